Context: an optimization exercise on an open-source flow, tuned for small area. The choices shown serve that exercise and are no tape-out recipe.
Where RTL was checked, it was by simulation tests only, not by an equivalence proof against the original.
Order is by start time. A run may have started before the one above it ended, and the first run may already hold edits.
Some runs may be left out. An edit can pass the tests and still lose a function that they never use.
The RTL of runs 3 and 5 was laid out without a check of its function.

==> design.v <==
module UC(
    input [17:0] sw,
    input ligar,
    input enviar,
    output [3:0] dest,
    output [3:0] src1,
    output [3:0] src2,
    output [15:0] imm_ext,
    output reg alu_src,
    output reg [2:0] alu_op,
    output reg write_enable,
	 output reg clear
);
    wire [2:0] opcode = sw[17:15];
    assign dest = sw[14:11];
    assign src1 = sw[10:7];
    assign src2 = sw[6:3];
    wire       sinal = sw[6];
    wire [5:0] valor = sw[5:0];
    assign imm_ext = (sinal) ? -{10'b0, valor} : {10'b0, valor};
    always @(*) begin
        write_enable = 0;
        alu_op = 3'b000;
        alu_src = 0;
		  clear=0;
        case (opcode)
            3'b000: begin  
                write_enable = 1;
                alu_src = 1;      
                alu_op = 3'b000;  
            end
            3'b001: begin  
                write_enable = 1;
                alu_src = 0;
                alu_op = 3'b001;
            end
            3'b010: begin  
                write_enable = 1;
                alu_src = 1;
                alu_op = 3'b001;   
            end
            3'b011: begin  
                write_enable = 1;
                alu_src = 0;
                alu_op = 3'b011;
            end
            3'b100: begin  
                write_enable = 1;
                alu_src = 1;
                alu_op = 3'b011;
            end
            3'b101: begin  
                write_enable = 1;
                alu_src = 0;
                alu_op = 3'b101;
            end
				3'b110: begin  
					write_enable = 1;
               alu_src = 0;
               alu_op = 3'b110;
					clear = 1;
				end
        endcase
    end
endmodule
module alu (
    input [15:0] A,
    input [15:0] B,
    input [2:0] op,
    output reg [15:0] result
);
    always @(*) begin
        case(op)
            3'b000: result = B;         
            3'b001: result = A + B;     
            3'b011: result = A - B;     
            3'b101: result = A * B;     
            default: result = 16'd0;
        endcase
    end
endmodule
module memory (
    input clock,
    input reset,           
    input write_enable,    
    input [3:0] addr_dest,  
    input [3:0] addr_src1,  
    input [3:0] addr_src2,  
    input [15:0] data_in,   
    output [15:0] out_src1,  
    output [15:0] out_src2   
);
    reg [15:0] ram [0:15];
    integer i;
    assign out_src1 = ram[addr_src1];
    assign out_src2 = ram[addr_src2];
    always @(posedge clock) begin
        if (reset) begin
            for (i = 0; i < 16; i = i + 1) begin
                ram[i] <= 16'b0;
            end
        end
        else if (write_enable) begin
            ram[addr_dest] <= data_in;
        end
    end
endmodule
module lcd_controller (
    input clk,
    input reset,
    input [7:0] data_in,
    input rs_in,
    input start,
    output reg done,
    output [7:0] LCD_DATA,
    output reg LCD_RS,
    output LCD_RW,
    output reg LCD_EN,
    output LCD_ON,
    output LCD_BLON
);
    assign LCD_RW   = 1'b0; 
    assign LCD_ON   = 1'b1; 
    assign LCD_BLON = 1'b1; 
    assign LCD_DATA = data_bus;
    reg [7:0] data_bus;
    reg [31:0] contador;  
    localparam IDLE      = 0;
    localparam SETUP     = 1; 
    localparam PULSE_HI  = 2; 
    localparam PULSE_LO  = 3; 
    localparam WAIT_HOLD = 4; 
    reg [2:0] estado;
    localparam DELAY_SAFE = 32'd250; 
    localparam PULSE_WIDTH = 32'd10;
    always @(posedge clk) begin
        if (reset) begin
            estado <= IDLE;
            LCD_EN <= 0;
            LCD_RS <= 0;
            done <= 0;
            data_bus <= 8'h00;
            contador <= 0;
        end 
        else begin
            case (estado)
                IDLE: begin
                    done <= 0;
                    LCD_EN <= 0;
                    if (start) begin
                        data_bus <= data_in;
                        LCD_RS   <= rs_in;
                        estado   <= SETUP;
                        contador <= 0;
                    end
                end
                SETUP: begin
                    LCD_EN <= 0;
                    if (contador < PULSE_WIDTH) begin
                        contador <= contador + 1'b1;
                    end else begin
                        estado <= PULSE_HI;
                        contador <= 0;
                    end
                end
                PULSE_HI: begin
                    LCD_EN <= 1;
                    if (contador < PULSE_WIDTH) begin
                        contador <= contador + 1'b1;
                    end else begin
                        estado <= PULSE_LO;
                        contador <= 0;
                    end
                end
                PULSE_LO: begin
                    LCD_EN <= 0;
                    estado <= WAIT_HOLD;
                    contador <= 0;
                end
                WAIT_HOLD: begin
                    if (contador < DELAY_SAFE) begin
                        contador <= contador + 1'b1;
                    end else begin
                        done <= 1;
                        estado <= IDLE;
                    end
                end
            endcase
        end
    end
endmodule
module lcd_ini (
    input clk,
    input reset,
    input [2:0] opcode_in,
    input [3:0] reg_index_in,
    input [15:0] reg_value_in,
    input update_in, 
    output [7:0] LCD_DATA,
    output LCD_RS, LCD_RW, LCD_EN, LCD_ON, LCD_BLON,
    output reg inicializado
);
    reg [7:0] lcd_data_in;
    reg lcd_rs_in;
    reg lcd_start;
    wire lcd_done;
	 reg [15:0] num;
	 reg sinal;
    lcd_controller u_lcd_driver (
        .clk(clk), .reset(reset),
        .data_in(lcd_data_in), .rs_in(lcd_rs_in), .start(lcd_start), .done(lcd_done),
        .LCD_DATA(LCD_DATA), .LCD_RS(LCD_RS), .LCD_RW(LCD_RW), .LCD_EN(LCD_EN),
        .LCD_ON(LCD_ON), .LCD_BLON(LCD_BLON)
    );
    reg [4:0] state; 
    reg [31:0] delay_boot; 
    reg [7:0] mensagem [0:31]; 
    reg [5:0] char_index;  
    reg update_prev;
    wire update_posedge;
    assign update_posedge = update_in && !update_prev; 
    integer i;
	 integer j;
    localparam CMD_INIT_FUNC = 8'h38;
    localparam CMD_DISPLAY   = 8'h0C;
    localparam CMD_CLEAR     = 8'h01;
    localparam CMD_ENTRY     = 8'h06;
    localparam CMD_NEW_LINE  = 8'hC0;
    localparam CMD_HOME      = 8'h02;
    always @(posedge clk) begin
        if (reset) begin
            state <= 0;
            lcd_start <= 0;
            inicializado <= 0;
            delay_boot <= 0;
            char_index <= 0;
            update_prev <= 0;
            for(i=0; i<32; i=i+1) mensagem[i] <= " ";
        end else begin
            update_prev <= update_in;
            case (state)
                0: begin 
                    if (delay_boot < 32'd1_000) delay_boot <= delay_boot + 1'b1; 
                    else state <= 1; 
                end
                1: begin lcd_data_in <= CMD_INIT_FUNC; lcd_rs_in <= 0; lcd_start <= 1; state <= 2; end
                2: begin if (lcd_start) lcd_start <= 0; if (lcd_done) state <= 3; end
                3: begin lcd_data_in <= CMD_DISPLAY;   lcd_rs_in <= 0; lcd_start <= 1; state <= 4; end
                4: begin if (lcd_start) lcd_start <= 0; if (lcd_done) state <= 5; end
                5: begin lcd_data_in <= CMD_CLEAR;     lcd_rs_in <= 0; lcd_start <= 1; state <= 6; end
                6: begin if (lcd_start) lcd_start <= 0; if (lcd_done) state <= 7; end
                7: begin lcd_data_in <= CMD_ENTRY;     lcd_rs_in <= 0; lcd_start <= 1; state <= 8; end
                8: begin 
                    if (lcd_start) lcd_start <= 0; 
                    if (lcd_done) begin 
                        inicializado <= 1; 
                        state <= 11;  
                    end 
                end
                11: begin
                    if (update_posedge) begin
                        state <= 12; 
                    end
                end
                12: begin
                    for(i=0; i<32; i=i+1) mensagem[i] = " ";
                    case(opcode_in)
                        3'b000: begin mensagem[0]="L"; mensagem[1]="O"; mensagem[2]="A"; mensagem[3]="D"; end
                        3'b001: begin mensagem[0]="A"; mensagem[1]="D"; mensagem[2]="D"; end
                        3'b010: begin mensagem[0]="A"; mensagem[1]="D"; mensagem[2]="D"; mensagem[3]="I"; end
                        3'b011: begin mensagem[0]="S"; mensagem[1]="U"; mensagem[2]="B"; end
                        3'b100: begin mensagem[0]="S"; mensagem[1]="U"; mensagem[2]="B"; mensagem[3]="I"; end
                        3'b101: begin mensagem[0]="M"; mensagem[1]="U"; mensagem[2]="L"; end
                        3'b110: begin mensagem[0]="C"; mensagem[1]="L"; mensagem[2]="R"; mensagem[3]="R"; end
                        default:begin mensagem[0]="?"; end
                    endcase
                    mensagem[10] = "[";
						  mensagem[11] = reg_index_in[3]? "1" : "0";
						  mensagem[12] = reg_index_in[2]? "1" : "0";
						  mensagem[13] = reg_index_in[1]? "1" : "0";
						  mensagem[14] = reg_index_in[0]? "1" : "0";
						  mensagem[15] = "]";
                    if (opcode_in == 3'b110) begin 
                         mensagem[16]="O"; mensagem[17]="K"; 
                    end else begin
								sinal = reg_value_in[15];
								if (sinal) begin
								  num = (~reg_value_in) + 1;  
								 end else begin
									  num = reg_value_in;
								 end
                         mensagem[31] = (num%10) + "0";
								 num=num/10;
                         mensagem[30] = (num%10) + "0";
								 num=num/10;
                         mensagem[29] = (num%10) + "0";
								 num=num/10;
                         mensagem[28] = (num%10) + "0";
								 num=num/10;
                         mensagem[27] = (num%10) + "0";
								 mensagem[26] = sinal?"-":"+";
                    end
                    state <= 13; 
                end
                13: begin lcd_data_in <= CMD_HOME; lcd_rs_in <= 0; lcd_start <= 1; state <= 14; end
                14: begin if (lcd_start) lcd_start <= 0; if (lcd_done) begin char_index <= 0; state <= 9; end end
                9: begin
                    if (char_index == 32) begin
                        state <= 11;  
                    end 
                    else if (char_index == 16) begin
                        lcd_data_in <= CMD_NEW_LINE; 
                        lcd_rs_in   <= 0;  
                        lcd_start   <= 1;
                        state       <= 15;  
                    end 
                    else begin
                        lcd_data_in <= mensagem[char_index];
                        lcd_rs_in   <= 1;  
                        lcd_start   <= 1;
                        state       <= 10;
                    end
                end
                10: begin 
                    if (lcd_start) lcd_start <= 0;
                    if (lcd_done) begin 
                        char_index <= char_index + 1'b1;
                        state <= 9; 
                    end
                end
                15: begin
                    if (lcd_start) lcd_start <= 0;
                    if (lcd_done) begin
                        lcd_data_in <= mensagem[16];
                        lcd_rs_in   <= 1;  
                        lcd_start   <= 1;
                        state       <= 16;  
                    end
                end
                16: begin
                    if (lcd_start) lcd_start <= 0;
                    if (lcd_done) begin
                        char_index <= 17;  
                        state <= 9;
                    end
                end
            endcase
        end
    end
endmodule
module mini_cpu (
    input clock,
    input reset,         
    input enviar,        
    input [17:0] sw,     
    output [15:0] ledr,  
    output [7:0] ledg,   
    output [7:0] LCD_DATA,
    output LCD_RS, LCD_RW, LCD_EN, LCD_ON, LCD_BLON
);
    wire [2:0] opcode; 
    assign opcode = sw[17:15]; 
    wire [3:0] dest, src1, src2;
    wire [15:0] imm_ext_uc;
    wire alu_src_uc;        
    wire [2:0] alu_op_uc;   
    wire write_enable_uc;   
    wire resetMemory;       
    wire [15:0] dado_reg1, dado_reg2;
    wire [15:0] entrada_b_ula; 
    wire [15:0] resultado_ula; 
    reg fsm_write_enable;        
    reg [15:0] dado_para_gravar; 
    reg [2:0]  lcd_opcode_reg;
    reg [3:0]  lcd_dest_reg;
    reg [15:0] lcd_value_reg;
    reg        lcd_update_signal;
    UC unidade_controle (
        .sw(sw),
        .ligar(1'b1), 
        .enviar(enviar),
        .dest(), .src1(src1), .src2(src2), 
        .imm_ext(imm_ext_uc),
        .alu_src(alu_src_uc),
        .alu_op(alu_op_uc),
        .write_enable(write_enable_uc),
        .clear(resetMemory)
    );
    assign dest = sw[14:11]; 
    memory banco_registradores (
        .clock(clock),
        .reset(~reset || resetMemory),       
        .write_enable(fsm_write_enable), 
        .addr_dest(dest),     
        .addr_src1(src1),     
        .addr_src2(src2),     
        .data_in(dado_para_gravar), 
        .out_src1(dado_reg1), 
        .out_src2(dado_reg2)  
    );
    assign entrada_b_ula = (alu_src_uc) ? imm_ext_uc : dado_reg2;
    alu ula (
        .A(dado_reg1),       
        .B(entrada_b_ula),   
        .op(alu_op_uc),      
        .result(resultado_ula)
    );
    wire lcd_pronto;
    lcd_ini meu_lcd (
        .clk(clock),
        .reset(~reset), 
        .opcode_in(opcode), 
        .reg_index_in(dest),
        .reg_value_in(lcd_value_reg),
        .update_in(lcd_update_signal), 
        .LCD_DATA(LCD_DATA),
        .LCD_RS(LCD_RS), .LCD_RW(LCD_RW), .LCD_EN(LCD_EN),
        .LCD_ON(LCD_ON), .LCD_BLON(LCD_BLON),
        .inicializado(lcd_pronto)
    );
    reg [2:0] estado;
    localparam IDLE     = 3'd0;
    localparam DECODE   = 3'd1;
    localparam EXECUTE  = 3'd2;
    localparam WRITE    = 3'd3;
    localparam WAIT_REL = 3'd4;
    assign ledg = {lcd_pronto, 4'b0, estado}; 
    assign ledr = dado_para_gravar; 
    always @(posedge clock) begin
        if (~reset) begin 
            estado <= IDLE;
            fsm_write_enable <= 0;
            dado_para_gravar <= 0;
            lcd_opcode_reg <= 3'b111;
            lcd_dest_reg <= 0;
            lcd_value_reg <= 0;
            lcd_update_signal <= 0;
        end else begin
            case (estado)
                IDLE: begin
                    fsm_write_enable <= 0;
                    lcd_update_signal <= 0; 
                    if (!enviar) estado <= DECODE; 
                end
                DECODE: begin
                    if (opcode == 3'b000) begin 
                        dado_para_gravar <= imm_ext_uc;
                        estado <= WRITE;
                    end else begin
                        estado <= EXECUTE; 
                    end
                end
                EXECUTE: begin
                    dado_para_gravar <= resultado_ula;
                    estado <= WRITE;
                end
                WRITE: begin
                    if (write_enable_uc) fsm_write_enable <= 1;
                    lcd_opcode_reg <= opcode;
                    lcd_dest_reg   <= dest;
                    lcd_value_reg  <= dado_para_gravar;
                    lcd_update_signal <= 1; 
                    estado <= WAIT_REL;
                end
                WAIT_REL: begin
                    fsm_write_enable <= 0; 
                    if (enviar) begin  
                        lcd_update_signal <= 0;  
                        estado <= IDLE;
                    end
                end
            endcase
        end
    end
endmodule
==> run.sh <==
#!/bin/bash
# synth_recipe.tcl (not shown) runs the flow's synth.tcl, then flattens the netlist and writes it again
# the make line also repeats each setting of config.mk as NAME=value (left out here)
make -C /OpenROAD-flow-scripts/flow DESIGN_CONFIG=/design/flow/config.mk WORK_HOME=/design/flow/orfs CLKGATE_MAP_FILE= SYNTH_SCRIPT=/design/flow/synth_recipe.tcl finish
==> config.mk <==
export PLATFORM = sky130hd
export DESIGN_NAME = mini_cpu
export DESIGN_NICKNAME = mini_cpu
export VERILOG_FILES = /design/flow/design.v
export SDC_FILE = /design/flow/constraint.sdc
export NUM_CORES = 4
export LEC_CHECK = 0
export CAP_MARGIN = 20
export CORE_MARGIN = 2
export CORE_UTILIZATION = 40
export SLEW_MARGIN = 20
==> constraint.sdc <==
create_clock -name core_clock -period 15.0 [get_ports {clock}]
set_input_delay 3.0000 -clock core_clock [delete_from_list [all_inputs] [get_ports {clock}]]
set_output_delay 3.0000 -clock core_clock [all_outputs]
set_load 0.01 [all_outputs]
==> results.cfg, run 1 <==
[synth]
netlist_top_cells_area = edfxtp_1 (24%), dfxtp_1 (12%), mux4_2 (11%), and2_1 (6.3%), fa_1 (4.9%)
yosysWarnings = 7
synth_top_flop_cell = edfxtp_1
ys_async_sr_fraction_pct = 0
syn_area_per_cell_um2 = 9.94
synth_cell_types = 116
yosysTopAreaCellShare_pct = 24.2
synthCells = 3307
seq_area_frac_synth_pct = 36.4
synth.cell_area_mm2 = 0.0329
ys_seq_elements = 465
synth_edf_count = 265
synth_area_leader_cell = edfxtp_1

[global_route]
grt_pass1_vias = 24347
grt_start_max_net_pins = 82
grt_use_total_pct = 21.7
overflow = 0
antenna_found_initial = 2
grt_pass1_wl_um = 145000

[worst_setup_path]
r2r_setup_slack_ns = 4.37
cp_num_cells = 26
cp.required_ns = 15.53
path_class = in2reg
crit_fanout = 40
crit_end = dado_para_gravar[15]
rr_endpoint = meu_lcd.mensagem[30][6]
rr_worst_depth = 33
rr_startpoint = lcd_value_reg[2]
cp_top_family = adder cells
arrival_ns = 11.20
cp-startpoint = sw[3]
crit_path_frequent_cell = xnor2_1
critPathMaxStageDelay_ns = 0.97
worstSetupEndpointType = flip-flop
crit_buf_inv = 5
slowest_stage = a21oi_1
start_kind = primary input

[finish]
drive_gt1_share_pct = 11.5
largest_registers = banco_registradores.ram (256), meu_lcd.mensagem (71)
fillCellCount = 7746
instances_no_fill = 4375
fin_util_pct = 44.0
largest-register = banco_registradores.ram
fin_nets = 3470
areaGrowthSynthToFinish_pct = 9.35
largest_register_ffs = 256
diodes = 0

[clock_network]
clkTransAtPathRegs_ns = 0.06
cts_made_buffers = 48
cts.sinks = 465
clock-root-buffer = clkbuf_16
cts_setup_buffers = 0
ctsLongestPathBuffers = 3
htree_levels = 2
cts_tree = yes
holdBufCountCts = 0
cts_resized = 0
insertion_delay_ns = 0.63

[floorplanning]
core_area_mm2 = 0.0817
std_cell_rows = 105
ios = 58
start_util_pct = 40.2
die_width_um = 291
fp.dieH_um = 291
die-area_mm2 = 0.0845

[route]
wirelength_um = 92800
drt-initial-drc-count = 2431
route.antenna.remaining_nets = 0
num_vias = 25284
routedWlPerCell_um = 21.2
firstDrtPassIters = 5
drc_errors = 0
via_per_inst = 5.78

[sta]
drv_slew = 0
fin_crit_ns = 10.66
clock.fmax_mhz = 93.8
finalSetupViolCount = 0
rsz0062_at_grt = no
slew_headroom_pct = 19.2
post-route-period-util_pct = 71.1
tns_ns = 0
finalClockSkew_ns = 0.0567
hold_violations = 0
worst_slew_pin_slew_ns = 1.21

[placement]
dp_cells = 4286
place_congestion = 0.927
dpl.hpwl_um = 65600
placement.io_buffers = 50

[outcome]
status = finished clean

[worst_hold_path]
hp-class = reg2reg

[run]
max_cap_violations = 0
-- stage by stage --
stage | hold slack (ns) | setup slack, ns | instance area, um2
after floorplan | 0.414 | 3.95 | 32900
after global placement | 0.439 | 3.83 | 34400
after detailed placement | 0.443 | 3.78 | 34400
after CTS | 0.454 | 4.38 | 35900
after global routing | 0.472 | 3.53 | 35900
final | 0.450 | 4.34 | 35900
-- cell usage after synthesis (36+ instances only) --
cell type and n:
inv_1 159, a21oi_1 136, ha_1 102, xor2_1 48, nor3_1 49, fa_1 81, nor2_1 223, nand3_1 79
edfxtp_1 265, xnor2_1 95, a31oi_1 36, nor2b_1 78, o21ai_0 130, nand2_1 311, mux4_2 157, a21boi_0 47
dfxtp_1 200, clkbuf_1 162, and2_1 329
-- layout make-up --
class                   instances  area [um2]  share of cell area [%]
clock buffers                  68        1290                    3.58
clock inverters                21         206                   0.574
inverters                     168         644                    1.79
multi-input cells            2470       19500                    54.4
flip-flops and latches        465       12000                    33.3
well taps                    1070        1340                    3.73
repair buffers                113         966                    2.69
-- tightest hold or removal path, cell delays in order, from the launching register on --
cell and delay (ns):
dfxtp_1 0.31, nand2_1 0.05, o21ai_1 0.05
-- logic make-up (layout without fill, tap and decap cells) --
group           after synthesis  after routing  synth area share (%)
compound gates              681            681                  14.5
buf+inv                     378            370                  4.56
flops                       465            465                  36.4
xor+xnor                    143            143                  3.81
fa+ha+maj                   185            185                  8.88
simple gates               1248           1248                  19.5
mux                         205            205                  12.3
other cells                   2              8                0.0229
-- cells in the final DEF, fill, tap and decap left out, drive strengths merged, types with 15 or more instances in the layout --
cell / count
nand4: 26
xnor2: 95
a221oi: 16
and3: 27
clkbuf: 68
inv: 162
nand2: 314
edfxtp: 265
ha: 102
and2: 331
dfxtp: 200
o21ai: 153
o21bai: 15
buf: 68
nor4: 22
o31ai: 15
a31oi: 36
a22oi: 27
fa: 81
mux2i: 35
nand3: 80
o211ai: 25
a21o: 24
nand2b: 32
a21oi: 138
nor2b: 78
xor2: 48
clkinv: 25
a211oi: 21
o211a: 28
mux4: 157
nor3: 52
nor2: 225
clkdlybuf4s50: 45
a21boi: 51
-- metal layers --
metal	global-route usage [%]	up-vias	routed length, um	part of all wire, %
li1	-	11860	-	-
met1	31.4	12421	42800	46
met2	33.9	860	40900	44
met3	3.11	143	6400	6.9
met4	6.18	0	2700	2.9
met5	0	-	0	0
-- worst min-delay path by stage --
stage / startpoint / endpoint / cells past startpoint
5_1_grt: meu_lcd.delay_boot[25] / meu_lcd.delay_boot[25] / 1
6_report: meu_lcd.mensagem[29][7] / meu_lcd.mensagem[29][7] / 2
4_1_cts: meu_lcd.mensagem[27][3] / meu_lcd.mensagem[27][3] / 2
3_3_place_gp: meu_lcd.mensagem[0][5] / meu_lcd.mensagem[0][5] / 1
3_5_place_dp: meu_lcd.mensagem[0][5] / meu_lcd.mensagem[0][5] / 1
2_1_floorplan: meu_lcd.mensagem[27][3] / meu_lcd.mensagem[27][3] / 2
Power of run 1 is not shown: the default activity estimate is doubtful for this run.
==> run 2, diff against run 1 <==
==> design.v (replaced) <==
module UC (
    input clock,
    input reset,
    input enviar,
    input [2:0] opcode,
    output [2:0] estado,      
    output load_res,          
    output reg_we,            
    output upd                
);
    reg [2:0] st;
    always @(posedge clock) begin
        if (~reset) st <= 3'd0;
        else case (st)
            3'd0: st <= enviar ? 3'd0 : 3'd1;
            3'd1: st <= (opcode == 3'b000) ? 3'd3 : 3'd2;
            3'd2: st <= 3'd3;
            3'd3: st <= (opcode == 3'b111) ? 3'd6 : 3'd4;
            default: st <= enviar ? 3'd0 : 3'd5;
        endcase
    end
    assign estado   = {st[2], st[1] & ~st[2], st[0] & ~st[2]};
    assign load_res = (st == 3'd2) | ((st == 3'd1) & (opcode == 3'b000));
    assign reg_we   = (st == 3'd4);
    assign upd      = st[2] & ~st[0];
endmodule
module alu (
    input [15:0] A,
    input [15:0] R2,
    input [17:0] sw,
    output reg [15:0] result
);
    wire [15:0] imm = sw[6] ? -{10'b0, sw[5:0]} : {10'b0, sw[5:0]};
    always @(*) begin
        case (sw[17:15])
            3'b000: result = imm;
            3'b001: result = A + R2;
            3'b010: result = A + imm;
            3'b011: result = A - R2;
            3'b100: result = A - imm;
            3'b101: result = A * R2;
            3'b110: result = 16'd0;
            default: result = R2;
        endcase
    end
endmodule
module memory (
    input clock,
    input clear,
    input write_enable,
    input [3:0] addr_dest,
    input [3:0] addr_src1,
    input [3:0] addr_src2,
    input [15:0] data_in,
    output [15:0] out_src1,
    output [15:0] out_src2
);
    reg [15:0] ram [0:15];
    integer i;
    assign out_src1 = ram[addr_src1];
    assign out_src2 = ram[addr_src2];
    always @(posedge clock) begin
        for (i = 0; i < 16; i = i + 1)
            if (clear) ram[i] <= 16'd0;
            else if (write_enable && addr_dest == i) ram[i] <= data_in;
    end
endmodule
module lcd_controller (
    input clk,
    input sample,            
    input [15:0] value,
    input [5:0] seq,         
    input load_ev,           
    output reg [3:0] digit
);
    reg [15:0] m;
    reg [3:0]  b;            
    reg        cy;
    reg        act;          
    reg        fin;          
    reg        neg;          
    wire conv   = (seq[5:3] == 3'b111) & (seq[2:0] != 3'b000) & (seq[2:0] != 3'b111);
    wire negsl  = (seq[2:0] == 3'b001);
    wire addph  = seq[0] & ~negsl;
    wire bnd    = (b == 4'd15);
    reg [15:0] kc;
    always @(*) begin
        case (seq[2:0])
            3'b010: kc = ~16'd10000;
            3'b011: kc = 16'd1000;
            3'b100: kc = ~16'd100;
            3'b101: kc = 16'd10;
            3'b110: kc = ~16'd1;
            default: kc = 16'd0;
        endcase
    end
    wire a  = m[0] ^ (act & negsl);
    wire k  = act & kc[b];
    wire ci = (b == 4'd0) ? (act & ~addph) : cy;
    wire s  = a ^ k ^ ci;
    wire co = (a & k) | (a & ci) | (k & ci);
    wire term = negsl | (addph ? co : ~co);
    always @(posedge clk) begin
        cy <= co;
        if (sample) begin
            m <= value;
            b <= 4'd0;
            neg <= value[15];
        end else begin
            m <= {s, m[15:1]};
            b <= b + 4'd1;
        end
        if (load_ev) begin
            digit <= seq[0] ? 4'd10 : 4'd15;
            fin <= 1'b0;
        end else if (bnd & act) begin
            digit <= addph ? digit - 4'd1 : digit + 4'd1;
            if (term) fin <= 1'b1;
        end
        if (bnd) act <= conv & ~fin & ~(act & term) & (~negsl | neg);
    end
endmodule
module lcd_ini (
    input clk,
    input reset,                 
    input [2:0] opcode_in,
    input [3:0] reg_index_in,
    input [15:0] reg_value_in,
    input update_in,             
    output reg [7:0] LCD_DATA,
    output reg LCD_RS,
    output LCD_EN,
    output inicializado
);
    reg [5:0] seq;
    reg [9:0] t;
    localparam S_BOOT = 6'd0, S_IDLE = 6'd5, S_SAMPLE = 6'd6, S_HOME = 6'd7, S_NL = 6'd8;
    reg [2:0] op;
    reg [3:0] rd;
    reg       sgn;
    wire [3:0] digit;
    wire sample  = (seq == S_SAMPLE);
    wire load_ev = (t == 10'd1) & (seq != S_BOOT);
    lcd_controller conv (
        .clk(clk), .sample(sample), .value(reg_value_in),
        .seq(seq), .load_ev(load_ev), .digit(digit)
    );
    wire slot_end = (seq == S_BOOT) ? (t == 10'd1000) :
                    (seq == S_NL)   ? (t == 10'd275)  :
                    (seq == 6'h3F)  ? (t == 10'd277)  :
                                      (t == 10'd276);
    always @(posedge clk) begin
        if (reset) begin
            seq <= S_BOOT;
            t <= 10'd0;
        end else if (seq == S_IDLE) begin
            t <= 10'd0;
            if (update_in) seq <= S_SAMPLE;
        end else if (seq == S_SAMPLE) begin
            t <= 10'd0;
            seq <= S_HOME;
        end else if (slot_end) begin
            t <= 10'd0;
            case (seq)
                6'd4:    seq <= S_IDLE;
                S_HOME:  seq <= 6'h20;
                6'h2F:   seq <= S_NL;
                S_NL:    seq <= 6'h30;
                6'h3F:   seq <= S_IDLE;
                default: seq <= seq + 6'd1;
            endcase
        end else begin
            t <= t + 10'd1;
        end
    end
    always @(posedge clk) begin
        if (sample) begin
            op  <= opcode_in;
            rd  <= reg_index_in;
            sgn <= reg_value_in[15];
        end
    end
    wire clr = (op == 3'b110);
    reg [7:0] ch;
    always @(*) begin
        ch = " ";
        case (seq[4:0])
            5'd0: case (op)
                      3'b000: ch = "L";
                      3'b001, 3'b010: ch = "A";
                      3'b011, 3'b100: ch = "S";
                      3'b101: ch = "M";
                      3'b110: ch = "C";
                      default: ch = "?";
                  endcase
            5'd1: case (op)
                      3'b000: ch = "O";
                      3'b001, 3'b010: ch = "D";
                      3'b011, 3'b100: ch = "U";
                      3'b101: ch = "U";
                      3'b110: ch = "L";
                      default: ch = " ";
                  endcase
            5'd2: case (op)
                      3'b000: ch = "A";
                      3'b001, 3'b010: ch = "D";
                      3'b011, 3'b100: ch = "B";
                      3'b101: ch = "L";
                      3'b110: ch = "R";
                      default: ch = " ";
                  endcase
            5'd3: case (op)
                      3'b000: ch = "D";
                      3'b010, 3'b100: ch = "I";
                      3'b110: ch = "R";
                      default: ch = " ";
                  endcase
            5'd10: ch = "[";
            5'd11: ch = rd[3] ? "1" : "0";
            5'd12: ch = rd[2] ? "1" : "0";
            5'd13: ch = rd[1] ? "1" : "0";
            5'd14: ch = rd[0] ? "1" : "0";
            5'd15: ch = "]";
            5'd16: ch = clr ? "O" : " ";
            5'd17: ch = clr ? "K" : " ";
            5'd26: ch = clr ? " " : (sgn ? "-" : "+");
            5'd27, 5'd28, 5'd29, 5'd30, 5'd31: ch = clr ? " " : {4'h3, digit};
            default: ch = " ";
        endcase
    end
    reg [7:0] byte_out;
    always @(*) begin
        if (seq[5]) byte_out = ch;
        else case (seq[3:0])
            4'd1: byte_out = 8'h38;
            4'd2: byte_out = 8'h0C;
            4'd3: byte_out = 8'h01;
            4'd4: byte_out = 8'h06;
            4'd7: byte_out = 8'h02;
            default: byte_out = 8'hC0;
        endcase
    end
    always @(posedge clk) begin
        if (reset) begin
            LCD_DATA <= 8'h00;
            LCD_RS <= 1'b0;
        end else if (load_ev) begin
            LCD_DATA <= byte_out;
            LCD_RS <= seq[5];
        end
    end
    assign LCD_EN = (seq != S_BOOT) & (t >= 10'd14) & (t <= 10'd24);
    assign inicializado = seq[5] | (seq[4:0] > 5'd4);
endmodule
module mini_cpu (
    input clock,
    input reset,         
    input enviar,        
    input [17:0] sw,
    output [15:0] ledr,
    output [7:0] ledg,
    output [7:0] LCD_DATA,
    output LCD_RS, LCD_RW, LCD_EN, LCD_ON, LCD_BLON
);
    wire [2:0] opcode = sw[17:15];
    wire [3:0] dest = sw[14:11];
    wire [2:0] estado;
    wire load_res;
    wire reg_we;
    wire upd;
    UC unidade_controle (
        .clock(clock), .reset(reset), .enviar(enviar), .opcode(opcode),
        .estado(estado), .load_res(load_res), .reg_we(reg_we), .upd(upd)
    );
    wire [15:0] dado_reg1, dado_reg2;
    reg  [15:0] dado_para_gravar;
    wire [15:0] resultado_ula;
    memory banco_registradores (
        .clock(clock),
        .clear(~reset | (opcode == 3'b110)),
        .write_enable(reg_we),
        .addr_dest(dest),
        .addr_src1(sw[10:7]),
        .addr_src2(sw[6:3]),
        .data_in(dado_para_gravar),
        .out_src1(dado_reg1),
        .out_src2(dado_reg2)
    );
    alu ula (
        .A(dado_reg1),
        .R2(dado_reg2),
        .sw(sw),
        .result(resultado_ula)
    );
    always @(posedge clock) begin
        if (~reset) dado_para_gravar <= 16'd0;
        else if (load_res) dado_para_gravar <= resultado_ula;
    end
    wire lcd_pronto;
    lcd_ini meu_lcd (
        .clk(clock),
        .reset(~reset),
        .opcode_in(opcode),
        .reg_index_in(dest),
        .reg_value_in(dado_para_gravar),
        .update_in(upd),
        .LCD_DATA(LCD_DATA),
        .LCD_RS(LCD_RS), .LCD_EN(LCD_EN),
        .inicializado(lcd_pronto)
    );
    assign LCD_RW   = 1'b0;
    assign LCD_ON   = 1'b1;
    assign LCD_BLON = 1'b1;
    assign ledg = {lcd_pronto, 4'b0, estado};
    assign ledr = dado_para_gravar;
endmodule
==> run 2 against run 1 <==
Against the previous run: still clean on timing, DRC and antenna; via count decreased by 0.79%; first-iteration DRC count increased by 38%; non-clock buffer count rose by 2; critical path type unchanged; largest cell class unchanged.
==> results.cfg, run 2 <==
[outcome]
status = finished clean

[finish]
largest_register_ffs = 256
multi_input_area_mm2 = 0.0160
final_common_cell = nand2_1
fin_util_pct = 44.4
fillCellCount = 6180
areaGrowthSynthToFinish_pct = 9.43
fin_nets = 3388
final_cell_mix = nand2_1 (752), a21oi_1 (375), dfxtp_1 (321)
ff_latch_area_mm2 = 0.00684
largest_registers = banco_registradores.ram (256), dado_para_gravar (16), meu_lcd.conv.m (16)
drive_gt1_share_pct = 7.21
largest-register = banco_registradores.ram

[clock_network]
ctsLongestPathBuffers = 3
clock-root-buffer = clkbuf_16
cts_setup_buffers = 0
insertion_delay_ns = 0.60
cts_made_buffers = 42
cts_tree = yes
cts_resized = 0
clkTransAtPathRegs_ns = 0.06
htree_levels = 2
cts.sinks = 335
holdBufCountCts = 0

[synth]
synth_edf_count = 13
synth_top_flop_cell = dfxtp_1
synthTopCellsByCount = nand2_1 (753), a21oi_1 (375), dfxtp_1 (322)
yosysTopAreaCellShare_pct = 26.3
synth-compound-area-share_pct = 23.3
synth.cell_area_mm2 = 0.0246
yosysWarnings = 7
ys_async_sr_fraction_pct = 0
synthCells = 3279
synth_top_family_by_area = simple AND/OR/NAND/NOR gates
synth_xor_area_share_pct = 3.06
synth_area_leader_cell = dfxtp_1
seq_area_frac_synth_pct = 27.8
synth.most_common_cell = nand2_1
syn_area_per_cell_um2 = 7.49
netlist_top_cells_area = dfxtp_1 (26%), nand2_1 (12%), a21oi_1 (7.6%), fa_1 (6.8%), ha_1 (4.1%)
synth_cell_types = 109
synthAdderAreaFrac_pct = 10.9
yosys.area_share.simple_pct = 23.5
synthMuxAreaShare_pct = 3.91
ys_seq_elements = 335

[global_route]
grt_start_max_net_pins = 98
antenna_found_initial = 1
grt_use_total_pct = 32.9
overflow = 0
grt_pass1_wl_um = 156000
grt_pass1_vias = 23316

[route]
drc_errors = 0
route.antenna.remaining_nets = 0
num_vias = 25084
via_per_inst = 6.25
wirelength_um = 106000
routedWlPerCell_um = 26.5
drt-initial-drc-count = 3351
firstDrtPassIters = 9

[floorplanning]
core_area_mm2 = 0.0605
die-area_mm2 = 0.0634
std_cell_rows = 90
fp.dieH_um = 252
start_util_pct = 40.6
die_width_um = 252
ios = 58

[sta]
clock.fmax_mhz = 93.5
rsz0062_at_grt = no
post-route-period-util_pct = 71.3
drv_slew = 0
slew_headroom_pct = 20.1
worst_slew_pin_slew_ns = 1.19
tns_ns = 0
finalClockSkew_ns = 0.0334
finalSetupViolCount = 0
fin_crit_ns = 10.70
hold_violations = 0

[worst_hold_path]
hp-class = reg2reg

[worst_setup_path]
crit_fanout = 53
worstSetupEndpointType = flip-flop
path_class = in2reg
cp.required_ns = 15.47
start_kind = primary input
arrival_ns = 11.17

[placement]
placement.io_buffers = 50
dpl.hpwl_um = 75000
place_congestion = 1.07

[run]
max_cap_violations = 0
run 2: cell types whose count changed in the layout (fill, tap and decap cells not counted), moves of 26 or more:
cell / previous run / this run
nand2_1: 311 / 752
and2_1: 329 / 18
edfxtp_1: 265 / 13
a21oi_1: 135 / 375
mux4_2: 157 / 3
dfxtp_1: 200 / 321
a21boi_0: 47 / 4
xnor2_1: 95 / 56
nor2b_1: 78 / 44
nand3_1: 79 / 51
xor2_1: 48 / 22
run 2: layout make-up:
cell class                 count  share of cell area (%)
timing repair buffer         115                    3.57
inverter                     183                    2.56
clock buffer                  58                    4.43
tap                          782                    3.64
multi-input combinational   2526                    59.4
clock inverter                15                   0.904
sequential                   335                    25.5
antenna                        2                  0.0186
run 2: cell families (layout without fill, tap and decap cells):
kind of cell / Yosys count / count (layout)
fa+ha+maj: 165 / 165
simple gates: 1311 / 1311
xor+xnor: 81 / 81
other cells: 2 / 9
compound gates: 874 / 874
flops: 335 / 335
buf+inv: 423 / 371
mux: 88 / 88
run 2: path summary, 6_finish.rpt:
check                                startpoint              endpoint  slack (ns)  depth (start not counted)
setup / recovery                         sw[10]  dado_para_gravar[15]        4.30                         28
setup reg to reg  banco_registradores.ram[1][1]  dado_para_gravar[14]        7.81                         27
hold / removal                meu_lcd.conv.m[9]     meu_lcd.conv.m[8]        0.42                          2
hold reg to reg               meu_lcd.conv.m[9]     meu_lcd.conv.m[8]        0.42                          2
run 2: routing by layer:
layer	GRT usage, %	vias up	share of wire [%]
met2	49.5	1601	42
met5	0	-	0
li1	-	11196	-
met1	43.9	11897	40
met4	18.6	0	6.5
met3	6.80	390	11
run 2: worst max-delay path, stage by stage:
cell and delay, ns:
buf_2 0.35, buf_4 0.62, inv_1 0.59, a32o_1 0.41
a31oi_1 0.13, o211ai_1 0.11, o22ai_1 0.65, inv_1 0.24
nand2_1 0.14, fa_1 0.45, fa_1 0.53, inv_1 0.06
fa_1 0.49, fa_1 0.49, inv_1 0.05, fa_1 0.45
fa_1 0.40, xor2_1 0.17, xnor2_1 0.20, xnor2_1 0.16
xnor2_1 0.16, xnor2_1 0.16, xnor2_1 0.15, xnor2_1 0.14
xnor3_1 0.44, xnor2_1 0.14, a21oi_1 0.15, a21oi_1 0.08
run 2: through the flow:
| step | worst slack, ns | hold WS, ns | area [um2] | cells |
|---|---|---|---|---|
| 3_3_place_gp | 3.95 | 0.405 | 25400 | 3940 |
| 2_1_floorplan | 5.35 | 0.399 | 24600 | 3284 |
| 3_5_place_dp | 3.92 | 0.410 | 25400 | 3940 |
| 4_1_cts | 4.45 | 0.424 | 26800 | 4013 |
| 6_report | 4.30 | 0.417 | 26900 | 4016 |
| 5_1_grt | 3.94 | 0.445 | 26900 | 4014 |
Power of run 2 is not shown: the default activity estimate is doubtful for this run.
==> run 3, diff against run 2 <==
--- a/design.v
+++ b/design.v
@@ -28,21 +28,284 @@
     input [15:0] A,
     input [15:0] R2,
     input [17:0] sw,
-    output reg [15:0] result
+    output [15:0] result
 );
-    wire [15:0] imm = sw[6] ? -{10'b0, sw[5:0]} : {10'b0, sw[5:0]};
-    always @(*) begin
-        case (sw[17:15])
-            3'b000: result = imm;
-            3'b001: result = A + R2;
-            3'b010: result = A + imm;
-            3'b011: result = A - R2;
-            3'b100: result = A - imm;
-            3'b101: result = A * R2;
-            3'b110: result = 16'd0;
-            default: result = R2;
-        endcase
-    end
+    wire [2:0] op = sw[17:15];
+    wire mul    = (op == 3'b101);
+    wire addsub = (op == 3'b001) | (op == 3'b010) | (op == 3'b011) | (op == 3'b100);
+    wire useimm = (op == 3'b000) | (op == 3'b010) | (op == 3'b100);
+    wire sub    = (op == 3'b011) | (op == 3'b100);
+    wire zero   = mul | (op == 3'b110);
+    wire negf   = (sub ^ (useimm & sw[6])) & ~zero;
+    wire [15:0] Bv = useimm ? {10'b0, sw[5:0]} : R2;
+    wire [15:0] N  = (Bv & {16{~zero}}) ^ {16{negf}};
+    wire [15:0] M  = mul ? R2 : {15'b0, addsub};
+    wire one0 = M[0] ^ 1'b0;
+    wire two0 = (M[1] & ~M[0] & ~1'b0) | (~M[1] & M[0] & 1'b0);
+    wire neg0 = M[1] & ~(M[0] & 1'b0);
+    wire pp0_0 = ((one0 & A[0]) | (two0 & 1'b0)) ^ neg0;
+    wire pp0_1 = ((one0 & A[1]) | (two0 & A[0])) ^ neg0;
+    wire pp0_2 = ((one0 & A[2]) | (two0 & A[1])) ^ neg0;
+    wire pp0_3 = ((one0 & A[3]) | (two0 & A[2])) ^ neg0;
+    wire pp0_4 = ((one0 & A[4]) | (two0 & A[3])) ^ neg0;
+    wire pp0_5 = ((one0 & A[5]) | (two0 & A[4])) ^ neg0;
+    wire pp0_6 = ((one0 & A[6]) | (two0 & A[5])) ^ neg0;
+    wire pp0_7 = ((one0 & A[7]) | (two0 & A[6])) ^ neg0;
+    wire pp0_8 = ((one0 & A[8]) | (two0 & A[7])) ^ neg0;
+    wire pp0_9 = ((one0 & A[9]) | (two0 & A[8])) ^ neg0;
+    wire pp0_10 = ((one0 & A[10]) | (two0 & A[9])) ^ neg0;
+    wire pp0_11 = ((one0 & A[11]) | (two0 & A[10])) ^ neg0;
+    wire pp0_12 = ((one0 & A[12]) | (two0 & A[11])) ^ neg0;
+    wire pp0_13 = ((one0 & A[13]) | (two0 & A[12])) ^ neg0;
+    wire pp0_14 = ((one0 & A[14]) | (two0 & A[13])) ^ neg0;
+    wire pp0_15 = ((one0 & A[15]) | (two0 & A[14])) ^ neg0;
+    wire one1 = M[2] ^ M[1];
+    wire two1 = (M[3] & ~M[2] & ~M[1]) | (~M[3] & M[2] & M[1]);
+    wire neg1 = M[3] & ~(M[2] & M[1]);
+    wire pp1_2 = ((one1 & A[0]) | (two1 & 1'b0)) ^ neg1;
+    wire pp1_3 = ((one1 & A[1]) | (two1 & A[0])) ^ neg1;
+    wire pp1_4 = ((one1 & A[2]) | (two1 & A[1])) ^ neg1;
+    wire pp1_5 = ((one1 & A[3]) | (two1 & A[2])) ^ neg1;
+    wire pp1_6 = ((one1 & A[4]) | (two1 & A[3])) ^ neg1;
+    wire pp1_7 = ((one1 & A[5]) | (two1 & A[4])) ^ neg1;
+    wire pp1_8 = ((one1 & A[6]) | (two1 & A[5])) ^ neg1;
+    wire pp1_9 = ((one1 & A[7]) | (two1 & A[6])) ^ neg1;
+    wire pp1_10 = ((one1 & A[8]) | (two1 & A[7])) ^ neg1;
+    wire pp1_11 = ((one1 & A[9]) | (two1 & A[8])) ^ neg1;
+    wire pp1_12 = ((one1 & A[10]) | (two1 & A[9])) ^ neg1;
+    wire pp1_13 = ((one1 & A[11]) | (two1 & A[10])) ^ neg1;
+    wire pp1_14 = ((one1 & A[12]) | (two1 & A[11])) ^ neg1;
+    wire pp1_15 = ((one1 & A[13]) | (two1 & A[12])) ^ neg1;
+    wire one2 = M[4] ^ M[3];
+    wire two2 = (M[5] & ~M[4] & ~M[3]) | (~M[5] & M[4] & M[3]);
+    wire neg2 = M[5] & ~(M[4] & M[3]);
+    wire pp2_4 = ((one2 & A[0]) | (two2 & 1'b0)) ^ neg2;
+    wire pp2_5 = ((one2 & A[1]) | (two2 & A[0])) ^ neg2;
+    wire pp2_6 = ((one2 & A[2]) | (two2 & A[1])) ^ neg2;
+    wire pp2_7 = ((one2 & A[3]) | (two2 & A[2])) ^ neg2;
+    wire pp2_8 = ((one2 & A[4]) | (two2 & A[3])) ^ neg2;
+    wire pp2_9 = ((one2 & A[5]) | (two2 & A[4])) ^ neg2;
+    wire pp2_10 = ((one2 & A[6]) | (two2 & A[5])) ^ neg2;
+    wire pp2_11 = ((one2 & A[7]) | (two2 & A[6])) ^ neg2;
+    wire pp2_12 = ((one2 & A[8]) | (two2 & A[7])) ^ neg2;
+    wire pp2_13 = ((one2 & A[9]) | (two2 & A[8])) ^ neg2;
+    wire pp2_14 = ((one2 & A[10]) | (two2 & A[9])) ^ neg2;
+    wire pp2_15 = ((one2 & A[11]) | (two2 & A[10])) ^ neg2;
+    wire one3 = M[6] ^ M[5];
+    wire two3 = (M[7] & ~M[6] & ~M[5]) | (~M[7] & M[6] & M[5]);
+    wire neg3 = M[7] & ~(M[6] & M[5]);
+    wire pp3_6 = ((one3 & A[0]) | (two3 & 1'b0)) ^ neg3;
+    wire pp3_7 = ((one3 & A[1]) | (two3 & A[0])) ^ neg3;
+    wire pp3_8 = ((one3 & A[2]) | (two3 & A[1])) ^ neg3;
+    wire pp3_9 = ((one3 & A[3]) | (two3 & A[2])) ^ neg3;
+    wire pp3_10 = ((one3 & A[4]) | (two3 & A[3])) ^ neg3;
+    wire pp3_11 = ((one3 & A[5]) | (two3 & A[4])) ^ neg3;
+    wire pp3_12 = ((one3 & A[6]) | (two3 & A[5])) ^ neg3;
+    wire pp3_13 = ((one3 & A[7]) | (two3 & A[6])) ^ neg3;
+    wire pp3_14 = ((one3 & A[8]) | (two3 & A[7])) ^ neg3;
+    wire pp3_15 = ((one3 & A[9]) | (two3 & A[8])) ^ neg3;
+    wire one4 = M[8] ^ M[7];
+    wire two4 = (M[9] & ~M[8] & ~M[7]) | (~M[9] & M[8] & M[7]);
+    wire neg4 = M[9] & ~(M[8] & M[7]);
+    wire pp4_8 = ((one4 & A[0]) | (two4 & 1'b0)) ^ neg4;
+    wire pp4_9 = ((one4 & A[1]) | (two4 & A[0])) ^ neg4;
+    wire pp4_10 = ((one4 & A[2]) | (two4 & A[1])) ^ neg4;
+    wire pp4_11 = ((one4 & A[3]) | (two4 & A[2])) ^ neg4;
+    wire pp4_12 = ((one4 & A[4]) | (two4 & A[3])) ^ neg4;
+    wire pp4_13 = ((one4 & A[5]) | (two4 & A[4])) ^ neg4;
+    wire pp4_14 = ((one4 & A[6]) | (two4 & A[5])) ^ neg4;
+    wire pp4_15 = ((one4 & A[7]) | (two4 & A[6])) ^ neg4;
+    wire one5 = M[10] ^ M[9];
+    wire two5 = (M[11] & ~M[10] & ~M[9]) | (~M[11] & M[10] & M[9]);
+    wire neg5 = M[11] & ~(M[10] & M[9]);
+    wire pp5_10 = ((one5 & A[0]) | (two5 & 1'b0)) ^ neg5;
+    wire pp5_11 = ((one5 & A[1]) | (two5 & A[0])) ^ neg5;
+    wire pp5_12 = ((one5 & A[2]) | (two5 & A[1])) ^ neg5;
+    wire pp5_13 = ((one5 & A[3]) | (two5 & A[2])) ^ neg5;
+    wire pp5_14 = ((one5 & A[4]) | (two5 & A[3])) ^ neg5;
+    wire pp5_15 = ((one5 & A[5]) | (two5 & A[4])) ^ neg5;
+    wire one6 = M[12] ^ M[11];
+    wire two6 = (M[13] & ~M[12] & ~M[11]) | (~M[13] & M[12] & M[11]);
+    wire neg6 = M[13] & ~(M[12] & M[11]);
+    wire pp6_12 = ((one6 & A[0]) | (two6 & 1'b0)) ^ neg6;
+    wire pp6_13 = ((one6 & A[1]) | (two6 & A[0])) ^ neg6;
+    wire pp6_14 = ((one6 & A[2]) | (two6 & A[1])) ^ neg6;
+    wire pp6_15 = ((one6 & A[3]) | (two6 & A[2])) ^ neg6;
+    wire one7 = M[14] ^ M[13];
+    wire two7 = (M[15] & ~M[14] & ~M[13]) | (~M[15] & M[14] & M[13]);
+    wire neg7 = M[15] & ~(M[14] & M[13]);
+    wire pp7_14 = ((one7 & A[0]) | (two7 & 1'b0)) ^ neg7;
+    wire pp7_15 = ((one7 & A[1]) | (two7 & A[0])) ^ neg7;
+    wire t1 = pp0_14 ^ pp1_14;
+    wire t2 = pp0_14 & pp1_14;
+    wire t3 = pp0_15 ^ pp1_15;
+    wire t5 = pp0_8 ^ pp1_8;
+    wire t6 = pp0_8 & pp1_8;
+    wire t7 = pp0_9 ^ pp1_9;
+    wire t8 = pp0_9 & pp1_9;
+    wire t9 = pp0_10 ^ pp1_10 ^ pp2_10;
+    wire t10 = (pp0_10 & pp1_10) | (pp0_10 & pp2_10) | (pp1_10 & pp2_10);
+    wire t11 = pp3_10 ^ pp4_10;
+    wire t12 = pp3_10 & pp4_10;
+    wire t13 = pp0_11 ^ pp1_11 ^ pp2_11;
+    wire t14 = (pp0_11 & pp1_11) | (pp0_11 & pp2_11) | (pp1_11 & pp2_11);
+    wire t15 = pp3_11 ^ pp4_11;
+    wire t16 = pp3_11 & pp4_11;
+    wire t17 = pp0_12 ^ pp1_12 ^ pp2_12;
+    wire t18 = (pp0_12 & pp1_12) | (pp0_12 & pp2_12) | (pp1_12 & pp2_12);
+    wire t19 = pp3_12 ^ pp4_12 ^ pp5_12;
+    wire t20 = (pp3_12 & pp4_12) | (pp3_12 & pp5_12) | (pp4_12 & pp5_12);
+    wire t21 = pp6_12 ^ neg6;
+    wire t22 = pp6_12 & neg6;
+    wire t23 = pp0_13 ^ pp1_13 ^ pp2_13;
+    wire t24 = (pp0_13 & pp1_13) | (pp0_13 & pp2_13) | (pp1_13 & pp2_13);
+    wire t25 = pp3_13 ^ pp4_13 ^ pp5_13;
+    wire t26 = (pp3_13 & pp4_13) | (pp3_13 & pp5_13) | (pp4_13 & pp5_13);
+    wire t27 = pp6_13 ^ N[13];
+    wire t28 = pp6_13 & N[13];
+    wire t29 = pp2_14 ^ pp3_14 ^ pp4_14;
+    wire t30 = (pp2_14 & pp3_14) | (pp2_14 & pp4_14) | (pp3_14 & pp4_14);
+    wire t31 = pp5_14 ^ pp6_14 ^ pp7_14;
+    wire t32 = (pp5_14 & pp6_14) | (pp5_14 & pp7_14) | (pp6_14 & pp7_14);
+    wire t33 = neg7 ^ N[14] ^ t1;
+    wire t34 = (neg7 & N[14]) | (neg7 & t1) | (N[14] & t1);
+    wire t35 = pp2_15 ^ pp3_15 ^ pp4_15;
+    wire t37 = pp5_15 ^ pp6_15 ^ pp7_15;
+    wire t39 = N[15] ^ t3 ^ t2;
+    wire t41 = pp0_4 ^ pp1_4;
+    wire t42 = pp0_4 & pp1_4;
+    wire t43 = pp0_5 ^ pp1_5;
+    wire t44 = pp0_5 & pp1_5;
+    wire t45 = pp0_6 ^ pp1_6 ^ pp2_6;
+    wire t46 = (pp0_6 & pp1_6) | (pp0_6 & pp2_6) | (pp1_6 & pp2_6);
+    wire t47 = pp3_6 ^ neg3;
+    wire t48 = pp3_6 & neg3;
+    wire t49 = pp0_7 ^ pp1_7 ^ pp2_7;
+    wire t50 = (pp0_7 & pp1_7) | (pp0_7 & pp2_7) | (pp1_7 & pp2_7);
+    wire t51 = pp3_7 ^ N[7];
+    wire t52 = pp3_7 & N[7];
+    wire t53 = pp2_8 ^ pp3_8 ^ pp4_8;
+    wire t54 = (pp2_8 & pp3_8) | (pp2_8 & pp4_8) | (pp3_8 & pp4_8);
+    wire t55 = neg4 ^ N[8] ^ t5;
+    wire t56 = (neg4 & N[8]) | (neg4 & t5) | (N[8] & t5);
+    wire t57 = pp2_9 ^ pp3_9 ^ pp4_9;
+    wire t58 = (pp2_9 & pp3_9) | (pp2_9 & pp4_9) | (pp3_9 & pp4_9);
+    wire t59 = N[9] ^ t6 ^ t7;
+    wire t60 = (N[9] & t6) | (N[9] & t7) | (t6 & t7);
+    wire t61 = pp5_10 ^ neg5 ^ N[10];
+    wire t62 = (pp5_10 & neg5) | (pp5_10 & N[10]) | (neg5 & N[10]);
+    wire t63 = t8 ^ t9 ^ t11;
+    wire t64 = (t8 & t9) | (t8 & t11) | (t9 & t11);
+    wire t65 = pp5_11 ^ N[11] ^ t10;
+    wire t66 = (pp5_11 & N[11]) | (pp5_11 & t10) | (N[11] & t10);
+    wire t67 = t12 ^ t13 ^ t15;
+    wire t68 = (t12 & t13) | (t12 & t15) | (t13 & t15);
+    wire t69 = N[12] ^ t14 ^ t16;
+    wire t70 = (N[12] & t14) | (N[12] & t16) | (t14 & t16);
+    wire t71 = t17 ^ t19 ^ t21;
+    wire t72 = (t17 & t19) | (t17 & t21) | (t19 & t21);
+    wire t73 = t18 ^ t20 ^ t22;
+    wire t74 = (t18 & t20) | (t18 & t22) | (t20 & t22);
+    wire t75 = t23 ^ t25 ^ t27;
+    wire t76 = (t23 & t25) | (t23 & t27) | (t25 & t27);
+    wire t77 = t24 ^ t26 ^ t28;
+    wire t78 = (t24 & t26) | (t24 & t28) | (t26 & t28);
+    wire t79 = t29 ^ t31 ^ t33;
+    wire t80 = (t29 & t31) | (t29 & t33) | (t31 & t33);
+    wire t81 = t35 ^ t37 ^ t39;
+    wire t83 = t30 ^ t32 ^ t34;
+    wire t85 = pp0_0 ^ neg0;
+    wire t86 = pp0_0 & neg0;
+    wire t87 = pp0_2 ^ pp1_2;
+    wire t88 = pp0_2 & pp1_2;
+    wire t89 = pp0_3 ^ pp1_3;
+    wire t90 = pp0_3 & pp1_3;
+    wire t91 = pp2_4 ^ neg2 ^ N[4];
+    wire t92 = (pp2_4 & neg2) | (pp2_4 & N[4]) | (neg2 & N[4]);
+    wire t93 = pp2_5 ^ N[5] ^ t42;
+    wire t94 = (pp2_5 & N[5]) | (pp2_5 & t42) | (N[5] & t42);
+    wire t95 = N[6] ^ t44 ^ t45;
+    wire t96 = (N[6] & t44) | (N[6] & t45) | (t44 & t45);
+    wire t97 = t46 ^ t48 ^ t49;
+    wire t98 = (t46 & t48) | (t46 & t49) | (t48 & t49);
+    wire t99 = t50 ^ t52 ^ t53;
+    wire t100 = (t50 & t52) | (t50 & t53) | (t52 & t53);
+    wire t101 = t54 ^ t56 ^ t57;
+    wire t102 = (t54 & t56) | (t54 & t57) | (t56 & t57);
+    wire t103 = t58 ^ t60 ^ t61;
+    wire t104 = (t58 & t60) | (t58 & t61) | (t60 & t61);
+    wire t105 = t62 ^ t64 ^ t65;
+    wire t106 = (t62 & t64) | (t62 & t65) | (t64 & t65);
+    wire t107 = t66 ^ t68 ^ t69;
+    wire t108 = (t66 & t68) | (t66 & t69) | (t68 & t69);
+    wire t109 = t70 ^ t72 ^ t73;
+    wire t110 = (t70 & t72) | (t70 & t73) | (t72 & t73);
+    wire t111 = t74 ^ t76 ^ t77;
+    wire t112 = (t74 & t76) | (t74 & t77) | (t76 & t77);
+    wire t113 = t81 ^ t83 ^ t78;
+    wire t115 = N[0] ^ negf;
+    wire t116 = N[0] & negf;
+    wire t117 = pp0_1 ^ N[1] ^ t86;
+    wire t118 = (pp0_1 & N[1]) | (pp0_1 & t86) | (N[1] & t86);
+    wire t119 = neg1 ^ N[2] ^ t87;
+    wire t120 = (neg1 & N[2]) | (neg1 & t87) | (N[2] & t87);
+    wire t121 = N[3] ^ t88 ^ t89;
+    wire t122 = (N[3] & t88) | (N[3] & t89) | (t88 & t89);
+    wire t123 = t41 ^ t90 ^ t91;
+    wire t124 = (t41 & t90) | (t41 & t91) | (t90 & t91);
+    wire t125 = t43 ^ t92 ^ t93;
+    wire t126 = (t43 & t92) | (t43 & t93) | (t92 & t93);
+    wire t127 = t47 ^ t94 ^ t95;
+    wire t128 = (t47 & t94) | (t47 & t95) | (t94 & t95);
+    wire t129 = t51 ^ t96 ^ t97;
+    wire t130 = (t51 & t96) | (t51 & t97) | (t96 & t97);
+    wire t131 = t55 ^ t98 ^ t99;
+    wire t132 = (t55 & t98) | (t55 & t99) | (t98 & t99);
+    wire t133 = t59 ^ t100 ^ t101;
+    wire t134 = (t59 & t100) | (t59 & t101) | (t100 & t101);
+    wire t135 = t63 ^ t102 ^ t103;
+    wire t136 = (t63 & t102) | (t63 & t103) | (t102 & t103);
+    wire t137 = t67 ^ t104 ^ t105;
+    wire t138 = (t67 & t104) | (t67 & t105) | (t104 & t105);
+    wire t139 = t71 ^ t106 ^ t107;
+    wire t140 = (t71 & t106) | (t71 & t107) | (t106 & t107);
+    wire t141 = t75 ^ t108 ^ t109;
+    wire t142 = (t75 & t108) | (t75 & t109) | (t108 & t109);
+    wire t143 = t79 ^ t110 ^ t111;
+    wire t144 = (t79 & t110) | (t79 & t111) | (t110 & t111);
+    wire t145 = t80 ^ t113 ^ t112;
+    wire t147 = t85 ^ t115;
+    wire t148 = t85 & t115;
+    wire t149 = t116 ^ t117 ^ t148;
+    wire t150 = (t116 & t117) | (t116 & t148) | (t117 & t148);
+    wire t151 = t118 ^ t119 ^ t150;
+    wire t152 = (t118 & t119) | (t118 & t150) | (t119 & t150);
+    wire t153 = t120 ^ t121 ^ t152;
+    wire t154 = (t120 & t121) | (t120 & t152) | (t121 & t152);
+    wire t155 = t122 ^ t123 ^ t154;
+    wire t156 = (t122 & t123) | (t122 & t154) | (t123 & t154);
+    wire t157 = t124 ^ t125 ^ t156;
+    wire t158 = (t124 & t125) | (t124 & t156) | (t125 & t156);
+    wire t159 = t126 ^ t127 ^ t158;
+    wire t160 = (t126 & t127) | (t126 & t158) | (t127 & t158);
+    wire t161 = t128 ^ t129 ^ t160;
+    wire t162 = (t128 & t129) | (t128 & t160) | (t129 & t160);
+    wire t163 = t130 ^ t131 ^ t162;
+    wire t164 = (t130 & t131) | (t130 & t162) | (t131 & t162);
+    wire t165 = t132 ^ t133 ^ t164;
+    wire t166 = (t132 & t133) | (t132 & t164) | (t133 & t164);
+    wire t167 = t134 ^ t135 ^ t166;
+    wire t168 = (t134 & t135) | (t134 & t166) | (t135 & t166);
+    wire t169 = t136 ^ t137 ^ t168;
+    wire t170 = (t136 & t137) | (t136 & t168) | (t137 & t168);
+    wire t171 = t138 ^ t139 ^ t170;
+    wire t172 = (t138 & t139) | (t138 & t170) | (t139 & t170);
+    wire t173 = t140 ^ t141 ^ t172;
+    wire t174 = (t140 & t141) | (t140 & t172) | (t141 & t172);
+    wire t175 = t142 ^ t143 ^ t174;
+    wire t176 = (t142 & t143) | (t142 & t174) | (t143 & t174);
+    wire t177 = t145 ^ t144 ^ t176;
+    assign result = {t177, t175, t173, t171, t169, t167, t165, t163, t161, t159, t157, t155, t153, t151, t149, t147};
 endmodule
 module memory (
     input clock,
@@ -56,33 +319,43 @@
     output [15:0] out_src2
 );
     reg [15:0] ram [0:15];
+    wire [15:0] wd = data_in & {16{~clear}};
+    reg [15:0] o1, o2;
     integer i;
-    assign out_src1 = ram[addr_src1];
-    assign out_src2 = ram[addr_src2];
-    always @(posedge clock) begin
-        for (i = 0; i < 16; i = i + 1)
-            if (clear) ram[i] <= 16'd0;
-            else if (write_enable && addr_dest == i) ram[i] <= data_in;
+    always @(*) begin
+        o1 = 16'd0; o2 = 16'd0;
+        for (i = 0; i < 16; i = i + 1) begin
+            o1 = o1 | (ram[i] & {16{addr_src1 == i}});
+            o2 = o2 | (ram[i] & {16{addr_src2 == i}});
+        end
     end
+    assign out_src1 = o1;
+    assign out_src2 = o2;
+    genvar r;
+    generate for (r = 0; r < 16; r = r + 1) begin : row
+        wire sel = clear | (write_enable & (addr_dest == r));
+        always @(posedge clock) ram[r] <= (ram[r] & {16{~sel}}) | (wd & {16{sel}});
+    end endgenerate
 endmodule
 module lcd_controller (
     input clk,
     input sample,            
     input [15:0] value,
     input [5:0] seq,         
+    input [9:0] t,           
     input load_ev,           
-    output reg [3:0] digit
+    output reg [3:0] digit,
+    output reg neg           
 );
     reg [15:0] m;
     reg [3:0]  b;            
     reg        cy;
     reg        act;          
-    reg        fin;          
-    reg        neg;          
     wire conv   = (seq[5:3] == 3'b111) & (seq[2:0] != 3'b000) & (seq[2:0] != 3'b111);
     wire negsl  = (seq[2:0] == 3'b001);
     wire addph  = seq[0] & ~negsl;
     wire bnd    = (b == 4'd15);
+    wire start_win = (t >= 10'd1) & (t <= 10'd16);
     reg [15:0] kc;
     always @(*) begin
         case (seq[2:0])
@@ -110,14 +383,9 @@
             m <= {s, m[15:1]};
             b <= b + 4'd1;
         end
-        if (load_ev) begin
-            digit <= seq[0] ? 4'd10 : 4'd15;
-            fin <= 1'b0;
-        end else if (bnd & act) begin
-            digit <= addph ? digit - 4'd1 : digit + 4'd1;
-            if (term) fin <= 1'b1;
-        end
-        if (bnd) act <= conv & ~fin & ~(act & term) & (~negsl | neg);
+        if (load_ev) digit <= seq[0] ? 4'd10 : 4'd15;
+        else if (bnd & act) digit <= addph ? digit - 4'd1 : digit + 4'd1;
+        if (bnd) act <= conv & (act ? ~term : (start_win & (~negsl | neg)));
     end
 endmodule
 module lcd_ini (
@@ -137,13 +405,13 @@
     localparam S_BOOT = 6'd0, S_IDLE = 6'd5, S_SAMPLE = 6'd6, S_HOME = 6'd7, S_NL = 6'd8;
     reg [2:0] op;
     reg [3:0] rd;
-    reg       sgn;
     wire [3:0] digit;
+    wire       sgn;
     wire sample  = (seq == S_SAMPLE);
     wire load_ev = (t == 10'd1) & (seq != S_BOOT);
     lcd_controller conv (
         .clk(clk), .sample(sample), .value(reg_value_in),
-        .seq(seq), .load_ev(load_ev), .digit(digit)
+        .seq(seq), .t(t), .load_ev(load_ev), .digit(digit), .neg(sgn)
     );
     wire slot_end = (seq == S_BOOT) ? (t == 10'd1000) :
                     (seq == S_NL)   ? (t == 10'd275)  :
@@ -177,7 +445,6 @@
         if (sample) begin
             op  <= opcode_in;
             rd  <= reg_index_in;
-            sgn <= reg_value_in[15];
         end
     end
     wire clr = (op == 3'b110);
==> flow/run.sh (new file) <==
#!/bin/bash
# Own layout flow: the standard flow (standard.sh) with two changes:
#  - synthesis maps the logic with an area-oriented ABC script (flow/area.abc);
#    everything before ABC, including the flip-flop mapping, is ORFS's synthesis
#    unchanged, so the registers are the standard synthesis's;
#  - port buffers use sky130_fd_sc_hd__buf_1.
# Each tool's full output goes to the ORFS logs under orfs/logs, and make's to flow_make.log.
set -euo pipefail
W=$(pwd)
F=$W/flow

sed 's|^\( *\)log_cmd abc {\*}\$abc_args|\1set abc_args [lreplace $abc_args 1 1 '"$F"'/area.abc]\n\1log_cmd abc {*}$abc_args|' \
    "$FLOW_HOME/scripts/synth.tcl" > "$W/own_synth.tcl"
grep -q 'area.abc' "$W/own_synth.tcl"
sed "s|source \$::env(SCRIPTS_DIR)/synth.tcl|source $W/own_synth.tcl|" "$W/synth_recipe.tcl" > "$W/own_synth_recipe.tcl"
grep -q 'own_synth.tcl' "$W/own_synth_recipe.tcl"

bash "$W/standard.sh" "SYNTH_SCRIPT=$W/own_synth_recipe.tcl" \
    "BUFFER_PORTS_ARGS=-buffer_cell sky130_fd_sc_hd__buf_1" \
    finish > "$W/flow_make.log" 2>&1
==> flow/area.abc (new file) <==
strash
&get -n
&st
&dch -f
&nf -R 1000
&put
strash
&get -n
&dch -f
&nf -R 1000
&put
==> standard.sh (new file) <==
#!/bin/bash
# synth_recipe.tcl (not shown) runs the flow's synth.tcl, then flattens the netlist and writes it again
# the make line also repeats each setting of config.mk as NAME=value (left out here)
make -C /OpenROAD-flow-scripts/flow DESIGN_CONFIG=/design/flow/config.mk WORK_HOME=/design/flow/orfs CLKGATE_MAP_FILE= SYNTH_SCRIPT=/design/flow/synth_recipe.tcl "${@:-finish}"
removed: run.sh
==> run 3 against run 2 <==
Against the previous run: maximum frequency down 20%; worst setup slack worse by 2.7 ns; flip-flop and latch count shrank 1; via count shrank 43%; synthesized cell count down 52%; hold slack better by 0.016 ns; utilization increased by 2.1 points; die area decreased by 26%; final cell count fell by 42%; clock skew fell by 0.014 ns.
==> results.cfg, run 3 <==
[worst_setup_path]
cp_num_cells = 42
crit_path_frequent_cell = fa_1
r2r_setup_slack_ns = 4.69
slowest_stage = a31oi_1
cp_top_family = adder cells
worstSetupEndpointType = flip-flop
crit_buf_inv = 10
critPathMaxStageDelay_ns = 0.62
crit_fanout = 18
arrival_ns = 13.83
rr_worst_depth = 38
path_class = in2reg
start_kind = primary input
cp.required_ns = 15.40

[floorplanning]
die-area_mm2 = 0.0470
core_area_mm2 = 0.0445
std_cell_rows = 77
fp.dieH_um = 217
ios = 58
die_width_um = 217
start_util_pct = 40.7

[synth]
synthMuxAreaShare_pct = 1.10
synth_area_leader_cell = edfxtp_1
synth.most_common_cell = edfxtp_1
yosysWarnings = 6
yosysTopAreaCellShare_pct = 44.6
syn_area_per_cell_um2 = 11.6
yosys.area_share.simple_pct = 11.8
ys_async_sr_fraction_pct = 0
ys_seq_elements = 334
synth_xor_area_share_pct = 5.75
synth_edf_count = 269
synth_top_flop_cell = edfxtp_1
synthCells = 1561
seq_area_frac_synth_pct = 51.8
synth.cell_area_mm2 = 0.0181
synthTopCellsByCount = edfxtp_1 (269), nor2_1 (114), nand2_1 (100)
synthAdderAreaFrac_pct = 9.76
netlist_top_cells_area = edfxtp_1 (45%), dfxtp_1 (7.2%), fa_1 (7.1%), a222oi_1 (4.3%), xnor2_1 (4.1%)
synth_top_family_by_area = compound AO/OA/AOI/OAI gates
synth_cell_types = 53
synth-compound-area-share_pct = 17.6

[placement]
pre_cts_ws_ns = 1.14
placement.io_buffers = 50
place_congestion = 0.904
place_area_mm2 = 0.0195
dpl.hpwl_um = 38100

[finish]
diodes = 0
stdcell_area_mm2 = 0.0207
drive_gt1_share_pct = 7.71
areaGrowthSynthToFinish_pct = 14.3
final_cell_mix = edfxtp_1 (269), nor2_1 (111), nand2_1 (100)
fillCellCount = 4109
final_common_cell = edfxtp_1
fin_nets = 1825

[clock_network]
holdBufCountCts = 0
cts_resized = 0
htree_levels = 2
cts.sinks = 334
cts_tree = yes
cts_made_buffers = 37
cts_setup_buffers = 0
clock-root-buffer = clkbuf_16
ctsLongestPathBuffers = 3
insertion_delay_ns = 0.56
clkTransAtPathRegs_ns = 0.06

[sta]
clock.fmax_mhz = 74.4
post-route-period-util_pct = 89.6
worst_slew_pin_slew_ns = 1.09
rsz0062_at_grt = no
finalSetupViolCount = 0
hold_violations = 0
slew_headroom_pct = 27.4
tns_ns = 0
drv_slew = 0
finalClockSkew_ns = 0.0190
setup_ws_ns = 1.57
fin_crit_ns = 13.43

[global_route]
grt_pass1_vias = 14067
grt_pass1_wl_um = 85800
overflow = 0
grt_start_max_net_pins = 38
antenna_found_initial = 0
grt_use_total_pct = 24.0

[route]
via_per_inst = 6.19
num_vias = 14344
drc_errors = 0
routedWlPerCell_um = 24.2
wirelength_um = 56000
route.antenna.remaining_nets = 0
drt-initial-drc-count = 2045
firstDrtPassIters = 9

[outcome]
status = finished clean

[worst_hold_path]
hp-class = reg2reg
min_path_cells = 1

[run]
max_cap_violations = 0
[run 3: changes by cell type after synthesis, sizes merged, moves of 152 or more]
cell / previous run / this run
a21oi: 378 / 73
clkbuf: 152 / 0
dfxtp: 322 / 65
edfxtp: 13 / 269
inv: 179 / 0
nand2: 753 / 100
[run 3: kinds of logic (layout without fill, tap and decap cells)]
| kind of cell | after synthesis | in the layout |
|---|---|---|
| AOI/OAI and AO/OA | 447 | 447 |
| and+or+nand+nor | 442 | 442 |
| DFF | 334 | 334 |
| xor gates and xnor gates | 119 | 119 |
| adders and majority gates | 103 | 103 |
| buffers and inverters | 96 | 256 |
| muxes | 18 | 18 |
| other | 2 | 7 |
[run 3: per-stage QoR]
step / hold WS (ns) / utilization [%] / instances
floorplan: 0.410 / - / 1566
global placement: 0.415 / 43.9 / 2253
detailed placement: 0.421 / 43.9 / 2253
CTS: 0.439 / 46.5 / 2317
global route: 0.462 / 46.5 / 2318
finish: 0.433 / 46.5 / 2318
[run 3: layout make-up]
cell class	instances	area, um2	share of cell area [%]
clock inverter	21	231	1.12
sequential	334	9380	45.3
inverter	87	327	1.58
tap	592	741	3.58
timing repair buffer	105	601	2.90
multi-input combinational	1136	8490	41.0
clock buffer	43	948	4.58
[run 3: worst paths after layout]
kind	to	start
max	dado_para_gravar[15]	sw[6]
min	meu_lcd.conv.m[12]	meu_lcd.conv.m[13]
max reg2reg	dado_para_gravar[15]	flip-flop
min reg2reg	meu_lcd.conv.m[12]	meu_lcd.conv.m[13]
[run 3: per-layer routing]
metal / vias to the layer above / GRT usage [%] / routed length, um
met5: - / 0 / 0
met4: 0 / 9.66 / 2010
met3: 119 / 3.77 / 5000
met2: 758 / 38.5 / 26000
met1: 7098 / 32.7 / 23000
li1: 6369 / - / -
Power of run 3 is not shown: the default activity estimate is doubtful for this run.
==> run 4, diff against run 3 <==
==> design.v (replaced) <==
module UC (
    input clock,
    input reset,
    input enviar,
    input [2:0] opcode,
    output [2:0] estado,      
    output load_res,          
    output reg_we,            
    output upd                
);
    reg [2:0] st;
    always @(posedge clock) begin
        if (~reset) st <= 3'd0;
        else case (st)
            3'd0: st <= enviar ? 3'd0 : 3'd1;
            3'd1: st <= (opcode == 3'b000) ? 3'd3 : 3'd2;
            3'd2: st <= 3'd3;
            3'd3: st <= (opcode == 3'b111) ? 3'd6 : 3'd4;
            default: st <= enviar ? 3'd0 : 3'd5;
        endcase
    end
    assign estado   = {st[2], st[1] & ~st[2], st[0] & ~st[2]};
    assign load_res = (st == 3'd2) | ((st == 3'd1) & (opcode == 3'b000));
    assign reg_we   = (st == 3'd4);
    assign upd      = st[2] & ~st[0];
endmodule
module alu (
    input [15:0] A,
    input [15:0] R2,
    input [17:0] sw,
    output [15:0] result
);
    wire [2:0] op = sw[17:15];
    wire mul    = (op == 3'b101);
    wire addsub = (op == 3'b001) | (op == 3'b010) | (op == 3'b011) | (op == 3'b100);
    wire useimm = (op == 3'b000) | (op == 3'b010) | (op == 3'b100);
    wire sub    = (op == 3'b011) | (op == 3'b100);
    wire zero   = mul | (op == 3'b110);
    wire negf   = (sub ^ (useimm & sw[6])) & ~zero;
    wire [15:0] Bv = useimm ? {10'b0, sw[5:0]} : R2;
    wire [15:0] N  = (Bv & {16{~zero}}) ^ {16{negf}};
    wire [15:0] M  = mul ? R2 : {15'b0, addsub};
    wire one0 = M[0] ^ 1'b0;
    wire two0 = (M[1] & ~M[0] & ~1'b0) | (~M[1] & M[0] & 1'b0);
    wire neg0 = M[1] & ~(M[0] & 1'b0);
    wire pp0_0 = (((one0 & A[0]) | (two0 & 1'b0)) ^ neg0);
    wire pp0_1 = (((one0 & A[1]) | (two0 & A[0])) ^ neg0);
    wire pp0_2 = (((one0 & A[2]) | (two0 & A[1])) ^ neg0);
    wire pp0_3 = (((one0 & A[3]) | (two0 & A[2])) ^ neg0);
    wire pp0_4 = (((one0 & A[4]) | (two0 & A[3])) ^ neg0);
    wire pp0_5 = (((one0 & A[5]) | (two0 & A[4])) ^ neg0);
    wire pp0_6 = (((one0 & A[6]) | (two0 & A[5])) ^ neg0);
    wire pp0_7 = (((one0 & A[7]) | (two0 & A[6])) ^ neg0);
    wire pp0_8 = (((one0 & A[8]) | (two0 & A[7])) ^ neg0);
    wire pp0_9 = (((one0 & A[9]) | (two0 & A[8])) ^ neg0);
    wire pp0_10 = (((one0 & A[10]) | (two0 & A[9])) ^ neg0);
    wire pp0_11 = (((one0 & A[11]) | (two0 & A[10])) ^ neg0);
    wire pp0_12 = (((one0 & A[12]) | (two0 & A[11])) ^ neg0);
    wire pp0_13 = (((one0 & A[13]) | (two0 & A[12])) ^ neg0);
    wire pp0_14 = (((one0 & A[14]) | (two0 & A[13])) ^ neg0);
    wire pp0_15 = (((one0 & A[15]) | (two0 & A[14])) ^ neg0);
    wire one1 = M[2] ^ M[1];
    wire two1 = (M[3] & ~M[2] & ~M[1]) | (~M[3] & M[2] & M[1]);
    wire neg1 = M[3] & ~(M[2] & M[1]);
    wire pp1_2 = (((one1 & A[0]) | (two1 & 1'b0)) ^ neg1) | N[2];
    wire pp1_3 = (((one1 & A[1]) | (two1 & A[0])) ^ neg1) | N[3];
    wire pp1_4 = (((one1 & A[2]) | (two1 & A[1])) ^ neg1) | N[4];
    wire pp1_5 = (((one1 & A[3]) | (two1 & A[2])) ^ neg1) | N[5];
    wire pp1_6 = (((one1 & A[4]) | (two1 & A[3])) ^ neg1) | N[6];
    wire pp1_7 = (((one1 & A[5]) | (two1 & A[4])) ^ neg1) | N[7];
    wire pp1_8 = (((one1 & A[6]) | (two1 & A[5])) ^ neg1) | N[8];
    wire pp1_9 = (((one1 & A[7]) | (two1 & A[6])) ^ neg1) | N[9];
    wire pp1_10 = (((one1 & A[8]) | (two1 & A[7])) ^ neg1) | N[10];
    wire pp1_11 = (((one1 & A[9]) | (two1 & A[8])) ^ neg1) | N[11];
    wire pp1_12 = (((one1 & A[10]) | (two1 & A[9])) ^ neg1) | N[12];
    wire pp1_13 = (((one1 & A[11]) | (two1 & A[10])) ^ neg1) | N[13];
    wire pp1_14 = (((one1 & A[12]) | (two1 & A[11])) ^ neg1) | N[14];
    wire pp1_15 = (((one1 & A[13]) | (two1 & A[12])) ^ neg1) | N[15];
    wire one2 = M[4] ^ M[3];
    wire two2 = (M[5] & ~M[4] & ~M[3]) | (~M[5] & M[4] & M[3]);
    wire neg2 = M[5] & ~(M[4] & M[3]);
    wire pp2_4 = (((one2 & A[0]) | (two2 & 1'b0)) ^ neg2);
    wire pp2_5 = (((one2 & A[1]) | (two2 & A[0])) ^ neg2);
    wire pp2_6 = (((one2 & A[2]) | (two2 & A[1])) ^ neg2);
    wire pp2_7 = (((one2 & A[3]) | (two2 & A[2])) ^ neg2);
    wire pp2_8 = (((one2 & A[4]) | (two2 & A[3])) ^ neg2);
    wire pp2_9 = (((one2 & A[5]) | (two2 & A[4])) ^ neg2);
    wire pp2_10 = (((one2 & A[6]) | (two2 & A[5])) ^ neg2);
    wire pp2_11 = (((one2 & A[7]) | (two2 & A[6])) ^ neg2);
    wire pp2_12 = (((one2 & A[8]) | (two2 & A[7])) ^ neg2);
    wire pp2_13 = (((one2 & A[9]) | (two2 & A[8])) ^ neg2);
    wire pp2_14 = (((one2 & A[10]) | (two2 & A[9])) ^ neg2);
    wire pp2_15 = (((one2 & A[11]) | (two2 & A[10])) ^ neg2);
    wire one3 = M[6] ^ M[5];
    wire two3 = (M[7] & ~M[6] & ~M[5]) | (~M[7] & M[6] & M[5]);
    wire neg3 = M[7] & ~(M[6] & M[5]);
    wire pp3_6 = (((one3 & A[0]) | (two3 & 1'b0)) ^ neg3);
    wire pp3_7 = (((one3 & A[1]) | (two3 & A[0])) ^ neg3);
    wire pp3_8 = (((one3 & A[2]) | (two3 & A[1])) ^ neg3);
    wire pp3_9 = (((one3 & A[3]) | (two3 & A[2])) ^ neg3);
    wire pp3_10 = (((one3 & A[4]) | (two3 & A[3])) ^ neg3);
    wire pp3_11 = (((one3 & A[5]) | (two3 & A[4])) ^ neg3);
    wire pp3_12 = (((one3 & A[6]) | (two3 & A[5])) ^ neg3);
    wire pp3_13 = (((one3 & A[7]) | (two3 & A[6])) ^ neg3);
    wire pp3_14 = (((one3 & A[8]) | (two3 & A[7])) ^ neg3);
    wire pp3_15 = (((one3 & A[9]) | (two3 & A[8])) ^ neg3);
    wire one4 = M[8] ^ M[7];
    wire two4 = (M[9] & ~M[8] & ~M[7]) | (~M[9] & M[8] & M[7]);
    wire neg4 = M[9] & ~(M[8] & M[7]);
    wire pp4_8 = (((one4 & A[0]) | (two4 & 1'b0)) ^ neg4);
    wire pp4_9 = (((one4 & A[1]) | (two4 & A[0])) ^ neg4);
    wire pp4_10 = (((one4 & A[2]) | (two4 & A[1])) ^ neg4);
    wire pp4_11 = (((one4 & A[3]) | (two4 & A[2])) ^ neg4);
    wire pp4_12 = (((one4 & A[4]) | (two4 & A[3])) ^ neg4);
    wire pp4_13 = (((one4 & A[5]) | (two4 & A[4])) ^ neg4);
    wire pp4_14 = (((one4 & A[6]) | (two4 & A[5])) ^ neg4);
    wire pp4_15 = (((one4 & A[7]) | (two4 & A[6])) ^ neg4);
    wire one5 = M[10] ^ M[9];
    wire two5 = (M[11] & ~M[10] & ~M[9]) | (~M[11] & M[10] & M[9]);
    wire neg5 = M[11] & ~(M[10] & M[9]);
    wire pp5_10 = (((one5 & A[0]) | (two5 & 1'b0)) ^ neg5);
    wire pp5_11 = (((one5 & A[1]) | (two5 & A[0])) ^ neg5);
    wire pp5_12 = (((one5 & A[2]) | (two5 & A[1])) ^ neg5);
    wire pp5_13 = (((one5 & A[3]) | (two5 & A[2])) ^ neg5);
    wire pp5_14 = (((one5 & A[4]) | (two5 & A[3])) ^ neg5);
    wire pp5_15 = (((one5 & A[5]) | (two5 & A[4])) ^ neg5);
    wire one6 = M[12] ^ M[11];
    wire two6 = (M[13] & ~M[12] & ~M[11]) | (~M[13] & M[12] & M[11]);
    wire neg6 = M[13] & ~(M[12] & M[11]);
    wire pp6_12 = (((one6 & A[0]) | (two6 & 1'b0)) ^ neg6);
    wire pp6_13 = (((one6 & A[1]) | (two6 & A[0])) ^ neg6);
    wire pp6_14 = (((one6 & A[2]) | (two6 & A[1])) ^ neg6);
    wire pp6_15 = (((one6 & A[3]) | (two6 & A[2])) ^ neg6);
    wire one7 = M[14] ^ M[13];
    wire two7 = (M[15] & ~M[14] & ~M[13]) | (~M[15] & M[14] & M[13]);
    wire neg7 = M[15] & ~(M[14] & M[13]);
    wire pp7_14 = (((one7 & A[0]) | (two7 & 1'b0)) ^ neg7);
    wire pp7_15 = (((one7 & A[1]) | (two7 & A[0])) ^ neg7);
    wire t1 = pp0_10 ^ pp1_10;
    wire t2 = pp0_10 & pp1_10;
    wire t3 = pp0_11 ^ pp1_11;
    wire t4 = pp0_11 & pp1_11;
    wire t5 = pp0_12 ^ pp1_12 ^ pp2_12;
    wire t6 = (pp0_12 & pp1_12) | (pp0_12 & pp2_12) | (pp1_12 & pp2_12);
    wire t7 = pp3_12 ^ pp4_12;
    wire t8 = pp3_12 & pp4_12;
    wire t9 = pp0_13 ^ pp1_13 ^ pp2_13;
    wire t10 = (pp0_13 & pp1_13) | (pp0_13 & pp2_13) | (pp1_13 & pp2_13);
    wire t11 = pp3_13 ^ pp4_13;
    wire t12 = pp3_13 & pp4_13;
    wire t13 = pp0_14 ^ pp1_14 ^ pp2_14;
    wire t14 = (pp0_14 & pp1_14) | (pp0_14 & pp2_14) | (pp1_14 & pp2_14);
    wire t15 = pp3_14 ^ pp4_14 ^ pp5_14;
    wire t16 = (pp3_14 & pp4_14) | (pp3_14 & pp5_14) | (pp4_14 & pp5_14);
    wire t17 = pp6_14 ^ pp7_14;
    wire t18 = pp6_14 & pp7_14;
    wire t19 = pp0_15 ^ pp1_15 ^ pp2_15;
    wire t21 = pp3_15 ^ pp4_15 ^ pp5_15;
    wire t23 = pp6_15 ^ pp7_15;
    wire t25 = pp0_6 ^ pp1_6;
    wire t26 = pp0_6 & pp1_6;
    wire t27 = pp0_7 ^ pp1_7;
    wire t28 = pp0_7 & pp1_7;
    wire t29 = pp0_8 ^ pp1_8 ^ pp2_8;
    wire t30 = (pp0_8 & pp1_8) | (pp0_8 & pp2_8) | (pp1_8 & pp2_8);
    wire t31 = pp3_8 ^ pp4_8;
    wire t32 = pp3_8 & pp4_8;
    wire t33 = pp0_9 ^ pp1_9 ^ pp2_9;
    wire t34 = (pp0_9 & pp1_9) | (pp0_9 & pp2_9) | (pp1_9 & pp2_9);
    wire t35 = pp3_9 ^ pp4_9;
    wire t36 = pp3_9 & pp4_9;
    wire t37 = pp2_10 ^ pp3_10 ^ pp4_10;
    wire t38 = (pp2_10 & pp3_10) | (pp2_10 & pp4_10) | (pp3_10 & pp4_10);
    wire t39 = pp5_10 ^ neg5 ^ t1;
    wire t40 = (pp5_10 & neg5) | (pp5_10 & t1) | (neg5 & t1);
    wire t41 = pp2_11 ^ pp3_11 ^ pp4_11;
    wire t42 = (pp2_11 & pp3_11) | (pp2_11 & pp4_11) | (pp3_11 & pp4_11);
    wire t43 = pp5_11 ^ t2 ^ t3;
    wire t44 = (pp5_11 & t2) | (pp5_11 & t3) | (t2 & t3);
    wire t45 = pp5_12 ^ pp6_12 ^ neg6;
    wire t46 = (pp5_12 & pp6_12) | (pp5_12 & neg6) | (pp6_12 & neg6);
    wire t47 = t4 ^ t5 ^ t7;
    wire t48 = (t4 & t5) | (t4 & t7) | (t5 & t7);
    wire t49 = pp5_13 ^ pp6_13 ^ t6;
    wire t50 = (pp5_13 & pp6_13) | (pp5_13 & t6) | (pp6_13 & t6);
    wire t51 = t8 ^ t9 ^ t11;
    wire t52 = (t8 & t9) | (t8 & t11) | (t9 & t11);
    wire t53 = neg7 ^ t10 ^ t12;
    wire t54 = (neg7 & t10) | (neg7 & t12) | (t10 & t12);
    wire t55 = t13 ^ t15 ^ t17;
    wire t56 = (t13 & t15) | (t13 & t17) | (t15 & t17);
    wire t57 = t19 ^ t21 ^ t23;
    wire t59 = t14 ^ t16 ^ t18;
    wire t61 = pp0_4 ^ pp1_4;
    wire t62 = pp0_4 & pp1_4;
    wire t63 = pp0_5 ^ pp1_5;
    wire t64 = pp0_5 & pp1_5;
    wire t65 = pp2_6 ^ pp3_6 ^ neg3;
    wire t66 = (pp2_6 & pp3_6) | (pp2_6 & neg3) | (pp3_6 & neg3);
    wire t67 = pp2_7 ^ pp3_7 ^ t26;
    wire t68 = (pp2_7 & pp3_7) | (pp2_7 & t26) | (pp3_7 & t26);
    wire t69 = neg4 ^ t28 ^ t29;
    wire t70 = (neg4 & t28) | (neg4 & t29) | (t28 & t29);
    wire t71 = t30 ^ t32 ^ t33;
    wire t72 = (t30 & t32) | (t30 & t33) | (t32 & t33);
    wire t73 = t34 ^ t36 ^ t37;
    wire t74 = (t34 & t36) | (t34 & t37) | (t36 & t37);
    wire t75 = t38 ^ t40 ^ t41;
    wire t76 = (t38 & t40) | (t38 & t41) | (t40 & t41);
    wire t77 = t42 ^ t44 ^ t45;
    wire t78 = (t42 & t44) | (t42 & t45) | (t44 & t45);
    wire t79 = t46 ^ t48 ^ t49;
    wire t80 = (t46 & t48) | (t46 & t49) | (t48 & t49);
    wire t81 = t50 ^ t52 ^ t53;
    wire t82 = (t50 & t52) | (t50 & t53) | (t52 & t53);
    wire t83 = t57 ^ t59 ^ t54;
    wire t85 = pp0_0 ^ (neg0 | N[0]);
    wire t86 = pp0_0 & (neg0 | N[0]);
    wire t87 = pp0_1 ^ N[1];
    wire t88 = pp0_1 & N[1];
    wire t89 = pp0_2 ^ pp1_2 ^ neg1;
    wire t90 = (pp0_2 & pp1_2) | (pp0_2 & neg1) | (pp1_2 & neg1);
    wire t91 = pp0_3 ^ pp1_3;
    wire t92 = pp0_3 & pp1_3;
    wire t93 = pp2_4 ^ neg2 ^ t61;
    wire t94 = (pp2_4 & neg2) | (pp2_4 & t61) | (neg2 & t61);
    wire t95 = pp2_5 ^ t62 ^ t63;
    wire t96 = (pp2_5 & t62) | (pp2_5 & t63) | (t62 & t63);
    wire t97 = t25 ^ t64 ^ t65;
    wire t98 = (t25 & t64) | (t25 & t65) | (t64 & t65);
    wire t99 = t27 ^ t66 ^ t67;
    wire t100 = (t27 & t66) | (t27 & t67) | (t66 & t67);
    wire t101 = t31 ^ t68 ^ t69;
    wire t102 = (t31 & t68) | (t31 & t69) | (t68 & t69);
    wire t103 = t35 ^ t70 ^ t71;
    wire t104 = (t35 & t70) | (t35 & t71) | (t70 & t71);
    wire t105 = t39 ^ t72 ^ t73;
    wire t106 = (t39 & t72) | (t39 & t73) | (t72 & t73);
    wire t107 = t43 ^ t74 ^ t75;
    wire t108 = (t43 & t74) | (t43 & t75) | (t74 & t75);
    wire t109 = t47 ^ t76 ^ t77;
    wire t110 = (t47 & t76) | (t47 & t77) | (t76 & t77);
    wire t111 = t51 ^ t78 ^ t79;
    wire t112 = (t51 & t78) | (t51 & t79) | (t78 & t79);
    wire t113 = t55 ^ t80 ^ t81;
    wire t114 = (t55 & t80) | (t55 & t81) | (t80 & t81);
    wire t115 = t56 ^ t83 ^ t82;
    wire t117 = negf ^ t85;
    wire t118 = negf & t85;
    wire t119 = t86 ^ t87 ^ t118;
    wire t120 = (t86 & t87) | (t86 & t118) | (t87 & t118);
    wire t121 = t88 ^ t89 ^ t120;
    wire t122 = (t88 & t89) | (t88 & t120) | (t89 & t120);
    wire t123 = t90 ^ t91 ^ t122;
    wire t124 = (t90 & t91) | (t90 & t122) | (t91 & t122);
    wire t125 = t92 ^ t93 ^ t124;
    wire t126 = (t92 & t93) | (t92 & t124) | (t93 & t124);
    wire t127 = t94 ^ t95 ^ t126;
    wire t128 = (t94 & t95) | (t94 & t126) | (t95 & t126);
    wire t129 = t96 ^ t97 ^ t128;
    wire t130 = (t96 & t97) | (t96 & t128) | (t97 & t128);
    wire t131 = t98 ^ t99 ^ t130;
    wire t132 = (t98 & t99) | (t98 & t130) | (t99 & t130);
    wire t133 = t100 ^ t101 ^ t132;
    wire t134 = (t100 & t101) | (t100 & t132) | (t101 & t132);
    wire t135 = t102 ^ t103 ^ t134;
    wire t136 = (t102 & t103) | (t102 & t134) | (t103 & t134);
    wire t137 = t104 ^ t105 ^ t136;
    wire t138 = (t104 & t105) | (t104 & t136) | (t105 & t136);
    wire t139 = t106 ^ t107 ^ t138;
    wire t140 = (t106 & t107) | (t106 & t138) | (t107 & t138);
    wire t141 = t108 ^ t109 ^ t140;
    wire t142 = (t108 & t109) | (t108 & t140) | (t109 & t140);
    wire t143 = t110 ^ t111 ^ t142;
    wire t144 = (t110 & t111) | (t110 & t142) | (t111 & t142);
    wire t145 = t112 ^ t113 ^ t144;
    wire t146 = (t112 & t113) | (t112 & t144) | (t113 & t144);
    wire t147 = t115 ^ t114 ^ t146;
    assign result = {t147, t145, t143, t141, t139, t137, t135, t133, t131, t129, t127, t125, t123, t121, t119, t117};
endmodule
module memory (
    input clock,
    input clear,
    input write_enable,
    input [3:0] addr_dest,
    input [3:0] addr_src1,
    input [3:0] addr_src2,
    input [15:0] data_in,
    output [15:0] out_src1,
    output [15:0] out_src2
);
    reg [15:0] ram [0:15];
    wire [15:0] wd = data_in & {16{~clear}};
    function [15:0] mux4;
        input [1:0] s; input [15:0] a, b, c, d;
        mux4 = s[1] ? (s[0] ? d : c) : (s[0] ? b : a);
    endfunction
    wire [15:0] l1a = mux4(addr_src1[1:0], ram[0], ram[1], ram[2], ram[3]);
    wire [15:0] l1b = mux4(addr_src1[1:0], ram[4], ram[5], ram[6], ram[7]);
    wire [15:0] l1c = mux4(addr_src1[1:0], ram[8], ram[9], ram[10], ram[11]);
    wire [15:0] l1d = mux4(addr_src1[1:0], ram[12], ram[13], ram[14], ram[15]);
    assign out_src1 = mux4(addr_src1[3:2], l1a, l1b, l1c, l1d);
    wire [15:0] l2a = mux4(addr_src2[1:0], ram[0], ram[1], ram[2], ram[3]);
    wire [15:0] l2b = mux4(addr_src2[1:0], ram[4], ram[5], ram[6], ram[7]);
    wire [15:0] l2c = mux4(addr_src2[1:0], ram[8], ram[9], ram[10], ram[11]);
    wire [15:0] l2d = mux4(addr_src2[1:0], ram[12], ram[13], ram[14], ram[15]);
    assign out_src2 = mux4(addr_src2[3:2], l2a, l2b, l2c, l2d);
    genvar r;
    generate for (r = 0; r < 16; r = r + 1) begin : row
        wire sel = clear | (write_enable & (addr_dest == r));
        always @(posedge clock) if (sel) ram[r] <= wd;
    end endgenerate
endmodule
module lcd_controller (
    input clk,
    input sample,            
    input [15:0] value,
    input [5:0] seq,         
    input [9:0] t,           
    input load_ev,           
    output reg [3:0] digit,
    output reg neg           
);
    reg [15:0] m;
    reg [3:0]  b;            
    reg        cy;
    reg        act;          
    wire conv   = (seq[5:3] == 3'b111) & (seq[2:0] != 3'b000) & (seq[2:0] != 3'b111);
    wire negsl  = (seq[2:0] == 3'b001);
    wire addph  = seq[0] & ~negsl;
    wire bnd    = (b == 4'd15);
    wire start_win = (t >= 10'd1) & (t <= 10'd16);
    reg [15:0] kc;
    always @(*) begin
        case (seq[2:0])
            3'b010: kc = ~16'd10000;
            3'b011: kc = 16'd1000;
            3'b100: kc = ~16'd100;
            3'b101: kc = 16'd10;
            3'b110: kc = ~16'd1;
            default: kc = 16'd0;
        endcase
    end
    wire a  = m[0] ^ (act & negsl);
    wire k  = act & kc[b];
    wire ci = (b == 4'd0) ? (act & ~addph) : cy;
    wire s  = a ^ k ^ ci;
    wire co = (a & k) | (a & ci) | (k & ci);
    wire term = negsl | (addph ? co : ~co);
    always @(posedge clk) begin
        cy <= co;
        if (sample) begin
            m <= value;
            b <= 4'd0;
            neg <= value[15];
        end else begin
            m <= {s, m[15:1]};
            b <= b + 4'd1;
        end
        if (load_ev) digit <= seq[0] ? 4'd10 : 4'd15;
        else if (bnd & act) digit <= addph ? digit - 4'd1 : digit + 4'd1;
        if (bnd) act <= conv & (act ? ~term : (start_win & (~negsl | neg)));
    end
endmodule
module lcd_ini (
    input clk,
    input reset,                 
    input [2:0] opcode_in,
    input [3:0] reg_index_in,
    input [15:0] reg_value_in,
    input update_in,             
    output reg [7:0] LCD_DATA,
    output reg LCD_RS,
    output LCD_EN,
    output inicializado
);
    reg [5:0] seq;
    reg [9:0] t;
    localparam S_BOOT = 6'd0, S_IDLE = 6'd5, S_SAMPLE = 6'd6, S_HOME = 6'd7, S_NL = 6'd8;
    reg [2:0] op;
    reg [3:0] rd;
    wire [3:0] digit;
    wire       sgn;
    wire sample  = (seq == S_SAMPLE);
    wire load_ev = (t == 10'd1) & (seq != S_BOOT);
    lcd_controller conv (
        .clk(clk), .sample(sample), .value(reg_value_in),
        .seq(seq), .t(t), .load_ev(load_ev), .digit(digit), .neg(sgn)
    );
    wire slot_end = (seq == S_BOOT) ? (t == 10'd1000) :
                    (seq == S_NL)   ? (t == 10'd275)  :
                    (seq == 6'h3F)  ? (t == 10'd277)  :
                                      (t == 10'd276);
    always @(posedge clk) begin
        if (reset) begin
            seq <= S_BOOT;
            t <= 10'd0;
        end else if (seq == S_IDLE) begin
            t <= 10'd0;
            if (update_in) seq <= S_SAMPLE;
        end else if (seq == S_SAMPLE) begin
            t <= 10'd0;
            seq <= S_HOME;
        end else if (slot_end) begin
            t <= 10'd0;
            case (seq)
                6'd4:    seq <= S_IDLE;
                S_HOME:  seq <= 6'h20;
                6'h2F:   seq <= S_NL;
                S_NL:    seq <= 6'h30;
                6'h3F:   seq <= S_IDLE;
                default: seq <= seq + 6'd1;
            endcase
        end else begin
            t <= t + 10'd1;
        end
    end
    always @(posedge clk) begin
        if (sample) begin
            op  <= opcode_in;
            rd  <= reg_index_in;
        end
    end
    wire clr = (op == 3'b110);
    reg [7:0] ch;
    always @(*) begin
        ch = " ";
        case (seq[4:0])
            5'd0: case (op)
                      3'b000: ch = "L";
                      3'b001, 3'b010: ch = "A";
                      3'b011, 3'b100: ch = "S";
                      3'b101: ch = "M";
                      3'b110: ch = "C";
                      default: ch = "?";
                  endcase
            5'd1: case (op)
                      3'b000: ch = "O";
                      3'b001, 3'b010: ch = "D";
                      3'b011, 3'b100: ch = "U";
                      3'b101: ch = "U";
                      3'b110: ch = "L";
                      default: ch = " ";
                  endcase
            5'd2: case (op)
                      3'b000: ch = "A";
                      3'b001, 3'b010: ch = "D";
                      3'b011, 3'b100: ch = "B";
                      3'b101: ch = "L";
                      3'b110: ch = "R";
                      default: ch = " ";
                  endcase
            5'd3: case (op)
                      3'b000: ch = "D";
                      3'b010, 3'b100: ch = "I";
                      3'b110: ch = "R";
                      default: ch = " ";
                  endcase
            5'd10: ch = "[";
            5'd11: ch = rd[3] ? "1" : "0";
            5'd12: ch = rd[2] ? "1" : "0";
            5'd13: ch = rd[1] ? "1" : "0";
            5'd14: ch = rd[0] ? "1" : "0";
            5'd15: ch = "]";
            5'd16: ch = clr ? "O" : " ";
            5'd17: ch = clr ? "K" : " ";
            5'd26: ch = clr ? " " : (sgn ? "-" : "+");
            5'd27, 5'd28, 5'd29, 5'd30, 5'd31: ch = clr ? " " : {4'h3, digit};
            default: ch = " ";
        endcase
    end
    reg [7:0] byte_out;
    always @(*) begin
        if (seq[5]) byte_out = ch;
        else case (seq[3:0])
            4'd1: byte_out = 8'h38;
            4'd2: byte_out = 8'h0C;
            4'd3: byte_out = 8'h01;
            4'd4: byte_out = 8'h06;
            4'd7: byte_out = 8'h02;
            default: byte_out = 8'hC0;
        endcase
    end
    always @(posedge clk) begin
        if (reset) begin
            LCD_DATA <= 8'h00;
            LCD_RS <= 1'b0;
        end else if (load_ev) begin
            LCD_DATA <= byte_out;
            LCD_RS <= seq[5];
        end
    end
    assign LCD_EN = (seq != S_BOOT) & (t >= 10'd14) & (t <= 10'd24);
    assign inicializado = seq[5] | (seq[4:0] > 5'd4);
endmodule
module mini_cpu (
    input clock,
    input reset,         
    input enviar,        
    input [17:0] sw,
    output [15:0] ledr,
    output [7:0] ledg,
    output [7:0] LCD_DATA,
    output LCD_RS, LCD_RW, LCD_EN, LCD_ON, LCD_BLON
);
    wire [2:0] opcode = sw[17:15];
    wire [3:0] dest = sw[14:11];
    wire [2:0] estado;
    wire load_res;
    wire reg_we;
    wire upd;
    UC unidade_controle (
        .clock(clock), .reset(reset), .enviar(enviar), .opcode(opcode),
        .estado(estado), .load_res(load_res), .reg_we(reg_we), .upd(upd)
    );
    wire [15:0] dado_reg1, dado_reg2;
    reg  [15:0] dado_para_gravar;
    wire [15:0] resultado_ula;
    memory banco_registradores (
        .clock(clock),
        .clear(~reset | (opcode == 3'b110)),
        .write_enable(reg_we),
        .addr_dest(dest),
        .addr_src1(sw[10:7]),
        .addr_src2(sw[6:3]),
        .data_in(dado_para_gravar),
        .out_src1(dado_reg1),
        .out_src2(dado_reg2)
    );
    alu ula (
        .A(dado_reg1),
        .R2(dado_reg2),
        .sw(sw),
        .result(resultado_ula)
    );
    always @(posedge clock) begin
        if (~reset) dado_para_gravar <= 16'd0;
        else if (load_res) dado_para_gravar <= resultado_ula;
    end
    wire lcd_pronto;
    lcd_ini meu_lcd (
        .clk(clock),
        .reset(~reset),
        .opcode_in(opcode),
        .reg_index_in(dest),
        .reg_value_in(dado_para_gravar),
        .update_in(upd),
        .LCD_DATA(LCD_DATA),
        .LCD_RS(LCD_RS), .LCD_EN(LCD_EN),
        .inicializado(lcd_pronto)
    );
    assign LCD_RW   = 1'b0;
    assign LCD_ON   = 1'b1;
    assign LCD_BLON = 1'b1;
    assign ledg = {lcd_pronto, 4'b0, estado};
    assign ledr = dado_para_gravar;
endmodule
==> run.sh (new file) <==
#!/bin/bash
# synth_recipe.tcl (not shown) runs the flow's synth.tcl, then flattens the netlist and writes it again
# the make line also repeats each setting of config.mk as NAME=value (left out here)
make -C /OpenROAD-flow-scripts/flow DESIGN_CONFIG=/design/flow/config.mk WORK_HOME=/design/flow/orfs CLKGATE_MAP_FILE= SYNTH_SCRIPT=/design/flow/synth_recipe.tcl finish
--- a/config.mk
+++ b/config.mk
@@ -8,4 +8,5 @@
 export CAP_MARGIN = 20
 export CORE_MARGIN = 2
 export CORE_UTILIZATION = 40
+export CTS_BUF_LIST = sky130_fd_sc_hd__clkbuf_4
 export SLEW_MARGIN = 20
removed: flow/run.sh
removed: flow/area.abc
removed: standard.sh
==> run 4 against run 3 <==
Against the previous run: non-clock buffer count shrank 23; critical path type unchanged; still clean; worst setup slack gained 0.88 ns; clock skew grew 0.090 ns.
==> results.cfg, run 4 <==
[worst_setup_path]
rr_startpoint = banco_registradores.ram[15][1]
arrival_ns = 13.35
r2r_setup_slack_ns = 5.06
slowest_stage = clkdlybuf4s50_1
crit_fanout = 29
path_class = in2reg
start_kind = primary input
cp.required_ns = 15.79
rr_endpoint = dado_para_gravar[15]
worstSetupEndpointType = flip-flop
critPathMaxStageDelay_ns = 0.93
crit_path_frequent_cell = fa_1
rr_worst_depth = 33

[clock_network]
htree_levels = 3
insertion_delay_ns = 0.86
cts_tree = yes
cts_made_buffers = 88
cts_setup_buffers = 0
cts.sinks = 334
ctsLongestPathBuffers = 3
cts_resized = 0
holdBufCountCts = 0
clock-root-buffer = clkbuf_4
clkTransAtPathRegs_ns = 0.08

[floorplanning]
start_util_pct = 40.5
core_area_mm2 = 0.0490
die-area_mm2 = 0.0514
std_cell_rows = 81
ios = 58
die_width_um = 227
fp.dieH_um = 227

[finish]
largest_registers = banco_registradores.ram (256), dado_para_gravar (16), meu_lcd.conv.m (16)
areaGrowthSynthToFinish_pct = 11.2
largest-register = banco_registradores.ram
drive_gt1_share_pct = 20.7
largest_register_ffs = 256
final_cell_mix = edfxtp_1 (269), nand2_1 (145), mux4_2 (137)
fin_nets = 1705
final_common_cell = edfxtp_1

[synth]
synthTopCellsByCount = edfxtp_1 (269), nand2_1 (145), mux4_2 (137)
synth.most_common_cell = edfxtp_1
synth_edf_count = 269
synth_top_flop_cell = edfxtp_1
ys_async_sr_fraction_pct = 0
synth_top_family_by_area = multiplexers
synthAdderAreaFrac_pct = 7.35
yosysTopAreaCellShare_pct = 40.7
seq_area_frac_synth_pct = 47.3
synth-compound-area-share_pct = 8.94
netlist_top_cells_area = edfxtp_1 (41%), mux4_2 (16%), dfxtp_1 (6.6%), fa_1 (4.9%), xnor2_1 (3.1%)
ys_seq_elements = 334
synth.cell_area_mm2 = 0.0198
yosysWarnings = 6
synth_cell_types = 76
syn_area_per_cell_um2 = 12.9
synth_area_leader_cell = edfxtp_1
synthMuxAreaShare_pct = 18.2
synthCells = 1535
yosys.area_share.simple_pct = 9.53
synth_xor_area_share_pct = 4.61

[global_route]
overflow = 0
antenna_found_initial = 7
grt_start_max_net_pins = 41
grt_pass1_vias = 13186
grt_use_total_pct = 21.5
grt_pass1_wl_um = 81200

[sta]
drv_slew = 0
finalSetupViolCount = 0
setup_ws_ns = 2.45
tns_ns = 0
slew_headroom_pct = 34.2
worst_slew_pin_slew_ns = 0.983
finalClockSkew_ns = 0.109
rsz0062_at_grt = no
fin_crit_ns = 12.55
post-route-period-util_pct = 83.7
clock.fmax_mhz = 79.7
hold_violations = 0

[worst_hold_path]
min_path_cells = 2
min_from = meu_lcd.conv.m[11]
whs_endpoint = meu_lcd.conv.m[10]
hp-class = reg2reg

[route]
route.antenna.remaining_nets = 0
via_per_inst = 5.78
wirelength_um = 53800
firstDrtPassIters = 5
drt-initial-drc-count = 1353
routedWlPerCell_um = 23.1
num_vias = 13442
drc_errors = 0

[run]
max_cap_violations = 0

[placement]
dpl.hpwl_um = 35600
pre_cts_ws_ns = 1.63
place_congestion = 0.876
placement.io_buffers = 50

[outcome]
status = finished clean
## run 4: per-stage QoR
step | hold slack, ns | cell area [um2] | instances | util (%)
floorplan | 0.399 | 19800 | 1540 | -
global placement | 0.408 | 21000 | 2171 | 42.8
detailed placement | 0.409 | 21000 | 2171 | 42.8
CTS | 0.363 | 22000 | 2324 | 45.0
global route | 0.409 | 22000 | 2326 | 45.0
finish | 0.364 | 22000 | 2326 | 45.0
## run 4: area by class of cell
class,instances,area (um2)
Tap cell,664,831
Multi-Input combinational cell,1022,9780
Sequential cell,334,9380
Timing Repair Buffer,82,728
Clock inverter,44,245
Inverter,69,259
Clock buffer,109,818
Antenna cell,2,5.00
Fill cell,4446,26900
## run 4: critical path, delay by kind of cell
family / cells / cell delay, ns
AOI/OAI and AO/OA: 2 / 0.43
xor gates and xnor gates: 7 / 1.32
adders and majority gates: 15 / 5.35
buffers and inverters: 4 / 1.87
muxes: 3 / 0.84
and+or+nand+nor: 3 / 0.50
## run 4: kinds of logic after synthesis
kind of cell | Yosys count
compound gates | 252
xor+xnor | 98
fa+ha+maj | 87
buf+inv | 184
flops | 334
mux | 177
other cells | 2
simple gates | 401
## run 4: worst max-delay path by stage
stage / end / from / slack (ns) / cells past startpoint
3_5_place_dp: dado_para_gravar[15] / sw[5] / 1.63 / 34
3_3_place_gp: dado_para_gravar[15] / sw[5] / 1.78 / 34
5_1_grt: dado_para_gravar[15] / sw[5] / 1.98 / 34
4_1_cts: dado_para_gravar[15] / sw[5] / 2.53 / 34
2_1_floorplan: dado_para_gravar[15] / sw[3] / 2.45 / 37
6_report: dado_para_gravar[15] / sw[5] / 2.45 / 34
## run 4: routing by layer
layer | GRT usage (%) | routed length [um] | vias up
met1 | 29.7 | 22600 | 6814
met5 | 0 | 11 | -
li1 | - | - | 5968
met3 | 4.30 | 4730 | 69
met2 | 34.3 | 25500 | 589
met4 | 6.18 | 945 | 2
Power of run 4 is not shown: the default activity estimate is doubtful for this run.
==> run 5, diff against run 4 <==
--- a/design.v
+++ b/design.v
@@ -291,24 +291,21 @@
 );
     reg [15:0] ram [0:15];
     wire [15:0] wd = data_in & {16{~clear}};
-    function [15:0] mux4;
-        input [1:0] s; input [15:0] a, b, c, d;
-        mux4 = s[1] ? (s[0] ? d : c) : (s[0] ? b : a);
-    endfunction
-    wire [15:0] l1a = mux4(addr_src1[1:0], ram[0], ram[1], ram[2], ram[3]);
-    wire [15:0] l1b = mux4(addr_src1[1:0], ram[4], ram[5], ram[6], ram[7]);
-    wire [15:0] l1c = mux4(addr_src1[1:0], ram[8], ram[9], ram[10], ram[11]);
-    wire [15:0] l1d = mux4(addr_src1[1:0], ram[12], ram[13], ram[14], ram[15]);
-    assign out_src1 = mux4(addr_src1[3:2], l1a, l1b, l1c, l1d);
-    wire [15:0] l2a = mux4(addr_src2[1:0], ram[0], ram[1], ram[2], ram[3]);
-    wire [15:0] l2b = mux4(addr_src2[1:0], ram[4], ram[5], ram[6], ram[7]);
-    wire [15:0] l2c = mux4(addr_src2[1:0], ram[8], ram[9], ram[10], ram[11]);
-    wire [15:0] l2d = mux4(addr_src2[1:0], ram[12], ram[13], ram[14], ram[15]);
-    assign out_src2 = mux4(addr_src2[3:2], l2a, l2b, l2c, l2d);
+    reg [15:0] o1, o2;
+    integer i;
+    always @(*) begin
+        o1 = 16'd0; o2 = 16'd0;
+        for (i = 0; i < 16; i = i + 1) begin
+            o1 = o1 | (ram[i] & {16{addr_src1 == i}});
+            o2 = o2 | (ram[i] & {16{addr_src2 == i}});
+        end
+    end
+    assign out_src1 = o1;
+    assign out_src2 = o2;
     genvar r;
     generate for (r = 0; r < 16; r = r + 1) begin : row
         wire sel = clear | (write_enable & (addr_dest == r));
-        always @(posedge clock) if (sel) ram[r] <= wd;
+        always @(posedge clock) ram[r] <= (ram[r] & {16{~sel}}) | (wd & {16{sel}});
     end endgenerate
 endmodule
 module lcd_controller (
==> flow/run.sh (new file) <==
#!/bin/bash
# Own layout flow: the standard flow (standard.sh) with these changes:
#  - synthesis maps the logic with an area-oriented ABC script (flow/area.abc);
#    everything before ABC, including the flip-flop mapping, is ORFS's synthesis
#    unchanged, so the registers are the standard synthesis's;
#  - port buffers are sky130_fd_sc_hd__buf_1;
#  - clock tree synthesis without dummy loads, from sky130_fd_sc_hd__clkbuf_4.
# Each tool's full output goes to the ORFS logs under orfs/logs, and make's to flow_make.log.
set -euo pipefail
W=$(pwd)
F=$W/flow

sed 's|^\( *\)log_cmd abc {\*}\$abc_args|\1set abc_args [lreplace $abc_args 1 1 '"$F"'/area.abc]\n\1log_cmd abc {*}$abc_args|' \
    "$FLOW_HOME/scripts/synth.tcl" > "$W/own_synth.tcl"
grep -q 'area.abc' "$W/own_synth.tcl"
sed "s|source \$::env(SCRIPTS_DIR)/synth.tcl|source $W/own_synth.tcl|" "$W/synth_recipe.tcl" > "$W/own_synth_recipe.tcl"
grep -q 'own_synth.tcl' "$W/own_synth_recipe.tcl"

bash "$W/standard.sh" "SYNTH_SCRIPT=$W/own_synth_recipe.tcl" \
    "BUFFER_PORTS_ARGS=-buffer_cell sky130_fd_sc_hd__buf_1" \
    "CTS_ARGS=-sink_clustering_enable -repair_clock_nets -dont_use_dummy_load -buf_list sky130_fd_sc_hd__clkbuf_4" \
    finish > "$W/flow_make.log" 2>&1
==> flow/area.abc (new file) <==
strash
&get -n
&st
&dch -f
&nf -R 1000
&put
strash
&get -n
&dch -f
&nf -R 1000
&put
==> standard.sh (new file) <==
#!/bin/bash
# synth_recipe.tcl (not shown) runs the flow's synth.tcl, then flattens the netlist and writes it again
# the make line also repeats each setting of config.mk as NAME=value (left out here)
make -C /OpenROAD-flow-scripts/flow DESIGN_CONFIG=/design/flow/config.mk WORK_HOME=/design/flow/orfs CLKGATE_MAP_FILE= SYNTH_SCRIPT=/design/flow/synth_recipe.tcl "${@:-finish}"
==> config.mk (replaced) <==
export PLATFORM = sky130hd
export DESIGN_NAME = mini_cpu
export DESIGN_NICKNAME = mini_cpu
export VERILOG_FILES = /design/flow/design.v
export SDC_FILE = /design/flow/constraint.sdc
export NUM_CORES = 4
export LEC_CHECK = 0
export CAP_MARGIN = 5
export CORE_MARGIN = 2
export CORE_UTILIZATION = 40
export SLEW_MARGIN = 5
removed: run.sh
==> run 5 against run 4 <==
Against the previous run: die area shrank 11%; highest routed layer is now met4; register-to-register slack better by 0.07 ns; still clean; clock skew is 0.00057 ns lower; final cell count is 0.52% higher; critical path type unchanged.
==> results.cfg, run 5 <==
[sta]
post-route-period-util_pct = 85.0
finalSetupViolCount = 0
clock.fmax_mhz = 78.4
fin_crit_ns = 12.75
rsz0062_at_grt = no
tns_ns = 0
hold_violations = 0
finalClockSkew_ns = 0.109
drv_slew = 0
slew_headroom_pct = 12.3
worst_slew_pin_slew_ns = 1.32

[route]
routedWlPerCell_um = 24.4
drc_errors = 0
route.antenna.remaining_nets = 0
firstDrtPassIters = 17
via_per_inst = 6.20
drt-initial-drc-count = 2092
wirelength_um = 57100
num_vias = 14501

[placement]
placement.io_buffers = 50
place_congestion = 0.926
dpl.hpwl_um = 38300

[global_route]
grt_start_max_net_pins = 31
grt_pass1_vias = 14535
grt_pass1_wl_um = 87000
overflow = 0
grt_use_total_pct = 24.9
antenna_found_initial = 3

[synth]
synth_edf_count = 269
seq_area_frac_synth_pct = 53.0
synth-compound-area-share_pct = 18.2
synth_xor_area_share_pct = 5.49
netlist_top_cells_area = edfxtp_1 (46%), dfxtp_1 (7.3%), a222oi_1 (5.5%), fa_1 (5.5%), a22oi_1 (5.0%)
yosysWarnings = 6
synthTopCellsByCount = edfxtp_1 (269), nand2_1 (175), a22oi_1 (119)
synth_cell_types = 49
synth_top_family_by_area = compound AO/OA/AOI/OAI gates
synthAdderAreaFrac_pct = 8.22
synth.cell_area_mm2 = 0.0177
synth_area_leader_cell = edfxtp_1
ys_async_sr_fraction_pct = 0
synth_top_flop_cell = edfxtp_1
yosysTopAreaCellShare_pct = 45.6
syn_area_per_cell_um2 = 11.4
yosys.area_share.simple_pct = 12.7
ys_seq_elements = 334
synthMuxAreaShare_pct = 0.360
synthCells = 1552
synth.most_common_cell = edfxtp_1

[worst_setup_path]
crit_fanout = 17
cp.required_ns = 15.68
slowest_stage = nor2_1
path_class = in2reg
crit_path_frequent_cell = fa_1
worstSetupEndpointType = flip-flop
start_kind = primary input
arrival_ns = 13.43
critPathMaxStageDelay_ns = 0.82

[clock_network]
cts_made_buffers = 91
cts_setup_buffers = 0
cts_tree = yes
holdBufCountCts = 0
htree_levels = 3
insertion_delay_ns = 0.83
clkTransAtPathRegs_ns = 0.05
ctsLongestPathBuffers = 3
clock-root-buffer = clkbuf_4
cts.sinks = 334
cts_resized = 0

[worst_hold_path]
hp-class = reg2reg

[floorplanning]
start_util_pct = 40.3
core_area_mm2 = 0.0439
die_width_um = 214
fp.dieH_um = 214
ios = 58
die-area_mm2 = 0.0460
std_cell_rows = 77

[finish]
final_common_cell = edfxtp_1
fillCellCount = 4167
drive_gt1_share_pct = 9.81
areaGrowthSynthToFinish_pct = 11.8
fin_nets = 1853
final_cell_mix = edfxtp_1 (269), nand2_1 (175), a22oi_1 (119)

[run]
max_cap_violations = 0

[outcome]
status = finished clean
run 5: area by class of cell:
cell class	instances	area, um2	area share (%)
flip-flops and latches	334	9380	47.4
well taps	592	741	3.74
inverters	74	278	1.40
repair buffers	104	593	3.00
multi-input cells	1140	8120	41.0
diodes	3	7.51	0.0379
clock buffers	91	683	3.45
run 5: path summary, 6_finish.rpt:
check,end,depth (start not counted),slack (ns),start
worst max-delay path,dado_para_gravar[15],37,2.25,sw[4]
worst min-delay path,meu_lcd.conv.m[10],2,0.40,meu_lcd.conv.m[11]
worst max register to register,dado_para_gravar[15],33,5.13,flip-flop
worst min register to register,meu_lcd.conv.m[10],2,0.40,meu_lcd.conv.m[11]
run 5: through the flow:
step / utilization [%] / cell area [um2] / hold WS (ns) / std cells / setup slack, ns
2_1_floorplan: - / 17700 / 0.399 / 1557 / 2.73
3_3_place_gp: 43.5 / 19100 / 0.402 / 2244 / 1.91
3_5_place_dp: 43.5 / 19100 / 0.409 / 2244 / 1.67
4_1_cts: 45.1 / 19800 / 0.420 / 2335 / 2.55
5_1_grt: 45.1 / 19800 / 0.442 / 2338 / 1.80
6_report: 45.1 / 19800 / 0.397 / 2338 / 2.25
run 5: logic make-up after synthesis:
kind of cell	Yosys count
simple gates	490
compound gates	439
flops	334
xor+xnor	111
fa+ha+maj	87
buf+inv	83
mux	6
other cells	2
run 5: critical path, delay by kind of cell:
kind | cells | cell delay, ns
AO/OA/AOI/OAI | 4 | 1.36
XOR/XNOR | 6 | 0.88
adder cells (fa/ha/maj) | 15 | 5.02
buffers and inverters | 5 | 0.91
AND/OR/NAND/NOR | 7 | 2.23
run 5: layer usage:
layer,GRT usage [%],vias up,wire (um)
li1,-,6494,-
met1,32.2,6934,22200
met5,0,-,0
met4,14.5,0,3250
met2,39.2,884,26100
met3,4.85,189,5530
Power of run 5 is not shown: the default activity estimate is doubtful for this run.
==> run 6, diff against run 5 <==
--- a/design.v
+++ b/design.v
@@ -38,104 +38,106 @@
     wire zero   = mul | (op == 3'b110);
     wire negf   = (sub ^ (useimm & sw[6])) & ~zero;
     wire [15:0] Bv = useimm ? {10'b0, sw[5:0]} : R2;
-    wire [15:0] N  = (Bv & {16{~zero}}) ^ {16{negf}};
+    wire nb     = ~zero;
+    wire [1:0] N = (Bv[1:0] & {2{nb}}) ^ {2{negf}};
     wire [15:0] M  = mul ? R2 : {15'b0, addsub};
     wire one0 = M[0] ^ 1'b0;
     wire two0 = (M[1] & ~M[0] & ~1'b0) | (~M[1] & M[0] & 1'b0);
     wire neg0 = M[1] & ~(M[0] & 1'b0);
-    wire pp0_0 = (((one0 & A[0]) | (two0 & 1'b0)) ^ neg0);
-    wire pp0_1 = (((one0 & A[1]) | (two0 & A[0])) ^ neg0);
-    wire pp0_2 = (((one0 & A[2]) | (two0 & A[1])) ^ neg0);
-    wire pp0_3 = (((one0 & A[3]) | (two0 & A[2])) ^ neg0);
-    wire pp0_4 = (((one0 & A[4]) | (two0 & A[3])) ^ neg0);
-    wire pp0_5 = (((one0 & A[5]) | (two0 & A[4])) ^ neg0);
-    wire pp0_6 = (((one0 & A[6]) | (two0 & A[5])) ^ neg0);
-    wire pp0_7 = (((one0 & A[7]) | (two0 & A[6])) ^ neg0);
-    wire pp0_8 = (((one0 & A[8]) | (two0 & A[7])) ^ neg0);
-    wire pp0_9 = (((one0 & A[9]) | (two0 & A[8])) ^ neg0);
-    wire pp0_10 = (((one0 & A[10]) | (two0 & A[9])) ^ neg0);
-    wire pp0_11 = (((one0 & A[11]) | (two0 & A[10])) ^ neg0);
-    wire pp0_12 = (((one0 & A[12]) | (two0 & A[11])) ^ neg0);
-    wire pp0_13 = (((one0 & A[13]) | (two0 & A[12])) ^ neg0);
-    wire pp0_14 = (((one0 & A[14]) | (two0 & A[13])) ^ neg0);
-    wire pp0_15 = (((one0 & A[15]) | (two0 & A[14])) ^ neg0);
+    wire pp0_0 = ((one0 & A[0]) | (two0 & 1'b0)) ^ neg0;
+    wire pp0_1 = ((one0 & A[1]) | (two0 & A[0])) ^ neg0;
+    wire pp0_2 = ((one0 & A[2]) | (two0 & A[1])) ^ neg0;
+    wire pp0_3 = ((one0 & A[3]) | (two0 & A[2])) ^ neg0;
+    wire pp0_4 = ((one0 & A[4]) | (two0 & A[3])) ^ neg0;
+    wire pp0_5 = ((one0 & A[5]) | (two0 & A[4])) ^ neg0;
+    wire pp0_6 = ((one0 & A[6]) | (two0 & A[5])) ^ neg0;
+    wire pp0_7 = ((one0 & A[7]) | (two0 & A[6])) ^ neg0;
+    wire pp0_8 = ((one0 & A[8]) | (two0 & A[7])) ^ neg0;
+    wire pp0_9 = ((one0 & A[9]) | (two0 & A[8])) ^ neg0;
+    wire pp0_10 = ((one0 & A[10]) | (two0 & A[9])) ^ neg0;
+    wire pp0_11 = ((one0 & A[11]) | (two0 & A[10])) ^ neg0;
+    wire pp0_12 = ((one0 & A[12]) | (two0 & A[11])) ^ neg0;
+    wire pp0_13 = ((one0 & A[13]) | (two0 & A[12])) ^ neg0;
+    wire pp0_14 = ((one0 & A[14]) | (two0 & A[13])) ^ neg0;
+    wire pp0_15 = ((one0 & A[15]) | (two0 & A[14])) ^ neg0;
     wire one1 = M[2] ^ M[1];
     wire two1 = (M[3] & ~M[2] & ~M[1]) | (~M[3] & M[2] & M[1]);
     wire neg1 = M[3] & ~(M[2] & M[1]);
-    wire pp1_2 = (((one1 & A[0]) | (two1 & 1'b0)) ^ neg1) | N[2];
-    wire pp1_3 = (((one1 & A[1]) | (two1 & A[0])) ^ neg1) | N[3];
-    wire pp1_4 = (((one1 & A[2]) | (two1 & A[1])) ^ neg1) | N[4];
-    wire pp1_5 = (((one1 & A[3]) | (two1 & A[2])) ^ neg1) | N[5];
-    wire pp1_6 = (((one1 & A[4]) | (two1 & A[3])) ^ neg1) | N[6];
-    wire pp1_7 = (((one1 & A[5]) | (two1 & A[4])) ^ neg1) | N[7];
-    wire pp1_8 = (((one1 & A[6]) | (two1 & A[5])) ^ neg1) | N[8];
-    wire pp1_9 = (((one1 & A[7]) | (two1 & A[6])) ^ neg1) | N[9];
-    wire pp1_10 = (((one1 & A[8]) | (two1 & A[7])) ^ neg1) | N[10];
-    wire pp1_11 = (((one1 & A[9]) | (two1 & A[8])) ^ neg1) | N[11];
-    wire pp1_12 = (((one1 & A[10]) | (two1 & A[9])) ^ neg1) | N[12];
-    wire pp1_13 = (((one1 & A[11]) | (two1 & A[10])) ^ neg1) | N[13];
-    wire pp1_14 = (((one1 & A[12]) | (two1 & A[11])) ^ neg1) | N[14];
-    wire pp1_15 = (((one1 & A[13]) | (two1 & A[12])) ^ neg1) | N[15];
+    wire n1 = neg1 | negf;
+    wire pp1_2 = ((one1 & A[0]) | (two1 & 1'b0) | (nb & Bv[2])) ^ n1;
+    wire pp1_3 = ((one1 & A[1]) | (two1 & A[0]) | (nb & Bv[3])) ^ n1;
+    wire pp1_4 = ((one1 & A[2]) | (two1 & A[1]) | (nb & Bv[4])) ^ n1;
+    wire pp1_5 = ((one1 & A[3]) | (two1 & A[2]) | (nb & Bv[5])) ^ n1;
+    wire pp1_6 = ((one1 & A[4]) | (two1 & A[3]) | (nb & Bv[6])) ^ n1;
+    wire pp1_7 = ((one1 & A[5]) | (two1 & A[4]) | (nb & Bv[7])) ^ n1;
+    wire pp1_8 = ((one1 & A[6]) | (two1 & A[5]) | (nb & Bv[8])) ^ n1;
+    wire pp1_9 = ((one1 & A[7]) | (two1 & A[6]) | (nb & Bv[9])) ^ n1;
+    wire pp1_10 = ((one1 & A[8]) | (two1 & A[7]) | (nb & Bv[10])) ^ n1;
+    wire pp1_11 = ((one1 & A[9]) | (two1 & A[8]) | (nb & Bv[11])) ^ n1;
+    wire pp1_12 = ((one1 & A[10]) | (two1 & A[9]) | (nb & Bv[12])) ^ n1;
+    wire pp1_13 = ((one1 & A[11]) | (two1 & A[10]) | (nb & Bv[13])) ^ n1;
+    wire pp1_14 = ((one1 & A[12]) | (two1 & A[11]) | (nb & Bv[14])) ^ n1;
+    wire pp1_15 = ((one1 & A[13]) | (two1 & A[12]) | (nb & Bv[15])) ^ n1;
     wire one2 = M[4] ^ M[3];
     wire two2 = (M[5] & ~M[4] & ~M[3]) | (~M[5] & M[4] & M[3]);
     wire neg2 = M[5] & ~(M[4] & M[3]);
-    wire pp2_4 = (((one2 & A[0]) | (two2 & 1'b0)) ^ neg2);
-    wire pp2_5 = (((one2 & A[1]) | (two2 & A[0])) ^ neg2);
-    wire pp2_6 = (((one2 & A[2]) | (two2 & A[1])) ^ neg2);
-    wire pp2_7 = (((one2 & A[3]) | (two2 & A[2])) ^ neg2);
-    wire pp2_8 = (((one2 & A[4]) | (two2 & A[3])) ^ neg2);
-    wire pp2_9 = (((one2 & A[5]) | (two2 & A[4])) ^ neg2);
-    wire pp2_10 = (((one2 & A[6]) | (two2 & A[5])) ^ neg2);
-    wire pp2_11 = (((one2 & A[7]) | (two2 & A[6])) ^ neg2);
-    wire pp2_12 = (((one2 & A[8]) | (two2 & A[7])) ^ neg2);
-    wire pp2_13 = (((one2 & A[9]) | (two2 & A[8])) ^ neg2);
-    wire pp2_14 = (((one2 & A[10]) | (two2 & A[9])) ^ neg2);
-    wire pp2_15 = (((one2 & A[11]) | (two2 & A[10])) ^ neg2);
+    wire pp2_4 = ((one2 & A[0]) | (two2 & 1'b0)) ^ neg2;
+    wire pp2_5 = ((one2 & A[1]) | (two2 & A[0])) ^ neg2;
+    wire pp2_6 = ((one2 & A[2]) | (two2 & A[1])) ^ neg2;
+    wire pp2_7 = ((one2 & A[3]) | (two2 & A[2])) ^ neg2;
+    wire pp2_8 = ((one2 & A[4]) | (two2 & A[3])) ^ neg2;
+    wire pp2_9 = ((one2 & A[5]) | (two2 & A[4])) ^ neg2;
+    wire pp2_10 = ((one2 & A[6]) | (two2 & A[5])) ^ neg2;
+    wire pp2_11 = ((one2 & A[7]) | (two2 & A[6])) ^ neg2;
+    wire pp2_12 = ((one2 & A[8]) | (two2 & A[7])) ^ neg2;
+    wire pp2_13 = ((one2 & A[9]) | (two2 & A[8])) ^ neg2;
+    wire pp2_14 = ((one2 & A[10]) | (two2 & A[9])) ^ neg2;
+    wire pp2_15 = ((one2 & A[11]) | (two2 & A[10])) ^ neg2;
     wire one3 = M[6] ^ M[5];
     wire two3 = (M[7] & ~M[6] & ~M[5]) | (~M[7] & M[6] & M[5]);
     wire neg3 = M[7] & ~(M[6] & M[5]);
-    wire pp3_6 = (((one3 & A[0]) | (two3 & 1'b0)) ^ neg3);
-    wire pp3_7 = (((one3 & A[1]) | (two3 & A[0])) ^ neg3);
-    wire pp3_8 = (((one3 & A[2]) | (two3 & A[1])) ^ neg3);
-    wire pp3_9 = (((one3 & A[3]) | (two3 & A[2])) ^ neg3);
-    wire pp3_10 = (((one3 & A[4]) | (two3 & A[3])) ^ neg3);
-    wire pp3_11 = (((one3 & A[5]) | (two3 & A[4])) ^ neg3);
-    wire pp3_12 = (((one3 & A[6]) | (two3 & A[5])) ^ neg3);
-    wire pp3_13 = (((one3 & A[7]) | (two3 & A[6])) ^ neg3);
-    wire pp3_14 = (((one3 & A[8]) | (two3 & A[7])) ^ neg3);
-    wire pp3_15 = (((one3 & A[9]) | (two3 & A[8])) ^ neg3);
+    wire pp3_6 = ((one3 & A[0]) | (two3 & 1'b0)) ^ neg3;
+    wire pp3_7 = ((one3 & A[1]) | (two3 & A[0])) ^ neg3;
+    wire pp3_8 = ((one3 & A[2]) | (two3 & A[1])) ^ neg3;
+    wire pp3_9 = ((one3 & A[3]) | (two3 & A[2])) ^ neg3;
+    wire pp3_10 = ((one3 & A[4]) | (two3 & A[3])) ^ neg3;
+    wire pp3_11 = ((one3 & A[5]) | (two3 & A[4])) ^ neg3;
+    wire pp3_12 = ((one3 & A[6]) | (two3 & A[5])) ^ neg3;
+    wire pp3_13 = ((one3 & A[7]) | (two3 & A[6])) ^ neg3;
+    wire pp3_14 = ((one3 & A[8]) | (two3 & A[7])) ^ neg3;
+    wire pp3_15 = ((one3 & A[9]) | (two3 & A[8])) ^ neg3;
     wire one4 = M[8] ^ M[7];
     wire two4 = (M[9] & ~M[8] & ~M[7]) | (~M[9] & M[8] & M[7]);
     wire neg4 = M[9] & ~(M[8] & M[7]);
-    wire pp4_8 = (((one4 & A[0]) | (two4 & 1'b0)) ^ neg4);
-    wire pp4_9 = (((one4 & A[1]) | (two4 & A[0])) ^ neg4);
-    wire pp4_10 = (((one4 & A[2]) | (two4 & A[1])) ^ neg4);
-    wire pp4_11 = (((one4 & A[3]) | (two4 & A[2])) ^ neg4);
-    wire pp4_12 = (((one4 & A[4]) | (two4 & A[3])) ^ neg4);
-    wire pp4_13 = (((one4 & A[5]) | (two4 & A[4])) ^ neg4);
-    wire pp4_14 = (((one4 & A[6]) | (two4 & A[5])) ^ neg4);
-    wire pp4_15 = (((one4 & A[7]) | (two4 & A[6])) ^ neg4);
+    wire pp4_8 = ((one4 & A[0]) | (two4 & 1'b0)) ^ neg4;
+    wire pp4_9 = ((one4 & A[1]) | (two4 & A[0])) ^ neg4;
+    wire pp4_10 = ((one4 & A[2]) | (two4 & A[1])) ^ neg4;
+    wire pp4_11 = ((one4 & A[3]) | (two4 & A[2])) ^ neg4;
+    wire pp4_12 = ((one4 & A[4]) | (two4 & A[3])) ^ neg4;
+    wire pp4_13 = ((one4 & A[5]) | (two4 & A[4])) ^ neg4;
+    wire pp4_14 = ((one4 & A[6]) | (two4 & A[5])) ^ neg4;
+    wire pp4_15 = ((one4 & A[7]) | (two4 & A[6])) ^ neg4;
     wire one5 = M[10] ^ M[9];
     wire two5 = (M[11] & ~M[10] & ~M[9]) | (~M[11] & M[10] & M[9]);
     wire neg5 = M[11] & ~(M[10] & M[9]);
-    wire pp5_10 = (((one5 & A[0]) | (two5 & 1'b0)) ^ neg5);
-    wire pp5_11 = (((one5 & A[1]) | (two5 & A[0])) ^ neg5);
-    wire pp5_12 = (((one5 & A[2]) | (two5 & A[1])) ^ neg5);
-    wire pp5_13 = (((one5 & A[3]) | (two5 & A[2])) ^ neg5);
-    wire pp5_14 = (((one5 & A[4]) | (two5 & A[3])) ^ neg5);
-    wire pp5_15 = (((one5 & A[5]) | (two5 & A[4])) ^ neg5);
+    wire pp5_10 = ((one5 & A[0]) | (two5 & 1'b0)) ^ neg5;
+    wire pp5_11 = ((one5 & A[1]) | (two5 & A[0])) ^ neg5;
+    wire pp5_12 = ((one5 & A[2]) | (two5 & A[1])) ^ neg5;
+    wire pp5_13 = ((one5 & A[3]) | (two5 & A[2])) ^ neg5;
+    wire pp5_14 = ((one5 & A[4]) | (two5 & A[3])) ^ neg5;
+    wire pp5_15 = ((one5 & A[5]) | (two5 & A[4])) ^ neg5;
     wire one6 = M[12] ^ M[11];
     wire two6 = (M[13] & ~M[12] & ~M[11]) | (~M[13] & M[12] & M[11]);
     wire neg6 = M[13] & ~(M[12] & M[11]);
-    wire pp6_12 = (((one6 & A[0]) | (two6 & 1'b0)) ^ neg6);
-    wire pp6_13 = (((one6 & A[1]) | (two6 & A[0])) ^ neg6);
-    wire pp6_14 = (((one6 & A[2]) | (two6 & A[1])) ^ neg6);
-    wire pp6_15 = (((one6 & A[3]) | (two6 & A[2])) ^ neg6);
+    wire pp6_12 = ((one6 & A[0]) | (two6 & 1'b0)) ^ neg6;
+    wire pp6_13 = ((one6 & A[1]) | (two6 & A[0])) ^ neg6;
+    wire pp6_14 = ((one6 & A[2]) | (two6 & A[1])) ^ neg6;
+    wire pp6_15 = ((one6 & A[3]) | (two6 & A[2])) ^ neg6;
     wire one7 = M[14] ^ M[13];
     wire two7 = (M[15] & ~M[14] & ~M[13]) | (~M[15] & M[14] & M[13]);
     wire neg7 = M[15] & ~(M[14] & M[13]);
-    wire pp7_14 = (((one7 & A[0]) | (two7 & 1'b0)) ^ neg7);
-    wire pp7_15 = (((one7 & A[1]) | (two7 & A[0])) ^ neg7);
+    wire pp7_14 = ((one7 & A[0]) | (two7 & 1'b0)) ^ neg7;
+    wire pp7_15 = ((one7 & A[1]) | (two7 & A[0])) ^ neg7;
     wire t1 = pp0_10 ^ pp1_10;
     wire t2 = pp0_10 & pp1_10;
     wire t3 = pp0_11 ^ pp1_11;
@@ -289,15 +291,15 @@
     output [15:0] out_src1,
     output [15:0] out_src2
 );
-    reg [15:0] ram [0:15];
+    reg [255:0] ram;
     wire [15:0] wd = data_in & {16{~clear}};
     reg [15:0] o1, o2;
     integer i;
     always @(*) begin
         o1 = 16'd0; o2 = 16'd0;
         for (i = 0; i < 16; i = i + 1) begin
-            o1 = o1 | (ram[i] & {16{addr_src1 == i}});
-            o2 = o2 | (ram[i] & {16{addr_src2 == i}});
+            o1 = o1 | (ram[16*i +: 16] & {16{addr_src1 == i}});
+            o2 = o2 | (ram[16*i +: 16] & {16{addr_src2 == i}});
         end
     end
     assign out_src1 = o1;
@@ -305,7 +307,7 @@
     genvar r;
     generate for (r = 0; r < 16; r = r + 1) begin : row
         wire sel = clear | (write_enable & (addr_dest == r));
-        always @(posedge clock) ram[r] <= (ram[r] & {16{~sel}}) | (wd & {16{sel}});
+        always @(posedge clock) if (sel) ram[16*r +: 16] <= wd;
     end endgenerate
 endmodule
 module lcd_controller (
@@ -315,10 +317,12 @@
     input [5:0] seq,         
     input [9:0] t,           
     input load_ev,           
-    output reg [3:0] digit,
+    output [3:0] digit,
     output reg neg           
 );
     reg [15:0] m;
+    reg [3:0]  cnt;
+    assign digit = cnt ^ {4{~seq[0]}};
     reg [3:0]  b;            
     reg        cy;
     reg        act;          
@@ -354,8 +358,8 @@
             m <= {s, m[15:1]};
             b <= b + 4'd1;
         end
-        if (load_ev) digit <= seq[0] ? 4'd10 : 4'd15;
-        else if (bnd & act) digit <= addph ? digit - 4'd1 : digit + 4'd1;
+        if (load_ev) cnt <= {~seq[0], 1'b1, ~seq[0], 1'b1};
+        else if (bnd & act) cnt <= cnt + 4'd1;
         if (bnd) act <= conv & (act ? ~term : (start_win & (~negsl | neg)));
     end
 endmodule
@@ -419,53 +423,32 @@
         end
     end
     wire clr = (op == 3'b110);
-    reg [7:0] ch;
+    wire [4:0] k = seq[4:0];
+    reg [7:0] mn;
     always @(*) begin
-        ch = " ";
-        case (seq[4:0])
-            5'd0: case (op)
-                      3'b000: ch = "L";
-                      3'b001, 3'b010: ch = "A";
-                      3'b011, 3'b100: ch = "S";
-                      3'b101: ch = "M";
-                      3'b110: ch = "C";
-                      default: ch = "?";
-                  endcase
-            5'd1: case (op)
-                      3'b000: ch = "O";
-                      3'b001, 3'b010: ch = "D";
-                      3'b011, 3'b100: ch = "U";
-                      3'b101: ch = "U";
-                      3'b110: ch = "L";
-                      default: ch = " ";
-                  endcase
-            5'd2: case (op)
-                      3'b000: ch = "A";
-                      3'b001, 3'b010: ch = "D";
-                      3'b011, 3'b100: ch = "B";
-                      3'b101: ch = "L";
-                      3'b110: ch = "R";
-                      default: ch = " ";
-                  endcase
-            5'd3: case (op)
-                      3'b000: ch = "D";
-                      3'b010, 3'b100: ch = "I";
-                      3'b110: ch = "R";
-                      default: ch = " ";
-                  endcase
-            5'd10: ch = "[";
-            5'd11: ch = rd[3] ? "1" : "0";
-            5'd12: ch = rd[2] ? "1" : "0";
-            5'd13: ch = rd[1] ? "1" : "0";
-            5'd14: ch = rd[0] ? "1" : "0";
-            5'd15: ch = "]";
-            5'd16: ch = clr ? "O" : " ";
-            5'd17: ch = clr ? "K" : " ";
-            5'd26: ch = clr ? " " : (sgn ? "-" : "+");
-            5'd27, 5'd28, 5'd29, 5'd30, 5'd31: ch = clr ? " " : {4'h3, digit};
-            default: ch = " ";
+        case ({op, k[1:0]})
+            5'b000_00: mn = "L"; 5'b000_01: mn = "O"; 5'b000_10: mn = "A"; 5'b000_11: mn = "D";
+            5'b001_00: mn = "A"; 5'b001_01: mn = "D"; 5'b001_10: mn = "D"; 5'b001_11: mn = " ";
+            5'b010_00: mn = "A"; 5'b010_01: mn = "D"; 5'b010_10: mn = "D"; 5'b010_11: mn = "I";
+            5'b011_00: mn = "S"; 5'b011_01: mn = "U"; 5'b011_10: mn = "B"; 5'b011_11: mn = " ";
+            5'b100_00: mn = "S"; 5'b100_01: mn = "U"; 5'b100_10: mn = "B"; 5'b100_11: mn = "I";
+            5'b101_00: mn = "M"; 5'b101_01: mn = "U"; 5'b101_10: mn = "L"; 5'b101_11: mn = " ";
+            5'b110_00: mn = "C"; 5'b110_01: mn = "L"; 5'b110_10: mn = "R"; 5'b110_11: mn = "R";
+            default:   mn = (k[1:0] == 2'b00) ? "?" : " ";
         endcase
     end
+    wire rdbit = (k[1:0] == 2'b11) ? rd[3] : (k[1:0] == 2'b00) ? rd[2] : (k[1:0] == 2'b01) ? rd[1] : rd[0];
+    reg [7:0] ch;
+    always @(*) begin
+        if (k[4:2] == 3'b000) ch = mn;
+        else if (k == 5'd10) ch = "[";
+        else if (k == 5'd15) ch = "]";
+        else if (k[4:2] == 3'b011 || k[4:2] == 3'b010 && k[1:0] == 2'b11) ch = {7'b0011000, rdbit};
+        else if (k[4:1] == 4'b1000) ch = clr ? (k[0] ? "K" : "O") : " ";
+        else if (k == 5'd26) ch = clr ? " " : (sgn ? "-" : "+");
+        else if (k[4:3] == 2'b11 && k[2:0] != 3'b000 && k[2:0] != 3'b001 && k[2:0] != 3'b010) ch = clr ? " " : {4'h3, digit};
+        else ch = " ";
+    end
     reg [7:0] byte_out;
     always @(*) begin
         if (seq[5]) byte_out = ch;
--- a/flow/run.sh
+++ b/flow/run.sh
@@ -4,7 +4,10 @@
 #    everything before ABC, including the flip-flop mapping, is ORFS's synthesis
 #    unchanged, so the registers are the standard synthesis's;
 #  - port buffers are sky130_fd_sc_hd__buf_1;
-#  - clock tree synthesis without dummy loads, from sky130_fd_sc_hd__clkbuf_4.
+#  - clock tree synthesis without dummy loads, from sky130_fd_sc_hd__clkbuf_4,
+#    with sink clusters of at most 8 flip-flops within 50 um;
+#  - after global routing, cells on paths with positive slack are downsized
+#    (RECOVER_POWER=100).
 # Each tool's full output goes to the ORFS logs under orfs/logs, and make's to flow_make.log.
 set -euo pipefail
 W=$(pwd)
@@ -18,5 +21,6 @@
 
 bash "$W/standard.sh" "SYNTH_SCRIPT=$W/own_synth_recipe.tcl" \
     "BUFFER_PORTS_ARGS=-buffer_cell sky130_fd_sc_hd__buf_1" \
-    "CTS_ARGS=-sink_clustering_enable -repair_clock_nets -dont_use_dummy_load -buf_list sky130_fd_sc_hd__clkbuf_4" \
+    "CTS_ARGS=-sink_clustering_enable -repair_clock_nets -dont_use_dummy_load -buf_list sky130_fd_sc_hd__clkbuf_4 -sink_clustering_size 8 -sink_clustering_max_diameter 50" \
+    RECOVER_POWER=100 \
     finish > "$W/flow_make.log" 2>&1
--- a/config.mk
+++ b/config.mk
@@ -7,5 +7,5 @@
 export LEC_CHECK = 0
 export CAP_MARGIN = 5
 export CORE_MARGIN = 2
-export CORE_UTILIZATION = 40
+export CORE_UTILIZATION = 60
 export SLEW_MARGIN = 5
==> run 6 against run 5 <==
Against the previous run: now fails the layout checks on max-capacitance violations, max-slew violations; hold slack improved by 0.011 ns; final cell count shrank 11%; critical path depth rose by 1; design area shrank 4.3%; non-clock buffer count up 1; flip-flop and latch count unchanged; worst setup slack worse by 0.38 ns; die area decreased by 33%; sequential share of layout area up 2.0 points; wire length shrank 4.6%; global-route usage is 11 points higher; via count shrank 0.39%; critical path type unchanged.
==> results.cfg, run 6 <==
[global_route]
grt_pass1_wl_um = 82600
grt_pass1_vias = 13921
grt_start_max_net_pins = 36
grt_most_used_layer = met2
grt_use_met1_pct = 50.5
met3_usage_pct = 7.70
antenna_found_initial = 3
overflow = 0
grt_use_total_pct = 35.7
grt_use_met2_pct = 54.7

[synth]
netlist_top_cells_area = edfxtp_1 (46%), dfxtp_1 (7.7%), fa_1 (5.5%), a222oi_1 (5.3%), nor2_1 (3.5%)
seq_area_frac_synth_pct = 53.4
ys_seq_elements = 334
yosysWarnings = 5
synthCells = 1540
synth_area_leader_cell = edfxtp_1
yosysTopAreaCellShare_pct = 45.7
synthTopCellsByCount = edfxtp_1 (267), nor2_1 (165), nand2_1 (114)
synth_edf_count = 267
syn_area_per_cell_um2 = 11.4
synth_cell_types = 54
ys_async_sr_fraction_pct = 0
synth.most_common_cell = edfxtp_1
synth.cell_area_mm2 = 0.0175
synth_top_flop_cell = edfxtp_1

[worst_setup_path]
critPathMaxStageDelay_ns = 0.91
worstSetupEndpointType = flip-flop
start_kind = primary input
crit_buf_inv = 6
crit_fanout = 20
slowest_stage = clkbuf_1
arrival_ns = 13.64
crit_path_frequent_cell = fa_1
path_class = in2reg
cp_top_family = adder cells
cp.required_ns = 15.50

[sta]
finalClockSkew_ns = 0.141
finalSetupViolCount = 0
worst_slew_pin_slew_ns = 3.41
fin_crit_ns = 13.13
drv_slew = 34
slew_headroom_pct = -130
clock.fmax_mhz = 76.1
post-route-period-util_pct = 87.5
rsz0062_at_grt = no
tns_ns = 0
hold_violations = 0

[clock_network]
cts.sinks = 334
clkTransAtPathRegs_ns = 0.10
insertion_delay_ns = 0.74
clock-root-buffer = clkbuf_4
cts_tree = yes
htree_levels = 2
cts_resized = 0
cts_setup_buffers = 0
ctsLongestPathBuffers = 3
holdBufCountCts = 0
cts_made_buffers = 50

[floorplanning]
die_width_um = 175
ios = 58
start_util_pct = 61.1
die-area_mm2 = 0.0306
std_cell_rows = 62
fp.dieH_um = 175
core_area_mm2 = 0.0287

[route]
drt-initial-drc-count = 2431
route.antenna.remaining_nets = 0
via_per_inst = 6.95
drc_errors = 0
firstDrtPassIters = 10
routedWlPerCell_um = 26.2
wirelength_um = 54500
num_vias = 14445

[worst_hold_path]
hp-class = reg2reg

[finish]
fin_util_pct = 66.0
areaGrowthSynthToFinish_pct = 8.07
final_cell_mix = edfxtp_1 (267), nor2_1 (164), nand2_1 (114)
largest_registers = banco_registradores.ram (256), dado_para_gravar (16), meu_lcd.conv.m (16)
largest-register = banco_registradores.ram
fin_nets = 1797
final_common_cell = edfxtp_1
drive_gt1_share_pct = 5.97
largest_register_ffs = 256
fillCellCount = 2305

[outcome]
failed_checks = max-capacitance violations, max-slew violations
status = failed layout checks

[placement]
placement.io_buffers = 50
place_congestion = 0.937
dpl.hpwl_um = 36900

[run]
max_cap_violations = 2
## run 6: cell types whose count changed in the layout (fill, tap and decap cells not counted), sizes merged, moves of 16 or more
cell	before	now
nand2	175	114
nor2	115	165
a21oi	52	86
a22oi	119	76
a221oi	22	38
buf	104	84
clkbuf	91	71
## run 6: layout make-up
cell class	instances	area [um2]	area share, %
Sequential cell	334	9360	49.4
Multi-Input combinational cell	1134	7940	41.9
Timing Repair Buffer	105	533	2.81
Tap cell	384	480	2.54
Clock buffer	50	375	1.98
Inverter	68	255	1.35
Antenna cell	2	5.00	0.0264
## run 6: routing by layer
| layer | vias to the layer above | wire (um) |
|---|---|---|
| met3 | 136 | 6660 |
| met5 | - | 0 |
| met1 | 6952 | 21100 |
| li1 | 6326 | - |
| met4 | 0 | 1990 |
| met2 | 1031 | 24700 |
## run 6: path summary, 6_finish.rpt
path	from	end	slack (ns)	depth (start not counted)
hold / removal	meu_lcd.conv.m[14]	meu_lcd.conv.m[13]	0.41	2
setup reg to reg	banco_registradores.ram[1]	dado_para_gravar[15]	4.50	34
setup / recovery	sw[4]	dado_para_gravar[15]	1.87	38
hold reg to reg	meu_lcd.conv.m[14]	meu_lcd.conv.m[13]	0.41	2
## run 6: stage by stage
stage	cells	hold slack (ns)	area [um2]	worst slack, ns
after floorplan	1545	0.431	17600	2.61
after global placement	2025	0.435	18700	2.22
after detailed placement	2025	0.448	18700	1.95
after CTS	2075	0.414	19000	2.63
after global routing	2077	0.432	18900	1.31
final	2077	0.408	18900	1.87
## run 6: logic make-up after synthesis
kind of cell	synth area share, %
buf+inv	1.84
simple gates	13.2
xor+xnor	5.20
flops	53.4
compound gates	18.3
fa+ha+maj	7.98
mux	0.0571
other cells	0.0428
## run 6: tightest hold or removal path: cells and delay by family (launching register included)
family	cells	cell delay, ns
flip-flops	1	0.30
AND/OR/NAND/NOR	2	0.12
Power of run 6 is not shown: the default activity estimate is doubtful for this run.
==> run 7, diff against run 6 <==
==> flow/area.abc (replaced) <==
strash
&get -n
&st
&dch -f
&nf -R 1000
&put
strash
&get -n
&dch -f
&nf -R 1000
&put
strash
&get -n
&dch -f
&nf -R 1000
&put
strash
&get -n
&dch -f
&nf -R 1000
&put
strash
&get -n
&dch -f
&nf -R 1000
&put
strash
&get -n
&dch -f
&nf -R 1000
&put
==> run 7 against run 6 <==
Against the previous run: still fails the layout checks on max-capacitance violations, max-slew violations; non-clock buffer count decreased by 1; final cell count fell by 2.8%; synthesized cell count shrank 4.0%; register-to-register slack improved by 0.44 ns; hold slack improved by 0.047 ns.
==> results.cfg, run 7 <==
[synth]
synth_top_flop_cell = edfxtp_1
seq_area_frac_synth_pct = 54.0
ys_async_sr_fraction_pct = 0
netlist_top_cells_area = edfxtp_1 (46%), dfxtp_1 (7.7%), a222oi_1 (6.9%), fa_1 (5.5%), nor2_1 (3.6%)
synth.cell_area_mm2 = 0.0173
synth.most_common_cell = edfxtp_1
synthTopCellsByCount = edfxtp_1 (267), nor2_1 (165), a222oi_1 (119)
yosysTopAreaCellShare_pct = 46.3
ys_seq_elements = 334
synth_cell_types = 45
yosysWarnings = 5
synthCells = 1479
synth_area_leader_cell = edfxtp_1
synth_edf_count = 267
syn_area_per_cell_um2 = 11.7

[placement]
placement.io_buffers = 50
dpl.hpwl_um = 36900
place_congestion = 0.959
place_area_mm2 = 0.0185

[worst_setup_path]
crit_fanout = 20
path_class = in2reg
cp-startpoint = sw[6]
rr_startpoint = banco_registradores.ram[81]
crit_path_frequent_cell = fa_1
worstSetupEndpointType = flip-flop
critPathMaxStageDelay_ns = 1.39
arrival_ns = 13.69
slowest_stage = nor2_1
start_kind = primary input
cp.required_ns = 15.53

[sta]
worst_slew_pin_slew_ns = 1.78
tns_ns = 0
finalClockSkew_ns = 0.100
post-route-period-util_pct = 87.7
slew_headroom_pct = -19.1
rsz0062_at_grt = no
finalSetupViolCount = 0
clock.fmax_mhz = 76.0
drv_slew = 156
hold_violations = 0
fin_crit_ns = 13.16

[floorplanning]
core_area_mm2 = 0.0285
ios = 58
fp.dieH_um = 174
die-area_mm2 = 0.0302
std_cell_rows = 62
start_util_pct = 60.7
die_width_um = 174

[finish]
largest_register_ffs = 256
final_cell_mix = edfxtp_1 (267), nor2_1 (165), a222oi_1 (119)
stdcell_area_mm2 = 0.0187
fin_nets = 1736
final_common_cell = edfxtp_1
areaGrowthSynthToFinish_pct = 8.23
drive_gt1_share_pct = 6.26
largest_registers = banco_registradores.ram (256), dado_para_gravar (16), meu_lcd.conv.m (16)
largest-register = banco_registradores.ram

[route]
num_vias = 14401
drc_errors = 0
firstDrtPassIters = 12
via_per_inst = 7.14
wirelength_um = 56100
routedWlPerCell_um = 27.8
route.antenna.remaining_nets = 0
drt-initial-drc-count = 2743

[clock_network]
cts_made_buffers = 51
htree_levels = 2
cts.sinks = 334
cts_setup_buffers = 0
ctsLongestPathBuffers = 3
holdBufCountCts = 0
insertion_delay_ns = 0.76
cts_resized = 0
clock-root-buffer = clkbuf_4
cts_tree = yes
clkTransAtPathRegs_ns = 0.08

[global_route]
grt_pass1_wl_um = 83500
grt_start_max_net_pins = 33
grt_pass1_vias = 14050
grt_use_total_pct = 36.9
antenna_found_initial = 2
overflow = 0

[outcome]
status = failed layout checks
failed_checks = max-capacitance violations, max-slew violations

[worst_hold_path]
min_from = meu_lcd.LCD_DATA[7]
hp-class = reg2reg

[run]
max_cap_violations = 11
==> run 7: cell count changes after synthesis, moves of 6 or more <==
cell | before | now
a211oi_1 | 2 | 8
nor2b_1 | 29 | 9
nand2_1 | 114 | 87
a21oi_1 | 86 | 59
a222oi_1 | 92 | 119
nand3_1 | 49 | 67
clkinv_1 | 68 | 61
a22o_1 | 10 | 4
nand4_1 | 24 | 16
==> run 7: final timing paths <==
| check | end | slack [ns] | depth (start not counted) |
|---|---|---|---|
| worst max-delay path | dado_para_gravar[15] | 1.84 | 34 |
| worst min register to register | meu_lcd.LCD_DATA[7] | 0.45 | 2 |
| worst min-delay path | meu_lcd.LCD_DATA[7] | 0.45 | 2 |
| worst max register to register | dado_para_gravar[15] | 4.94 | 33 |
==> run 7: area by class of cell <==
| type | instances | area (um2) |
|---|---|---|
| clock buffers | 51 | 383 |
| fillers | 2270 | 9800 |
| multi-input cells | 1080 | 7760 |
| diodes | 4 | 10.0 |
| flip-flops and latches | 334 | 9360 |
| inverters | 61 | 229 |
| well taps | 384 | 480 |
| repair buffers | 104 | 526 |
==> run 7: logic make-up (layout without fill, tap and decap cells) <==
kind of cell	Yosys count	in the layout	share of synthesized area [%]
simple gates	452	452	12.1
compound gates	430	430	18.5
flops	334	334	54.0
xor+xnor	105	105	5.31
fa+ha+maj	83	83	8.08
buf+inv	70	216	1.71
mux	3	3	0.188
other cells	2	11	0.0434
==> run 7: stage by stage <==
step           worst slack, ns  hold WS (ns)  utilization, %  std cells
4_1_cts                   2.35         0.460            66.1       2014
3_5_place_dp              1.63         0.443            64.7       1963
6_report                  1.84         0.455            65.7       2018
3_3_place_gp              1.96         0.443            64.7       1963
2_1_floorplan             2.17         0.431               -       1484
5_1_grt                   1.32         0.481            65.7       2016
==> run 7: routing by layer <==
layer / wire length (um) / global-route usage [%] / up-vias / part of all wire (%)
met2: 24800 / 56.4 / 1093 / 44
met5: 0 / 0.641 / - / 0
li1: - / - / 6203 / -
met4: 2990 / 18.7 / 0 / 5.3
met1: 20900 / 49.7 / 6863 / 37
met3: 7390 / 8.77 / 242 / 13
==> run 7: critical path: cells and delay by family <==
kind / cells / cell delay (ns)
adder cells (fa/ha/maj): 15 / 5.02
buffers and inverters: 4 / 0.64
AND/OR/NAND/NOR: 5 / 3.36
AO/OA/AOI/OAI: 4 / 0.75
XOR/XNOR: 6 / 0.89
Power of run 7 is not shown: the default activity estimate is doubtful for this run.
==> run 8, diff against run 7 <==
--- a/flow/run.sh
+++ b/flow/run.sh
@@ -5,9 +5,7 @@
 #    unchanged, so the registers are the standard synthesis's;
 #  - port buffers are sky130_fd_sc_hd__buf_1;
 #  - clock tree synthesis without dummy loads, from sky130_fd_sc_hd__clkbuf_4,
-#    with sink clusters of at most 8 flip-flops within 50 um;
-#  - after global routing, cells on paths with positive slack are downsized
-#    (RECOVER_POWER=100).
+#    with sink clusters of at most 8 flip-flops within 50 um.
 # Each tool's full output goes to the ORFS logs under orfs/logs, and make's to flow_make.log.
 set -euo pipefail
 W=$(pwd)
@@ -22,5 +20,4 @@
 bash "$W/standard.sh" "SYNTH_SCRIPT=$W/own_synth_recipe.tcl" \
     "BUFFER_PORTS_ARGS=-buffer_cell sky130_fd_sc_hd__buf_1" \
     "CTS_ARGS=-sink_clustering_enable -repair_clock_nets -dont_use_dummy_load -buf_list sky130_fd_sc_hd__clkbuf_4 -sink_clustering_size 8 -sink_clustering_max_diameter 50" \
-    RECOVER_POWER=100 \
     finish > "$W/flow_make.log" 2>&1
--- a/config.mk
+++ b/config.mk
@@ -5,7 +5,7 @@
 export SDC_FILE = /design/flow/constraint.sdc
 export NUM_CORES = 4
 export LEC_CHECK = 0
-export CAP_MARGIN = 5
+export CAP_MARGIN = 20
 export CORE_MARGIN = 2
 export CORE_UTILIZATION = 60
-export SLEW_MARGIN = 5
+export SLEW_MARGIN = 20
==> run 8 against run 7 <==
Against the previous run: the run now finishes clean; final cell count about the same; critical path type unchanged; largest cell class unchanged; critical path depth increased by 3; wire length about the same; area after synthesis unchanged; clock-buffer cell count unchanged; utilization increased by 0.46 points.
==> results.cfg, run 8 <==
[placement]
place_congestion = 0.959
dpl.hpwl_um = 36900
placement.io_buffers = 50

[sta]
drv_slew = 0
post-route-period-util_pct = 85.2
clock.fmax_mhz = 78.3
tns_ns = 0
rsz0062_at_grt = no
hold_violations = 0
worst_slew_pin_slew_ns = 1.09
fin_crit_ns = 12.77
finalSetupViolCount = 0
finalClockSkew_ns = 0.0820
slew_headroom_pct = 27.0

[synth]
synth_top_flop_cell = edfxtp_1
yosysWarnings = 5
ys_async_sr_fraction_pct = 0
yosysTopAreaCellShare_pct = 46.3
ys_seq_elements = 334
synth.most_common_cell = edfxtp_1
syn_area_per_cell_um2 = 11.7
synth_edf_count = 267
synth_cell_types = 45
synth.cell_area_mm2 = 0.0173
synthTopCellsByCount = edfxtp_1 (267), nor2_1 (165), a222oi_1 (119)
seq_area_frac_synth_pct = 54.0
synth_area_leader_cell = edfxtp_1
synthCells = 1479
netlist_top_cells_area = edfxtp_1 (46%), dfxtp_1 (7.7%), a222oi_1 (6.9%), fa_1 (5.5%), nor2_1 (3.6%)

[route]
via_per_inst = 7.12
num_vias = 14366
firstDrtPassIters = 12
wl_met3_um = 7780
drt-initial-drc-count = 2718
top_layer = met4
route.antenna.remaining_nets = 0
wl_met2_um = 24700
routedWlPerCell_um = 27.8
met1_length_um = 20500
drc_errors = 0
wirelength_um = 56200

[floorplanning]
fp.dieH_um = 174
ios = 58
core_area_mm2 = 0.0285
die-area_mm2 = 0.0302
std_cell_rows = 62
die_width_um = 174
start_util_pct = 60.7

[clock_network]
ctsLongestPathBuffers = 3
insertion_delay_ns = 0.75
cts.sinks = 334
clkTransAtPathRegs_ns = 0.08
holdBufCountCts = 0
cts_resized = 0
htree_levels = 2
cts_setup_buffers = 0
clock-root-buffer = clkbuf_4
cts_tree = yes
cts_made_buffers = 51

[worst_setup_path]
cp.required_ns = 15.54
crit_path_frequent_cell = fa_1
path_class = in2reg
slowest_stage = fa_1
start_kind = primary input
arrival_ns = 13.32
cp_top_family = adder cells
worstSetupEndpointType = flip-flop
crit_fanout = 20
crit_buf_inv = 4
critPathMaxStageDelay_ns = 0.57
r2r_setup_slack_ns = 5.15

[finish]
final_cell_mix = edfxtp_1 (267), nor2_1 (163), a222oi_1 (119)
fin_nets = 1736
final_common_cell = edfxtp_1
drive_gt1_share_pct = 8.40
largest-register = banco_registradores.ram
largest_registers = banco_registradores.ram (256), dado_para_gravar (16), meu_lcd.conv.m (16)
largest_register_ffs = 256
areaGrowthSynthToFinish_pct = 8.99

[global_route]
grt_use_total_pct = 36.9
overflow = 0
grt_start_max_net_pins = 33
grt_pass1_vias = 14050
grt_pass1_wl_um = 83500
antenna_found_initial = 2

[worst_hold_path]
hp-class = reg2reg

[outcome]
status = finished clean

[run]
max_cap_violations = 0
run 8: cell counts after synthesis:
No cell type changed its count.
run 8: logic make-up after synthesis:
logic type / count (synthesis) / synth area share [%]
adders and majority gates: 83 / 8.08
DFF: 334 / 54.0
muxes: 3 / 0.188
AOI/OAI and AO/OA: 430 / 18.5
and+or+nand+nor: 452 / 12.1
buffers and inverters: 70 / 1.71
other: 2 / 0.0434
xor gates and xnor gates: 105 / 5.31
run 8: worst paths after layout:
kind | from | endpoint | cells past startpoint
min | meu_lcd.LCD_DATA[7] | meu_lcd.LCD_DATA[7] | 2
max | sw[6] | dado_para_gravar[15] | 37
max reg2reg | banco_registradores.ram[81] | dado_para_gravar[15] | 33
min reg2reg | meu_lcd.LCD_DATA[7] | meu_lcd.LCD_DATA[7] | 2
run 8: worst register-to-register path, delay by kind of cell, from the launching register on:
kind	cells	cell delay [ns]
adder cells (fa/ha/maj)	15	5.22
flip-flops	1	0.43
AO/OA/AOI/OAI	4	1.23
AND/OR/NAND/NOR	5	1.57
buffers and inverters	2	0.14
XOR/XNOR	7	1.07
run 8: per-layer routing:
| layer | vias up | track usage, % |
|---|---|---|
| met3 | 268 | 8.77 |
| met5 | - | 0.641 |
| met4 | 0 | 18.7 |
| li1 | 6207 | - |
| met1 | 6776 | 49.7 |
| met2 | 1115 | 56.4 |
run 8: cell type report:
class / count / area, um2
Antenna cell: 5 / 12.5
Timing Repair Buffer: 104 / 593
Multi-Input combinational cell: 1080 / 7820
Sequential cell: 334 / 9360
Inverter: 61 / 229
Clock buffer: 51 / 383
Fill cell: 2224 / 9670
Tap cell: 384 / 480
run 8: through the flow:
step	instance area [um2]	utilization, %	hold slack, ns	worst slack [ns]	instances
2_1_floorplan	17300	-	0.431	2.17	1484
3_3_place_gp	18500	64.7	0.443	1.96	1963
3_5_place_dp	18500	64.7	0.443	1.63	1963
4_1_cts	18900	66.1	0.460	2.35	2014
5_1_grt	18900	66.1	0.481	1.71	2016
6_report	18900	66.1	0.455	2.23	2019
Power of run 8 is not shown: the default activity estimate is doubtful for this run.
==> run 9, diff against run 8 <==
--- a/config.mk
+++ b/config.mk
@@ -5,7 +5,7 @@
 export SDC_FILE = /design/flow/constraint.sdc
 export NUM_CORES = 4
 export LEC_CHECK = 0
-export CAP_MARGIN = 20
+export CAP_MARGIN = 10
 export CORE_MARGIN = 2
 export CORE_UTILIZATION = 60
-export SLEW_MARGIN = 20
+export SLEW_MARGIN = 10
==> run 9 against run 8 <==
Against the previous run: still clean on timing, DRC and antenna; flip-flop and latch count did not move; wire length did not move; utilization did not move; area after synthesis did not move; final cell count did not move; design area did not move; hold slack did not move; clock skew did not move; synthesized cell count did not move; critical path depth did not move; critical path type unchanged.
==> results.cfg, run 9 <==
[worst_setup_path]
cp_top_family = adder cells
path_class = in2reg
rr_startpoint = banco_registradores.ram[81]
r2r_setup_slack_ns = 5.15
critPathMaxStageDelay_ns = 0.57
crit_buf_inv = 4
worstSetupEndpointType = flip-flop
arrival_ns = 13.32
cp.required_ns = 15.54
cp_num_cells = 37
rr_worst_depth = 33
slowest_stage = fa_1
crit_end = dado_para_gravar[15]
start_kind = primary input
rr_endpoint = dado_para_gravar[15]
crit_path_frequent_cell = fa_1
cp-startpoint = sw[6]
crit_fanout = 20

[finish]
areaGrowthSynthToFinish_pct = 8.99
ff_latch_area_mm2 = 0.00936
largest_register_ffs = 256
fillCellCount = 2224
drive_gt1_share_pct = 8.40
stdcell_area_mm2 = 0.0189
largest-register = banco_registradores.ram
final_cell_mix = edfxtp_1 (267), nor2_1 (163), a222oi_1 (119)
multi_input_area_mm2 = 0.00782
largest_registers = banco_registradores.ram (256), dado_para_gravar (16), meu_lcd.conv.m (16)
final_common_cell = edfxtp_1
fin_nets = 1736

[sta]
fin_crit_ns = 12.77
drv_slew = 0
tns_ns = 0
rsz0062_at_grt = no
finalSetupViolCount = 0
slew_headroom_pct = 27.0
worst_slew_pin_slew_ns = 1.09
hold_violations = 0
finalClockSkew_ns = 0.0820
setup_ws_ns = 2.23
clock.fmax_mhz = 78.3
post-route-period-util_pct = 85.2

[floorplanning]
ios = 58
start_util_pct = 60.7
std_cell_rows = 62
core_area_mm2 = 0.0285
fp.dieH_um = 174
die-area_mm2 = 0.0302
die_width_um = 174

[placement]
dpl.hpwl_um = 36900
pre_cts_ws_ns = 1.63
placement.io_buffers = 50
place_area_mm2 = 0.0185
place_congestion = 0.959

[synth]
synth_area_leader_cell = edfxtp_1
synth.most_common_cell = edfxtp_1
ys_async_sr_fraction_pct = 0
netlist_top_cells_area = edfxtp_1 (46%), dfxtp_1 (7.7%), a222oi_1 (6.9%), fa_1 (5.5%), nor2_1 (3.6%)
synth_top_flop_cell = edfxtp_1
synthCells = 1479
synth_edf_count = 267
synth.cell_area_mm2 = 0.0173
synthTopCellsByCount = edfxtp_1 (267), nor2_1 (165), a222oi_1 (119)
seq_area_frac_synth_pct = 54.0
ys_seq_elements = 334
synth_cell_types = 45
yosysWarnings = 5
syn_area_per_cell_um2 = 11.7
yosysTopAreaCellShare_pct = 46.3

[clock_network]
clock-root-buffer = clkbuf_4
holdBufCountCts = 0
insertion_delay_ns = 0.75
cts.sinks = 334
ctsLongestPathBuffers = 3
clkTransAtPathRegs_ns = 0.08
cts_made_buffers = 51
cts_resized = 0
cts_tree = yes
cts_setup_buffers = 0
htree_levels = 2

[worst_hold_path]
hp-class = reg2reg
min_from = meu_lcd.LCD_DATA[7]

[route]
via_per_inst = 7.12
route.antenna.remaining_nets = 0
drc_errors = 0
firstDrtPassIters = 12
num_vias = 14366
wirelength_um = 56200
drt-initial-drc-count = 2718
routedWlPerCell_um = 27.8

[global_route]
antenna_found_initial = 2
overflow = 0
grt_pass1_vias = 14050
grt_start_max_net_pins = 33
grt_use_total_pct = 36.9
grt_pass1_wl_um = 83500

[run]
max_cap_violations = 0

[outcome]
status = finished clean
==> run 9: cell counts after synthesis <==
Identical to the previous run, type by type.
==> run 9: metal layers <==
metal / vias up / GRT usage, % / share of wire (%)
met3: 268 / 8.77 / 14
met4: 0 / 18.7 / 5.6
li1: 6207 / - / -
met5: - / 0.641 / 0
met2: 1115 / 56.4 / 44
met1: 6776 / 49.7 / 36
==> run 9: worst min path at each step <==
stage | endpoint | slack [ns] | cells after the start
CTS | meu_lcd.LCD_DATA[7] | 0.46 | 2
floorplan | meu_lcd.conv.m[0] | 0.43 | 2
finish | meu_lcd.LCD_DATA[7] | 0.45 | 2
detailed placement | meu_lcd.conv.m[9] | 0.44 | 2
global placement | meu_lcd.conv.m[13] | 0.44 | 2
global route | meu_lcd.LCD_DATA[7] | 0.48 | 2
==> run 9: through the flow <==
stage	instances	utilization (%)	hold slack, ns
after global routing	2016	66.1	0.481
after floorplan	1484	-	0.431
after CTS	2014	66.1	0.460
final	2019	66.1	0.455
after detailed placement	1963	64.7	0.443
after global placement	1963	64.7	0.443
==> run 9: area by class of cell <==
class	count	area share, %
flip-flops and latches	334	49.6
multi-input cells	1080	41.4
repair buffers	104	3.14
well taps	384	2.54
clock buffers	51	2.03
inverters	61	1.21
diodes	5	0.0663
==> run 9: cell families (layout without fill, tap and decap cells) <==
group | count (synthesis) | in the layout | share of synthesized area (%)
adder cells (fa/ha/maj) | 83 | 83 | 8.08
buffers and inverters | 70 | 216 | 1.71
AND/OR/NAND/NOR | 452 | 452 | 12.1
flip-flops | 334 | 334 | 54.0
AO/OA/AOI/OAI | 430 | 430 | 18.5
other | 2 | 12 | 0.0434
multiplexers | 3 | 3 | 0.188
XOR/XNOR | 105 | 105 | 5.31
==> run 9: tightest hold or removal path, stage by stage (launching register included) <==
cell	delay, ns
dfxtp_1	0.30
nand2_1	0.05
a21oi_1	0.05
Power of run 9 is not shown: the default activity estimate is doubtful for this run.

re-timing with driven ports:
How much do the figures lean on ideal ports? The routed layouts below were timed once more, with nothing changed but the port constraints. Step 1 assumes that a clkbuf_16 drives the clock port and a buf_2 every other input. Step 2, shift: input delay + t, output delay - t, t = (earliest + latest rising clock arrival at the registers) / 2. This alone moves slack from input paths to output paths. a / b / c = ideal ports / drivers / drivers and shift; a / b = the first two.
run	shift t [ns]	slack for setup (ns)	worst slew at a driven data input, ns
run 1	0.657	4.337 / 4.368 / 3.712	0.03
run 2	0.656	4.302 / 4.338 / 3.682	0.08
run 3	0.615	1.567 / 1.600 / 0.985	0.07
run 4	0.862	2.447 / 2.451 / 1.589	0.08
run 5	0.846	2.252 / 2.247 / 1.401	0.08
run 6	0.720	1.868 / 1.868 / 1.149	0.08
run 7	0.746	1.838 / 1.865 / 1.119	0.09
run 8	0.748	2.226 / 2.253 / 1.505	0.09
run 9	0.748	2.226 / 2.253 / 1.505	0.09
For run 4, which loses most, drivers alone change the setup slack by +0.004 ns; drivers and shift together by -0.858 ns.
